From an optimization exercise on the open Yosys and OpenROAD flow, aimed at small area; shortcuts taken in it are not production practice. Where RTL was checked, it was by simulation tests only, not by an equivalence proof against the original. Order is by start time. A run may have started before the one above it ended, and the first run may already hold edits. Not every run is shown, and edits may drop behaviour that the tests do not exercise. The RTL of run 12 was laid out without a check of its function.

==> flow/design.v <==
`timescale 1ns / 1ps
module line_buffers #(
    parameter W = 5
)(
    input  wire clk,
    input  wire rst,
    input  wire [7:0] pixel_in,
    input  wire pixel_valid,
    output reg [7:0] row0,
    output reg [7:0] row1,
    output reg [7:0] row2
);
    reg [7:0] line1 [0:W-1];
    reg [7:0] line2 [0:W-1];
    integer i;
    always @(posedge clk) begin
        if (rst) begin
            for(i=0;i<W;i=i+1) begin
                line1[i] <= 0;
                line2[i] <= 0;
            end
            row0 <= 0;
            row1 <= 0;
            row2 <= 0;
        end 
        else if (pixel_valid) begin
            for(i=W-1;i>0;i=i-1)
                line2[i] <= line2[i-1];
            line2[0] <= line1[W-1];
            for(i=W-1;i>0;i=i-1)
                line1[i] <= line1[i-1];
            line1[0] <= pixel_in;
            row0 <= pixel_in;
            row1 <= line1[W-1];
            row2 <= line2[W-1];
        end
    end
endmodule
`timescale 1ns / 1ps
module window_3x3 (
    input wire clk,
    input wire rst,
    input wire pixel_valid,
    input wire [7:0] row0,
    input wire [7:0] row1,
    input wire [7:0] row2,
    output reg [7:0] w00, w01, w02,
    output reg [7:0] w10, w11, w12,
    output reg [7:0] w20, w21, w22
);
    reg [7:0] row0_s1, row0_s2;
    reg [7:0] row1_s1, row1_s2;
    reg [7:0] row2_s1, row2_s2;
    always @(posedge clk) begin
        if (rst) begin
            row0_s1 <= 0; row0_s2 <= 0;
            row1_s1 <= 0; row1_s2 <= 0;
            row2_s1 <= 0; row2_s2 <= 0;
            w00 <= 0; w01 <= 0; w02 <= 0;
            w10 <= 0; w11 <= 0; w12 <= 0;
            w20 <= 0; w21 <= 0; w22 <= 0;
        end
        else if (pixel_valid) begin
            row0_s2 <= row0_s1;
            row0_s1 <= row0;
            row1_s2 <= row1_s1;
            row1_s1 <= row1;
            row2_s2 <= row2_s1;
            row2_s1 <= row2;
            w22 <= row0;
            w21 <= row0_s1;
            w20 <= row0_s2;
            w12 <= row1;
            w11 <= row1_s1;
            w10 <= row1_s2;
            w02 <= row2;
            w01 <= row2_s1;
            w00 <= row2_s2;
        end
    end
endmodule
`timescale 1ns / 1ps
module conv_mac_3x3 (
    input wire clk,
    input wire rst,
    input wire pixel_valid,
    input wire [7:0] w00, w01, w02,
    input wire [7:0] w10, w11, w12,
    input wire [7:0] w20, w21, w22,
    input wire signed [7:0] k00, k01, k02,
    input wire signed [7:0] k10, k11, k12,
    input wire signed [7:0] k20, k21, k22,
    output reg signed [19:0] conv_out,
    output reg conv_valid
);
    reg signed [15:0] p00,p01,p02,p10,p11,p12,p20,p21,p22;
    reg signed [19:0] sum;
    always @(posedge clk) begin
        if (rst) begin
            conv_out <= 0;
            conv_valid <= 0;
        end
        else if (pixel_valid) begin
            p00 <= $signed({1'b0,w00}) * k00;
            p01 <= $signed({1'b0,w01}) * k01;
            p02 <= $signed({1'b0,w02}) * k02;
            p10 <= $signed({1'b0,w10}) * k10;
            p11 <= $signed({1'b0,w11}) * k11;
            p12 <= $signed({1'b0,w12}) * k12;
            p20 <= $signed({1'b0,w20}) * k20;
            p21 <= $signed({1'b0,w21}) * k21;
            p22 <= $signed({1'b0,w22}) * k22;
            sum <= p00 + p01 + p02 + p10 + p11 + p12 + p20 + p21 + p22;
            conv_out <= sum;
            conv_valid <= 1'b1;
        end
        else begin
            conv_valid <= 1'b0;
        end
    end
endmodule
`timescale 1ns / 1ps
module cnn_top #(
    parameter W = 128
)(
    input wire clk,
    input wire rst,
    input wire [7:0] pixel_in,
    input wire pixel_valid,
    output reg [7:0] pixel_out,
    output reg pixel_out_valid
);
    wire [7:0] row0,row1,row2;
    wire [7:0] w00,w01,w02,w10,w11,w12,w20,w21,w22;
    wire signed [19:0] conv_out;
    wire conv_valid;
    wire signed [7:0] k00 = 0, k01 = -1, k02 = 0;
    wire signed [7:0] k10 = -1,k11 = 4, k12 = -1;
    wire signed [7:0] k20 = 0, k21 = -1, k22 = 0;
    reg [15:0] col_cnt;
    reg [1:0]  row_cnt;    
    reg [4:0] win_ok;
    line_buffers #(.W(W)) LB (
        .clk(clk), .rst(rst),
        .pixel_in(pixel_in),
        .pixel_valid(pixel_valid),
        .row0(row0), .row1(row1), .row2(row2)
    );
    window_3x3 WG (
        .clk(clk), .rst(rst),
        .pixel_valid(pixel_valid),
        .row0(row0), .row1(row1), .row2(row2),
        .w00(w00), .w01(w01), .w02(w02),
        .w10(w10), .w11(w11), .w12(w12),
        .w20(w20), .w21(w21), .w22(w22)
    );
    conv_mac_3x3 MAC (
        .clk(clk), .rst(rst),
        .pixel_valid(pixel_valid),
        .w00(w00), .w01(w01), .w02(w02),
        .w10(w10), .w11(w11), .w12(w12),
        .w20(w20), .w21(w21), .w22(w22),
        .k00(k00), .k01(k01), .k02(k02),
        .k10(k10), .k11(k11), .k12(k12),
        .k20(k20), .k21(k21), .k22(k22),
        .conv_out(conv_out),
        .conv_valid(conv_valid)
    );
    always @(posedge clk) begin
        if (rst) begin
            col_cnt <= 0;
            row_cnt <= 0;
            win_ok  <= 0;
        end
        else if (pixel_valid) begin
            if (col_cnt == W-1) begin
                col_cnt <= 0;
                if (row_cnt != 2'd2)
                    row_cnt <= row_cnt + 1;
            end
            else
                col_cnt <= col_cnt + 1;
            win_ok <= {win_ok[3:0], (row_cnt == 2'd2 && col_cnt >= 2)};
        end
    end
    always @(posedge clk) begin
        if (rst) begin
            pixel_out <= 0;
            pixel_out_valid <= 0;
        end
        else if (conv_valid) begin
            if (win_ok[4]) begin
                if (conv_out < 0)
                    pixel_out <= 0;
                else if (conv_out > 255)
                    pixel_out <= 8'hFF;
                else
                    pixel_out <= conv_out[7:0];
                pixel_out_valid <= 1'b1;
            end
            else begin
                pixel_out_valid <= 1'b0;
            end
        end
        else begin
            pixel_out_valid <= 1'b0;
        end
    end
endmodule
==> flow/run.sh <==
#!/bin/bash
# synth_recipe.tcl (not shown) runs the flow's synth.tcl, then flattens the netlist and writes it again
# the make line also repeats each setting of config.mk as NAME=value (left out here)
make -C /OpenROAD-flow-scripts/flow DESIGN_CONFIG=/design/flow/config.mk WORK_HOME=/design/flow/orfs CLKGATE_MAP_FILE= SYNTH_SCRIPT=/design/flow/synth_recipe.tcl finish
==> flow/config.mk <==
export PLATFORM = sky130hd
export DESIGN_NAME = cnn_top
export DESIGN_NICKNAME = cnn_top
export VERILOG_FILES = /design/flow/design.v
export SDC_FILE = /design/flow/constraint.sdc
export NUM_CORES = 4
export LEC_CHECK = 0
export CAP_MARGIN = 20
export CORE_MARGIN = 2
export CORE_UTILIZATION = 45
export SLEW_MARGIN = 20
==> flow/constraint.sdc <==
create_clock -name core_clock -period 6.0 [get_ports {clk}]
set_input_delay 1.2000 -clock core_clock [delete_from_list [all_inputs] [get_ports {clk}]]
set_output_delay 1.2000 -clock core_clock [all_outputs]
set_load 0.01 [all_outputs]
==> results of run 1 <==
-- metrics by stage --
step	instances	hold slack [ns]	area, sq um	setup WS, ns	util, %
final	9719	0.461	88700	1.22	50.4
after global placement	9319	0.443	81400	1.21	46.2
after global routing	9718	0.475	88700	0.829	50.4
after detailed placement	9319	0.443	81400	1.19	46.2
after floorplan	7387	0.429	79700	1.28	-
after CTS	9718	0.462	88700	1.14	50.4
-- flip-flops by register name, summed over array words and instances (netlist names), 15 cells and up --
| register | count |
|---|---|
| LB.line2 | 1000 |
| MAC.p01 | 15 |
| MAC.p12 | 15 |
| LB.line1 | 1016 |
| MAC.conv_out | 20 |
| col_cnt | 16 |
| MAC.p21 | 15 |
| MAC.p10 | 15 |
| MAC.sum | 20 |
-- worst reg2reg max path: stages (launching register included) --
cell and delay, ns:
edfxtp_1 0.33, ha_1 0.19, inv_1 0.08, fa_1 0.45
nand2b_1 0.18, a21oi_1 0.16, o21ai_1 0.10, nand2b_1 0.20
xor2_1 0.13, fa_1 0.54, inv_1 0.05, fa_1 0.52
inv_1 0.04, ha_1 0.36, nand4_1 0.14, nand3_1 0.12
a31oi_1 0.56, o211ai_1 0.21, xnor2_1 0.16
-- per-layer routing --
metal	vias to the layer above	routed length (um)	track usage (%)
met5	-	0	0
met4	0	2790	4.31
met3	223	3920	2.70
met2	356	51300	21.3
met1	21561	57500	16.4
li1	24293	-	-
-- placed cells by master (no fill, tap or decap), types with 20 or more instances in the layout --
master        n
edfxtp_1     88
dfxtp_1    2125
clkbuf_8     57
clkbuf_16   227
nand2_1      47
ha_1         51
fa_1         27
mux2i_1    2099
inv_1        65
clkinv_2     35
a21oi_1      34
nor3_1       23
buf_4        29
nor2_1     2157
clkbuf_1     54
buf_12       20
xnor2_1      34
xor2_1       24
-- cells by family (layout without fill, tap and decap cells) --
kind of cell | after synthesis | in the layout | synth area share [%]
other | 0 | 1 | 0
xor gates and xnor gates | 58 | 58 | 0.638
and+or+nand+nor | 2302 | 2302 | 11.1
DFF | 2213 | 2213 | 56.7
buffers and inverters | 542 | 533 | 2.89
muxes | 2099 | 2099 | 26.4
adders and majority gates | 78 | 78 | 1.48
AOI/OAI and AO/OA | 95 | 95 | 0.776
-- worst min path at each step --
stage	end	cells after the start
detailed placement	MAC.p11[6]	0
global placement	MAC.p11[8]	0
floorplan	MAC.p11[2]	0
finish	MAC.p11[8]	0
global route	MAC.p11[6]	0
CTS	MAC.p11[6]	0
-- cells in the mapped netlist, types with 3 or more instances --
cell	instances	area (sq um)
o211ai_1	5	37.5
xnor2_1	34	298
fa_1	27	541
o21ai_0	10	50.1
buf_2	212	1060
clkbuf_1	259	972
a21oi_1	34	170
a21o_1	9	67.6
edfxtp_1	88	2640
nand3_1	17	85.1
nand3b_1	5	37.5
mux2i_1	2099	21000
dfxtp_1	2125	42500
nor3_1	23	115
buf_1	6	22.5
a31oi_1	3	18.8
nand2_1	47	176
and3_1	5	31.3
inv_1	65	244
or3_1	5	31.3
nor2_1	2157	8100
ha_1	51	638
xor2_1	24	210
or4_1	6	45.0
nand4_1	7	43.8
nor2b_1	5	31.3
nand2b_1	7	43.8
nor4_1	7	43.8
a211oi_1	9	67.6
o21ai_1	5	25.0
-- cell type report --
cell class	instances	area share (%)
clock inverter	60	0.747
timing repair buffer	69	0.963
sequential	2213	50.9
tap	2340	3.30
inverter	65	0.275
antenna	1	0.00282
clock buffer	339	7.52
multi-input combinational	4632	36.3
==> results.tsv, run 1 <==
stage	metric	value	unit
status	status	timing/DRC/antenna clean	
critical_path	worst r2r dst	MAC.sum[18]	
critical_path	crit path DAT	5.33	ns
floorplanning	Die Ht	425	um
synth	Yosys reg bits	2213	
grt	gr ovfl total	0	
clocking	Root Buffer	clkbuf_16	
critical_path	RR Startpoint	MAC.p01[0]	
clocking	Sink Count	2213	
critical_path	CP Depth	18	
grt	first-pass GRT wire length	204000	um
layout	NumNets Final	7291	
sta	setup_tns	0	ns
min_path	Hold Crit Start	LB.line2[2][6]	
critical_path	CP max FO	7	
sta	fin crit share	79.6	%
layout	fraction of layout cells with a size suffix above 1	5.46	%
sta	RSZ-0062 raised after global routing	no	
synth	FFs w/ async S/R, synth	0	%
sta	Max Clock Freq	0.209	GHz
critical_path	Worst Path Required	6.56	ns
floorplanning	standard-cell rows	154	
critical_path	cell family with most CP delay	adder cells	
clocking	CTS buffer count	221	
detailed_routing	post-route ant nets	0	
placement	Buffers on Ports	19	
critical_path	WS Path Type	register to register	
critical_path	CP bufs+invs	3	
layout	area added between synthesis and finish	11.4	%
synth	Yosys Warn Count	6	
synth	Post-Syn Nets	7476	
layout	Fillers	15866	
synth	Synth Flop Type	dfxtp_1	
sta	max-slew violations	0	
sta	Slew @ Worst Pin	1.10	ns
sta	worst rel slew slack	26.7	%
critical_path	R2R Setup Slk	1.22	ns
floorplanning	die area	180000	sq um
sta	clk_skew	0.0277	ns
detailed_routing	detailed router's first-iteration violation count	2519	
synth	synth unique cells	55	
synth	Post-synth EDFFs	88	
critical_path	crit path launch	MAC.p01[0]	
synth	sequential share of the synthesized area	56.7	%
grt	largest net degree at the start of global routing	248	
layout	multi-input logic area	32200	sq um
synth	Mapped Area	79700	sq um
critical_path	CP max stage cell	a31oi_1	
placement	DPL Wire Length	64400	um
clocking	clock slew at reported path FFs	0.06	ns
sta	min Tclk post-route	4.78	ns
grt	number of global-route vias before repair	44600	
detailed_routing	vias per inst	4.78	
grt	initial antenna violation count	0	
sta	final setup fails	0	
clocking	CTS Buffer Depth	3	
clocking	Worst-Skew Late Latency	0.83	ns
floorplanning	Die W	425	um
floorplanning	Placeable Area	176000	sq um
min_path	Hold WC Path Type	register to register	
detailed_routing	drt pass-1 iters	5	
detailed_routing	DRC	0	
placement	routability-driven placement congestion ratio	0.729	
critical_path	CP endpoint	MAC.sum[18]	
clocking	CTS tree	yes	
clocking	Post-CTS Setup Inserts	0	
synth	synthesized area per cell	10.8	sq um
floorplanning	IO Count	20	
critical_path	crit path cell chain	ha_1 > inv_1 > fa_1 > nand2b_1 > a21oi_1 > o21ai_1 > nand2b_1 > xor2_1 > fa_1 > inv_1 > fa_1 > inv_1 > ha_1 > nand4_1 > nand3_1 > a31oi_1 > o211ai_1 > xnor2_1	
grt	GRT Overall Usage	12.8	%
clocking	Hold Buf Count CTS	0	
critical_path	Setup crit end kind	register	
layout	Register Area	45200	sq um
floorplanning	initial core utilization	45.2	%
synth	Mapped Cells	7387	
detailed_routing	mean routed wirelength per cell	11.9	um
critical_path	CP max stage delay	0.56	ns
clocking	post-cts sizing count	0	
detailed_routing	total wire length	116000	um
critical_path	Worst R2R Path Depth	18	
flow_run	MaxCap Viol Count	0	
clocking	H-Tree Depth	4	
detailed_routing	vias after detailed routing	46433	
sta	Final Hold Fails	0	
critical_path	Startpoint Class	register	
Power of run 1 is not shown: the default activity estimate is doubtful for this run.
==> run 2, diff against run 1 <==
==> flow/design.v (replaced) <==
`timescale 1ns / 1ps
module line_buffers #(
    parameter W = 128
)(
    input  wire clk,
    input  wire [7:0] pixel_in,
    input  wire pixel_valid,
    output wire [7:0] top,      
    output wire [7:0] left,     
    output wire [7:0] center,   
    output wire [7:0] right,    
    output wire [7:0] bottom    
);
    localparam N = 2*W + 1;
    reg [8*N-1:0] taps;
    always @(posedge clk) begin
        if (pixel_valid)
            taps <= {taps[8*(N-1)-1:0], pixel_in};
    end
    assign bottom = taps[7:0];
    assign right  = taps[8*(W-1) +: 8];
    assign center = taps[8*W +: 8];
    assign left   = taps[8*(W+1) +: 8];
    assign top    = taps[8*(2*W) +: 8];
endmodule
`timescale 1ns / 1ps
module window_3x3 #(
    parameter W = 128
)(
    input  wire clk,
    input  wire rst,
    input  wire pixel_valid,
    output wire win_ok
);
    reg [6:0] col_cnt;      
    reg [1:0] row_cnt;    
    always @(posedge clk) begin
        if (rst) begin
            col_cnt <= 0;
            row_cnt <= 0;
        end
        else if (pixel_valid) begin
            if (col_cnt == W-1) begin
                col_cnt <= 0;
                if (row_cnt != 2'd2)
                    row_cnt <= row_cnt + 1'b1;
            end
            else
                col_cnt <= col_cnt + 1'b1;
        end
    end
    assign win_ok = (row_cnt == 2'd2) && (col_cnt >= 2);
endmodule
`timescale 1ns / 1ps
module conv_mac_3x3 (
    input  wire [7:0] top,
    input  wire [7:0] left,
    input  wire [7:0] center,
    input  wire [7:0] right,
    input  wire [7:0] bottom,
    output wire [7:0] result
);
    wire [9:0]  ring = top + left + right + bottom;
    wire [10:0] diff = {1'b0, center, 2'b00} - {1'b0, ring};
    assign result = diff[10] ? 8'd0 : (|diff[9:8]) ? 8'hFF : diff[7:0];
endmodule
`timescale 1ns / 1ps
module cnn_top #(
    parameter W = 128
)(
    input wire clk,
    input wire rst,
    input wire [7:0] pixel_in,
    input wire pixel_valid,
    output reg [7:0] pixel_out,
    output reg pixel_out_valid
);
    wire [7:0] top, left, center, right, bottom;
    wire [7:0] result;
    wire win_ok;
    line_buffers #(.W(W)) LB (
        .clk(clk),
        .pixel_in(pixel_in),
        .pixel_valid(pixel_valid),
        .top(top), .left(left), .center(center), .right(right), .bottom(bottom)
    );
    window_3x3 #(.W(W)) WG (
        .clk(clk), .rst(rst),
        .pixel_valid(pixel_valid),
        .win_ok(win_ok)
    );
    conv_mac_3x3 MAC (
        .top(top), .left(left), .center(center), .right(right), .bottom(bottom),
        .result(result)
    );
    always @(posedge clk) begin
        pixel_out <= result;
        pixel_out_valid <= !rst && pixel_valid && win_ok;
    end
endmodule
==> run 2 against run 1 <==
Wire length shrank 35%. Maximum frequency shrank 9.5%. Die area shrank 20%. Utilization grew 1.4 points. Sequential share of layout area grew 35 points. Hold slack lost 0.054 ns. Cell count shrank 53%. Critical path depth grew 1. First-iteration DRC count shrank 26%.
==> results.tsv, run 2 <==
stage	metric	value	unit	change
status	status	timing/DRC/antenna clean		
grt	largest net degree at the start of global routing	198		-20%
clocking	CTS buffer count	191		-14%
clocking	CTS tree	yes		
critical_path	CP bufs+invs	2		-1
flow_run	MaxCap Viol Count	0		unchanged
synth	top cells by count, synth	2056 x edfxtp_1, 43 x inv_1, 28 x ha_1		
critical_path	CP max stage delay	0.50	ns	-0.06 ns
critical_path	CP max FO	8		+1
clocking	Worst-Skew Late Latency	0.79	ns	-0.04 ns
detailed_routing	mean routed wirelength per cell	16.6	um	+39%
layout	Fillers	10636		-33%
synth	synthesized area per cell	27.9	sq um	+160%
clocking	clock slew at reported path FFs	0.07	ns	about the same
critical_path	Worst Path Required	6.63	ns	+0.07 ns
synth	Mapped Cells	2279		-69%
detailed_routing	post-route ant nets	0		unchanged
clocking	post-cts sizing count	0		unchanged
placement	DPL Wire Length	32100	um	-50%
layout	NumNets Final	2560		-65%
sta	Slew @ Worst Pin	1.05	ns	-0.0549 ns
sta	RSZ-0062 raised after global routing	no		
synth	FFs w/ async S/R, synth	0	%	unchanged
critical_path	Startpoint Class	register		
synth	Yosys reg bits	2074		-6.3%
floorplanning	Die Ht	380	um	-11%
sta	final setup fails	0		unchanged
min_path	Hold WC Path Type	register to register		
layout	Top Registers	LB.taps: 2056 flops, pixel_out: 8 flops, WG.col_cnt: 7 flops		
grt	first-pass GRT wire length	121000	um	-41%
floorplanning	Die W	380	um	-11%
floorplanning	standard-cell rows	137		-11%
layout	max reg flops	2056		+100%
synth	post-synth top area share	97.0	%	+44 points
synth	top cells by area, synth	edfxtp_1 97%, dfxtp_1 0.57%, ha_1 0.55%, fa_1 0.31%, inv_1 0.25%		
layout	leading cell type in the layout, fill and taps excluded	edfxtp_1		
critical_path	crit path DAT	5.91	ns	+0.58 ns
critical_path	crit path cell chain	ha_1 > inv_1 > fa_1 > fa_1 > inv_1 > ha_1 > fa_1 > a21o_1 > a21oi_1 > o21bai_1 > a21oi_1 > xor2_1 > ha_1 > o21ai_0 > nor2_1 > a2bb2oi_1 > mux2_4 > o311ai_4 > a21oi_1		
floorplanning	die area	144000	sq um	-20%
detailed_routing	drt pass-1 iters	4		-1
sta	fin crit share	88.0	%	+8.3 points
synth	count leader, synth	edfxtp_1		
synth	Mapped Area	63600	sq um	-20%
clocking	Post-CTS Setup Inserts	0		unchanged
floorplanning	initial core utilization	45.5	%	+0.24 points
synth	Post-synth EDFFs	2056		+2200%
detailed_routing	total wire length	75300	um	-35%
detailed_routing	vias after detailed routing	21054		-55%
grt	GRT Overall Usage	10.5	%	-2.3 points
synth	Yosys Warn Count	3		-3
detailed_routing	vias per inst	4.63		-3.1%
sta	setup_tns	0	ns	unchanged
critical_path	CP max stage cell	fa_1		
layout	Most flops, register	LB.taps		
clocking	Hold Buf Count CTS	0		unchanged
sta	clk_skew	0.0193	ns	-0.00841 ns
clocking	Sink Count	2074		-6.3%
layout	area added between synthesis and finish	13.9	%	
layout	# diodes	0		-1
sta	Final Hold Fails	0		unchanged
placement	Buffers on Ports	19		unchanged
grt	initial antenna violation count	2		+2
synth	synth unique cells	37		-33%
layout	commonest cells after routing, fill and taps aside	2056 x edfxtp_1, 194 x clkbuf_16, 53 x clkbuf_1		
floorplanning	IO Count	20		unchanged
detailed_routing	detailed router's first-iteration violation count	1852		-26%
clocking	Root Buffer	clkbuf_16		
sta	max-slew violations	0		unchanged
critical_path	cell family with most CP delay	adder cells		
clocking	CTS Buffer Depth	3		unchanged
critical_path	Setup crit end kind	register		
placement	routability-driven placement congestion ratio	0.759		+4.0%
sta	worst rel slew slack	30.3	%	+3.7 points
sta	Max Clock Freq	0.189	GHz	-9.5%
grt	number of global-route vias before repair	21170		-53%
synth	sequential share of the synthesized area	97.6	%	+41 points
synth	Synth Flop Type	edfxtp_1		
floorplanning	Placeable Area	140000	sq um	-21%
layout	fraction of layout cells with a size suffix above 1	10.9	%	+5.4 points
clocking	H-Tree Depth	4		unchanged
grt	gr ovfl total	0		unchanged
sta	min Tclk post-route	5.28	ns	+0.500 ns
critical_path	WS Path Type	register to register		
synth	Post-Syn Nets	2328		-69%
detailed_routing	DRC	0		unchanged
synth	area leader, netlist	edfxtp_1		
## run 2: changes by cell type in the layout (fill, tap and decap cells not counted), sizes merged, moves of 23 or more
cell	previous run	this run
buf	52	23
clkbuf	339	247
clkinv	40	84
dfxtp	2125	18
edfxtp	88	2056
ha	51	28
mux2i	2099	0
nand2	47	8
nor2	2157	22
## run 2: kinds of logic (layout without fill, tap and decap cells)
kind of cell / after synthesis / after routing / share of synthesized area (%)
DFF: 2074 / 2074 / 97.6
AOI/OAI and AO/OA: 48 / 48 / 0.537
and+or+nand+nor: 48 / 48 / 0.350
buffers and inverters: 45 / 438 / 0.266
adders and majority gates: 38 / 38 / 0.865
xor gates and xnor gates: 25 / 25 / 0.344
muxes: 1 / 1 / 0.0236
## run 2: worst paths after layout
path	slack, ns	depth (start not counted)	endpoint	startpoint
max	0.72	19	pixel_out[6]	LB.taps[1032]
min	0.41	0	LB.taps[30]	LB.taps[22]
max reg2reg	0.72	19	pixel_out[6]	LB.taps[1032]
min reg2reg	0.41	0	LB.taps[30]	LB.taps[22]
## run 2: per-stage QoR
stage               cells  util (%)  hold slack [ns]  instance area, sq um  setup WS, ns
floorplan            2279         -            0.400                 63600          1.36
global placement     4194      47.5            0.402                 66500          1.04
detailed placement   4194      47.5            0.405                 66500         0.820
CTS                  4548      51.8            0.402                 72400         0.800
global route         4548      51.8            0.406                 72400         0.457
finish               4548      51.8            0.407                 72400         0.722
## run 2: cell type report
| cell class | count | area [sq um] | share of cell area [%] |
|---|---|---|---|
| Inverter | 43 | 161 | 0.223 |
| Multi-Input combinational cell | 160 | 1350 | 1.86 |
| Clock buffer | 247 | 5050 | 6.98 |
| Timing Repair Buffer | 41 | 510 | 0.705 |
| Clock inverter | 107 | 916 | 1.26 |
| Tap cell | 1876 | 2350 | 3.24 |
| Sequential cell | 2074 | 62100 | 85.7 |
## run 2: metal layers
metal | global-route usage (%) | up-vias | wire, um
li1 | - | 9668 | -
met1 | 16.8 | 10908 | 39200
met2 | 13.5 | 302 | 31100
met3 | 2.55 | 174 | 2910
met4 | 4.75 | 2 | 2090
met5 | 0 | - | 13
Power of run 2 is not shown: the default activity estimate is doubtful for this run.
==> run 3, diff against run 2 <==
--- a/flow/config.mk
+++ b/flow/config.mk
@@ -10,2 +10,5 @@
 export CORE_UTILIZATION = 45
+export CTS_BUF_LIST = sky130_fd_sc_hd__clkbuf_16
+export CTS_CLUSTER_DIAMETER = 100
+export CTS_CLUSTER_SIZE = 30
 export SLEW_MARGIN = 20
==> run 3 against run 2 <==
Critical path depth unchanged. First-iteration DRC count down 1.7%. Hold slack better by 0.0059 ns. Utilization down 2.7 points. Cell count down 5.5%.
==> results.tsv, run 3 <==
stage	metric	value	unit	change
layout	commonest cells after routing, fill and taps aside	2056 x edfxtp_1, 83 x clkbuf_16, 56 x inv_1		
synth	synthesized area per cell	27.9	sq um	unchanged
synth	sequential share of the synthesized area	97.6	%	unchanged
clocking	Hold Buf Count CTS	0		unchanged
detailed_routing	detailed router's first-iteration violation count	1820		-1.7%
grt	gr ovfl total	0		unchanged
critical_path	WS Path Type	register to register		
critical_path	crit path launch	LB.taps[1032]		
critical_path	worst r2r dst	pixel_out[6]		
sta	clk_skew	0.0199	ns	+0.000614 ns
critical_path	CP max stage cell	fa_1		
critical_path	Setup crit end kind	register		
sta	Final Hold Fails	0		unchanged
detailed_routing	drt pass-1 iters	4		unchanged
clocking	Worst-Skew Late Latency	0.70	ns	-0.09 ns
critical_path	RR Startpoint	LB.taps[1032]		
layout	final std cells w/o fill	4300		-5.5%
clocking	CTS Buffer Depth	3		unchanged
synth	post-synth top area share	97.0	%	unchanged
floorplanning	standard-cell rows	137		unchanged
grt	initial antenna violation count	3		+1
synth	top cells by area, synth	edfxtp_1 97%, dfxtp_1 0.57%, ha_1 0.55%, fa_1 0.31%, inv_1 0.25%		
clocking	post-cts sizing count	0		unchanged
placement	DPL Wire Length	32100	um	unchanged
clocking	H-Tree Depth	3		-1
sta	final setup fails	0		unchanged
synth	Mapped Cells	2279		unchanged
layout	leading cell type in the layout, fill and taps excluded	edfxtp_1		
layout	area added between synthesis and finish	7.98	%	
detailed_routing	vias per inst	4.67		+0.97%
layout	Fillers	10903		+2.5%
clocking	CTS tree	yes		
flow_run	MaxCap Viol Count	0		unchanged
synth	Mapped Area	63600	sq um	unchanged
critical_path	CP max FO	8		unchanged
clocking	CTS buffer count	80		-58%
placement	Buffers on Ports	19		unchanged
clocking	clock slew at reported path FFs	0.11	ns	+0.04 ns
floorplanning	Placeable Area	140000	sq um	unchanged
sta	RSZ-0062 raised after global routing	no		
sta	fin crit share	88.1	%	+0.12 points
critical_path	R2R Setup Slk	0.71	ns	about the same
floorplanning	die area	144000	sq um	unchanged
critical_path	CP bufs+invs	2		unchanged
synth	Post-synth EDFFs	2056		unchanged
layout	fraction of layout cells with a size suffix above 1	4.95	%	-5.9 points
detailed_routing	total wire length	72000	um	-4.4%
layout	max reg flops	2056		unchanged
sta	setup_tns	0	ns	unchanged
critical_path	CP endpoint	pixel_out[6]		
critical_path	CP Depth	19		unchanged
synth	top cells by count, synth	2056 x edfxtp_1, 43 x inv_1, 28 x ha_1		
layout	Top Registers	LB.taps: 2056 flops, pixel_out: 8 flops, WG.col_cnt: 7 flops		
grt	GRT Overall Usage	9.87	%	-0.62 points
grt	first-pass GRT wire length	115000	um	-4.9%
sta	Max Clock Freq	0.189	GHz	-0.13%
sta	max-slew violations	0		unchanged
detailed_routing	post-route ant nets	0		unchanged
synth	Yosys Warn Count	3		unchanged
min_path	Hold WC Path Type	register to register		
critical_path	CP max stage delay	0.50	ns	about the same
layout	Most flops, register	LB.taps		
critical_path	cell family with most CP delay	adder cells		
placement	routability-driven placement congestion ratio	0.759		unchanged
synth	area leader, netlist	edfxtp_1		
synth	Synth Flop Type	edfxtp_1		
synth	count leader, synth	edfxtp_1		
critical_path	crit path DAT	5.84	ns	-0.07 ns
clocking	Sink Count	2074		unchanged
detailed_routing	mean routed wirelength per cell	16.7	um	+1.1%
critical_path	crit path cell chain	ha_1 > inv_1 > fa_1 > fa_1 > inv_1 > ha_1 > fa_1 > a21o_1 > a21oi_1 > o21bai_1 > a21oi_1 > xor2_1 > ha_1 > o21ai_0 > nor2_1 > a2bb2oi_1 > mux2_4 > o311ai_4 > a21oi_1		
floorplanning	IO Count	20		unchanged
critical_path	Worst R2R Path Depth	19		unchanged
grt	number of global-route vias before repair	19791		-6.5%
clocking	Post-CTS Setup Inserts	0		unchanged
synth	Post-Syn Nets	2328		unchanged
critical_path	Worst Path Required	6.56	ns	-0.07 ns
floorplanning	initial core utilization	45.5	%	unchanged
floorplanning	Die Ht	380	um	unchanged
detailed_routing	vias after detailed routing	20099		-4.5%
grt	largest net degree at the start of global routing	198		unchanged
sta	Slew @ Worst Pin	1.03	ns	-0.0145 ns
clocking	Root Buffer	clkbuf_16		
synth	FFs w/ async S/R, synth	0	%	unchanged
detailed_routing	DRC	0		unchanged
layout	NumNets Final	2449		-4.3%
floorplanning	Die W	380	um	unchanged
sta	min Tclk post-route	5.29	ns	+0.00703 ns
sta	worst rel slew slack	31.3	%	+0.96 points
synth	synth unique cells	37		unchanged
status	status	timing/DRC/antenna clean		
placement	Placed Cells	4194		unchanged
critical_path	Startpoint Class	register		
synth	Yosys reg bits	2074		unchanged
run 3: cell counts after synthesis:
Identical to the previous run, type by type.
run 3: stage by stage:
step / setup WS, ns / hold WS, ns / area, sq um / utilization, %
2_1_floorplan: 1.36 / 0.400 / 63600 / -
3_3_place_gp: 1.04 / 0.402 / 66500 / 47.5
3_5_place_dp: 0.820 / 0.405 / 66500 / 47.5
4_1_cts: 0.790 / 0.414 / 68700 / 49.1
5_1_grt: 0.442 / 0.418 / 68700 / 49.1
6_report: 0.715 / 0.413 / 68700 / 49.1
run 3: layer usage:
metal  vias up  GRT usage (%)  part of all wire (%)
met1     10534           16.3                    53
met3       117           2.14                   3.4
met5         -              0                     0
met2       164           13.1                    41
li1       9284              -                     -
met4         0           2.85                   2.5
run 3: worst reg2reg max path: stages, from the launching register on:
cell	delay [ns]
edfxtp_1	0.42
ha_1	0.22
inv_1	0.08
fa_1	0.44
fa_1	0.50
inv_1	0.05
ha_1	0.22
fa_1	0.41
a21o_1	0.19
a21oi_1	0.22
o21bai_1	0.09
a21oi_1	0.23
xor2_1	0.11
ha_1	0.40
o21ai_0	0.13
nor2_1	0.15
a2bb2oi_1	0.38
mux2_4	0.36
o311ai_4	0.41
a21oi_1	0.13
run 3: cell type report:
cell class | count | area (sq um) | share of cell area [%]
clock inverter | 21 | 141 | 0.206
antenna | 2 | 5.00 | 0.00729
inverter | 43 | 161 | 0.235
timing repair buffer | 41 | 510 | 0.743
tap | 1876 | 2350 | 3.42
multi-input combinational | 160 | 1350 | 1.96
clock buffer | 83 | 2080 | 3.02
sequential | 2074 | 62100 | 90.4
run 3: logic make-up (layout without fill, tap and decap cells):
logic type | after synthesis | count (layout) | share of synthesized area, %
xor+xnor | 25 | 25 | 0.344
flops | 2074 | 2074 | 97.6
other cells | 0 | 2 | 0
mux | 1 | 1 | 0.0236
fa+ha+maj | 38 | 38 | 0.865
buf+inv | 45 | 188 | 0.266
compound gates | 48 | 48 | 0.537
simple gates | 48 | 48 | 0.350
run 3: worst min path at each step:
stage / startpoint / end / slack, ns / cells past startpoint
final: LB.taps[912] / LB.taps[920] / 0.41 / 0
after global routing: LB.taps[1785] / LB.taps[1793] / 0.42 / 0
after CTS: LB.taps[912] / LB.taps[920] / 0.41 / 0
after detailed placement: LB.taps[1084] / LB.taps[1092] / 0.40 / 0
after global placement: LB.taps[897] / LB.taps[905] / 0.40 / 0
after floorplan: LB.taps[992] / LB.taps[1000] / 0.40 / 0
Power of run 3 is not shown: the default activity estimate is doubtful for this run.
==> run 4, diff against run 3 <==
--- a/flow/config.mk
+++ b/flow/config.mk
@@ -10,5 +10,5 @@
 export CORE_UTILIZATION = 45
-export CTS_BUF_LIST = sky130_fd_sc_hd__clkbuf_16
-export CTS_CLUSTER_DIAMETER = 100
-export CTS_CLUSTER_SIZE = 30
+export CTS_BUF_LIST = sky130_fd_sc_hd__clkbuf_8
+export CTS_CLUSTER_DIAMETER = 60
+export CTS_CLUSTER_SIZE = 20
 export SLEW_MARGIN = 20
==> run 4 against run 3 <==
Critical path type unchanged. Hold slack got worse by 0.0017 ns. Cell count rose by 1.8%. Worst setup slack got worse by 0.0032 ns. Count of clock-buffer cells in the layout rose by 50. Wire length rose by 1.6%. Utilization rose by 0.065 points. Sequential cell count did not move. First-iteration DRC count rose by 1.5%. Clock skew rose by 0.0086 ns. Sequential share of layout area fell by 0.12 points.
==> results.tsv, run 4 <==
stage	metric	value	unit	change
status	status	timing/DRC/antenna clean		
layout	leading cell type in the layout, fill and taps excluded	edfxtp_1		
critical_path	CP endpoint	pixel_out[5]		
critical_path	WS Path Type	register to register		
critical_path	Worst Path Required	6.72	ns	+0.16 ns
placement	Buffers on Ports	19		unchanged
critical_path	crit path DAT	6.01	ns	+0.17 ns
synth	simple-gate share of the synthesized area	0.350	%	unchanged
placement	DPL Wire Length	32100	um	unchanged
sta	RSZ-0062 raised after global routing	no		
clocking	Hold Buf Count CTS	0		unchanged
synth	post-synthesis compound-gate area fraction	0.537	%	unchanged
critical_path	CP max FO	8		unchanged
clocking	H-Tree Depth	4		+1
layout	max reg flops	2056		unchanged
floorplanning	Die W	380	um	unchanged
clocking	post-cts sizing count	0		unchanged
critical_path	cell family with most CP delay	adder cells		
layout	Most flops, register	LB.taps		
detailed_routing	mean routed wirelength per cell	16.7	um	-0.20%
synth	Mapped Cells	2279		unchanged
floorplanning	standard-cell rows	137		unchanged
sta	clk_skew	0.0285	ns	+0.00864 ns
critical_path	Startpoint Class	register		
min_path	Hold WC Path Type	register to register		
clocking	CTS tree	yes		
layout	area added between synthesis and finish	8.12	%	
sta	min Tclk post-route	5.29	ns	+0.00323 ns
synth	Post-Synth XOR/XNOR Area	0.344	%	unchanged
critical_path	CP Depth	19		unchanged
synth	post-synth top area share	97.0	%	unchanged
placement	Post-Place Setup Slack	0.820	ns	unchanged
detailed_routing	drt pass-1 iters	5		+1
critical_path	RR Startpoint	LB.taps[1032]		
detailed_routing	post-route ant nets	0		unchanged
synth	Mapped Area	63600	sq um	unchanged
synth	post-synthesis mux area share	0.0236	%	unchanged
grt	largest net degree at the start of global routing	198		unchanged
synth	sequential share of the synthesized area	97.6	%	unchanged
sta	Hold Slack	0.411	ns	-0.00167 ns
clocking	clock slew at reported path FFs	0.11	ns	about the same
placement	routability-driven placement congestion ratio	0.759		unchanged
detailed_routing	total wire length	73100	um	+1.6%
sta	fin crit share	88.1	%	about the same
synth	count leader, synth	edfxtp_1		
synth	Post-Syn Nets	2328		unchanged
clocking	Root Buffer	clkbuf_8		
floorplanning	IO Count	20		unchanged
critical_path	R2R Setup Slk	0.71	ns	about the same
critical_path	crit path launch	LB.taps[1032]		
grt	gr ovfl total	0		unchanged
synth	Adder-Cell Fraction of Synth Area	0.865	%	unchanged
layout	NumNets Final	2499		+2.0%
detailed_routing	vias per inst	4.67		about the same
floorplanning	initial core utilization	45.5	%	unchanged
sta	setup_tns	0	ns	unchanged
synth	Yosys Warn Count	3		unchanged
sta	worst rel slew slack	31.2	%	-0.068 points
sta	Final Hold Fails	0		unchanged
sta	Slew @ Worst Pin	1.03	ns	+0.00102 ns
sta	final setup fails	0		unchanged
clocking	Sink Count	2074		unchanged
clocking	CTS Buffer Depth	3		unchanged
detailed_routing	vias after detailed routing	20458		+1.8%
clocking	Worst-Skew Late Latency	0.87	ns	+0.17 ns
floorplanning	die area	144000	sq um	unchanged
floorplanning	Die Ht	380	um	unchanged
sta	final setup margin	0.712	ns	-0.00323 ns
layout	commonest cells after routing, fill and taps aside	2056 x edfxtp_1, 133 x clkbuf_8, 51 x inv_1		
synth	top cells by area, synth	edfxtp_1 97%, dfxtp_1 0.57%, ha_1 0.55%, fa_1 0.31%, inv_1 0.25%		
layout	Top Registers	LB.taps: 2056 flops, pixel_out: 8 flops, WG.col_cnt: 7 flops		
synth	combinational family with the most area after synthesis	adder cells		
grt	first-pass GRT wire length	117000	um	+1.9%
floorplanning	Placeable Area	140000	sq um	unchanged
critical_path	CP max stage cell	fa_1		
critical_path	Setup crit end kind	register		
synth	top cells by count, synth	2056 x edfxtp_1, 43 x inv_1, 28 x ha_1		
synth	Synth Flop Type	edfxtp_1		
grt	initial antenna violation count	5		+2
critical_path	crit path cell chain	ha_1 > inv_1 > fa_1 > fa_1 > inv_1 > ha_1 > fa_1 > a21o_1 > a21oi_1 > o21bai_1 > a21oi_1 > xor2_1 > ha_1 > o21ai_0 > nor2_1 > a2bb2oi_1 > mux2_4 > o311ai_4 > a21oi_1		
layout	fin util	49.2	%	+0.065 points
grt	GRT Overall Usage	10.2	%	+0.31 points
synth	Post-synth EDFFs	2056		unchanged
grt	number of global-route vias before repair	20426		+3.2%
synth	synth unique cells	37		unchanged
sta	Max Clock Freq	0.189	GHz	about the same
critical_path	CP max stage delay	0.50	ns	about the same
synth	FFs w/ async S/R, synth	0	%	unchanged
critical_path	Worst R2R Path Depth	19		unchanged
critical_path	worst r2r dst	pixel_out[5]		
detailed_routing	DRC	0		unchanged
layout	Fillers	10893		-0.092%
synth	synthesized area per cell	27.9	sq um	unchanged
critical_path	CP bufs+invs	2		unchanged
sta	max-slew violations	0		unchanged
clocking	Post-CTS Setup Inserts	0		unchanged
synth	Yosys reg bits	2074		unchanged
layout	fraction of layout cells with a size suffix above 1	7.84	%	+2.9 points
synth	area leader, netlist	edfxtp_1		
flow_run	MaxCap Viol Count	0		unchanged
detailed_routing	detailed router's first-iteration violation count	1847		+1.5%
clocking	CTS buffer count	130		+63%
run 4: cell counts after synthesis:
No cell type changed its count.
run 4: stage by stage:
step	cells	area (sq um)
final	4378	68800
after global routing	4378	68800
after CTS	4375	68800
after detailed placement	4194	66500
after global placement	4194	66500
after floorplan	2279	63600
run 4: worst min path at each step:
stage                             start             to  slack, ns  cells past startpoint
final                     LB.taps[1453]  LB.taps[1461]       0.41                      0
after global routing      LB.taps[1453]  LB.taps[1461]       0.42                      0
after CTS                 LB.taps[1453]  LB.taps[1461]       0.41                      0
after detailed placement  LB.taps[1084]  LB.taps[1092]       0.40                      0
after global placement     LB.taps[897]   LB.taps[905]       0.40                      0
after floorplan            LB.taps[992]  LB.taps[1000]       0.40                      0
run 4: cells by family after synthesis:
group                    count (synthesis)
buffers and inverters                   45
XOR/XNOR                                25
flip-flops                            2074
adder cells (fa/ha/maj)                 38
AO/OA/AOI/OAI                           48
multiplexers                             1
AND/OR/NAND/NOR                         48
run 4: area by class of cell:
type | count | area [sq um] | area share (%)
sequential | 2074 | 62100 | 90.3
clock inverter | 48 | 477 | 0.693
clock buffer | 133 | 1830 | 2.66
tap | 1876 | 2350 | 3.41
inverter | 43 | 161 | 0.235
multi-input combinational | 160 | 1350 | 1.96
timing repair buffer | 41 | 510 | 0.742
antenna | 3 | 7.51 | 0.0109
run 4: layer usage:
metal,vias to the layer above,global-route usage [%],share of wire [%]
li1,9386,-,-
met1,10671,16.4,52
met2,251,13.2,42
met3,148,2.61,3.9
met4,2,3.73,2.4
met5,-,0,0.014
run 4: worst reg2reg max path: stages (launching register included):
cell	delay (ns)
edfxtp_1	0.42
ha_1	0.22
inv_1	0.08
fa_1	0.44
fa_1	0.50
inv_1	0.05
ha_1	0.24
fa_1	0.41
a21o_1	0.19
a21oi_1	0.22
o21bai_1	0.09
a21oi_1	0.23
xor2_1	0.12
ha_1	0.39
o21ai_0	0.11
nor2_1	0.14
a2bb2oi_1	0.38
mux2_4	0.36
o311ai_4	0.40
a21oi_1	0.14
Power of run 4 is not shown: the default activity estimate is doubtful for this run.
==> run 5, diff against run 4 <==
--- a/flow/config.mk
+++ b/flow/config.mk
@@ -10,5 +10,5 @@
 export CORE_UTILIZATION = 45
-export CTS_BUF_LIST = sky130_fd_sc_hd__clkbuf_8
+export CTS_BUF_LIST = sky130_fd_sc_hd__clkbuf_16
 export CTS_CLUSTER_DIAMETER = 60
-export CTS_CLUSTER_SIZE = 20
+export CTS_CLUSTER_SIZE = 40
 export SLEW_MARGIN = 20
==> run 5 against run 4 <==
Hold slack got worse by 0.0039 ns. Worst setup slack improved by 0.032 ns. Register-to-register slack improved by 0.03 ns. Sequential cell count did not move. First-iteration DRC count rose by 1.4%. Critical endpoint is now pixel_out[6]. Highest routed layer unchanged.
==> results.tsv, run 5 <==
stage	metric	value	unit	change
layout	# diodes	0		-3
min_path	Hold WC Path Type	register to register		
detailed_routing	post-route ant nets	0		unchanged
floorplanning	initial core utilization	45.5	%	unchanged
critical_path	CP bufs+invs	2		unchanged
clocking	CTS Buffer Depth	3		unchanged
clocking	Post-CTS Setup Inserts	0		unchanged
critical_path	CP max FO	8		unchanged
grt	initial antenna violation count	2		-3
layout	Fillers	10756		-1.3%
synth	area leader, netlist	edfxtp_1		
placement	placed cell area	66500	sq um	unchanged
placement	routability-driven placement congestion ratio	0.759		unchanged
critical_path	cell family with most CP delay	adder cells		
clocking	CTS tree	yes		
clocking	CTS buffer count	119		-8.5%
floorplanning	IO Count	20		unchanged
clocking	Worst-Skew Late Latency	0.74	ns	-0.13 ns
synth	top cells by area, synth	edfxtp_1 97%, dfxtp_1 0.57%, ha_1 0.55%, fa_1 0.31%, inv_1 0.25%		
layout	NumNets Final	2488		-0.44%
layout	area added between synthesis and finish	11.3	%	
detailed_routing	detailed router's first-iteration violation count	1873		+1.4%
grt	gr ovfl total	0		unchanged
critical_path	WS Path Type	register to register		
floorplanning	Placeable Area	140000	sq um	unchanged
floorplanning	standard-cell rows	137		unchanged
clocking	clock slew at reported path FFs	0.09	ns	-0.02 ns
floorplanning	Die Ht	380	um	unchanged
synth	Yosys Warn Count	3		unchanged
critical_path	crit path DAT	5.84	ns	-0.17 ns
clocking	post-cts sizing count	0		unchanged
sta	Max Clock Freq	0.190	GHz	+0.62%
detailed_routing	mean routed wirelength per cell	16.5	um	-1.3%
sta	max-slew violations	0		unchanged
detailed_routing	vias per inst	4.65		-0.59%
grt	number of global-route vias before repair	20245		-0.89%
floorplanning	die area	144000	sq um	unchanged
detailed_routing	total wire length	72900	um	-0.30%
synth	synth unique cells	37		unchanged
sta	Final Hold Fails	0		unchanged
placement	Buffers on Ports	19		unchanged
synth	FFs w/ async S/R, synth	0	%	unchanged
synth	post-synth top area share	97.0	%	unchanged
floorplanning	Die W	380	um	unchanged
grt	largest net degree at the start of global routing	198		unchanged
layout	Most flops, register	LB.taps		
synth	Mapped Cells	2279		unchanged
critical_path	CP max stage delay	0.50	ns	about the same
critical_path	Worst Path Required	6.58	ns	-0.14 ns
grt	met2 Usage GRT	13.2	%	about the same
layout	Final Cell Area	70800	sq um	+2.9%
critical_path	Setup crit end kind	register		
synth	Yosys reg bits	2074		unchanged
clocking	Sink Count	2074		unchanged
synth	sequential share of the synthesized area	97.6	%	unchanged
sta	Slew @ Worst Pin	1.04	ns	+0.0115 ns
detailed_routing	vias after detailed routing	20537		+0.39%
sta	final setup fails	0		unchanged
detailed_routing	drt pass-1 iters	5		unchanged
sta	setup_tns	0	ns	unchanged
critical_path	Startpoint Class	register		
sta	min Tclk post-route	5.26	ns	-0.0324 ns
sta	fin crit share	87.6	%	-0.54 points
layout	Top Registers	LB.taps: 2056 flops, pixel_out: 8 flops, WG.col_cnt: 7 flops		
clocking	Root Buffer	clkbuf_16		
critical_path	CP max stage cell	fa_1		
grt	GRT busiest layer	met1		
layout	max reg flops	2056		unchanged
synth	Mapped Area	63600	sq um	unchanged
grt	met3 GRT Util	2.30	%	-0.31 points
sta	clk_skew	0.0247	ns	-0.00385 ns
grt	first-pass GRT wire length	117000	um	about the same
synth	synthesized area per cell	27.9	sq um	unchanged
clocking	H-Tree Depth	3		-1
critical_path	crit path cell chain	ha_1 > inv_1 > fa_1 > fa_1 > inv_1 > ha_1 > fa_1 > a21o_1 > a21oi_1 > o21bai_1 > a21oi_1 > xor2_1 > ha_1 > o21ai_0 > nor2_1 > a2bb2oi_1 > mux2_4 > o311ai_4 > a21oi_1		
grt	GR Layer Usage met1	16.6	%	+0.12 points
synth	top cells by count, synth	2056 x edfxtp_1, 43 x inv_1, 28 x ha_1		
sta	worst rel slew slack	30.5	%	-0.77 points
flow_run	MaxCap Viol Count	0		unchanged
clocking	Hold Buf Count CTS	0		unchanged
sta	RSZ-0062 raised after global routing	no		
synth	count leader, synth	edfxtp_1		
layout	commonest cells after routing, fill and taps aside	2056 x edfxtp_1, 122 x clkbuf_16, 45 x inv_1		
synth	Post-synth EDFFs	2056		unchanged
layout	leading cell type in the layout, fill and taps excluded	edfxtp_1		
placement	DPL Wire Length	32100	um	unchanged
synth	Post-Syn Nets	2328		unchanged
status	status	timing/DRC/antenna clean		
synth	Synth Flop Type	edfxtp_1		
detailed_routing	DRC	0		unchanged
layout	fraction of layout cells with a size suffix above 1	9.98	%	+2.1 points
grt	GRT Overall Usage	10.0	%	-0.12 points
## run 5: cell families (layout without fill, tap and decap cells)
kind of cell	after synthesis	in the layout	synth area share [%]
AO/OA/AOI/OAI	48	48	0.537
XOR/XNOR	25	25	0.344
adder cells (fa/ha/maj)	38	38	0.865
buffers and inverters	45	311	0.266
flip-flops	2074	2074	97.6
multiplexers	1	1	0.0236
AND/OR/NAND/NOR	48	48	0.350
## run 5: final timing paths
kind	slack [ns]	depth (start not counted)	start	end
setup / recovery	0.74	19	LB.taps[1032]	pixel_out[6]
setup reg to reg	0.74	19	LB.taps[1032]	pixel_out[6]
hold / removal	0.41	0	LB.taps[1616]	LB.taps[1624]
hold reg to reg	0.41	0	LB.taps[1616]	LB.taps[1624]
## run 5: layout make-up
cell class | instances | area [sq um] | area share (%)
Sequential cell | 2074 | 62100 | 87.7
Multi-Input combinational cell | 160 | 1350 | 1.91
Tap cell | 1876 | 2350 | 3.32
Clock inverter | 105 | 1280 | 1.80
Inverter | 43 | 161 | 0.228
Clock buffer | 122 | 3050 | 4.31
Timing Repair Buffer | 41 | 510 | 0.721
## run 5: stage by stage
step           hold slack, ns  cells  utilization, %  setup WS, ns
2_1_floorplan           0.400   2279               -          1.36
3_3_place_gp            0.402   4194            47.5          1.04
3_5_place_dp            0.405   4194            47.5         0.820
4_1_cts                 0.400   4421            50.6         0.788
5_1_grt                 0.413   4421            50.6         0.441
6_report                0.407   4421            50.6         0.744
## run 5: metal layers
layer	vias up	share of wire, %
met3	141	3.3
met5	-	0.018
met1	10696	53
met2	221	41
li1	9477	-
met4	2	2.5
Power of run 5 is not shown: the default activity estimate is doubtful for this run.
==> run 6, diff against run 5 <==
--- a/flow/config.mk
+++ b/flow/config.mk
@@ -10,5 +10,5 @@
 export CORE_UTILIZATION = 45
-export CTS_BUF_LIST = sky130_fd_sc_hd__clkbuf_16
-export CTS_CLUSTER_DIAMETER = 60
-export CTS_CLUSTER_SIZE = 40
+export CTS_BUF_LIST = sky130_fd_sc_hd__clkbuf_8
+export CTS_CLUSTER_DIAMETER = 40
+export CTS_CLUSTER_SIZE = 24
 export SLEW_MARGIN = 20
==> run 6 against run 5 <==
Still clean on timing, DRC and antenna. Synthesized area stayed put. Via count is 2.0% higher. Clock skew is 0.0077 ns higher. Design area hardly changed. Count of clock-buffer cells in the layout is 66 higher. Global-route usage is 0.31 points higher. Critical path depth stayed put. Register-to-register slack worse by 0.03 ns. Synthesized cell count stayed put. Cell count is 2.8% higher. Utilization hardly changed. Critical endpoint unchanged.
==> results.tsv, run 6 <==
stage	metric	value	unit	change
synth	FFs w/ async S/R, synth	0	%	unchanged
layout	NumNets Final	2552		+2.6%
status	status	timing/DRC/antenna clean		
floorplanning	Placeable Area	140000	sq um	unchanged
synth	Post-synth EDFFs	2056		unchanged
synth	Post-Syn Nets	2328		unchanged
clocking	CTS buffer count	183		+54%
grt	gr ovfl total	0		unchanged
synth	area leader, netlist	edfxtp_1		
synth	sequential share of the synthesized area	97.6	%	unchanged
clocking	CTS tree	yes		
synth	top cells by count, synth	2056 x edfxtp_1, 43 x inv_1, 28 x ha_1		
critical_path	CP max stage cell	fa_1		
detailed_routing	total wire length	74500	um	+2.1%
clocking	H-Tree Depth	4		+1
detailed_routing	DRC	0		unchanged
detailed_routing	detailed router's first-iteration violation count	1760		-6.0%
sta	max-slew violations	0		unchanged
sta	Final Hold Fails	0		unchanged
floorplanning	IO Count	20		unchanged
synth	top cells by area, synth	edfxtp_1 97%, dfxtp_1 0.57%, ha_1 0.55%, fa_1 0.31%, inv_1 0.25%		
critical_path	crit path cell chain	ha_1 > inv_1 > fa_1 > fa_1 > inv_1 > ha_1 > fa_1 > a21o_1 > a21oi_1 > o21bai_1 > a21oi_1 > xor2_1 > ha_1 > o21ai_0 > nor2_1 > a2bb2oi_1 > mux2_4 > o311ai_4 > a21oi_1		
critical_path	cell family with most CP delay	adder cells		
clocking	CTS Buffer Depth	3		unchanged
critical_path	CP max stage delay	0.50	ns	about the same
clocking	Worst-Skew Late Latency	0.88	ns	+0.14 ns
synth	Mapped Area	63600	sq um	unchanged
floorplanning	standard-cell rows	137		unchanged
floorplanning	initial core utilization	45.5	%	unchanged
sta	fin crit share	88.1	%	+0.47 points
placement	Buffers on Ports	19		unchanged
layout	Fillers	10752		-0.037%
min_path	Hold WC Path Type	register to register		
grt	number of global-route vias before repair	21014		+3.8%
sta	worst rel slew slack	30.4	%	about the same
layout	Top Registers	LB.taps: 2056 flops, pixel_out: 8 flops, WG.col_cnt: 7 flops		
sta	clk_skew	0.0324	ns	+0.00774 ns
sta	Hold Slack	0.393	ns	-0.0144 ns
critical_path	CP max FO	8		unchanged
grt	first-pass GRT wire length	120000	um	+2.1%
clocking	Post-CTS Setup Inserts	0		unchanged
synth	synth unique cells	37		unchanged
synth	count leader, synth	edfxtp_1		
sta	Max Clock Freq	0.189	GHz	-0.53%
detailed_routing	mean routed wirelength per cell	16.4	um	-0.60%
layout	fraction of layout cells with a size suffix above 1	13.5	%	+3.5 points
sta	min Tclk post-route	5.28	ns	+0.0280 ns
critical_path	WS Path Type	register to register		
clocking	post-cts sizing count	0		unchanged
grt	GRT Overall Usage	10.4	%	+0.31 points
synth	Yosys Warn Count	3		unchanged
layout	leading cell type in the layout, fill and taps excluded	edfxtp_1		
layout	commonest cells after routing, fill and taps aside	2056 x edfxtp_1, 188 x clkbuf_8, 52 x inv_1		
detailed_routing	vias after detailed routing	20951		+2.0%
layout	Most flops, register	LB.taps		
sta	final setup fails	0		unchanged
critical_path	Startpoint Class	register		
sta	RSZ-0062 raised after global routing	no		
critical_path	CP bufs+invs	2		unchanged
placement	DPL Wire Length	32100	um	unchanged
floorplanning	Die W	380	um	unchanged
sta	setup_tns	0	ns	unchanged
placement	routability-driven placement congestion ratio	0.759		unchanged
synth	Yosys reg bits	2074		unchanged
grt	largest net degree at the start of global routing	198		unchanged
floorplanning	Die Ht	380	um	unchanged
critical_path	Worst Path Required	6.72	ns	+0.14 ns
clocking	Sink Count	2074		unchanged
synth	Mapped Cells	2279		unchanged
critical_path	crit path DAT	6.01	ns	+0.17 ns
sta	Slew @ Worst Pin	1.04	ns	+0.000409 ns
synth	post-synth top area share	97.0	%	unchanged
synth	synthesized area per cell	27.9	sq um	unchanged
layout	area added between synthesis and finish	11.4	%	about the same
clocking	Hold Buf Count CTS	0		unchanged
clocking	clock slew at reported path FFs	0.11	ns	+0.02 ns
detailed_routing	post-route ant nets	0		unchanged
grt	initial antenna violation count	3		+1
clocking	Root Buffer	clkbuf_8		
flow_run	MaxCap Viol Count	0		unchanged
floorplanning	die area	144000	sq um	unchanged
layout	max reg flops	2056		unchanged
critical_path	Setup crit end kind	register		
detailed_routing	vias per inst	4.61		-0.72%
synth	Synth Flop Type	edfxtp_1		
detailed_routing	drt pass-1 iters	4		-1
==> run 6: changes by cell type in the layout (fill, tap and decap cells not counted), sizes merged <==
cell      change
diode         +1
bufinv        +6
clkinv       +26
clkinvlp     +11
inv          +12
clkbuf       +66
==> run 6: path summary, 6_finish.rpt <==
kind / slack [ns] / endpoint / depth (start not counted) / startpoint
setup / recovery: 0.72 / pixel_out[6] / 19 / LB.taps[1032]
hold / removal: 0.39 / LB.taps[675] / 0 / LB.taps[667]
setup reg to reg: 0.72 / pixel_out[6] / 19 / LB.taps[1032]
hold reg to reg: 0.39 / LB.taps[675] / 0 / LB.taps[667]
==> run 6: area by class of cell <==
class                           count  area, sq um  area share [%]
Sequential cell                  2074        62100            87.7
Multi-Input combinational cell    160         1350            1.90
Tap cell                         1876         2350            3.31
Inverter                           43          161           0.228
Clock buffer                      188         2590            3.65
Timing Repair Buffer               41          510           0.721
Antenna cell                        1         2.50         0.00353
Clock inverter                    160         1790            2.52
==> run 6: logic make-up after synthesis <==
group                    count (synthesis)  synth area share, %
flip-flops                            2074                 97.6
XOR/XNOR                                25                0.344
AND/OR/NAND/NOR                         48                0.350
multiplexers                             1               0.0236
adder cells (fa/ha/maj)                 38                0.865
AO/OA/AOI/OAI                           48                0.537
buffers and inverters                   45                0.266
==> run 6: metal layers <==
metal | vias up | track usage [%] | wire length (um)
li1 | 9645 | - | -
met1 | 10835 | 16.4 | 38300
met2 | 287 | 13.4 | 30900
met3 | 180 | 3.05 | 3440
met4 | 4 | 3.92 | 1870
met5 | - | 0 | 27
==> run 6: per-stage QoR <==
step	util (%)	area [sq um]	worst slack [ns]	cells
after floorplan	-	63600	1.36	2279
after global placement	47.5	66500	1.04	4194
after detailed placement	47.5	66500	0.820	4194
after CTS	50.6	70800	0.759	4542
after global routing	50.6	70800	0.402	4543
final	50.6	70800	0.716	4543
Power of run 6 is not shown: the default activity estimate is doubtful for this run.
==> run 7, diff against run 6 <==
==> flow/flow/run.sh (new file) <==
#!/bin/bash
# Standard ORFS layout with a leaner clock tree: no dummy loads for balancing, and
# larger sink clusters driven by clkbuf_8.
set -euo pipefail
export CTS_ARGS="-sink_clustering_enable -repair_clock_nets -dont_use_dummy_load -buf_list sky130_fd_sc_hd__clkbuf_8 -sink_clustering_size 20 -sink_clustering_max_diameter 100"
bash standard.sh > standard.log 2>&1
==> flow/standard.sh (new file) <==
#!/bin/bash
# synth_recipe.tcl (not shown) runs the flow's synth.tcl, then flattens the netlist and writes it again
# the make line also repeats each setting of config.mk as NAME=value (left out here)
make -C /OpenROAD-flow-scripts/flow DESIGN_CONFIG=/design/flow/config.mk WORK_HOME=/design/flow/orfs CLKGATE_MAP_FILE= SYNTH_SCRIPT=/design/flow/synth_recipe.tcl "${@:-finish}"
--- a/flow/config.mk
+++ b/flow/config.mk
@@ -10,5 +10,2 @@
 export CORE_UTILIZATION = 45
-export CTS_BUF_LIST = sky130_fd_sc_hd__clkbuf_8
-export CTS_CLUSTER_DIAMETER = 40
-export CTS_CLUSTER_SIZE = 24
 export SLEW_MARGIN = 20
removed: flow/run.sh
==> run 7 against run 6 <==
Wire length is 2.3% lower. Worst setup slack worse by 0.048 ns. Count of clock-buffer cells in the layout is 74 lower. Hold slack worse by 0.029 ns. Critical endpoint is now pixel_out[2].
==> results.tsv, run 7 <==
stage	metric	value	unit	change
placement	routability-driven placement congestion ratio	0.759		unchanged
clocking	post-cts sizing count	0		unchanged
synth	count leader, synth	edfxtp_1		
detailed_routing	mean routed wirelength per cell	16.9	um	+2.9%
synth	top cells by count, synth	2056 x edfxtp_1, 43 x inv_1, 28 x ha_1		
critical_path	crit path DAT	5.98	ns	-0.03 ns
sta	worst rel slew slack	32.2	%	+1.7 points
layout	NumNets Final	2483		-2.7%
clocking	CTS Buffer Depth	3		unchanged
floorplanning	Placeable Area	140000	sq um	unchanged
critical_path	Setup crit end kind	register		
placement	Buffers on Ports	19		unchanged
clocking	CTS tree	yes		
critical_path	Worst R2R Path Depth	19		unchanged
status	status	timing/DRC/antenna clean		
floorplanning	IO Count	20		unchanged
sta	RSZ-0062 raised after global routing	no		
synth	FFs w/ async S/R, synth	0	%	unchanged
detailed_routing	total wire length	72700	um	-2.3%
floorplanning	die area	144000	sq um	unchanged
floorplanning	standard-cell rows	137		unchanged
critical_path	crit path launch	LB.taps[1032]		
synth	Yosys reg bits	2074		unchanged
sta	final setup fails	0		unchanged
sta	fin crit share	88.9	%	+0.80 points
synth	synth unique cells	37		unchanged
sta	clk_skew	0.0639	ns	+0.0314 ns
layout	commonest cells after routing, fill and taps aside	2056 x edfxtp_1, 114 x clkbuf_8, 43 x inv_1		
clocking	Worst-Skew Late Latency	0.84	ns	-0.04 ns
grt	gr ovfl total	0		unchanged
layout	leading cell type in the layout, fill and taps excluded	edfxtp_1		
min_path	Hold WC Path Type	register to register		
sta	final setup margin	0.668	ns	-0.0478 ns
clocking	Post-CTS Setup Inserts	0		unchanged
sta	min Tclk post-route	5.33	ns	+0.0478 ns
sta	Max Clock Freq	0.188	GHz	-0.90%
clocking	Sink Count	2074		unchanged
clocking	Hold Buf Count CTS	0		unchanged
layout	max reg flops	2056		unchanged
detailed_routing	drt pass-1 iters	4		unchanged
sta	setup_tns	0	ns	unchanged
layout	Top Registers	LB.taps: 2056 flops, pixel_out: 8 flops, WG.col_cnt: 7 flops		
clocking	Root Buffer	clkbuf_8		
floorplanning	Die W	380	um	unchanged
synth	area leader, netlist	edfxtp_1		
grt	initial antenna violation count	6		+3
grt	first-pass GRT wire length	117000	um	-2.8%
critical_path	crit path cell chain	ha_1 > inv_1 > fa_1 > fa_1 > inv_1 > ha_1 > fa_1 > a21o_1 > a21oi_1 > o21bai_1 > a21oi_1 > xor2_1 > ha_1 > o21ai_0 > nor2_1 > a2bb2oi_1 > mux2_4 > o311ai_4 > a21oi_1		
critical_path	RR Startpoint	LB.taps[1032]		
critical_path	CP max stage delay	0.50	ns	about the same
critical_path	CP max FO	8		unchanged
sta	Hold Slack	0.364	ns	-0.0292 ns
synth	Post-Syn Nets	2328		unchanged
critical_path	Startpoint Class	register		
grt	number of global-route vias before repair	20139		-4.2%
placement	DPL Wire Length	32100	um	unchanged
synth	Yosys Warn Count	3		unchanged
detailed_routing	vias after detailed routing	20269		-3.3%
floorplanning	Die Ht	380	um	unchanged
clocking	CTS buffer count	114		-38%
critical_path	worst r2r dst	pixel_out[2]		
clocking	clock slew at reported path FFs	0.11	ns	about the same
critical_path	WS Path Type	register to register		
detailed_routing	vias per inst	4.70		+1.9%
synth	Synth Flop Type	edfxtp_1		
synth	post-synth top area share	97.0	%	unchanged
synth	Post-synth EDFFs	2056		unchanged
clocking	H-Tree Depth	3		-1
detailed_routing	DRC	0		unchanged
sta	Slew @ Worst Pin	1.02	ns	-0.0258 ns
grt	GRT Overall Usage	10.0	%	-0.35 points
detailed_routing	detailed router's first-iteration violation count	1930		+9.7%
flow_run	MaxCap Viol Count	0		unchanged
critical_path	CP max stage cell	fa_1		
layout	fraction of layout cells with a size suffix above 1	5.88	%	-7.6 points
grt	largest net degree at the start of global routing	198		unchanged
synth	Mapped Cells	2279		unchanged
critical_path	Worst Path Required	6.65	ns	-0.07 ns
placement	Post-Place Setup Slack	0.820	ns	unchanged
floorplanning	initial core utilization	45.5	%	unchanged
synth	synthesized area per cell	27.9	sq um	unchanged
critical_path	CP endpoint	pixel_out[2]		
layout	Most flops, register	LB.taps		
synth	sequential share of the synthesized area	97.6	%	unchanged
synth	top cells by area, synth	edfxtp_1 97%, dfxtp_1 0.57%, ha_1 0.55%, fa_1 0.31%, inv_1 0.25%		
sta	max-slew violations	0		unchanged
layout	area added between synthesis and finish	6.97	%	
synth	Mapped Area	63600	sq um	unchanged
detailed_routing	post-route ant nets	0		unchanged
sta	Final Hold Fails	0		unchanged
critical_path	R2R Setup Slk	0.67	ns	-0.05 ns
[run 7: cell counts after synthesis]
No cell type changed its count.
[run 7: through the flow]
step	instances	utilization [%]	instance area, sq um
2_1_floorplan	2279	-	63600
5_1_grt	4313	48.7	68000
4_1_cts	4308	48.6	68000
3_3_place_gp	4194	47.5	66500
3_5_place_dp	4194	47.5	66500
6_report	4313	48.7	68000
[run 7: worst min-delay path by stage]
stage	cells past startpoint	end	startpoint	slack, ns
after floorplan	0	LB.taps[1000]	LB.taps[992]	0.40
after global placement	0	LB.taps[905]	LB.taps[897]	0.40
after detailed placement	0	LB.taps[1092]	LB.taps[1084]	0.40
after CTS	0	LB.taps[743]	LB.taps[735]	0.37
after global routing	0	LB.taps[328]	LB.taps[320]	0.36
final	0	LB.taps[328]	LB.taps[320]	0.36
[run 7: final cells by class]
type / instances / area, sq um
Multi-Input combinational cell: 160 / 1350
Antenna cell: 5 / 12.5
Clock buffer: 114 / 1570
Tap cell: 1876 / 2350
Inverter: 43 / 161
Fill cell: 10940 / 71800
Sequential cell: 2074 / 62100
Timing Repair Buffer: 41 / 510
[run 7: routing by layer]
| metal | global-route usage (%) | wire length, um | part of all wire, % |
|---|---|---|---|
| met1 | 16.2 | 38200 | 53 |
| met5 | 0 | 23 | 0.032 |
| met3 | 2.52 | 2710 | 3.7 |
| met2 | 13.2 | 29800 | 41 |
| met4 | 3.06 | 1990 | 2.7 |
[run 7: cells by family after synthesis]
family                     after synthesis  share of synthesized area (%)
AOI/OAI and AO/OA                       48                          0.537
xor gates and xnor gates                25                          0.344
adders and majority gates               38                          0.865
DFF                                   2074                           97.6
buffers and inverters                   45                          0.266
muxes                                    1                         0.0236
and+or+nand+nor                         48                          0.350
[run 7: worst max-delay path: cells and delay by family, from the launching register on]
kind	cells	cell delay, ns
AOI/OAI and AO/OA	8	1.78
muxes	1	0.36
DFF	1	0.43
adders and majority gates	6	2.19
xor gates and xnor gates	1	0.11
buffers and inverters	2	0.13
and+or+nand+nor	1	0.15
Power of run 7 is not shown: the default activity estimate is doubtful for this run.
==> run 8, diff against run 7 <==
--- a/flow/design.v
+++ b/flow/design.v
@@ -62,4 +62,3 @@
 );
-    wire [9:0]  ring = top + left + right + bottom;
-    wire [10:0] diff = {1'b0, center, 2'b00} - {1'b0, ring};
+    wire [10:0] diff = {1'b0, center, 2'b00} + {3'b111, ~top} + {3'b111, ~left} + {3'b111, ~right} + {3'b111, ~bottom} + 11'd4;
     assign result = diff[10] ? 8'd0 : (|diff[9:8]) ? 8'hFF : diff[7:0];
==> flow/run.sh (new file) <==
#!/bin/bash
# synth_recipe.tcl (not shown) runs the flow's synth.tcl, then flattens the netlist and writes it again
# the make line also repeats each setting of config.mk as NAME=value (left out here)
make -C /OpenROAD-flow-scripts/flow DESIGN_CONFIG=/design/flow/config.mk WORK_HOME=/design/flow/orfs CLKGATE_MAP_FILE= SYNTH_SCRIPT=/design/flow/synth_recipe.tcl finish
--- a/flow/config.mk
+++ b/flow/config.mk
@@ -10,2 +10,5 @@
 export CORE_UTILIZATION = 45
+export CTS_BUF_LIST = sky130_fd_sc_hd__clkbuf_16
+export CTS_CLUSTER_DIAMETER = 100
+export CTS_CLUSTER_SIZE = 30
 export SLEW_MARGIN = 20
removed: flow/flow/run.sh
removed: flow/standard.sh
==> run 8 against run 7 <==
Die area decreased by 0.22%. First-iteration DRC count decreased by 7.6%. Worst setup slack improved by 1.4 ns. Utilization increased by 0.44 points. Global-route usage decreased by 0.098 points. Non-clock buffer count increased by 4. Count of clock-buffer cells in the layout decreased by 33. Synthesized area decreased by 0.22%. Critical path type unchanged. Largest cell class unchanged. Highest routed layer is now met4.
==> results.tsv, run 8 <==
stage	metric	value	unit	change
status	status	timing/DRC/antenna clean		
synth	area leader, netlist	edfxtp_1		
placement	Buffers on Ports	19		unchanged
clocking	Post-CTS Setup Inserts	0		unchanged
synth	Synth Flop Type	edfxtp_1		
synth	top cells by area, synth	edfxtp_1 97%, fa_1 0.69%, dfxtp_1 0.57%, ha_1 0.37%, inv_1 0.23%		
grt	first-pass GRT wire length	115000	um	-1.7%
synth	Post-synth EDFFs	2056		unchanged
clocking	H-Tree Depth	3		unchanged
sta	setup_tns	0	ns	unchanged
synth	post-synthesis mux area share	0.0315	%	+0.0079 points
floorplanning	Die W	380	um	-0.11%
flow_run	MaxCap Viol Count	0		unchanged
clocking	Hold Buf Count CTS	0		unchanged
critical_path	CP max FO	8		unchanged
synth	Mapped Cells	2242		-1.6%
layout	max reg flops	2056		unchanged
sta	Max Clock Freq	0.255	GHz	+36%
synth	Post-Syn Nets	2294		-1.5%
synth	FFs w/ async S/R, synth	0	%	unchanged
detailed_routing	vias per inst	4.65		-0.96%
clocking	Worst-Skew Late Latency	0.70	ns	-0.14 ns
placement	routability-driven placement congestion ratio	0.736		-3.0%
floorplanning	IO Count	20		unchanged
clocking	clock slew at reported path FFs	0.11	ns	about the same
layout	leading cell type in the layout, fill and taps excluded	edfxtp_1		
detailed_routing	total wire length	72000	um	-1.0%
layout	area added between synthesis and finish	8.03	%	
sta	final setup fails	0		unchanged
critical_path	WS Path Type	register to register		
min_path	Hold WC Path Type	register to register		
grt	gr ovfl total	0		unchanged
placement	DPL Wire Length	32700	um	+1.7%
sta	Final Hold Fails	0		unchanged
layout	Register Area	62100	sq um	unchanged
detailed_routing	detailed router's first-iteration violation count	1784		-7.6%
sta	fin crit share	65.4	%	-24 points
detailed_routing	vias after detailed routing	19875		-1.9%
layout	multi-input logic area	1220	sq um	-9.3%
synth	combinational family with the most area after synthesis	adder cells		
synth	top cells by count, synth	2056 x edfxtp_1, 39 x inv_1, 22 x fa_1		
clocking	CTS buffer count	79		-31%
layout	Fillers	10772		-1.5%
synth	Adder-Cell Fraction of Synth Area	1.07	%	+0.20 points
synth	post-synth top area share	97.3	%	+0.21 points
sta	max-slew violations	0		unchanged
synth	Yosys Warn Count	3		unchanged
layout	Most flops, register	LB.taps		
critical_path	crit path DAT	4.49	ns	-1.49 ns
synth	synth unique cells	37		unchanged
synth	sequential share of the synthesized area	97.8	%	+0.22 points
sta	RSZ-0062 raised after global routing	no		
grt	initial antenna violation count	0		-6
clocking	CTS tree	yes		
synth	Yosys reg bits	2074		unchanged
critical_path	Worst Path Required	6.57	ns	-0.08 ns
synth	Mapped Area	63500	sq um	-0.22%
critical_path	Startpoint Class	register		
sta	Slew @ Worst Pin	1.03	ns	+0.0156 ns
detailed_routing	DRC	0		unchanged
layout	Top Registers	LB.taps: 2056 flops, pixel_out: 8 flops, WG.col_cnt: 7 flops		
detailed_routing	post-route ant nets	0		unchanged
floorplanning	initial core utilization	45.4	%	about the same
floorplanning	die area	144000	sq um	-0.22%
critical_path	Setup crit end kind	register		
sta	min Tclk post-route	3.92	ns	-1.41 ns
sta	clk_skew	0.0284	ns	-0.0355 ns
clocking	Sink Count	2074		unchanged
sta	worst rel slew slack	31.1	%	-1.0 points
grt	number of global-route vias before repair	19650		-2.4%
layout	NumNets Final	2418		-2.6%
synth	count leader, synth	edfxtp_1		
clocking	Root Buffer	clkbuf_16		
grt	GRT Overall Usage	9.91	%	-0.098 points
floorplanning	Die Ht	380	um	-0.11%
layout	commonest cells after routing, fill and taps aside	2056 x edfxtp_1, 81 x clkbuf_16, 60 x inv_1		
floorplanning	standard-cell rows	137		unchanged
clocking	post-cts sizing count	0		unchanged
synth	post-synthesis compound-gate area fraction	0.375	%	-0.16 points
layout	# diodes	0		-5
synth	simple-gate share of the synthesized area	0.290	%	-0.060 points
synth	synthesized area per cell	28.3	sq um	+1.4%
detailed_routing	drt pass-1 iters	4		unchanged
floorplanning	Placeable Area	140000	sq um	-0.12%
layout	fraction of layout cells with a size suffix above 1	5.10	%	-0.78 points
clocking	CTS Buffer Depth	3		unchanged
synth	Post-Synth XOR/XNOR Area	0.164	%	-0.18 points
detailed_routing	mean routed wirelength per cell	16.9	um	about the same
grt	largest net degree at the start of global routing	177		-11%
## run 8: cell types whose count changed after synthesis, moves of 3 or more
cell and delta:
fa_1 +12, ha_1 -9, nor2_1 -9, xnor2_1 -9
xor2_1 -6, o21ai_0 -5, a21o_1 -4, inv_1 -4
a211oi_1 -3, a21oi_2 +3
## run 8: worst paths after layout
kind	startpoint	endpoint	slack, ns	cells past startpoint
min	LB.taps[329]	LB.taps[337]	0.40	0
max reg2reg	LB.taps[1027]	pixel_out[2]	2.08	13
min reg2reg	LB.taps[329]	LB.taps[337]	0.40	0
max	LB.taps[1027]	pixel_out[2]	2.08	13
## run 8: metal layers
layer / GRT usage, % / up-vias / share of wire (%)
met5: 0 / - / 0
met4: 3.29 / 0 / 2.2
met3: 1.80 / 104 / 2.9
met2: 13.0 / 172 / 41
met1: 16.6 / 10430 / 54
li1: - / 9169 / -
## run 8: layout make-up
type | instances | share of cell area [%]
multi-input cells | 127 | 1.78
clock buffers | 81 | 2.96
inverters | 39 | 0.213
flip-flops and latches | 2074 | 90.6
well taps | 1876 | 3.42
repair buffers | 45 | 0.843
clock inverters | 28 | 0.223
## run 8: stage by stage
step                      setup WS, ns  area, sq um  cells  hold WS, ns  utilization, %
after floorplan                   2.45        63500   2242        0.400               -
after global placement            2.28        66400   4161        0.400            47.5
after detailed placement          2.09        66400   4161        0.405            47.5
after CTS                         2.06        68600   4270        0.398            49.1
after global routing              1.80        68600   4270        0.416            49.1
final                             2.08        68600   4270        0.404            49.1
## run 8: critical path, cell delays in order (launching register included)
cell      delay (ns)
edfxtp_1        0.43
inv_1           0.10
fa_1            0.44
fa_1            0.50
fa_1            0.52
inv_1           0.04
ha_1            0.36
a21oi_2         0.20
nor3b_2         0.23
a22oi_2         0.12
a21o_1          0.20
a21oi_2         0.18
xor2_2          0.36
a21oi_1         0.11
## run 8: cells by family after synthesis
kind of cell	Yosys count
fa+ha+maj	41
xor+xnor	11
mux	2
flops	2074
buf+inv	41
compound gates	36
simple gates	37
Power of run 8 is not shown: the default activity estimate is doubtful for this run.
==> run 9, diff against run 8 <==
==> flow/flow/run.sh (new file) <==
#!/bin/bash
# Standard ORFS layout with a leaner clock tree (no dummy loads for balancing, sink
# clusters of up to 18 flip-flops driven by clkbuf_8) and plain buf_1 cells as port buffers.
set -euo pipefail
export CTS_ARGS="-sink_clustering_enable -repair_clock_nets -dont_use_dummy_load -buf_list sky130_fd_sc_hd__clkbuf_8 -sink_clustering_size 18 -sink_clustering_max_diameter 100"
export BUFFER_PORTS_ARGS="-buffer_cell sky130_fd_sc_hd__buf_1"
bash standard.sh > standard.log 2>&1
==> flow/standard.sh (new file) <==
#!/bin/bash
# synth_recipe.tcl (not shown) runs the flow's synth.tcl, then flattens the netlist and writes it again
# the make line also repeats each setting of config.mk as NAME=value (left out here)
make -C /OpenROAD-flow-scripts/flow DESIGN_CONFIG=/design/flow/config.mk WORK_HOME=/design/flow/orfs CLKGATE_MAP_FILE= SYNTH_SCRIPT=/design/flow/synth_recipe.tcl "${@:-finish}"
==> flow/config.mk (replaced) <==
export PLATFORM = sky130hd
export DESIGN_NAME = cnn_top
export DESIGN_NICKNAME = cnn_top
export VERILOG_FILES = /design/flow/design.v
export SDC_FILE = /design/flow/constraint.sdc
export NUM_CORES = 4
export LEC_CHECK = 0
export CAP_MARGIN = 10
export CORE_MARGIN = 2
export CORE_UTILIZATION = 45
export SLEW_MARGIN = 10
removed: flow/run.sh
==> run 9 against run 8 <==
Still clean. Maximum frequency is 0.76% higher. Synthesized area stayed put. Sequential share of layout area is 0.54 points higher. Cell count is 0.73% higher. First-iteration DRC count is 6.4% higher. Register-to-register slack better by 0.03 ns. Critical endpoint is now pixel_out[0]. Largest cell class unchanged. Highest routed layer unchanged.
==> results.tsv, run 9 <==
stage	metric	value	unit	change
layout	multi-input logic area	1220	sq um	unchanged
clocking	Post-CTS Setup Inserts	0		unchanged
floorplanning	Die W	380	um	unchanged
sta	fin crit share	64.9	%	-0.49 points
synth	top cells by area, synth	edfxtp_1 97%, fa_1 0.69%, dfxtp_1 0.57%, ha_1 0.37%, inv_1 0.23%		
clocking	CTS tree	yes		
layout	area added between synthesis and finish	7.39	%	
layout	commonest cells after routing, fill and taps aside	2056 x edfxtp_1, 133 x clkbuf_8, 39 x inv_1		
grt	first-pass GRT wire length	115000	um	+0.77%
sta	final setup fails	0		unchanged
clocking	CTS buffer count	133		+68%
detailed_routing	post-route ant nets	0		unchanged
layout	max reg flops	2056		unchanged
min_path	Hold WC Path Type	register to register		
placement	Buffers on Ports	19		unchanged
layout	Register Area	62100	sq um	unchanged
layout	leading cell type in the layout, fill and taps excluded	edfxtp_1		
placement	DPL Wire Length	33200	um	+1.6%
synth	Synth Flop Type	edfxtp_1		
synth	synthesized area per cell	28.3	sq um	unchanged
flow_run	MaxCap Viol Count	0		unchanged
critical_path	crit path DAT	4.64	ns	+0.15 ns
sta	max-slew violations	0		unchanged
detailed_routing	drt pass-1 iters	4		unchanged
sta	RSZ-0062 raised after global routing	no		
synth	synth unique cells	37		unchanged
sta	setup_tns	0	ns	unchanged
sta	worst rel slew slack	25.0	%	-6.1 points
sta	Final Hold Fails	0		unchanged
status	status	timing/DRC/antenna clean		
grt	gr ovfl total	0		unchanged
floorplanning	IO Count	20		unchanged
synth	Yosys reg bits	2074		unchanged
critical_path	Setup crit end kind	register		
clocking	H-Tree Depth	4		+1
clocking	post-cts sizing count	0		unchanged
synth	FFs w/ async S/R, synth	0	%	unchanged
detailed_routing	total wire length	73200	um	+1.7%
synth	Post-Syn Nets	2294		unchanged
synth	Yosys Warn Count	3		unchanged
floorplanning	initial core utilization	45.4	%	unchanged
critical_path	WS Path Type	register to register		
synth	Post-synth EDFFs	2056		unchanged
grt	number of global-route vias before repair	19959		+1.6%
critical_path	CP max FO	8		unchanged
floorplanning	die area	144000	sq um	unchanged
detailed_routing	vias per inst	4.67		+0.28%
critical_path	Worst Path Required	6.75	ns	+0.18 ns
grt	largest net degree at the start of global routing	169		-4.5%
floorplanning	Placeable Area	140000	sq um	unchanged
synth	count leader, synth	edfxtp_1		
grt	GRT Overall Usage	10.1	%	+0.20 points
layout	Top Registers	LB.taps: 2056 flops, pixel_out: 8 flops, WG.col_cnt: 7 flops		
detailed_routing	DRC	0		unchanged
layout	Fillers	10752		-0.19%
clocking	Worst-Skew Late Latency	0.85	ns	+0.15 ns
floorplanning	Die Ht	380	um	unchanged
synth	sequential share of the synthesized area	97.8	%	unchanged
clocking	Root Buffer	clkbuf_8		
synth	Mapped Area	63500	sq um	unchanged
sta	Slew @ Worst Pin	1.12	ns	+0.0914 ns
grt	initial antenna violation count	1		+1
clocking	CTS Buffer Depth	3		unchanged
detailed_routing	detailed router's first-iteration violation count	1898		+6.4%
clocking	Hold Buf Count CTS	0		unchanged
layout	NumNets Final	2476		+2.4%
detailed_routing	mean routed wirelength per cell	17.0	um	+0.95%
synth	area leader, netlist	edfxtp_1		
floorplanning	standard-cell rows	137		unchanged
sta	Max Clock Freq	0.257	GHz	+0.76%
sta	min Tclk post-route	3.89	ns	-0.0295 ns
layout	fraction of layout cells with a size suffix above 1	7.14	%	+2.0 points
placement	routability-driven placement congestion ratio	0.725		-1.5%
clocking	clock slew at reported path FFs	0.11	ns	about the same
layout	Most flops, register	LB.taps		
critical_path	Startpoint Class	register		
synth	top cells by count, synth	2056 x edfxtp_1, 39 x inv_1, 22 x fa_1		
synth	Mapped Cells	2242		unchanged
synth	post-synth top area share	97.3	%	unchanged
clocking	Sink Count	2074		unchanged
detailed_routing	vias after detailed routing	20076		+1.0%
sta	clk_skew	0.0450	ns	+0.0166 ns
==> run 9: worst max-delay path, cell delays in order (launching register included) <==
cell	delay, ns
edfxtp_1	0.43
fa_1	0.58
fa_1	0.45
fa_1	0.51
inv_1	0.04
ha_1	0.36
a21o_1	0.22
a21oi_2	0.20
a21boi_0	0.24
a22oi_1	0.12
a32oi_1	0.26
nand3_2	0.21
a21oi_1	0.21
==> run 9: final cells by class <==
type	instances	area share (%)
antenna	3	0.0110
multi-input combinational	127	1.80
sequential	2074	91.1
clock buffer	133	2.69
timing repair buffer	49	0.753
tap	1876	3.44
inverter	39	0.215
==> run 9: logic make-up (layout without fill, tap and decap cells) <==
| logic type | after synthesis | count (layout) | share of synthesized area [%] |
|---|---|---|---|
| AO/OA/AOI/OAI | 36 | 36 | 0.374 |
| XOR/XNOR | 11 | 11 | 0.164 |
| adder cells (fa/ha/maj) | 41 | 41 | 1.07 |
| buffers and inverters | 41 | 221 | 0.242 |
| flip-flops | 2074 | 2074 | 97.8 |
| multiplexers | 2 | 2 | 0.0315 |
| other | 0 | 3 | 0 |
| AND/OR/NAND/NOR | 37 | 37 | 0.290 |
==> run 9: path summary, 6_finish.rpt <==
| kind | startpoint | end | slack, ns | cells past startpoint |
|---|---|---|---|---|
| worst max-delay path | LB.taps[6] | pixel_out[0] | 2.11 | 12 |
| worst min-delay path | LB.taps[2024] | LB.taps[2032] | 0.39 | 0 |
| worst max register to register | LB.taps[6] | pixel_out[0] | 2.11 | 12 |
| worst min register to register | LB.taps[2024] | LB.taps[2032] | 0.39 | 0 |
==> run 9: through the flow <==
stage               area [sq um]  setup slack (ns)  hold slack [ns]  instances  util (%)
floorplan                  63500              2.45            0.400       2242         -
global placement           66300              2.27            0.401       4165      47.5
detailed placement         66300              2.14            0.405       4165      47.5
CTS                        68200              2.11            0.387       4298      48.8
global route               68200              1.86            0.392       4300      48.8
finish                     68200              2.11            0.388       4301      48.8
==> run 9: routing by layer <==
layer  share of wire, %  up-vias  GRT usage (%)
met5                  0        -              0
met4                2.4        0           3.28
met3                4.0      132           2.79
met2                 40      239           12.8
met1                 53    10484           16.7
li1                   -     9221              -
Power of run 9 is not shown: the default activity estimate is doubtful for this run.
==> run 10, diff against run 9 <==
==> flow/flow/run.sh (replaced) <==
#!/bin/bash
# Standard ORFS layout with a leaner clock tree (no dummy loads for balancing, sink
# clusters of up to 20 flip-flops driven by clkbuf_8) and plain buf_1 cells as port buffers.
set -euo pipefail
export CTS_ARGS="-sink_clustering_enable -repair_clock_nets -dont_use_dummy_load -buf_list sky130_fd_sc_hd__clkbuf_8 -sink_clustering_size 20 -sink_clustering_max_diameter 100"
export BUFFER_PORTS_ARGS="-buffer_cell sky130_fd_sc_hd__buf_1"
bash standard.sh > standard.log 2>&1
--- a/flow/config.mk
+++ b/flow/config.mk
@@ -7,5 +7,5 @@
 export LEC_CHECK = 0
-export CAP_MARGIN = 10
+export CAP_MARGIN = 20
 export CORE_MARGIN = 2
-export CORE_UTILIZATION = 45
-export SLEW_MARGIN = 10
+export CORE_UTILIZATION = 70
+export SLEW_MARGIN = 20
==> run 10 against run 9 <==
Wire length shrank 5.1%. Count of clock-buffer cells in the layout fell by 20. Synthesized area is the same. Sequential cell count unchanged. Critical path depth stayed put.
==> results.tsv, run 10 <==
stage	metric	value	unit	change
status	status	timing/DRC/antenna clean		
synth	top cells by count, synth	2056 x edfxtp_1, 39 x inv_1, 22 x fa_1		
critical_path	CP max stage cell	fa_1		
layout	leading cell type in the layout, fill and taps excluded	edfxtp_1		
min_path	Hold WC Path Type	register to register		
critical_path	Worst Path Required	6.69	ns	-0.06 ns
sta	setup_tns	0	ns	unchanged
detailed_routing	vias after detailed routing	19841		-1.2%
critical_path	CP max FO	8		unchanged
floorplanning	standard-cell rows	110		-20%
clocking	CTS tree	yes		
placement	DPL Wire Length	32900	um	-0.94%
synth	synth unique cells	37		unchanged
detailed_routing	DRC	0		unchanged
clocking	clock slew at reported path FFs	0.11	ns	about the same
synth	Post-Syn Nets	2294		unchanged
critical_path	cell family with most CP delay	adder cells		
detailed_routing	detailed router's first-iteration violation count	1891		-0.37%
grt	first-pass GRT wire length	110000	um	-4.9%
synth	sequential share of the synthesized area	97.8	%	unchanged
synth	Mapped Area	63500	sq um	unchanged
synth	FFs w/ async S/R, synth	0	%	unchanged
min_path	Hold Crit Start	LB.taps[679]		
layout	Top Registers	LB.taps: 2056 flops, pixel_out: 8 flops, WG.col_cnt: 7 flops		
floorplanning	die area	93100	sq um	-35%
grt	met2 Usage GRT	19.7	%	+7.0 points
clocking	Root Buffer	clkbuf_8		
synth	synthesized area per cell	28.3	sq um	unchanged
sta	RSZ-0062 raised after global routing	no		
sta	Max Clock Freq	0.255	GHz	-0.65%
layout	max reg flops	2056		unchanged
sta	Slew @ Worst Pin	0.865	ns	-0.260 ns
critical_path	WS Path Type	register to register		
synth	Post-synth EDFFs	2056		unchanged
sta	min Tclk post-route	3.92	ns	+0.0254 ns
sta	clk_skew	0.0272	ns	-0.0178 ns
clocking	CTS buffer count	113		-15%
synth	Mapped Cells	2242		unchanged
clocking	Post-CTS Setup Inserts	0		unchanged
detailed_routing	total wire length	69500	um	-5.1%
critical_path	crit path DAT	4.61	ns	-0.03 ns
critical_path	Startpoint Class	register		
clocking	Sink Count	2074		unchanged
synth	area leader, netlist	edfxtp_1		
grt	number of global-route vias before repair	19351		-3.0%
grt	largest net degree at the start of global routing	168		-0.59%
clocking	Hold Buf Count CTS	0		unchanged
critical_path	Setup crit end kind	register		
grt	initial antenna violation count	5		+4
sta	max-slew violations	0		unchanged
layout	NumNets Final	2457		-0.77%
critical_path	crit path launch	LB.taps[6]		
layout	final std cells w/o fill	3585		-17%
grt	GRT Overall Usage	15.3	%	+5.2 points
layout	fraction of layout cells with a size suffix above 1	6.41	%	-0.73 points
sta	worst rel slew slack	42.3	%	+17 points
sta	Final Hold Fails	0		unchanged
synth	count leader, synth	edfxtp_1		
detailed_routing	mean routed wirelength per cell	19.4	um	+14%
placement	Buffers on Ports	19		unchanged
sta	final setup fails	0		unchanged
grt	met3 GRT Util	3.00	%	+0.21 points
detailed_routing	vias per inst	5.53		+19%
detailed_routing	drt pass-1 iters	6		+2
sta	fin crit share	65.3	%	+0.42 points
clocking	H-Tree Depth	3		-1
critical_path	CP bufs+invs	1		unchanged
layout	Most flops, register	LB.taps		
clocking	CTS Buffer Depth	3		unchanged
synth	Yosys Warn Count	3		unchanged
layout	area added between synthesis and finish	5.54	%	
clocking	post-cts sizing count	0		unchanged
layout	commonest cells after routing, fill and taps aside	2056 x edfxtp_1, 113 x clkbuf_8, 39 x inv_1		
clocking	Worst-Skew Late Latency	0.77	ns	-0.08 ns
grt	GR Layer Usage met1	27.3	%	+11 points
detailed_routing	post-route ant nets	0		unchanged
floorplanning	Die Ht	305	um	-20%
critical_path	Top cell by count, worst path	fa_1		
flow_run	MaxCap Viol Count	0		unchanged
grt	GRT busiest layer	met1		
synth	Yosys reg bits	2074		unchanged
critical_path	crit path cell chain	fa_1 > fa_1 > fa_1 > inv_1 > ha_1 > a21o_1 > a21oi_2 > a21boi_0 > a22oi_1 > a32oi_1 > nand3_2 > a21oi_1		
critical_path	RR Startpoint	LB.taps[6]		
floorplanning	Placeable Area	89900	sq um	-36%
floorplanning	initial core utilization	70.6	%	+25 points
critical_path	CP max stage delay	0.58	ns	about the same
synth	post-synth top area share	97.3	%	unchanged
synth	top cells by area, synth	edfxtp_1 97%, fa_1 0.69%, dfxtp_1 0.57%, ha_1 0.37%, inv_1 0.23%		
synth	Synth Flop Type	edfxtp_1		
floorplanning	Die W	305	um	-20%
grt	gr ovfl total	0		unchanged
floorplanning	IO Count	20		unchanged
placement	Placed Cells	3466		-17%
placement	routability-driven placement congestion ratio	0.718		-0.91%
==> run 10: cell counts after synthesis <==
Identical to the previous run, type by type.
==> run 10: worst paths after layout <==
| path | slack [ns] | cells after the start | end |
|---|---|---|---|
| min | 0.39 | 0 | LB.taps[687] |
| max reg2reg | 2.08 | 12 | pixel_out[6] |
| min reg2reg | 0.39 | 0 | LB.taps[687] |
| max | 2.08 | 12 | pixel_out[6] |
==> run 10: cell families after synthesis <==
| family | share of synthesized area [%] |
|---|---|
| flops | 97.8 |
| buf+inv | 0.242 |
| fa+ha+maj | 1.07 |
| simple gates | 0.290 |
| compound gates | 0.374 |
| xor+xnor | 0.164 |
| mux | 0.0315 |
==> run 10: per-layer routing <==
| metal | vias up | share of wire [%] |
|---|---|---|
| met5 | - | 0.019 |
| met4 | 2 | 2.3 |
| met3 | 124 | 3.6 |
| met2 | 243 | 42 |
| met1 | 10291 | 52 |
| li1 | 9181 | - |
==> run 10: final cells by class <==
class	count	area [sq um]
timing repair buffer	50	483
tap	1176	1470
antenna	6	15.0
inverter	39	146
clock buffer	113	1560
sequential	2074	62100
multi-input combinational	127	1220
fill	4628	22900
==> run 10: metrics by stage <==
| stage | hold WS (ns) | cell area (sq um) | setup WS (ns) | utilization [%] |
|---|---|---|---|---|
| detailed placement | 0.405 | 65400 | 2.09 | 72.8 |
| CTS | 0.396 | 67000 | 2.06 | 74.5 |
| global route | 0.396 | 67000 | 1.91 | 74.5 |
| global placement | 0.401 | 65400 | 2.32 | 72.8 |
| floorplan | 0.400 | 63500 | 2.45 | - |
| finish | 0.393 | 67000 | 2.08 | 74.5 |
Power of run 10 is not shown: the default activity estimate is doubtful for this run.
==> run 11, diff against run 10 <==
--- a/flow/design.v
+++ b/flow/design.v
@@ -5,4 +5,7 @@
     input  wire clk,
+    input  wire rst,
     input  wire [7:0] pixel_in,
     input  wire pixel_valid,
+    output reg        shift_q,  
+    output reg        parity,   
     output wire [7:0] top,      
@@ -14,6 +17,12 @@
     localparam N = 2*W + 1;
+    reg [7:0] pix_q;
+    reg       hold_q;           
     reg [8*N-1:0] taps;
+    wire [8*N-1:0] prev = {taps[8*(N-1)-1:0], pix_q ^ {8{parity}}};
     always @(posedge clk) begin
-        if (pixel_valid)
-            taps <= {taps[8*(N-1)-1:0], pixel_in};
+        pix_q   <= pixel_in;
+        shift_q <= pixel_valid && !rst;
+        hold_q  <= !(pixel_valid && !rst);
+        parity  <= !rst && !parity;
+        taps    <= ~((prev | {8*N{hold_q}}) & (taps | {8*N{shift_q}}));
     end
@@ -55,2 +64,3 @@
 module conv_mac_3x3 (
+    input  wire       inv,
     input  wire [7:0] top,
@@ -62,3 +72,4 @@
 );
-    wire [10:0] diff = {1'b0, center, 2'b00} + {3'b111, ~top} + {3'b111, ~left} + {3'b111, ~right} + {3'b111, ~bottom} + 11'd4;
+    wire [10:0] lap  = {1'b0, center, 2'b00} + {3'b111, ~top} + {3'b111, ~left} + {3'b111, ~right} + {3'b111, ~bottom} + 11'd4;
+    wire [10:0] diff = inv ? -lap : lap;
     assign result = diff[10] ? 8'd0 : (|diff[9:8]) ? 8'hFF : diff[7:0];
@@ -79,6 +90,10 @@
     wire win_ok;
+    wire shift;
+    wire parity;
     line_buffers #(.W(W)) LB (
-        .clk(clk),
+        .clk(clk), .rst(rst),
         .pixel_in(pixel_in),
         .pixel_valid(pixel_valid),
+        .shift_q(shift),
+        .parity(parity),
         .top(top), .left(left), .center(center), .right(right), .bottom(bottom)
@@ -87,3 +102,3 @@
         .clk(clk), .rst(rst),
-        .pixel_valid(pixel_valid),
+        .pixel_valid(shift),
         .win_ok(win_ok)
@@ -91,2 +106,3 @@
     conv_mac_3x3 MAC (
+        .inv(parity),
         .top(top), .left(left), .center(center), .right(right), .bottom(bottom),
@@ -96,3 +112,3 @@
         pixel_out <= result;
-        pixel_out_valid <= !rst && pixel_valid && win_ok;
+        pixel_out_valid <= !rst && shift && win_ok;
     end
==> flow/run.sh (new file) <==
#!/bin/bash
# synth_recipe.tcl (not shown) runs the flow's synth.tcl, then flattens the netlist and writes it again
# the make line also repeats each setting of config.mk as NAME=value (left out here)
make -C /OpenROAD-flow-scripts/flow DESIGN_CONFIG=/design/flow/config.mk WORK_HOME=/design/flow/orfs CLKGATE_MAP_FILE= SYNTH_SCRIPT=/design/flow/synth_recipe.tcl finish
--- a/flow/config.mk
+++ b/flow/config.mk
@@ -9,3 +9,6 @@
 export CORE_MARGIN = 2
-export CORE_UTILIZATION = 70
+export CORE_UTILIZATION = 45
+export CTS_BUF_LIST = sky130_fd_sc_hd__clkbuf_16
+export CTS_CLUSTER_DIAMETER = 100
+export CTS_CLUSTER_SIZE = 30
 export SLEW_MARGIN = 20
removed: flow/flow/run.sh
removed: flow/standard.sh
==> run 11 against run 10 <==
Non-clock buffer count grew 9. Worst setup slack lost 0.70 ns. Utilization shrank 27 points. First-iteration DRC count grew 5.5%. Still clean on timing, DRC and antenna. Hold slack gained 0.038 ns. Count of clock-buffer cells in the layout shrank 30. Critical endpoint unchanged. Global-route usage shrank 2.0 points. Synthesized cell count grew 110%. Design area shrank 8.6%. Sequential cell count grew 11.
==> results.tsv, run 11 <==
stage	metric	value	unit	change
synth	Mapped Area	58000	sq um	-8.7%
critical_path	CP max FO	8		unchanged
grt	first-pass GRT wire length	155000	um	+41%
floorplanning	Die W	363	um	+19%
floorplanning	IO Count	20		unchanged
placement	Buffers on Ports	19		unchanged
synth	combinational family with the most area after synthesis	compound AO/OA/AOI/OAI gates		
placement	DPL Wire Length	49000	um	+49%
clocking	Sink Count	2085		+0.53%
synth	Post-synth EDFFs	0		-100%
critical_path	crit path DAT	5.16	ns	+0.55 ns
sta	final setup fails	0		unchanged
critical_path	CP endpoint	pixel_out[6]		
clocking	CTS Buffer Depth	3		unchanged
clocking	Root Buffer	clkbuf_16		
detailed_routing	DRC	0		unchanged
detailed_routing	total wire length	90300	um	+30%
sta	RSZ-0062 raised after global routing	no		
critical_path	worst r2r dst	pixel_out[6]		
synth	FFs w/ async S/R, synth	0	%	unchanged
synth	post-synthesis mux area share	0.0345	%	+0.0030 points
synth	Post-Syn Nets	4857		+110%
clocking	CTS buffer count	79		-30%
synth	simple-gate share of the synthesized area	0.445	%	+0.15 points
floorplanning	die area	132000	sq um	+41%
synth	post-synth top area share	72.0	%	-25 points
clocking	clock slew at reported path FFs	0.11	ns	about the same
detailed_routing	vias after detailed routing	34484		+74%
layout	# diodes	0		-6
sta	Slew @ Worst Pin	1.20	ns	+0.330 ns
critical_path	crit path launch	LB.taps[1017]		
floorplanning	standard-cell rows	131		+19%
critical_path	Worst Path Required	6.54	ns	-0.15 ns
layout	area added between synthesis and finish	5.57	%	about the same
layout	commonest cells after routing, fill and taps aside	2083 x dfxtp_1, 2056 x o22ai_1, 83 x clkbuf_16		
floorplanning	initial core utilization	45.4	%	-25 points
sta	Max Clock Freq	0.217	GHz	-15%
floorplanning	Die Ht	363	um	+19%
synth	Yosys Warn Count	3		unchanged
critical_path	Worst R2R Path Depth	15		+3
synth	synthesized area per cell	12.1	sq um	-57%
layout	NumNets Final	4535		+85%
detailed_routing	mean routed wirelength per cell	14.7	um	-24%
grt	number of global-route vias before repair	32674		+69%
layout	max reg flops	2056		unchanged
critical_path	RR Startpoint	LB.taps[1017]		
sta	clk_skew	0.0242	ns	-0.00293 ns
clocking	CTS tree	yes		
layout	leading cell type in the layout, fill and taps excluded	dfxtp_1		
clocking	post-cts sizing count	0		unchanged
synth	Adder-Cell Fraction of Synth Area	1.19	%	+0.12 points
detailed_routing	detailed router's first-iteration violation count	1995		+5.5%
grt	gr ovfl total	0		unchanged
synth	synth unique cells	39		+5.4%
sta	setup_tns	0	ns	unchanged
synth	top cells by area, synth	dfxtp_1 72%, o22ai_1 22%, clkbuf_1 2.7%, fa_1 0.76%, ha_1 0.43%		
synth	Post-Synth XOR/XNOR Area	0.451	%	+0.29 points
status	status	timing/DRC/antenna clean		
clocking	Post-CTS Setup Inserts	0		unchanged
detailed_routing	drt pass-1 iters	4		-2
synth	Mapped Cells	4804		+110%
sta	Final Hold Fails	0		unchanged
sta	max-slew violations	0		unchanged
clocking	H-Tree Depth	3		unchanged
layout	Top Registers	LB.taps: 2056 flops, LB.pix_q: 8 flops, pixel_out: 8 flops		
placement	routability-driven placement congestion ratio	0.691		-3.8%
synth	sequential share of the synthesized area	72.0	%	-26 points
synth	count leader, synth	dfxtp_1		
synth	Yosys reg bits	2085		+0.53%
min_path	hold path cells	1		+1
critical_path	Setup crit end kind	register		
critical_path	WS Path Type	register to register		
min_path	Hold Crit Start	LB.taps[844]		
clocking	Worst-Skew Late Latency	0.68	ns	-0.09 ns
detailed_routing	vias per inst	5.61		+1.3%
detailed_routing	post-route ant nets	0		unchanged
layout	Most flops, register	LB.taps		
sta	min Tclk post-route	4.62	ns	+0.701 ns
synth	Synth Flop Type	dfxtp_1		
synth	top cells by count, synth	2085 x dfxtp_1, 2056 x o22ai_1, 414 x clkbuf_1		
synth	area leader, netlist	dfxtp_1		
sta	worst rel slew slack	20.3	%	-22 points
flow_run	MaxCap Viol Count	0		unchanged
sta	fin crit share	77.0	%	+12 points
floorplanning	Placeable Area	128000	sq um	+42%
synth	post-synthesis compound-gate area fraction	22.6	%	+22 points
grt	initial antenna violation count	0		-5
clocking	Hold Buf Count CTS	0		unchanged
layout	fraction of layout cells with a size suffix above 1	3.05	%	-3.4 points
grt	largest net degree at the start of global routing	265		+58%
critical_path	Startpoint Class	register		
min_path	Hold WC Path Type	register to register		
grt	GRT Overall Usage	13.3	%	-2.0 points
critical_path	R2R Setup Slk	1.38	ns	-0.70 ns
==> run 11: changes by cell type after synthesis, sizes merged, moves of 12 or more <==
cell and delta:
dfxtp +2067, edfxtp -2056, o22ai +2056, clkbuf +413, buf +47, xor2 +12
==> run 11: layout make-up <==
| type | instances | area (sq um) |
|---|---|---|
| multi-input cells | 2219 | 14400 |
| repair buffers | 59 | 741 |
| inverters | 38 | 143 |
| well taps | 1662 | 2080 |
| clock inverters | 6 | 57.6 |
| clock buffers | 83 | 2080 |
| fillers | 11544 | 66500 |
| flip-flops and latches | 2085 | 41700 |
==> run 11: kinds of logic (layout without fill, tap and decap cells) <==
family,count (synthesis),in the layout
flip-flops,2085,2085
multiplexers,2,2
buffers and inverters,500,186
AND/OR/NAND/NOR,52,52
adder cells (fa/ha/maj),42,42
XOR/XNOR,29,29
AO/OA/AOI/OAI,2094,2094
==> run 11: routing by layer <==
metal / wire [um] / track usage, %
met5: 0 / 0
met4: 1730 / 3.29
met3: 1730 / 1.84
met2: 40200 / 22.0
met1: 46600 / 18.3
==> run 11: how the worst min path moves through the flow <==
stage,endpoint,slack (ns)
after floorplan,LB.taps[1017],0.41
after global placement,LB.taps[1881],0.43
after detailed placement,LB.taps[386],0.43
after CTS,LB.taps[899],0.43
after global routing,LB.taps[518],0.44
final,LB.taps[852],0.43
==> run 11: through the flow <==
stage / setup WS, ns / cells / utilization [%] / hold slack [ns] / instance area (sq um)
floorplan: 1.74 / 4804 / - / 0.412 / 58000
global placement: 1.46 / 6063 / 46.3 / 0.427 / 59100
detailed placement: 1.39 / 6063 / 46.3 / 0.433 / 59100
CTS: 1.34 / 6152 / 47.9 / 0.433 / 61200
global route: 1.06 / 6152 / 47.9 / 0.438 / 61200
finish: 1.38 / 6152 / 47.9 / 0.431 / 61200
==> run 11: critical path: stages (launching register included) <==
cell,delay (ns)
dfxtp_1,0.37
inv_1,0.07
fa_1,0.53
inv_1,0.06
fa_1,0.39
fa_1,0.52
inv_1,0.04
ha_1,0.33
a21oi_1,0.22
nand2_1,0.11
xor2_1,0.19
or3_1,0.40
or4_4,0.54
o41ai_1,0.34
a32o_2,0.29
a21oi_1,0.11
Power of run 11 is not shown: the default activity estimate is doubtful for this run.
==> run 12, diff against run 11 <==
--- a/flow/design.v
+++ b/flow/design.v
@@ -72,4 +72,4 @@
 );
-    wire [10:0] lap  = {1'b0, center, 2'b00} + {3'b111, ~top} + {3'b111, ~left} + {3'b111, ~right} + {3'b111, ~bottom} + 11'd4;
-    wire [10:0] diff = inv ? -lap : lap;
+    wire [10:0] lap  = {1'b0, center, 2'b00} + {3'b111, ~top} + {3'b111, ~left} + {3'b111, ~right} + {3'b111, ~bottom} + 11'd3 + {10'd0, !inv};
+    wire [10:0] diff = lap ^ {11{inv}};
     assign result = diff[10] ? 8'd0 : (|diff[9:8]) ? 8'hFF : diff[7:0];
@@ -84,7 +84,6 @@
     input wire pixel_valid,
-    output reg [7:0] pixel_out,
-    output reg pixel_out_valid
+    output wire [7:0] pixel_out,
+    output wire pixel_out_valid
 );
     wire [7:0] top, left, center, right, bottom;
-    wire [7:0] result;
     wire win_ok;
@@ -108,8 +107,5 @@
         .top(top), .left(left), .center(center), .right(right), .bottom(bottom),
-        .result(result)
+        .result(pixel_out)
     );
-    always @(posedge clk) begin
-        pixel_out <= result;
-        pixel_out_valid <= !rst && shift && win_ok;
-    end
+    assign pixel_out_valid = shift && win_ok;
 endmodule
==> flow/flow/run.sh (new file) <==
#!/bin/bash
# Standard ORFS layout with a leaner clock tree (no dummy loads for balancing, sink
# clusters of up to 10 flip-flops driven by clkbuf_4) and plain buf_1 cells as port buffers.
set -euo pipefail
export CTS_ARGS="-sink_clustering_enable -repair_clock_nets -dont_use_dummy_load -buf_list sky130_fd_sc_hd__clkbuf_4 -sink_clustering_size 10 -sink_clustering_max_diameter 60"
export BUFFER_PORTS_ARGS="-buffer_cell sky130_fd_sc_hd__buf_1"
bash standard.sh > standard.log 2>&1
==> flow/standard.sh (new file) <==
#!/bin/bash
# synth_recipe.tcl (not shown) runs the flow's synth.tcl, then flattens the netlist and writes it again
# the make line also repeats each setting of config.mk as NAME=value (left out here)
make -C /OpenROAD-flow-scripts/flow DESIGN_CONFIG=/design/flow/config.mk WORK_HOME=/design/flow/orfs CLKGATE_MAP_FILE= SYNTH_SCRIPT=/design/flow/synth_recipe.tcl "${@:-finish}"
--- a/flow/config.mk
+++ b/flow/config.mk
@@ -9,6 +9,3 @@
 export CORE_MARGIN = 2
-export CORE_UTILIZATION = 45
-export CTS_BUF_LIST = sky130_fd_sc_hd__clkbuf_16
-export CTS_CLUSTER_DIAMETER = 100
-export CTS_CLUSTER_SIZE = 30
+export CORE_UTILIZATION = 60
 export SLEW_MARGIN = 20
removed: flow/run.sh
==> run 12 against run 11 <==
Wire length is 0.86% lower. Critical path depth is 3 lower. Hold slack lost 0.24 ns. Sequential cell count is 9 lower. Synthesized area is 0.48% lower. Non-clock buffer count up 11. Via count grew 2.0%. Critical path type is now register to output pin.
==> results.tsv, run 12 <==
stage	metric	value	unit	change
status	status	timing/DRC/antenna clean		
synth	top cells by count, synth	2076 x dfxtp_1, 2056 x o22ai_1, 427 x clkbuf_1		
placement	Post-Place Setup Slack	0.905	ns	-0.485 ns
layout	area added between synthesis and finish	4.17	%	
layout	max reg flops	2056		unchanged
synth	Synth Flop Type	dfxtp_1		
synth	post-synthesis mux area share	0.0173	%	-0.017 points
synth	Post-Syn Nets	4834		-0.47%
detailed_routing	detailed router's first-iteration violation count	2036		+2.1%
synth	combinational family with the most area after synthesis	compound AO/OA/AOI/OAI gates		
layout	leading cell type in the layout, fill and taps excluded	dfxtp_1		
detailed_routing	mean routed wirelength per cell	15.2	um	+3.7%
grt	initial antenna violation count	2		+2
min_path	Hold Path End	LB.pix_q[2]		
synth	Post-synth EDFFs	0		unchanged
placement	routability-driven placement congestion ratio	0.743		+7.4%
synth	post-synth top area share	72.0	%	about the same
clocking	clock slew at reported path FFs	0.10	ns	about the same
sta	final setup margin	0.0412	ns	-1.34 ns
critical_path	Worst R2R Path Depth	3		-12
critical_path	CP max stage cell	fa_1		
grt	GRT Overall Usage	18.1	%	+4.8 points
sta	RSZ-0062 raised after global routing	yes		
clocking	Sink Count	2076		-0.43%
flow_run	MaxCap Viol Count	0		unchanged
critical_path	worst r2r dst	LB.taps[1585]		
min_path	Hold Crit Start	pixel_in[2]		
clocking	CTS Buffer Depth	3		unchanged
synth	Yosys Warn Count	2		-1
clocking	H-Tree Depth	4		+1
grt	number of global-route vias before repair	33755		+3.3%
layout	Top Registers	LB.taps: 2056 flops, LB.pix_q: 8 flops, WG.col_cnt: 7 flops		
critical_path	CP max stage delay	0.56	ns	+0.02 ns
critical_path	Top cell by count, worst path	fa_1		
layout	commonest cells after routing, fill and taps aside	2066 x dfxtp_1, 2056 x o22ai_1, 225 x clkbuf_4		
layout	Most flops, register	LB.taps		
layout	final std cells w/o fill	5882		-4.4%
critical_path	WS Path Type	register to output pin		
synth	top cells by area, synth	dfxtp_1 72%, o22ai_1 22%, clkbuf_1 2.8%, fa_1 0.76%, ha_1 0.39%		
sta	Max Clock Freq	0.168	GHz	-22%
min_path	hold path cells	1		unchanged
synth	count leader, synth	dfxtp_1		
critical_path	crit path cell chain	fa_1 > fa_1 > fa_1 > inv_2 > ha_4 > o211ai_2 > o21a_1 > a221o_1 > a211oi_4 > and2b_1 > a22oi_1 > buf_2		
synth	Adder-Cell Fraction of Synth Area	1.15	%	-0.038 points
sta	Slew @ Worst Pin	1.04	ns	-0.154 ns
critical_path	CP max FO	6		-2
clocking	CTS tree	yes		
placement	Placed Cells	5643		-6.9%
clocking	Worst-Skew Late Latency	1.13	ns	+0.45 ns
grt	largest net degree at the start of global routing	257		-3.0%
floorplanning	IO Count	20		unchanged
synth	synth unique cells	41		+5.1%
grt	gr ovfl total	0		unchanged
placement	Buffers on Ports	19		unchanged
critical_path	Worst Path Required	4.80	ns	-1.74 ns
synth	Post-Synth XOR/XNOR Area	0.273	%	-0.18 points
synth	Mapped Area	57700	sq um	-0.48%
detailed_routing	DRC	0		unchanged
synth	post-synthesis compound-gate area fraction	22.9	%	+0.26 points
critical_path	crit path launch	LB.taps[1021]		
critical_path	crit path DAT	4.76	ns	-0.40 ns
sta	final setup fails	0		unchanged
detailed_routing	drt pass-1 iters	7		+3
floorplanning	standard-cell rows	113		-14%
floorplanning	initial core utilization	60.6	%	+15 points
synth	Yosys reg bits	2076		-0.43%
detailed_routing	post-route ant nets	0		unchanged
sta	fin crit share	99.3	%	+22 points
critical_path	Setup crit end kind	output pin		
min_path	Hold WC Path Type	input pin to register		
synth	FFs w/ async S/R, synth	0	%	unchanged
detailed_routing	vias after detailed routing	35157		+2.0%
clocking	Root Buffer	clkbuf_4		
critical_path	R2R Setup Slk	3.01	ns	+1.63 ns
layout	Fillers	7746		-33%
synth	synthesized area per cell	12.1	sq um	about the same
floorplanning	Placeable Area	95200	sq um	-25%
critical_path	Startpoint Class	register		
sta	Final Hold Fails	0		unchanged
synth	Mapped Cells	4783		-0.44%
clocking	Hold Buf Count CTS	0		unchanged
sta	max-slew violations	0		unchanged
detailed_routing	vias per inst	5.98		+6.6%
sta	min Tclk post-route	5.96	ns	+1.34 ns
sta	worst rel slew slack	30.6	%	+10 points
layout	NumNets Final	4669		+3.0%
sta	clk_skew	0.0731	ns	+0.0489 ns
detailed_routing	total wire length	89500	um	-0.86%
synth	sequential share of the synthesized area	72.0	%	about the same
floorplanning	Die Ht	314	um	-13%
placement	DPL Wire Length	46700	um	-4.8%
clocking	CTS buffer count	225		+180%
synth	area leader, netlist	dfxtp_1		
floorplanning	die area	98700	sq um	-25%
synth	simple-gate share of the synthesized area	0.364	%	-0.080 points
grt	first-pass GRT wire length	156000	um	+0.63%
floorplanning	Die W	314	um	-13%
layout	fraction of layout cells with a size suffix above 1	7.04	%	+4.0 points
critical_path	RR Startpoint	LB.shift_q		
[run 12: cells by family (layout without fill, tap and decap cells)]
| kind of cell | Yosys count | in the layout |
|---|---|---|
| compound gates | 2106 | 2106 |
| xor+xnor | 18 | 18 |
| fa+ha+maj | 40 | 40 |
| buf+inv | 500 | 333 |
| flops | 2076 | 2076 |
| mux | 1 | 1 |
| other cells | 0 | 1 |
| simple gates | 42 | 42 |
[run 12: layer usage]
layer | routed length [um] | up-vias | global-route usage [%]
met3 | 3080 | 146 | 3.95
met1 | 46900 | 16576 | 25.2
li1 | - | 18131 | -
met5 | 14 | - | 0
met4 | 1620 | 2 | 5.72
met2 | 37900 | 302 | 28.2
[run 12: cell type report]
| class | count | area, sq um | share of cell area (%) |
|---|---|---|---|
| multi-input cells | 2207 | 14500 | 24.1 |
| repair buffers | 70 | 643 | 1.07 |
| diodes | 1 | 2.50 | 0.00416 |
| clock buffers | 225 | 1690 | 2.81 |
| well taps | 1265 | 1580 | 2.63 |
| inverters | 38 | 143 | 0.237 |
| flip-flops and latches | 2076 | 41600 | 69.2 |
[run 12: worst max-delay path by stage]
stage | slack (ns) | end
floorplan | 1.32 | pixel_out[3]
global placement | 0.99 | pixel_out[4]
detailed placement | 0.90 | pixel_out[7]
CTS | -0.09 | pixel_out[7]
global route | -0.23 | pixel_out[3]
finish | 0.04 | pixel_out[7]
[run 12: what timing repair did]
action,CTS,global route
buffers inserted,12,1
pin swaps,27,12
endpoints found under the setup margin,8,8
resized for setup,47,5
endpoints found under the hold margin,0,0
cloned,0,0
[run 12: critical path, delay by kind of cell, from the launching register on]
| kind | cells | cell delay, ns |
|---|---|---|
| compound gates | 5 | 1.12 |
| fa+ha+maj | 4 | 1.79 |
| buf+inv | 2 | 0.21 |
| flops | 1 | 0.35 |
| simple gates | 1 | 0.22 |
[run 12: stage by stage]
stage	hold WS [ns]	setup TNS [ns]	utilization, %	instance area (sq um)
2_1_floorplan	0.412	0	-	57700
6_report	0.196	0	63.2	60100
3_5_place_dp	0.431	0	61.0	58100
5_1_grt	0.0396	-1.58	63.2	60100
4_1_cts	0.00698	-0.450	63.1	60100
3_3_place_gp	0.426	0	61.0	58100
Power of run 12 is not shown: the default activity estimate is doubtful for this run.
==> run 13, diff against run 12 <==
--- a/flow/design.v
+++ b/flow/design.v
@@ -84,6 +84,7 @@
     input wire pixel_valid,
-    output wire [7:0] pixel_out,
-    output wire pixel_out_valid
+    output reg [7:0] pixel_out,
+    output reg pixel_out_valid
 );
     wire [7:0] top, left, center, right, bottom;
+    wire [7:0] result;
     wire win_ok;
@@ -107,5 +108,8 @@
         .top(top), .left(left), .center(center), .right(right), .bottom(bottom),
-        .result(pixel_out)
+        .result(result)
     );
-    assign pixel_out_valid = shift && win_ok;
+    always @(posedge clk) begin
+        pixel_out <= result;
+        pixel_out_valid <= !rst && shift && win_ok;
+    end
 endmodule
==> flow/flow/run.sh (replaced) <==
#!/bin/bash
# Standard ORFS layout with a leaner clock tree (no dummy loads for balancing, sink
# clusters of up to 19 flip-flops driven by clkbuf_8) and plain buf_1 cells as port buffers.
set -euo pipefail
export CTS_ARGS="-sink_clustering_enable -repair_clock_nets -dont_use_dummy_load -buf_list sky130_fd_sc_hd__clkbuf_8 -sink_clustering_size 19 -sink_clustering_max_diameter 100"
export BUFFER_PORTS_ARGS="-buffer_cell sky130_fd_sc_hd__buf_1"
bash standard.sh > standard.log 2>&1
==> run 13 against run 12 <==
Worst setup slack improved by 1.9 ns. Hold slack improved by 0.23 ns. Critical endpoint is now pixel_out[3]. First-iteration DRC count up 4.9%. Clock skew fell by 0.037 ns. Wire length fell by 6.0%. Synthesized area up 0.23%. Sequential share of layout area rose by 0.60 points. Highest routed layer is now met4.
==> results.tsv, run 13 <==
stage	metric	value	unit	change
synth	Yosys Warn Count	3		+1
grt	number of global-route vias before repair	32433		-3.9%
sta	Slew @ Worst Pin	1.07	ns	+0.0249 ns
detailed_routing	mean routed wirelength per cell	14.6	um	-3.9%
layout	max reg flops	2056		unchanged
clocking	Root Buffer	clkbuf_8		
synth	Synth Flop Type	dfxtp_1		
placement	Buffers on Ports	19		unchanged
floorplanning	Placeable Area	95300	sq um	+0.15%
floorplanning	IO Count	20		unchanged
sta	worst rel slew slack	28.9	%	-1.7 points
clocking	Sink Count	2085		+0.43%
synth	sequential share of the synthesized area	72.2	%	+0.14 points
grt	GRT Overall Usage	16.8	%	-1.2 points
clocking	Worst-Skew Late Latency	0.80	ns	-0.33 ns
synth	top cells by area, synth	dfxtp_1 72%, o22ai_1 22%, clkbuf_1 2.9%, fa_1 0.76%, ha_1 0.39%		
layout	Fillers	7736		-0.13%
synth	count leader, synth	dfxtp_1		
detailed_routing	drt pass-1 iters	4		-3
critical_path	crit path cell chain	ha_1 > fa_1 > inv_1 > fa_1 > ha_1 > inv_1 > fa_1 > nor2b_1 > o31a_1 > o2bb2ai_2 > xnor2_1 > nor3_1 > a211oi_1		
critical_path	Worst Path Required	6.68	ns	+1.88 ns
synth	synth unique cells	39		-4.9%
grt	largest net degree at the start of global routing	232		-9.7%
critical_path	crit path DAT	4.78	ns	+0.02 ns
critical_path	CP max stage delay	0.56	ns	about the same
floorplanning	initial core utilization	60.7	%	about the same
grt	initial antenna violation count	2		unchanged
sta	min Tclk post-route	4.10	ns	-1.86 ns
sta	max-slew violations	0		unchanged
clocking	CTS tree	yes		
layout	fraction of layout cells with a size suffix above 1	3.39	%	-3.7 points
placement	DPL Wire Length	44100	um	-5.6%
detailed_routing	vias after detailed routing	34361		-2.3%
clocking	H-Tree Depth	3		-1
synth	Yosys reg bits	2085		+0.43%
floorplanning	Die Ht	314	um	+0.11%
floorplanning	standard-cell rows	113		unchanged
detailed_routing	post-route ant nets	0		unchanged
synth	area leader, netlist	dfxtp_1		
flow_run	MaxCap Viol Count	0		unchanged
critical_path	Startpoint Class	register		
floorplanning	die area	98900	sq um	+0.23%
layout	commonest cells after routing, fill and taps aside	2083 x dfxtp_1, 2057 x o22ai_1, 119 x clkbuf_8		
detailed_routing	DRC	0		unchanged
critical_path	WS Path Type	register to register		
sta	final setup margin	1.90	ns	+1.86 ns
clocking	CTS buffer count	119		-47%
synth	post-synth top area share	72.2	%	+0.14 points
critical_path	Setup crit end kind	register		
synth	FFs w/ async S/R, synth	0	%	unchanged
sta	setup_tns	0	ns	unchanged
status	status	timing/DRC/antenna clean		
clocking	Post-CTS Setup Inserts	0		-12
sta	clk_skew	0.0365	ns	-0.0366 ns
synth	Post-synth EDFFs	0		unchanged
layout	area added between synthesis and finish	3.45	%	
floorplanning	Die W	314	um	+0.11%
critical_path	CP max stage cell	xnor2_1		
sta	Hold Slack	0.427	ns	+0.230 ns
synth	Mapped Area	57800	sq um	+0.23%
min_path	Hold WC Path Type	register to register		
sta	RSZ-0062 raised after global routing	no		
layout	Top Registers	LB.taps: 2056 flops, LB.pix_q: 8 flops, pixel_out: 8 flops		
synth	synthesized area per cell	12.1	sq um	+0.21%
grt	first-pass GRT wire length	148000	um	-4.9%
clocking	Hold Buf Count CTS	0		unchanged
sta	final setup fails	0		unchanged
clocking	clock slew at reported path FFs	0.11	ns	about the same
critical_path	CP max FO	14		+8
placement	Post-Place Setup Slack	1.93	ns	+1.03 ns
critical_path	Top cell by count, worst path	fa_1		
detailed_routing	total wire length	84100	um	-6.0%
layout	leading cell type in the layout, fill and taps excluded	dfxtp_1		
layout	Most flops, register	LB.taps		
synth	top cells by count, synth	2085 x dfxtp_1, 2057 x o22ai_1, 454 x clkbuf_1		
synth	Mapped Cells	4784		+0.021%
layout	NumNets Final	4540		-2.8%
grt	gr ovfl total	0		unchanged
detailed_routing	detailed router's first-iteration violation count	2135		+4.9%
sta	Max Clock Freq	0.244	GHz	+45%
sta	fin crit share	68.3	%	-31 points
placement	routability-driven placement congestion ratio	0.741		-0.22%
clocking	CTS Buffer Depth	3		unchanged
sta	Final Hold Fails	0		unchanged
clocking	post-cts sizing count	0		-100%
synth	Post-Syn Nets	4835		+0.021%
detailed_routing	vias per inst	5.97		-0.11%
[run 13: cell types whose count changed after synthesis, moves of 3 or more]
cell and change:
nand2b_1 -3, a21oi_1 -7, nor3_1 +8, buf_1 -28, o22a_1 -5, clkbuf_1 +27
o21ai_0 -5, a211oi_1 +8, dfxtp_1 +9, a22oi_1 -4, nand2_1 -4
[run 13: final cells by class]
type | instances | area, sq um | share of cell area (%)
sequential | 2085 | 41700 | 69.8
multi-input combinational | 2199 | 14200 | 23.8
clock buffer | 119 | 1640 | 2.74
tap | 1265 | 1580 | 2.65
timing repair buffer | 45 | 492 | 0.822
inverter | 39 | 146 | 0.245
antenna | 3 | 7.51 | 0.0125
[run 13: layer usage]
layer	vias up	global-route usage (%)	wire [um]
li1	17749	-	-
met5	-	0	0
met4	0	4.68	1950
met1	16317	23.0	44100
met3	125	2.86	2000
met2	170	27.7	36100
[run 13: cells by family (layout without fill, tap and decap cells)]
| kind of cell | after synthesis | in the layout | synth area share (%) |
|---|---|---|---|
| AND/OR/NAND/NOR | 45 | 45 | 0.385 |
| adder cells (fa/ha/maj) | 40 | 40 | 1.15 |
| buffers and inverters | 500 | 203 | 3.25 |
| other | 0 | 3 | 0 |
| flip-flops | 2085 | 2085 | 72.2 |
| AO/OA/AOI/OAI | 2091 | 2091 | 22.7 |
| multiplexers | 2 | 2 | 0.0346 |
| XOR/XNOR | 21 | 21 | 0.318 |
[run 13: final timing paths]
path	depth (start not counted)	start	endpoint	slack, ns
worst min-delay path	1	LB.taps[313]	LB.taps[321]	0.43
worst min register to register	1	LB.taps[313]	LB.taps[321]	0.43
worst max register to register	13	LB.parity	pixel_out[3]	1.90
worst max-delay path	13	LB.parity	pixel_out[3]	1.90
[run 13: metrics by stage]
step	util, %	instances	instance area, sq um
2_1_floorplan	-	4784	57800
3_3_place_gp	61.1	5633	58200
3_5_place_dp	61.1	5633	58200
4_1_cts	62.8	5752	59800
5_1_grt	62.8	5755	59800
6_report	62.8	5755	59800
[run 13: worst max-delay path, delay by kind of cell (launching register included)]
kind / cells / cell delay, ns
buf+inv: 2 / 0.12
fa+ha+maj: 5 / 1.94
simple gates: 2 / 0.28
xor+xnor: 1 / 0.56
compound gates: 3 / 0.58
flops: 1 / 0.53
Power of run 13 is not shown: the default activity estimate is doubtful for this run.
==> run 14, diff against run 13 <==
==> flow/flow/run.sh (replaced) <==
#!/bin/bash
# Standard ORFS layout with a leaner clock tree (no dummy loads for balancing, sink
# clusters of up to 20 flip-flops driven by clkbuf_8) and plain buf_1 cells as port buffers.
set -euo pipefail
export CTS_ARGS="-sink_clustering_enable -repair_clock_nets -dont_use_dummy_load -buf_list sky130_fd_sc_hd__clkbuf_8 -sink_clustering_size 20 -sink_clustering_max_diameter 100"
export BUFFER_PORTS_ARGS="-buffer_cell sky130_fd_sc_hd__buf_1"
bash standard.sh > standard.log 2>&1
--- a/flow/config.mk
+++ b/flow/config.mk
@@ -9,3 +9,3 @@
 export CORE_MARGIN = 2
-export CORE_UTILIZATION = 60
+export CORE_UTILIZATION = 65
 export SLEW_MARGIN = 20
==> run 14 against run 13 <==
Still clean. Register-to-register slack about the same. Synthesized area unchanged. Sequential share of layout area up 0.14 points. Worst setup slack better by 0.012 ns. Wire length up 1.4%. Utilization up 4.9 points. Design area down 0.20%. Critical path depth unchanged. Hold slack worse by 0.054 ns. Global-route usage up 1.6 points. Sequential cell count unchanged.
==> results.tsv, run 14 <==
stage	metric	value	unit	change
status	status	timing/DRC/antenna clean		
clocking	CTS tree	yes		
critical_path	Setup crit end kind	register		
sta	RSZ-0062 raised after global routing	no		
clocking	CTS buffer count	114		-4.2%
detailed_routing	mean routed wirelength per cell	15.1	um	+3.2%
synth	Post-Syn Nets	4835		unchanged
grt	gr ovfl total	0		unchanged
synth	combinational family with the most area after synthesis	compound AO/OA/AOI/OAI gates		
layout	Top Registers	LB.taps: 2056 flops, LB.pix_q: 8 flops, pixel_out: 8 flops		
sta	fin crit share	68.1	%	-0.20 points
synth	FFs w/ async S/R, synth	0	%	unchanged
synth	Mapped Area	57800	sq um	unchanged
grt	GRT Overall Usage	18.4	%	+1.6 points
clocking	Post-CTS Setup Inserts	0		unchanged
detailed_routing	wl on met1	44200	um	+0.20%
detailed_routing	wire length on met3	1840	um	-7.8%
clocking	Sink Count	2085		unchanged
detailed_routing	drt pass-1 iters	6		+2
synth	Post-Synth XOR/XNOR Area	0.318	%	unchanged
synth	count leader, synth	dfxtp_1		
flow_run	MaxCap Viol Count	0		unchanged
sta	setup_tns	0	ns	unchanged
detailed_routing	detailed router's first-iteration violation count	2068		-3.1%
detailed_routing	DRC	0		unchanged
sta	min Tclk post-route	4.09	ns	-0.0119 ns
clocking	post-cts sizing count	0		unchanged
synth	synthesized area per cell	12.1	sq um	unchanged
critical_path	Startpoint Class	register		
clocking	Hold Buf Count CTS	0		unchanged
layout	Register Area	41700	sq um	unchanged
synth	post-synthesis mux area share	0.0346	%	unchanged
detailed_routing	total wire length	85400	um	+1.4%
layout	NumNets Final	4542		+0.044%
grt	first-pass GRT wire length	148000	um	about the same
clocking	clock slew at reported path FFs	0.11	ns	about the same
min_path	Hold WC Path Type	register to register		
sta	final setup fails	0		unchanged
clocking	Worst-Skew Late Latency	0.80	ns	about the same
critical_path	Worst Path Required	6.68	ns	about the same
sta	Final Hold Fails	0		unchanged
sta	Hold Slack	0.372	ns	-0.0545 ns
placement	routability-driven placement congestion ratio	0.731		-1.3%
layout	fraction of layout cells with a size suffix above 1	3.43	%	+0.043 points
synth	Adder-Cell Fraction of Synth Area	1.15	%	unchanged
synth	area leader, netlist	dfxtp_1		
clocking	Root Buffer	clkbuf_8		
detailed_routing	met2 WL	37400	um	+3.7%
synth	post-synth top area share	72.2	%	unchanged
synth	Yosys Warn Count	3		unchanged
synth	Post-synth EDFFs	0		unchanged
critical_path	CP max FO	14		unchanged
sta	clk_skew	0.0706	ns	+0.0341 ns
sta	max-slew violations	0		unchanged
floorplanning	initial core utilization	65.5	%	+4.9 points
synth	top cells by count, synth	2085 x dfxtp_1, 2057 x o22ai_1, 454 x clkbuf_1		
layout	Most flops, register	LB.taps		
grt	initial antenna violation count	1		-1
layout	multi-input logic area	14200	sq um	unchanged
detailed_routing	post-route ant nets	0		unchanged
synth	Synth Flop Type	dfxtp_1		
layout	area added between synthesis and finish	3.24	%	
synth	synth unique cells	39		unchanged
placement	Buffers on Ports	19		unchanged
layout	Fillers	6728		-13%
critical_path	WS Path Type	register to register		
sta	worst rel slew slack	22.5	%	-6.4 points
clocking	H-Tree Depth	3		unchanged
synth	sequential share of the synthesized area	72.2	%	unchanged
floorplanning	IO Count	20		unchanged
sta	Slew @ Worst Pin	1.16	ns	+0.0960 ns
sta	Max Clock Freq	0.245	GHz	+0.29%
floorplanning	standard-cell rows	109		-3.5%
floorplanning	die area	91400	sq um	-7.6%
synth	top cells by area, synth	dfxtp_1 72%, o22ai_1 22%, clkbuf_1 2.9%, fa_1 0.76%, ha_1 0.39%		
detailed_routing	vias after detailed routing	34244		-0.34%
grt	largest net degree at the start of global routing	258		+11%
synth	Yosys reg bits	2085		unchanged
synth	Mapped Cells	4784		unchanged
synth	simple-gate share of the synthesized area	0.385	%	unchanged
floorplanning	Placeable Area	88200	sq um	-7.4%
floorplanning	Die W	302	um	-3.9%
detailed_routing	vias per inst	6.06		+1.4%
critical_path	crit path DAT	4.77	ns	about the same
floorplanning	Die Ht	302	um	-3.9%
layout	leading cell type in the layout, fill and taps excluded	dfxtp_1		
grt	number of global-route vias before repair	32280		-0.47%
clocking	CTS Buffer Depth	3		unchanged
synth	post-synthesis compound-gate area fraction	22.7	%	unchanged
layout	commonest cells after routing, fill and taps aside	2083 x dfxtp_1, 2057 x o22ai_1, 114 x clkbuf_8		
layout	max reg flops	2056		unchanged
detailed_routing	DR top layer	met4		
placement	DPL Wire Length	46800	um	+6.2%
[run 14: changes by cell type in the layout (fill, tap and decap cells not counted)]
cell / previous run / this run
buf_4: 8 / 13
clkbuf_8: 119 / 114
buf_12: 18 / 20
diode_2: 3 / 1
[run 14: metrics by stage]
stage	worst slack, ns	instance area, sq um	utilization (%)	std cells
after floorplan	2.58	57800	-	4784
after global routing	1.55	59700	67.7	5655
final	1.91	59700	67.7	5655
after CTS	1.88	59700	67.7	5654
after detailed placement	1.91	58100	65.9	5540
after global placement	2.04	58100	65.9	5540
[run 14: cells by family (layout without fill, tap and decap cells)]
kind of cell,Yosys count,count (layout)
adders and majority gates,40,40
buffers and inverters,500,205
AOI/OAI and AO/OA,2091,2091
and+or+nand+nor,45,45
muxes,2,2
xor gates and xnor gates,21,21
DFF,2085,2085
other,0,1
[run 14: final cells by class]
| class | instances | share of cell area (%) |
|---|---|---|
| inverter | 39 | 0.245 |
| tap | 1165 | 2.44 |
| timing repair buffer | 52 | 0.953 |
| multi-input combinational | 2199 | 23.8 |
| clock buffer | 114 | 2.63 |
| antenna | 1 | 0.00419 |
| sequential | 2085 | 69.9 |
[run 14: worst paths after layout]
check	start	slack [ns]	endpoint	cells after the start
hold / removal	LB.taps[270]	0.37	LB.taps[278]	1
setup / recovery	LB.parity	1.91	pixel_out[0]	13
setup reg to reg	LB.parity	1.91	pixel_out[0]	13
hold reg to reg	LB.taps[270]	0.37	LB.taps[278]	1
[run 14: metal layers]
| layer | vias to the layer above | track usage (%) |
|---|---|---|
| li1 | 17769 | - |
| met1 | 16163 | 25.3 |
| met2 | 196 | 30.6 |
| met3 | 116 | 2.85 |
| met4 | 0 | 4.89 |
| met5 | - | 0 |
[run 14: worst max-delay path: stages, from the launching register on]
cell	delay, ns
dfxtp_1	0.53
ha_1	0.31
fa_1	0.51
inv_1	0.05
fa_1	0.48
ha_1	0.19
inv_1	0.07
fa_1	0.46
nor2b_1	0.18
o31a_1	0.25
o2bb2ai_2	0.09
xnor2_1	0.54
nor3_1	0.10
a211oi_1	0.24
Power of run 14 is not shown: the default activity estimate is doubtful for this run.
==> run 15, diff against run 14 <==
==> flow/flow/run.sh (replaced) <==
#!/bin/bash
# Standard ORFS layout with a leaner clock tree (no dummy loads for balancing, sink
# clusters of up to 20 flip-flops driven by clkbuf_4 sky130_fd_sc_hd__clkbuf_8) and plain buf_1 cells as port buffers.
set -euo pipefail
export CTS_ARGS="-sink_clustering_enable -repair_clock_nets -dont_use_dummy_load -buf_list {sky130_fd_sc_hd__clkbuf_4 sky130_fd_sc_hd__clkbuf_8} -sink_clustering_size 20 -sink_clustering_max_diameter 100"
export BUFFER_PORTS_ARGS="-buffer_cell sky130_fd_sc_hd__buf_1"
bash standard.sh > standard.log 2>&1
--- a/flow/config.mk
+++ b/flow/config.mk
@@ -9,3 +9,3 @@
 export CORE_MARGIN = 2
-export CORE_UTILIZATION = 65
+export CORE_UTILIZATION = 60
 export SLEW_MARGIN = 20
==> run 15 against run 14 <==
Worst setup slack got worse by 0.012 ns. Count of clock-buffer cells in the layout did not move. Largest cell class unchanged. Die area rose by 8.2%. Highest routed layer unchanged. Critical path type unchanged.
==> results.tsv, run 15 <==
stage	metric	value	unit	change
critical_path	Setup crit end kind	register		
critical_path	WS Path Type	register to register		
sta	min Tclk post-route	4.10	ns	+0.0122 ns
synth	top cells by count, synth	2085 x dfxtp_1, 2057 x o22ai_1, 454 x clkbuf_1		
grt	GRT busiest layer	met2		
synth	count leader, synth	dfxtp_1		
flow_run	MaxCap Viol Count	0		unchanged
critical_path	CP bufs+invs	2		unchanged
critical_path	Startpoint Class	register		
layout	area added between synthesis and finish	3.33	%	about the same
synth	Yosys Warn Count	3		unchanged
layout	Most flops, register	LB.taps		
detailed_routing	detailed router's first-iteration violation count	2138		+3.4%
clocking	H-Tree Depth	3		unchanged
synth	synth unique cells	39		unchanged
sta	max-slew violations	0		unchanged
critical_path	CP Depth	13		unchanged
sta	RSZ-0062 raised after global routing	no		
detailed_routing	DRC	0		unchanged
synth	Mapped Cells	4784		unchanged
detailed_routing	total wire length	84100	um	-1.5%
floorplanning	standard-cell rows	113		+3.7%
clocking	CTS buffer count	114		unchanged
critical_path	CP max FO	14		unchanged
grt	met3 GRT Util	2.93	%	+0.080 points
sta	clk_skew	0.0595	ns	-0.0111 ns
floorplanning	IO Count	20		unchanged
synth	sequential share of the synthesized area	72.2	%	unchanged
layout	leading cell type in the layout, fill and taps excluded	dfxtp_1		
grt	gr ovfl total	0		unchanged
critical_path	cell family with most CP delay	adder cells		
sta	Max Clock Freq	0.244	GHz	-0.30%
grt	largest net degree at the start of global routing	232		-10%
detailed_routing	vias after detailed routing	34343		+0.29%
clocking	Root Buffer	clkbuf_8		
clocking	Sink Count	2085		unchanged
grt	GRT Overall Usage	16.8	%	-1.6 points
sta	final setup fails	0		unchanged
grt	first-pass GRT wire length	148000	um	about the same
critical_path	crit path cell chain	ha_1 > fa_1 > inv_1 > fa_1 > ha_1 > inv_1 > fa_1 > nor2b_1 > o31a_1 > o2bb2ai_2 > xnor2_1 > nor3_1 > a211oi_1		
synth	top cells by area, synth	dfxtp_1 72%, o22ai_1 22%, clkbuf_1 2.9%, fa_1 0.76%, ha_1 0.39%		
layout	max reg flops	2056		unchanged
placement	DPL Wire Length	44100	um	-5.9%
grt	initial antenna violation count	1		unchanged
floorplanning	Die Ht	314	um	+4.0%
min_path	Hold WC Path Type	register to register		
synth	Post-Syn Nets	4835		unchanged
sta	Hold Slack	0.374	ns	+0.00201 ns
detailed_routing	vias per inst	5.97		-1.4%
floorplanning	Die W	314	um	+4.0%
clocking	CTS tree	yes		
critical_path	Worst R2R Path Depth	13		unchanged
sta	fin crit share	68.3	%	+0.20 points
grt	GR Layer Usage met1	22.9	%	-2.4 points
grt	number of global-route vias before repair	32446		+0.51%
detailed_routing	mean routed wirelength per cell	14.6	um	-3.1%
clocking	Hold Buf Count CTS	0		unchanged
clocking	clock slew at reported path FFs	0.12	ns	about the same
clocking	CTS Buffer Depth	3		unchanged
grt	met2 Usage GRT	27.7	%	-2.9 points
synth	Yosys reg bits	2085		unchanged
sta	worst rel slew slack	28.6	%	+6.1 points
layout	NumNets Final	4535		-0.15%
status	status	timing/DRC/antenna clean		
synth	Synth Flop Type	dfxtp_1		
clocking	Post-CTS Setup Inserts	0		unchanged
critical_path	Top cell by count, worst path	fa_1		
clocking	post-cts sizing count	0		unchanged
sta	setup_tns	0	ns	unchanged
layout	commonest cells after routing, fill and taps aside	2083 x dfxtp_1, 2057 x o22ai_1, 114 x clkbuf_8		
critical_path	CP max stage cell	xnor2_1		
clocking	Worst-Skew Late Latency	0.79	ns	about the same
synth	FFs w/ async S/R, synth	0	%	unchanged
synth	Mapped Area	57800	sq um	unchanged
detailed_routing	drt pass-1 iters	4		-2
floorplanning	die area	98900	sq um	+8.2%
floorplanning	Placeable Area	95300	sq um	+8.0%
floorplanning	initial core utilization	60.7	%	-4.9 points
sta	Final Hold Fails	0		unchanged
synth	post-synth top area share	72.2	%	unchanged
layout	Top Registers	LB.taps: 2056 flops, LB.pix_q: 8 flops, pixel_out: 8 flops		
detailed_routing	post-route ant nets	0		unchanged
synth	synthesized area per cell	12.1	sq um	unchanged
sta	Slew @ Worst Pin	1.07	ns	-0.0912 ns
layout	fraction of layout cells with a size suffix above 1	3.28	%	-0.15 points
critical_path	Worst Path Required	6.69	ns	about the same
critical_path	CP max stage delay	0.56	ns	+0.02 ns
critical_path	crit path DAT	4.79	ns	+0.02 ns
placement	Buffers on Ports	19		unchanged
synth	area leader, netlist	dfxtp_1		
synth	Post-synth EDFFs	0		unchanged
min_path	hold path cells	1		unchanged
placement	routability-driven placement congestion ratio	0.741		+1.4%
-- run 15: worst paths after layout --
kind | start | to | slack [ns]
min | LB.taps[302] | LB.taps[310] | 0.37
max reg2reg | LB.parity | pixel_out[3] | 1.90
max | LB.parity | pixel_out[3] | 1.90
min reg2reg | LB.taps[302] | LB.taps[310] | 0.37
-- run 15: logic make-up after synthesis --
kind of cell             share of synthesized area, %
flip-flops                                       72.2
multiplexers                                   0.0346
AO/OA/AOI/OAI                                    22.7
XOR/XNOR                                        0.318
buffers and inverters                            3.25
adder cells (fa/ha/maj)                          1.15
AND/OR/NAND/NOR                                 0.385
-- run 15: cell type report --
cell class	instances	area [sq um]
timing repair buffer	45	492
tap	1265	1580
fill	7740	35500
inverter	39	146
antenna	3	7.51
sequential	2085	41700
multi-input combinational	2199	14200
clock buffer	114	1570
-- run 15: worst register-to-register path, delay by kind of cell (launching register included) --
family / cells / cell delay [ns]
adders and majority gates: 5 / 1.95
buffers and inverters: 2 / 0.12
and+or+nand+nor: 2 / 0.28
DFF: 1 / 0.54
AOI/OAI and AO/OA: 3 / 0.57
xor gates and xnor gates: 1 / 0.56
-- run 15: metrics by stage --
step | util (%) | instances | worst slack, ns | area, sq um
floorplan | - | 4784 | 2.58 | 57800
global route | 62.7 | 5749 | 1.54 | 59800
CTS | 62.7 | 5747 | 1.88 | 59800
global placement | 61.1 | 5633 | 2.07 | 58200
detailed placement | 61.1 | 5633 | 1.93 | 58200
finish | 62.7 | 5750 | 1.90 | 59800
-- run 15: metal layers --
| layer | part of all wire, % | routed length, um |
|---|---|---|
| met5 | 0 | 0 |
| met4 | 2.4 | 1980 |
| met3 | 2.4 | 2030 |
| met2 | 43 | 36100 |
| met1 | 52 | 43900 |
Power of run 15 is not shown: the default activity estimate is doubtful for this run.
==> run 16, diff against run 15 <==
==> flow/flow/run.sh (replaced) <==
#!/bin/bash
# Standard ORFS layout with a leaner clock tree (no dummy loads for balancing, sink
# clusters of up to 20 flip-flops driven by clkbuf_2 sky130_fd_sc_hd__clkbuf_4 sky130_fd_sc_hd__clkbuf_8) and plain buf_1 cells as port buffers.
set -euo pipefail
export CTS_ARGS="-sink_clustering_enable -repair_clock_nets -dont_use_dummy_load -buf_list {sky130_fd_sc_hd__clkbuf_2 sky130_fd_sc_hd__clkbuf_4 sky130_fd_sc_hd__clkbuf_8} -sink_clustering_size 20 -sink_clustering_max_diameter 100"
export BUFFER_PORTS_ARGS="-buffer_cell sky130_fd_sc_hd__buf_1"
bash standard.sh > standard.log 2>&1
==> run 16 against run 15 <==
Utilization stayed put. Synthesized cell count stayed put. Non-clock buffer count stayed put.
==> results.tsv, run 16 <==
stage	metric	value	unit	change
sta	Slew @ Worst Pin	1.07	ns	unchanged
floorplanning	Die W	314	um	unchanged
critical_path	Worst Path Required	6.69	ns	about the same
placement	Buffers on Ports	19		unchanged
detailed_routing	mean routed wirelength per cell	14.6	um	unchanged
grt	first-pass GRT wire length	148000	um	unchanged
clocking	Worst-Skew Late Latency	0.79	ns	about the same
synth	Synth Flop Type	dfxtp_1		
sta	RSZ-0062 raised after global routing	no		
sta	Max Clock Freq	0.244	GHz	unchanged
grt	largest net degree at the start of global routing	232		unchanged
layout	fraction of layout cells with a size suffix above 1	3.28	%	unchanged
clocking	H-Tree Depth	3		unchanged
clocking	Sink Count	2085		unchanged
clocking	post-cts sizing count	0		unchanged
placement	DPL Wire Length	44100	um	unchanged
synth	post-synth top area share	72.2	%	unchanged
detailed_routing	total wire length	84100	um	unchanged
status	status	timing/DRC/antenna clean		
flow_run	MaxCap Viol Count	0		unchanged
detailed_routing	detailed router's first-iteration violation count	2138		unchanged
synth	Mapped Cells	4784		unchanged
synth	Mapped Area	57800	sq um	unchanged
critical_path	CP max stage cell	xnor2_1		
clocking	CTS buffer count	114		unchanged
sta	clk_skew	0.0595	ns	unchanged
floorplanning	IO Count	20		unchanged
clocking	Post-CTS Setup Inserts	0		unchanged
floorplanning	Die Ht	314	um	unchanged
critical_path	Setup crit end kind	register		
sta	setup_tns	0	ns	unchanged
synth	FFs w/ async S/R, synth	0	%	unchanged
layout	Top Registers	LB.taps: 2056 flops, LB.pix_q: 8 flops, pixel_out: 8 flops		
placement	routability-driven placement congestion ratio	0.741		unchanged
clocking	CTS tree	yes		
layout	leading cell type in the layout, fill and taps excluded	dfxtp_1		
grt	gr ovfl total	0		unchanged
layout	area added between synthesis and finish	3.33	%	unchanged
placement	Post-Place Setup Slack	1.93	ns	unchanged
critical_path	crit path DAT	4.79	ns	about the same
layout	NumNets Final	4535		unchanged
clocking	clock slew at reported path FFs	0.12	ns	about the same
critical_path	crit path cell chain	ha_1 > fa_1 > inv_1 > fa_1 > ha_1 > inv_1 > fa_1 > nor2b_1 > o31a_1 > o2bb2ai_2 > xnor2_1 > nor3_1 > a211oi_1		
critical_path	Top cell by count, worst path	fa_1		
detailed_routing	vias per inst	5.97		unchanged
synth	synthesized area per cell	12.1	sq um	unchanged
sta	max-slew violations	0		unchanged
detailed_routing	post-route ant nets	0		unchanged
critical_path	CP max FO	14		unchanged
floorplanning	standard-cell rows	113		unchanged
sta	fin crit share	68.3	%	unchanged
placement	placed cell area	58200	sq um	unchanged
layout	max reg flops	2056		unchanged
layout	Most flops, register	LB.taps		
synth	Yosys reg bits	2085		unchanged
synth	synth unique cells	39		unchanged
clocking	Root Buffer	clkbuf_8		
sta	final setup fails	0		unchanged
critical_path	CP max stage delay	0.56	ns	about the same
floorplanning	die area	98900	sq um	unchanged
synth	area leader, netlist	dfxtp_1		
sta	Final Hold Fails	0		unchanged
synth	Post-synth EDFFs	0		unchanged
grt	number of global-route vias before repair	32446		unchanged
sta	worst rel slew slack	28.6	%	unchanged
floorplanning	initial core utilization	60.7	%	unchanged
synth	top cells by count, synth	2085 x dfxtp_1, 2057 x o22ai_1, 454 x clkbuf_1		
synth	Yosys Warn Count	3		unchanged
critical_path	Startpoint Class	register		
sta	final setup margin	1.90	ns	unchanged
clocking	Hold Buf Count CTS	0		unchanged
critical_path	WS Path Type	register to register		
layout	Final Cell Area	59800	sq um	unchanged
detailed_routing	vias after detailed routing	34343		unchanged
detailed_routing	drt pass-1 iters	4		unchanged
sta	min Tclk post-route	4.10	ns	unchanged
floorplanning	Placeable Area	95300	sq um	unchanged
clocking	CTS Buffer Depth	3		unchanged
grt	GRT Overall Usage	16.8	%	unchanged
synth	top cells by area, synth	dfxtp_1 72%, o22ai_1 22%, clkbuf_1 2.9%, fa_1 0.76%, ha_1 0.39%		
synth	Post-Syn Nets	4835		unchanged
layout	commonest cells after routing, fill and taps aside	2083 x dfxtp_1, 2057 x o22ai_1, 114 x clkbuf_8		
synth	sequential share of the synthesized area	72.2	%	unchanged
detailed_routing	DRC	0		unchanged
synth	count leader, synth	dfxtp_1		
grt	initial antenna violation count	1		unchanged
min_path	Hold WC Path Type	register to register		
==> run 16: cell counts after synthesis <==
Identical to the previous run, type by type.
==> run 16: layout make-up <==
class / count / area (sq um)
sequential: 2085 / 41700
fill: 7740 / 35500
multi-input combinational: 2199 / 14200
tap: 1265 / 1580
clock buffer: 114 / 1570
timing repair buffer: 45 / 492
inverter: 39 / 146
antenna: 3 / 7.51
==> run 16: worst max-delay path, delay by kind of cell (launching register included) <==
family,cells,cell delay [ns]
adders and majority gates,5,1.94
xor gates and xnor gates,1,0.56
buffers and inverters,2,0.12
DFF,1,0.54
AOI/OAI and AO/OA,3,0.57
and+or+nand+nor,2,0.28
==> run 16: stage by stage <==
stage / util [%] / hold WS, ns / cells
after floorplan: - / 0.412 / 4784
after global placement: 61.1 / 0.428 / 5633
after detailed placement: 61.1 / 0.433 / 5633
after CTS: 62.7 / 0.380 / 5747
after global routing: 62.7 / 0.388 / 5749
final: 62.7 / 0.374 / 5750
==> run 16: logic make-up (layout without fill, tap and decap cells) <==
| family | after synthesis | in the layout | synth area share [%] |
|---|---|---|---|
| XOR/XNOR | 21 | 21 | 0.318 |
| flip-flops | 2085 | 2085 | 72.2 |
| multiplexers | 2 | 2 | 0.0346 |
| adder cells (fa/ha/maj) | 40 | 40 | 1.15 |
| AND/OR/NAND/NOR | 45 | 45 | 0.385 |
| buffers and inverters | 500 | 198 | 3.25 |
| other | 0 | 3 | 0 |
| AO/OA/AOI/OAI | 2091 | 2091 | 22.7 |
==> run 16: layer usage <==
layer  global-route usage [%]  wire length, um
met5                        0                0
met4                     4.49             1980
met3                     2.93             2030
met2                     27.7            36100
met1                     22.9            43900
==> run 16: final timing paths <==
path           startpoint  cells after the start           end  slack (ns)
max reg2reg     LB.parity                     13  pixel_out[3]        1.90
min reg2reg  LB.taps[302]                      1  LB.taps[310]        0.37
max             LB.parity                     13  pixel_out[3]        1.90
min          LB.taps[302]                      1  LB.taps[310]        0.37
Power of run 16 is not shown: the default activity estimate is doubtful for this run.
==> run 17, diff against run 16 <==
==> flow/flow/run.sh (replaced) <==
#!/bin/bash
# Standard ORFS layout with a leaner clock tree (no dummy loads for balancing, sink
# clusters of up to 19 flip-flops driven by clkbuf_4 sky130_fd_sc_hd__clkbuf_8) and plain buf_1 cells as port buffers.
set -euo pipefail
export CTS_ARGS="-sink_clustering_enable -repair_clock_nets -dont_use_dummy_load -buf_list {sky130_fd_sc_hd__clkbuf_4 sky130_fd_sc_hd__clkbuf_8} -sink_clustering_size 19 -sink_clustering_max_diameter 100"
export BUFFER_PORTS_ARGS="-buffer_cell sky130_fd_sc_hd__buf_1"
bash standard.sh > standard.log 2>&1
==> run 17 against run 16 <==
Register-to-register slack barely moved. Synthesized cell count did not move. Die area did not move. Still clean. Critical path depth did not move. Critical path type unchanged.
==> results.tsv, run 17 <==
stage	metric	value	unit	change
status	status	timing/DRC/antenna clean		
layout	leading cell type in the layout, fill and taps excluded	dfxtp_1		
placement	Buffers on Ports	19		unchanged
floorplanning	IO Count	20		unchanged
detailed_routing	DRC	0		unchanged
sta	Hold Slack	0.427	ns	+0.0525 ns
clocking	CTS buffer count	119		+4.4%
layout	fraction of layout cells with a size suffix above 1	3.39	%	+0.11 points
placement	Placed Cells	5633		unchanged
sta	clk_skew	0.0365	ns	-0.0230 ns
synth	Mapped Area	57800	sq um	unchanged
synth	FFs w/ async S/R, synth	0	%	unchanged
critical_path	cell family with most CP delay	adder cells		
sta	fin crit share	68.3	%	about the same
clocking	post-cts sizing count	0		unchanged
detailed_routing	vias per inst	5.97		about the same
floorplanning	initial core utilization	60.7	%	unchanged
clocking	H-Tree Depth	3		unchanged
synth	Mapped Cells	4784		unchanged
layout	NumNets Final	4540		+0.11%
layout	max reg flops	2056		unchanged
critical_path	WS Path Type	register to register		
layout	Most flops, register	LB.taps		
sta	RSZ-0062 raised after global routing	no		
critical_path	Setup crit end kind	register		
synth	Post-Syn Nets	4835		unchanged
clocking	Hold Buf Count CTS	0		unchanged
synth	synthesized area per cell	12.1	sq um	unchanged
critical_path	CP max stage cell	xnor2_1		
clocking	Root Buffer	clkbuf_8		
synth	Synth Flop Type	dfxtp_1		
detailed_routing	total wire length	84100	um	about the same
floorplanning	Die W	314	um	unchanged
grt	initial antenna violation count	2		+1
grt	GRT Overall Usage	16.8	%	+0.022 points
detailed_routing	mean routed wirelength per cell	14.6	um	about the same
synth	Post-synth EDFFs	0		unchanged
sta	Final Hold Fails	0		unchanged
synth	synth unique cells	39		unchanged
detailed_routing	vias after detailed routing	34361		+0.052%
placement	DPL Wire Length	44100	um	unchanged
detailed_routing	drt pass-1 iters	4		unchanged
sta	min Tclk post-route	4.10	ns	-0.000370 ns
grt	largest net degree at the start of global routing	232		unchanged
min_path	Hold WC Path Type	register to register		
critical_path	CP bufs+invs	2		unchanged
synth	Yosys reg bits	2085		unchanged
critical_path	crit path cell chain	ha_1 > fa_1 > inv_1 > fa_1 > ha_1 > inv_1 > fa_1 > nor2b_1 > o31a_1 > o2bb2ai_2 > xnor2_1 > nor3_1 > a211oi_1		
synth	area leader, netlist	dfxtp_1		
floorplanning	Placeable Area	95300	sq um	unchanged
clocking	Post-CTS Setup Inserts	0		unchanged
sta	setup_tns	0	ns	unchanged
critical_path	Worst Path Required	6.68	ns	about the same
synth	top cells by area, synth	dfxtp_1 72%, o22ai_1 22%, clkbuf_1 2.9%, fa_1 0.76%, ha_1 0.39%		
sta	final setup fails	0		unchanged
layout	area added between synthesis and finish	3.45	%	
layout	commonest cells after routing, fill and taps aside	2083 x dfxtp_1, 2057 x o22ai_1, 119 x clkbuf_8		
layout	Top Registers	LB.taps: 2056 flops, LB.pix_q: 8 flops, pixel_out: 8 flops		
layout	final std cells w/o fill	5755		+0.087%
detailed_routing	post-route ant nets	0		unchanged
grt	number of global-route vias before repair	32433		-0.040%
detailed_routing	detailed router's first-iteration violation count	2135		-0.14%
synth	Yosys Warn Count	3		unchanged
grt	first-pass GRT wire length	148000	um	+0.17%
synth	post-synth top area share	72.2	%	unchanged
sta	Slew @ Worst Pin	1.07	ns	-0.00472 ns
grt	gr ovfl total	0		unchanged
clocking	Sink Count	2085		unchanged
floorplanning	die area	98900	sq um	unchanged
critical_path	CP max FO	14		unchanged
clocking	clock slew at reported path FFs	0.11	ns	about the same
synth	top cells by count, synth	2085 x dfxtp_1, 2057 x o22ai_1, 454 x clkbuf_1		
critical_path	Startpoint Class	register		
clocking	Worst-Skew Late Latency	0.80	ns	about the same
clocking	CTS tree	yes		
sta	max-slew violations	0		unchanged
synth	count leader, synth	dfxtp_1		
critical_path	crit path DAT	4.78	ns	about the same
floorplanning	Die Ht	314	um	unchanged
flow_run	MaxCap Viol Count	0		unchanged
sta	Max Clock Freq	0.244	GHz	about the same
critical_path	CP max stage delay	0.56	ns	about the same
synth	sequential share of the synthesized area	72.2	%	unchanged
placement	routability-driven placement congestion ratio	0.741		unchanged
sta	worst rel slew slack	28.9	%	+0.31 points
floorplanning	standard-cell rows	113		unchanged
clocking	CTS Buffer Depth	3		unchanged
critical_path	Top cell by count, worst path	fa_1		
-- run 17: cell families (layout without fill, tap and decap cells) --
group,after synthesis,after routing,synth area share (%)
XOR/XNOR,21,21,0.318
AND/OR/NAND/NOR,45,45,0.385
multiplexers,2,2,0.0346
flip-flops,2085,2085,72.2
other,0,3,0
adder cells (fa/ha/maj),40,40,1.15
AO/OA/AOI/OAI,2091,2091,22.7
buffers and inverters,500,203,3.25
-- run 17: area by class of cell --
type	count	area, sq um
diodes	3	7.51
clock buffers	119	1640
fillers	7736	35500
inverters	39	146
multi-input cells	2199	14200
flip-flops and latches	2085	41700
well taps	1265	1580
repair buffers	45	492
-- run 17: layer usage --
| layer | wire (um) | global-route usage (%) | vias up |
|---|---|---|---|
| met5 | 0 | 0 | - |
| met4 | 1950 | 4.68 | 0 |
| met3 | 2000 | 2.86 | 125 |
| met2 | 36100 | 27.7 | 170 |
| met1 | 44100 | 23.0 | 16317 |
| li1 | - | - | 17749 |
-- run 17: final timing paths --
| path | slack, ns | endpoint | depth (start not counted) | from |
|---|---|---|---|---|
| min reg2reg | 0.43 | LB.taps[321] | 1 | LB.taps[313] |
| max | 1.90 | pixel_out[3] | 13 | LB.parity |
| min | 0.43 | LB.taps[321] | 1 | LB.taps[313] |
| max reg2reg | 1.90 | pixel_out[3] | 13 | LB.parity |
-- run 17: worst reg2reg max path, delay by kind of cell (launching register included) --
family	cells	cell delay, ns
fa+ha+maj	5	1.95
simple gates	2	0.28
flops	1	0.53
compound gates	3	0.58
buf+inv	2	0.12
xor+xnor	1	0.56
-- run 17: through the flow --
step           utilization (%)  instance area [sq um]  setup slack [ns]
2_1_floorplan                -                  57800              2.58
3_3_place_gp              61.1                  58200              2.07
3_5_place_dp              61.1                  58200              1.93
4_1_cts                   62.8                  59800              1.89
5_1_grt                   62.8                  59800              1.56
6_report                  62.8                  59800              1.90
Power of run 17 is not shown: the default activity estimate is doubtful for this run.

## separate check: timing with driven ports
Ports are ideal in the flow. The routed layouts listed here were re-timed in OpenROAD. Step 1 assumes that a clkbuf_16 drives the clock port and a buf_2 every other input. Step 2 moves the port delays by t, midway between the first and last clock arrival at a register: inputs arrive t later, outputs are due t later. That takes back most of the time a late clock gives input paths. Slacks: no drivers / after step 1 / after step 2; pairs: no drivers / after step 1.
run	shift t [ns]	setup WS [ns]	clock arrival spread, ns
run 1	0.884	1.221 / 1.221 / 1.221	0.048 / 0.048
run 2	0.841	0.722 / 0.722 / 0.722	0.025 / 0.025
run 3	0.753	0.715 / 0.715 / 0.715	0.028 / 0.028
run 4	0.915	0.712 / 0.712 / 0.712	0.037 / 0.037
run 5	0.788	0.744 / 0.744 / 0.744	0.034 / 0.034
run 6	0.931	0.716 / 0.716 / 0.716	0.050 / 0.050
run 7	0.856	0.668 / 0.668 / 0.668	0.118 / 0.118
run 8	0.755	2.078 / 2.078 / 2.078	0.039 / 0.040
run 9	0.897	2.108 / 2.108 / 2.108	0.060 / 0.060
run 10	0.822	2.083 / 2.083 / 2.083	0.037 / 0.038
run 11	0.740	1.382 / 1.382 / 1.382	0.027 / 0.027
run 12	1.155	0.041 / -0.020 / 1.135	0.084 / 0.085
run 13	0.842	1.901 / 1.901 / 1.901	0.044 / 0.044
run 14	0.827	1.913 / 1.913 / 1.913	0.077 / 0.077
run 15	0.825	1.901 / 1.901 / 1.901	0.060 / 0.060
run 16	0.825	1.901 / 1.901 / 1.901	0.060 / 0.060
run 17	0.842	1.901 / 1.901 / 1.901	0.044 / 0.044
After both steps every run listed still meets setup and hold.
